Source: an optimization exercise on an open RTL-to-GDS flow (aim: small area). Production flows keep margins and buffers that such runs may drop.
The RTL was checked by simulation tests, not by an equivalence proof against the original design.
Order is by start time. A run may have started before the one above it ended, and the first run may already hold edits.
Some runs may be left out. An edit can pass the tests and still lose a function that they never use.

[flow/run.sh]
#!/bin/bash
# synth_recipe.tcl (not shown) runs the flow's synth.tcl, then flattens the netlist and writes it again
# the make line also repeats each setting of config.mk as NAME=value (left out here)
make -C /OpenROAD-flow-scripts/flow DESIGN_CONFIG=/design/flow/config.mk WORK_HOME=/design/flow/orfs CLKGATE_MAP_FILE= SYNTH_SCRIPT=/design/flow/synth_recipe.tcl finish
[flow/config.mk]
export PLATFORM = sky130hd
export DESIGN_NAME = btle_rx
export DESIGN_NICKNAME = btle_rx
export VERILOG_FILES = /design/flow/design.v
export SDC_FILE = /design/flow/constraint.sdc
export NUM_CORES = 4
export LEC_CHECK = 0
export CAP_MARGIN = 20
export CORE_MARGIN = 2
export CORE_UTILIZATION = 35
export PLACE_DENSITY = 0.5
export SLEW_MARGIN = 20
[flow/constraint.sdc]
create_clock -name core_clock -period 20.0 [get_ports {clk}]
set_input_delay 4.0000 -clock core_clock [delete_from_list [all_inputs] [get_ports {clk}]]
set_output_delay 4.0000 -clock core_clock [all_outputs]
set_load 0.01 [all_outputs]
[flow/design.v]
`timescale 1ns / 1ps
module btle_rx #
(
  parameter SAMPLE_PER_SYMBOL = 8,
  parameter GFSK_DEMODULATION_BIT_WIDTH = 16,
  parameter LEN_UNIQUE_BIT_SEQUENCE = 32,
  parameter CHANNEL_NUMBER_BIT_WIDTH = 6,
  parameter CRC_STATE_BIT_WIDTH = 24
) (
  input wire clk,
  input wire rst,
  input wire [(LEN_UNIQUE_BIT_SEQUENCE-1) : 0] unique_bit_sequence,
  input wire [(CHANNEL_NUMBER_BIT_WIDTH-1) : 0] channel_number,
  input wire [(CRC_STATE_BIT_WIDTH-1) : 0] crc_state_init_bit,
  input wire signed [(GFSK_DEMODULATION_BIT_WIDTH-1) : 0] i,
  input wire signed [(GFSK_DEMODULATION_BIT_WIDTH-1) : 0] q,
  input wire iq_valid,
  output wire hit_flag,
  output reg  decode_run,
  output reg  decode_end,
  output reg  crc_ok,
  output reg  [2:0] best_phase,
  output reg  [6:0] payload_length,
  output reg  [7:0] pdu_octet_mem_data,
  input  wire [5:0] pdu_octet_mem_addr
);
localparam [0:0] IDLE                     = 0,
                 WAIT_DECODE_END_LONGEST  = 1;
reg signed [(GFSK_DEMODULATION_BIT_WIDTH-1) : 0] i_store [0 : (SAMPLE_PER_SYMBOL-1)];
reg signed [(GFSK_DEMODULATION_BIT_WIDTH-1) : 0] q_store [0 : (SAMPLE_PER_SYMBOL-1)];
reg [(SAMPLE_PER_SYMBOL-1) : 0] iq_valid_store;
reg [2:0] iq_phase;
wire [(SAMPLE_PER_SYMBOL-1) : 0] hit_flag_internal;
wire [6:0] payload_length_internal [0 : (SAMPLE_PER_SYMBOL-1)];
wire [(SAMPLE_PER_SYMBOL-1) : 0] payload_length_valid;
wire [(SAMPLE_PER_SYMBOL-1) : 0] bit_internal;
wire [(SAMPLE_PER_SYMBOL-1) : 0] bit_valid;
wire [7:0] octet_internal [0 : (SAMPLE_PER_SYMBOL-1)];
wire [(SAMPLE_PER_SYMBOL-1) : 0] octet_valid;
wire [(SAMPLE_PER_SYMBOL-1) : 0] decode_end_internal;
wire [(SAMPLE_PER_SYMBOL-1) : 0] crc_ok_internal;
wire [7:0] data_internal [0 : (SAMPLE_PER_SYMBOL-1)];
reg  [6:0] payload_length_store [0 : (SAMPLE_PER_SYMBOL-1)];
reg  [(SAMPLE_PER_SYMBOL-1) : 0] crc_ok_store;
reg  [(SAMPLE_PER_SYMBOL-1) : 0] decode_end_store;
wire [(SAMPLE_PER_SYMBOL-1) : 0] decode_end_and_crc_ok_store;
reg  [(SAMPLE_PER_SYMBOL-1) : 0] hit_flag_all_phase;
wire [6:0] payload_length_store_wire [0 : (SAMPLE_PER_SYMBOL-1)];
wire hit_flag_any;
reg  hit_flag_any_delay;
wire decode_end_all;
wire decode_end_any;
wire decode_end_early;
reg [0:0] decode_end_state;
assign payload_length_store_wire[0] = payload_length_store[0];
assign payload_length_store_wire[1] = payload_length_store[1];
assign payload_length_store_wire[2] = payload_length_store[2];
assign payload_length_store_wire[3] = payload_length_store[3];
assign payload_length_store_wire[4] = payload_length_store[4];
assign payload_length_store_wire[5] = payload_length_store[5];
assign payload_length_store_wire[6] = payload_length_store[6];
assign payload_length_store_wire[7] = payload_length_store[7];
assign hit_flag_any = (|hit_flag_all_phase);
assign decode_end_all = (&decode_end_store);
assign decode_end_any = (|decode_end_store);
assign decode_end_and_crc_ok_store = (decode_end_store&crc_ok_store);
assign decode_end_early = (|decode_end_and_crc_ok_store);
assign hit_flag = (hit_flag_any==1 && hit_flag_any_delay==0);
always @ (posedge clk) begin
  if (rst) begin
    decode_run <= 0;
    hit_flag_any_delay <= 0;
    decode_end <= 0;
    crc_ok <= 0;
    best_phase <= 0;
    payload_length <= 0;
    decode_end_state <= IDLE;
  end else begin
    hit_flag_any_delay <= hit_flag_any;
    if (hit_flag) begin
      decode_run <= 1;
    end else if (decode_end) begin
      decode_run <= 0;
    end
    case (decode_end_and_crc_ok_store)
      8'h01 : begin 
        best_phase <= 0;
        payload_length <= payload_length_store_wire[0];
        end
      8'h02 : begin 
        best_phase <= 1;
        payload_length <= payload_length_store_wire[1];
        end
      8'h04 : begin 
        best_phase <= 2;
        payload_length <= payload_length_store_wire[2];
        end
      8'h08 : begin 
        best_phase <= 3;
        payload_length <= payload_length_store_wire[3];
        end
      8'h10 : begin 
        best_phase <= 4;
        payload_length <= payload_length_store_wire[4];
        end
      8'h20 : begin 
        best_phase <= 5;
        payload_length <= payload_length_store_wire[5];
        end
      8'h40 : begin 
        best_phase <= 6;
        payload_length <= payload_length_store_wire[6];
        end
      8'h80 : begin 
        best_phase <= 7;
        payload_length <= payload_length_store_wire[7];
        end
      default:begin 
        best_phase <= best_phase;
        payload_length <= payload_length;
        end
    endcase
    case(decode_end_state)
      IDLE: begin
        decode_end <= 0;
        crc_ok <= 0;
        decode_end_state <= (hit_flag? WAIT_DECODE_END_LONGEST : decode_end_state);
      end
      WAIT_DECODE_END_LONGEST: begin
        if (decode_end_early) begin
          decode_end <= 1;
          crc_ok <= 1;
          decode_end_state <= IDLE;
        end else if (decode_end_all) begin  
          decode_end <= 1;
          decode_end_state <= IDLE;
        end
      end
    endcase
  end
end
always @* begin
  case (best_phase)
      3'd0 : begin 
        pdu_octet_mem_data = data_internal[0]; 
        end
      3'd1 : begin 
        pdu_octet_mem_data = data_internal[1]; 
        end
      3'd2 : begin 
        pdu_octet_mem_data = data_internal[2]; 
        end
      3'd3 : begin 
        pdu_octet_mem_data = data_internal[3]; 
        end
      3'd4 : begin 
        pdu_octet_mem_data = data_internal[4]; 
        end
      3'd5 : begin 
        pdu_octet_mem_data = data_internal[5]; 
        end
      3'd6 : begin 
        pdu_octet_mem_data = data_internal[6]; 
        end
      3'd7 : begin
        pdu_octet_mem_data = data_internal[7]; 
        end
  endcase
end
integer idx;
always @ (posedge clk) begin
  if (rst) begin
    iq_valid_store <= 0;
    iq_phase <= 0;
      for (idx=0; idx<SAMPLE_PER_SYMBOL; idx = idx + 1) begin
        i_store[idx] <= 0;
        q_store[idx] <= 0;
      end
  end else begin
    if (iq_valid) begin
      iq_phase <= iq_phase + 1;
      i_store[iq_phase] <= i;
      q_store[iq_phase] <= q;
      iq_valid_store <= (1<<iq_phase);
    end else begin
      iq_valid_store <= 0;
    end
  end
end
genvar gen_idx;
generate
  for (gen_idx=0; gen_idx<SAMPLE_PER_SYMBOL; gen_idx=gen_idx+1) begin
    btle_rx_core # (
      .GFSK_DEMODULATION_BIT_WIDTH(GFSK_DEMODULATION_BIT_WIDTH),
      .LEN_UNIQUE_BIT_SEQUENCE(LEN_UNIQUE_BIT_SEQUENCE),
      .CHANNEL_NUMBER_BIT_WIDTH(CHANNEL_NUMBER_BIT_WIDTH),
      .CRC_STATE_BIT_WIDTH(CRC_STATE_BIT_WIDTH)
    ) btle_rx_core_i (
      .clk(clk),
      .rst(rst|decode_end_early|decode_end_all),
      .unique_bit_sequence(unique_bit_sequence),
      .channel_number(channel_number),
      .crc_state_init_bit(crc_state_init_bit),
      .i(i_store[gen_idx]),
      .q(q_store[gen_idx]),
      .iq_valid(iq_valid_store[gen_idx]),
      .hit_flag(hit_flag_internal[gen_idx]),
      .payload_length(payload_length_internal[gen_idx]),
      .payload_length_valid(payload_length_valid[gen_idx]),
      .info_bit(bit_internal[gen_idx]),
      .bit_valid(bit_valid[gen_idx]),
      .octet(octet_internal[gen_idx]),
      .octet_valid(octet_valid[gen_idx]),
      .decode_end(decode_end_internal[gen_idx]),
      .crc_ok(crc_ok_internal[gen_idx])
    );
    serial_in_ram_out # (
      .DATA_WIDTH(8),
      .ADDRESS_WIDTH(6)
    ) serial_in_ram_out_i (
      .clk(clk),
      .rst(rst|hit_flag_internal[gen_idx]),
      .data_in(octet_internal[gen_idx]),
      .data_in_valid(octet_valid[gen_idx]),
      .addr(pdu_octet_mem_addr),
      .data(data_internal[gen_idx])
    );
    always @ (posedge clk) begin
      if (rst|hit_flag_internal[gen_idx]) begin
        payload_length_store[gen_idx] <= 0;
      end else if (payload_length_valid[gen_idx]) begin
        payload_length_store[gen_idx] <= payload_length_internal[gen_idx];
      end
    end
    always @ (posedge clk) begin
      if (rst|hit_flag_internal[gen_idx]) begin
        crc_ok_store[gen_idx] <= 0;
        decode_end_store[gen_idx] <= 0;
      end else if (decode_end_internal[gen_idx]) begin
        crc_ok_store[gen_idx] <= crc_ok_internal[gen_idx];
        decode_end_store[gen_idx] <= 1;
      end
    end
    always @ (posedge clk) begin
      if (rst|decode_end_internal[gen_idx]|decode_end_early|decode_end_all) begin
        hit_flag_all_phase[gen_idx] <= 0;
      end else if (hit_flag_internal[gen_idx]) begin
        hit_flag_all_phase[gen_idx] <= 1;
      end
    end
  end
endgenerate
endmodule
`timescale 1ns / 1ps
module btle_rx_core #
(
  parameter GFSK_DEMODULATION_BIT_WIDTH = 16,
  parameter LEN_UNIQUE_BIT_SEQUENCE = 32,
  parameter CHANNEL_NUMBER_BIT_WIDTH = 6,
  parameter CRC_STATE_BIT_WIDTH = 24
) (
  input wire clk,
  input wire rst,
  input wire [(LEN_UNIQUE_BIT_SEQUENCE-1) : 0] unique_bit_sequence,
  input wire [(CHANNEL_NUMBER_BIT_WIDTH-1) : 0] channel_number,
  input wire [(CRC_STATE_BIT_WIDTH-1) : 0] crc_state_init_bit,
  input wire signed [(GFSK_DEMODULATION_BIT_WIDTH-1) : 0] i,
  input wire signed [(GFSK_DEMODULATION_BIT_WIDTH-1) : 0] q,
  input wire iq_valid,
  output wire hit_flag,
  output reg  [6:0] payload_length,
  output reg  payload_length_valid,
  output wire info_bit,
  output wire bit_valid,
  output reg  [7:0] octet,
  output reg  octet_valid,
  output reg  decode_end,
  output reg  crc_ok
);
localparam [1:0] IDLE           = 0,
                 EXTRACT_LENGTH = 1,
                 CHECK_CRC      = 2;
wire adv_pdu_flag;
wire phy_bit;
wire phy_bit_valid;
wire [(CRC_STATE_BIT_WIDTH-1) : 0] lfsr;
wire [(CRC_STATE_BIT_WIDTH-1) : 0] crc24_bit;
reg        bit_valid_delay;
reg  [1:0] phy_rx_state;
reg  [9:0] bit_count;
wire [6:0] octet_count;
assign adv_pdu_flag = (channel_number==37 || channel_number==38 || channel_number==39);
assign octet_count = bit_count[9:3];
assign crc24_bit = lfsr;
always @ (posedge clk) begin
  if (rst) begin
    bit_valid_delay <= 0;
    octet <= 0;
    octet_valid <= 0;
    bit_count <= 0;
    payload_length <= 0;
    payload_length_valid <= 0;
    decode_end <= 0;
    crc_ok <= 0;
    phy_rx_state <= IDLE;
  end else begin
    bit_valid_delay <= bit_valid;
    case(phy_rx_state)
      IDLE: begin
        octet <= 0;
        octet_valid <= 0;
        bit_count <= 0;
        payload_length <= 0;
        payload_length_valid <= 0;
        decode_end <= 0;
        crc_ok <= 0;
        phy_rx_state <= (hit_flag? EXTRACT_LENGTH : phy_rx_state);
      end
      EXTRACT_LENGTH: begin
        if (bit_valid) begin
          octet[7] <= info_bit;
          octet[6:0] <= octet[7:1];
          bit_count <= bit_count + 1;
        end
        if (octet_count == 2) begin
          payload_length <= (adv_pdu_flag? octet[5:0] : octet[4:0]);
          payload_length_valid <= 1;
          bit_count <= 0;
          phy_rx_state <= CHECK_CRC;
        end
        octet_valid <= (octet_count>=1? (bit_valid_delay && bit_count[2:0] == 0) : octet_valid);
      end
      CHECK_CRC: begin
        payload_length_valid <= 0;
        if (bit_valid) begin
          octet[7] <= info_bit;
          octet[6:0] <= octet[7:1];
          bit_count <= bit_count + 1;
        end
        if (octet_count == (payload_length+3)) begin
          decode_end <= 1;
          crc_ok <= (crc24_bit == 0);
          phy_rx_state <= IDLE;
        end else if (octet_count >= 1 && octet_count <= payload_length) begin
          octet_valid <= (bit_valid_delay && bit_count[2:0] == 0);
        end else begin
          octet_valid <= 0;
        end
      end
    endcase
  end
end
gfsk_demodulation # (
  .GFSK_DEMODULATION_BIT_WIDTH(GFSK_DEMODULATION_BIT_WIDTH)
) gfsk_demodulation_i (
  .clk(clk),
  .rst(rst),
  .i(i),
  .q(q),
  .iq_valid(iq_valid),
  .signal_for_decision(),
  .signal_for_decision_valid(),
  .phy_bit(phy_bit),
  .bit_valid(phy_bit_valid)
);
search_unique_bit_sequence # (
  .LEN_UNIQUE_BIT_SEQUENCE(LEN_UNIQUE_BIT_SEQUENCE)
) search_unique_bit_sequence_i (
  .clk(clk),
  .rst(rst),
  .phy_bit(phy_bit),
  .bit_valid(phy_bit_valid),
  .unique_bit_sequence(unique_bit_sequence),
  .hit_flag(hit_flag)
);
scramble_core # (
  .CHANNEL_NUMBER_BIT_WIDTH(CHANNEL_NUMBER_BIT_WIDTH)
) scramble_core_i (
  .clk(clk),
  .rst(rst|hit_flag),
  .channel_number(channel_number),
  .channel_number_load(1'b0),
  .data_in(phy_bit),
  .data_in_valid(phy_bit_valid),
  .data_out(info_bit),
  .data_out_valid(bit_valid)
);
crc24_core # (
  .CRC_STATE_BIT_WIDTH(CRC_STATE_BIT_WIDTH)
) crc24_core_i (
  .clk(clk),
  .rst(rst|hit_flag),
  .crc_state_init_bit(crc_state_init_bit),
  .crc_state_init_bit_load(1'b0),
  .data_in(info_bit),
  .data_in_valid(bit_valid),
  .lfsr(lfsr)
);
endmodule
`timescale 1ns / 1ps
module gfsk_demodulation #
(
  parameter GFSK_DEMODULATION_BIT_WIDTH = 16
) (
  input wire clk,
  input wire rst,
  input wire signed [(GFSK_DEMODULATION_BIT_WIDTH-1) : 0] i,
  input wire signed [(GFSK_DEMODULATION_BIT_WIDTH-1) : 0] q,
  input wire iq_valid,
  output reg signed [(2*GFSK_DEMODULATION_BIT_WIDTH-1) : 0] signal_for_decision,
  output wire signal_for_decision_valid,
  output reg  phy_bit,
  output wire bit_valid
);
reg signed [(2*GFSK_DEMODULATION_BIT_WIDTH-1) : 0] i0;
reg signed [(2*GFSK_DEMODULATION_BIT_WIDTH-1) : 0] i1;
reg signed [(2*GFSK_DEMODULATION_BIT_WIDTH-1) : 0] q0;
reg signed [(2*GFSK_DEMODULATION_BIT_WIDTH-1) : 0] q1;
reg iq_valid_delay1;
reg iq_valid_delay2;
reg iq_valid_delay3;
assign signal_for_decision_valid = iq_valid_delay2;
assign bit_valid = iq_valid_delay3;
always @ (posedge clk) begin
  if (rst) begin
    i0 <= 0;
    i1 <= 0;
    q0 <= 0;
    q1 <= 0;
    signal_for_decision <= 0;
    phy_bit <= 0;
    iq_valid_delay1 <= 0;
    iq_valid_delay2 <= 0;
    iq_valid_delay3 <= 0;
  end else begin
    iq_valid_delay1 <= iq_valid;
    iq_valid_delay2 <= iq_valid_delay1;
    iq_valid_delay3 <= iq_valid_delay2;
    if (iq_valid) begin
      i1 <= {{GFSK_DEMODULATION_BIT_WIDTH{i[GFSK_DEMODULATION_BIT_WIDTH-1]}}, i};
      i0 <= i1;
      q1 <= {{GFSK_DEMODULATION_BIT_WIDTH{q[GFSK_DEMODULATION_BIT_WIDTH-1]}}, q};
      q0 <= q1;
    end
    signal_for_decision <= i0*q1 - i1*q0;
    phy_bit <= (signal_for_decision > 0);
  end
end
endmodule
`timescale 1ns / 1ps
module search_unique_bit_sequence #
(
  parameter LEN_UNIQUE_BIT_SEQUENCE = 32
) (
  input wire clk,
  input wire rst,
  input wire phy_bit,
  input wire bit_valid,
  input wire [(LEN_UNIQUE_BIT_SEQUENCE-1) : 0] unique_bit_sequence,
  output wire hit_flag
);
reg bit_valid_delay1;
reg [(LEN_UNIQUE_BIT_SEQUENCE-1) : 0] bit_store;
assign hit_flag = (bit_store == unique_bit_sequence)&bit_valid_delay1;
always @ (posedge clk) begin
  if (rst) begin
    bit_store <= 0;
    bit_valid_delay1 <= 0;
  end else begin
    bit_valid_delay1 <= bit_valid;
    if (bit_valid) begin
      bit_store[LEN_UNIQUE_BIT_SEQUENCE-1] <= phy_bit;
      bit_store[(LEN_UNIQUE_BIT_SEQUENCE-2) : 0] <= bit_store[(LEN_UNIQUE_BIT_SEQUENCE-1) : 1];
    end
  end
end
endmodule
`timescale 1ns / 1ps
module scramble_core #
(
  parameter CHANNEL_NUMBER_BIT_WIDTH = 6
) (
  input wire clk,
  input wire rst,
  input  wire [(CHANNEL_NUMBER_BIT_WIDTH-1) : 0] channel_number,  
  input  wire channel_number_load,
  input  wire data_in,
  input  wire data_in_valid,
  output reg  data_out,
  output reg  data_out_valid
);
reg [CHANNEL_NUMBER_BIT_WIDTH : 0] lfsr;
always @ (posedge clk) begin
  if (rst) begin
    data_out <= 0;
    data_out_valid <= 0;
    lfsr[0] <= 1;
    lfsr[1] <= channel_number[5];
    lfsr[2] <= channel_number[4];
    lfsr[3] <= channel_number[3];
    lfsr[4] <= channel_number[2];
    lfsr[5] <= channel_number[1];
    lfsr[6] <= channel_number[0];
  end else begin
    if (channel_number_load) begin
      lfsr[0] <= 1;
      lfsr[1] <= channel_number[5];
      lfsr[2] <= channel_number[4];
      lfsr[3] <= channel_number[3];
      lfsr[4] <= channel_number[2];
      lfsr[5] <= channel_number[1];
      lfsr[6] <= channel_number[0];
    end else begin
      if (data_in_valid) begin
        lfsr[0] <= lfsr[6];
        lfsr[1] <= lfsr[0];
        lfsr[2] <= lfsr[1];
        lfsr[3] <= lfsr[2];
        lfsr[4] <= lfsr[3]^lfsr[6];
        lfsr[5] <= lfsr[4];
        lfsr[6] <= lfsr[5];
        data_out <= lfsr[6]^data_in;
        data_out_valid <= 1;
      end else begin
        data_out_valid <= 0;
      end
    end
  end
end
endmodule
`timescale 1ns / 1ps
module crc24_core #
(
  parameter CRC_STATE_BIT_WIDTH = 24
) (
  input wire clk,
  input wire rst,
  input  wire [(CRC_STATE_BIT_WIDTH-1) : 0] crc_state_init_bit,  
  input  wire crc_state_init_bit_load,
  input  wire data_in,
  input  wire data_in_valid,
  output reg  [(CRC_STATE_BIT_WIDTH-1) : 0] lfsr
);
wire [(CRC_STATE_BIT_WIDTH-1) : 0] crc_state_init_bit_switch;
wire new_bit;
assign crc_state_init_bit_switch[7:0] = crc_state_init_bit[(16+7):(16+0)];
assign crc_state_init_bit_switch[(8+7):(8+0)] = crc_state_init_bit[(8+7):(8+0)];
assign crc_state_init_bit_switch[(16+7):(16+0)] = crc_state_init_bit[7:0];
assign new_bit = lfsr[23]^data_in;
always @ (posedge clk) begin
  if (rst) begin
    lfsr <= crc_state_init_bit_switch;
  end else begin
    if (crc_state_init_bit_load) begin
      lfsr <= crc_state_init_bit_switch;
    end else begin
      if (data_in_valid) begin
        lfsr[0] <= new_bit;
        lfsr[1] <= lfsr[0]^new_bit;
        lfsr[2] <= lfsr[1];
        lfsr[3] <= lfsr[2]^new_bit;
        lfsr[4] <= lfsr[3]^new_bit;
        lfsr[5] <= lfsr[4];
        lfsr[6] <= lfsr[5]^new_bit;
        lfsr[7] <= lfsr[6];
        lfsr[8] <= lfsr[7];
        lfsr[9] <= lfsr[8]^new_bit;
        lfsr[10] <= lfsr[9]^new_bit;
        lfsr[23:11] <= lfsr[22:10];
      end
    end
  end
end
endmodule
`timescale 1ns / 1ps
module serial_in_ram_out #
(
  parameter DATA_WIDTH = 8,
  parameter ADDRESS_WIDTH = 6
) (
  input wire clk,
  input wire rst,
  input  wire [(DATA_WIDTH-1) : 0] data_in,
  input  wire data_in_valid,
  input  wire [(ADDRESS_WIDTH-1) : 0] addr,
  output wire [(DATA_WIDTH-1) : 0] data
);
reg [(ADDRESS_WIDTH-1) : 0] addr_internal;
always @ (posedge clk) begin
  if (rst) begin
    addr_internal <= 0;
  end else begin
    if (data_in_valid) begin
      addr_internal <= addr_internal + 1;
    end
  end
end
dpram # (
  .DATA_WIDTH(DATA_WIDTH),
  .ADDRESS_WIDTH(ADDRESS_WIDTH)
) cos_table_dpram_i (
  .clk(clk),
  .rst(rst),
  .write_address(addr_internal),
  .write_data(data_in),
  .write_enable(1'b1),
  .read_address(addr),
  .read_data(data)
);
endmodule
`timescale 1ns / 1ps
module dpram #
(
  parameter DATA_WIDTH = 8,
  parameter ADDRESS_WIDTH = 11
) (
  input wire clk,
  input wire rst,
  input wire [ADDRESS_WIDTH-1:0] write_address,
  input wire [DATA_WIDTH-1:0] write_data,
  input wire write_enable,
  input wire [ADDRESS_WIDTH-1:0] read_address,
  output wire [DATA_WIDTH-1:0] read_data
);
reg [DATA_WIDTH-1:0] memory [0:(1<<ADDRESS_WIDTH)-1];
integer i;
assign read_data = memory[read_address];
always @ (posedge clk) begin
  if (rst) begin
  end else begin
    if (write_enable) begin
      memory[write_address] <= write_data;
    end
  end
end
endmodule
==> results.sh, run 1 <==
export IMPL_outcome="timing/DRC/antenna clean"
export IMPL_period_share=0.7035
export IMPL_place_ws_ns=5.759
export IMPL_num_io_pins=125
export IMPL_antenna_found_initial=86
export IMPL_layout_common_cells="inv_1 (5343), fa_1 (4616), edfxtp_1 (4592), and2_1 (2516), nand2_1 (2082)"
export IMPL_end_kind="primary output"
export IMPL_finClkSkew_ns=0.1474
export IMPL_final_nets=37400
export IMPL_hold_buffers=0
export IMPL_setup_violations=0
export IMPL_die_w_um=1069
export IMPL_clockBufferDepth=5
export IMPL_cts_repair_resized=0
export IMPL_r2r_setup_slack_ns=10.80
export IMPL_drive_above_1_share=0.1030
export IMPL_start_util=0.3508
export IMPL_tightest_slew_ns=1.226
export IMPL_syn_cell_area_um2=397100
export IMPL_avgSynthCellArea_um2=12.68
export IMPL_cap_viol_max_count=0
export IMPL_dr_first_iter_drc_count=18030
export IMPL_crit_chain="buf_8 -> buf_12 -> buf_4 -> buf_4 -> mux4_2 -> mux2_2 -> o311ai_0 -> nor3_1 -> buf_4 -> a2111oi_0 -> buf_4 -> nand3_1 -> clkdlybuf4s50_1"
export IMPL_synth_cells=31330
export IMPL_synthXorXnorAreaFrac=0.01924
export IMPL_synth_edf_count=4592
export IMPL_synth_area_mux_share=0.09378
export IMPL_arrival_ns=10.07
export IMPL_critPathTopFamily="buffers and inverters"
export IMPL_wirelength_um=1111000
export IMPL_crit_path_max_fanout=86
export IMPL_yosysTopAreaCellShare=0.3473
export IMPL_min_period_ns=14.07
export IMPL_yosys_area_share_simple=0.09850
export IMPL_rows=391
export IMPL_synthAdderAreaFrac=0.2765
export IMPL_critPathBufInv=7
export IMPL_timing_setup_tns_ns=0
export IMPL_hold_path_class="reg2reg"
export IMPL_yosys_top_cells_area="edfxtp_1 (35%), fa_1 (23%), dfxtp_1 (7.5%)"
export IMPL_postLayoutSetupSlackWorst_ns=5.930
export IMPL_cts_root_buffer="clkbuf_16"
export IMPL_wl_per_cell_um=23.56
export IMPL_gr_usage_all_layers=0.1944
export IMPL_dpl_instance_area_um2=416100
export IMPL_start_kind="primary input"
export IMPL_synth_main_ff_cell="edfxtp_1"
export IMPL_final_antenna_net_count=0
export IMPL_ys_types=87
export IMPL_grt_start_max_net_pins=164
export IMPL_grt_overflow_total=0
export IMPL_gp_congestion=0.8267
export IMPL_worstRegToRegCells=22
export IMPL_crit_path_top_delay_cell="buf_4"
export IMPL_synth_warnings=10
export IMPL_htreeDepth=6
export IMPL_firstDrtPassIters=6
export IMPL_cp_required_ns=16.00
export IMPL_yosysSeqAreaShare=0.4219
export IMPL_grt_pass1_vias=250200
export IMPL_synth_async_reset_ratio=0
export IMPL_die_area_um2=1143000
export IMPL_report_final_hold_viol_count=0
export IMPL_drcViolationCount=0
export IMPL_synth_top_area_cell="edfxtp_1"
export IMPL_vias=234900
export IMPL_slew_headroom=0.1740
export IMPL_clk_pin_slew_ns=0.06
export IMPL_clk_latency_ns=1.17
export IMPL_final_common_cell="inv_1"
export IMPL_coreArea_um2=1132000
export IMPL_crit_top_cell="buf_4"
export IMPL_critPathMaxStageDelay_ns=0.76
export IMPL_rsz0062_at_grt="false"
export IMPL_area_growth_synth_to_final_pct=10.75
export IMPL_dp_hpwl_um=796200
export IMPL_cts_tree="yes"
export IMPL_clock_sinks=6073
export IMPL_synth_compound_area_share=0.02503
export IMPL_slew_violations=0
export IMPL_cts_setup_buffers=0
export IMPL_design_area_um2=439800
export IMPL_die_height_um=1069
export IMPL_synth_top_family_by_area="adder cells"
export IMPL_path_class="in2out"
export IMPL_ys_ff_latch=6073
export IMPL_grt_pass1_wl_um=1666000
export IMPL_viasPerCell=4.980
export IMPL_worstHoldPathCells=1
export IMPL_port_buffers=123
export IMPL_cts_buffers=693
export IMPL_synth_nets=37430
export IMPL_fmax_mhz=71.08
-- per-layer routing --
layer / track usage / wire (um) / vias up
met2: 0.3303 / 545100 / 6190
met4: 0.05550 / 32010 / 14
li1: - / - / 102800
met3: 0.02331 / 60650 / 1309
met1: 0.2633 / 473400 / 124600
met5: 0 / 96 / -
-- worst register-to-register path: stages, from the launching register on --
cell and delay, ns:
dfxtp_1 0.89, nand2_1 0.43, inv_1 0.75, fa_1 0.59
fa_1 0.49, fa_1 0.49, inv_1 0.05, fa_1 0.48
fa_1 0.58, fa_1 0.43, fa_1 0.55, inv_1 0.07
fa_1 0.48, inv_1 0.04, ha_1 0.34, a21o_1 0.21
a21o_1 0.19, a21o_1 0.22, a2111oi_1 0.74, o21ai_1 0.25
a2111oi_0 0.58, or4_1 0.19, o21ai_0 0.07
-- registers in the layout, indices dropped and copies added, names as in the netlist, 16 cells and up, named ones only --
name / cells
genblk1.btle_rx_core_i.octet: 64
genblk1.btle_rx_core_i.phy_rx_state: 16
payload_length_store: 48
genblk1.btle_rx_core_i.gfsk_demodulation_i.i1: 128
q_store: 128
genblk1.btle_rx_core_i.crc24_core_i.lfsr: 192
i_store: 128
genblk1.btle_rx_core_i.scramble_core_i.lfsr: 56
genblk1.btle_rx_core_i.gfsk_demodulation_i.q1: 128
genblk1.btle_rx_core_i.gfsk_demodulation_i.q0: 128
genblk1.btle_rx_core_i.gfsk_demodulation_i.i0: 128
genblk1.btle_rx_core_i.bit_count: 80
genblk1.btle_rx_core_i.payload_length: 48
genblk1.serial_in_ram_out_i.cos_table_dpram_i.memory: 4096
genblk1.serial_in_ram_out_i.addr_internal: 48
-- layout make-up --
type | count | area (um2)
multi-input cells | 18520 | 204200
inverters | 5345 | 20070
repair buffers | 667 | 5524
clock inverters | 383 | 4379
clock buffers | 891 | 18550
flip-flops and latches | 6073 | 167700
well taps | 15130 | 18930
fillers | 107900 | 692300
diodes | 160 | 400.4
-- kinds of logic (layout without fill, tap and decap cells) --
family / after synthesis / in the layout
AND/OR/NAND/NOR: 7923 / 7923
buffers and inverters: 6738 / 7286
AO/OA/AOI/OAI: 1487 / 1487
flip-flops: 6073 / 6073
adder cells (fa/ha/maj): 6004 / 6004
multiplexers: 2234 / 2234
other: 1 / 161
XOR/XNOR: 866 / 866
-- per-stage QoR --
step	cells	hold WS, ns	utilization
floorplan	31330	0.3762	-
global placement	45690	0.3888	0.3672
detailed placement	45710	0.3807	0.3676
CTS	46980	0.3912	0.3878
global route	47070	0.4070	0.3883
finish	47160	0.3895	0.3885
-- synth_stat cells, types with 19 or more instances --
library cell,n
a211o_1,20
a211oi_1,66
a21o_1,81
a21oi_1,374
a221oi_1,43
a22o_1,39
a22oi_1,252
a31oi_1,32
and2_1,2517
and3_1,55
buf_1,88
buf_2,149
buf_4,41
buf_6,26
clkbuf_1,1088
dfxtp_1,1481
edfxtp_1,4592
fa_1,4616
ha_1,1388
inv_1,5343
mux2_2,175
mux2i_1,875
mux4_2,1170
nand2_1,2082
nand2b_1,173
nand3_1,223
nand3b_1,48
nand4_1,112
nor2_1,2029
nor2b_1,180
nor3_1,134
nor3b_1,22
nor4_1,164
o211ai_1,22
o21a_1,71
o21ai_0,233
o21bai_1,23
o22ai_1,33
or2_2,36
or3_1,57
or3b_2,19
or4_1,30
xnor2_1,445
xor2_1,417
-- how the worst max path moves through the flow --
stage / from / endpoint / slack [ns] / cells after the start
finish: pdu_octet_mem_addr[1] / pdu_octet_mem_data[4] / 5.93 / 13
global route: pdu_octet_mem_addr[0] / pdu_octet_mem_data[0] / 5.63 / 11
CTS: pdu_octet_mem_addr[0] / pdu_octet_mem_data[0] / 5.74 / 11
detailed placement: pdu_octet_mem_addr[0] / pdu_octet_mem_data[0] / 5.76 / 11
global placement: pdu_octet_mem_addr[3] / pdu_octet_mem_data[7] / 5.76 / 14
floorplan: pdu_octet_mem_addr[0] / pdu_octet_mem_data[7] / 9.57 / 12
Power of run 1 is not shown: the default activity estimate is doubtful for this run.
==> run 2: changes to the inputs <==
==> flow/design.v (replaced) <==
`timescale 1ns / 1ps
module btle_rx #
(
  parameter SAMPLE_PER_SYMBOL = 8,
  parameter GFSK_DEMODULATION_BIT_WIDTH = 16,
  parameter LEN_UNIQUE_BIT_SEQUENCE = 32,
  parameter CHANNEL_NUMBER_BIT_WIDTH = 6,
  parameter CRC_STATE_BIT_WIDTH = 24
) (
  input wire clk,
  input wire rst,
  input wire [(LEN_UNIQUE_BIT_SEQUENCE-1) : 0] unique_bit_sequence,
  input wire [(CHANNEL_NUMBER_BIT_WIDTH-1) : 0] channel_number,
  input wire [(CRC_STATE_BIT_WIDTH-1) : 0] crc_state_init_bit,
  input wire signed [(GFSK_DEMODULATION_BIT_WIDTH-1) : 0] i,
  input wire signed [(GFSK_DEMODULATION_BIT_WIDTH-1) : 0] q,
  input wire iq_valid,
  output wire hit_flag,
  output reg  decode_run,
  output reg  decode_end,
  output reg  crc_ok,
  output reg  [2:0] best_phase,
  output reg  [6:0] payload_length,
  output reg  [7:0] pdu_octet_mem_data,
  input  wire [5:0] pdu_octet_mem_addr
);
localparam [0:0] IDLE                     = 0,
                 WAIT_DECODE_END_LONGEST  = 1;
wire [7:0] hit_flag_internal;
wire [6:0] payload_length_internal [0:7];
wire [7:0] payload_length_valid;
wire [7:0] octet_internal [0:7];
wire [7:0] octet_valid;
wire [7:0] decode_end_internal;
wire [7:0] crc_ok_internal;
reg  [6:0] payload_length_store [0:7];
reg  [7:0] crc_ok_store;
reg  [7:0] decode_end_store;
wire [7:0] decode_end_and_crc_ok_store;
reg  [7:0] hit_flag_all_phase;
wire hit_flag_any;
reg  hit_flag_any_delay;
wire decode_end_all;
wire decode_end_early;
reg  [0:0] decode_end_state;
wire crst;
assign hit_flag_any = (|hit_flag_all_phase);
assign decode_end_all = (&decode_end_store);
assign decode_end_and_crc_ok_store = (decode_end_store&crc_ok_store);
assign decode_end_early = (|decode_end_and_crc_ok_store);
assign crst = rst|decode_end_early|decode_end_all;
assign hit_flag = (hit_flag_any==1 && hit_flag_any_delay==0);
always @ (posedge clk) begin
  if (rst) begin
    decode_run <= 0;
    hit_flag_any_delay <= 0;
    decode_end <= 0;
    crc_ok <= 0;
    best_phase <= 0;
    payload_length <= 0;
    decode_end_state <= IDLE;
  end else begin
    hit_flag_any_delay <= hit_flag_any;
    if (hit_flag) begin
      decode_run <= 1;
    end else if (decode_end) begin
      decode_run <= 0;
    end
    case (decode_end_and_crc_ok_store)
      8'h01 : begin best_phase <= 0; payload_length <= payload_length_store[0]; end
      8'h02 : begin best_phase <= 1; payload_length <= payload_length_store[1]; end
      8'h04 : begin best_phase <= 2; payload_length <= payload_length_store[2]; end
      8'h08 : begin best_phase <= 3; payload_length <= payload_length_store[3]; end
      8'h10 : begin best_phase <= 4; payload_length <= payload_length_store[4]; end
      8'h20 : begin best_phase <= 5; payload_length <= payload_length_store[5]; end
      8'h40 : begin best_phase <= 6; payload_length <= payload_length_store[6]; end
      8'h80 : begin best_phase <= 7; payload_length <= payload_length_store[7]; end
      default: ;
    endcase
    case(decode_end_state)
      IDLE: begin
        decode_end <= 0;
        crc_ok <= 0;
        decode_end_state <= (hit_flag? WAIT_DECODE_END_LONGEST : decode_end_state);
      end
      WAIT_DECODE_END_LONGEST: begin
        if (decode_end_early) begin
          decode_end <= 1;
          crc_ok <= 1;
          decode_end_state <= IDLE;
        end else if (decode_end_all) begin
          decode_end <= 1;
          decode_end_state <= IDLE;
        end
      end
    endcase
  end
end
reg [31:0] h [0:7];
reg [31:0] pr;             
reg [2:0]  iq_phase;
reg        v1, v2, v3, v4, v5, v6;
reg [2:0]  tag1, tag2, tag3, tag4, tag5, tag6;
reg        b2, b3, b4;
reg        info5;
integer k;
always @ (posedge clk) begin
  if (rst) begin
    for (k=0; k<8; k=k+1) h[k] <= 0;
    iq_phase <= 0;
  end else begin
    if (iq_valid) begin
      iq_phase <= iq_phase + 1;
      h[0] <= {i, q};
      for (k=1; k<8; k=k+1) h[k] <= crst ? 32'd0 : h[k-1];
    end else if (crst) begin
      for (k=0; k<8; k=k+1) h[k] <= 0;
    end
  end
end
always @ (posedge clk) begin
  pr <= crst ? 32'd0 : h[7];
  v1 <= iq_valid & ~rst;
  tag1 <= iq_phase;
end
wire signed [15:0] new_i = h[0][31:16];
wire signed [15:0] new_q = h[0][15:0];
wire signed [15:0] old_i = pr[31:16];
wire signed [15:0] old_q = pr[15:0];
wire signed [31:0] prod_a = old_i * new_q;
wire signed [31:0] prod_b = new_i * old_q;
wire cross_pos = (prod_a > prod_b);
always @ (posedge clk) begin
  b2 <= cross_pos;
  b3 <= b2;
  b4 <= b3;
  v2 <= v1 & ~crst;
  v3 <= v2 & ~crst;
  v4 <= v3 & ~crst;
  v5 <= v4 & ~crst;
  v6 <= v5 & ~crst;
  tag2 <= tag1;
  tag3 <= tag2;
  tag4 <= tag3;
  tag5 <= tag4;
  tag6 <= tag5;
end
reg  [255:0] sr;
wire [31:0]  view;
genvar g;
generate
  for (g=0; g<32; g=g+1) begin : g_view
    assign view[31-g] = sr[8*g];
  end
endgenerate
always @ (posedge clk) begin
  if (crst) begin
    sr <= 0;
  end else if (v4) begin
    sr <= {sr[254:0], b4};
  end
end
wire aa_match = (view == unique_bit_sequence);
wire [6:0] wl_init = {channel_number[0], channel_number[1], channel_number[2],
                      channel_number[3], channel_number[4], channel_number[5], 1'b1};
reg  [6:0] wl [0:7];
reg  [7:0] wl6;
always @* begin
  for (k=0; k<8; k=k+1) wl6[k] = wl[k][6];
end
always @ (posedge clk) begin
  info5 <= wl6[tag4] ^ b4;
end
wire [23:0] crc_init_sw = {crc_state_init_bit[7:0], crc_state_init_bit[15:8],
                           crc_state_init_bit[23:16]};
wire adv_pdu_flag = (channel_number==37 || channel_number==38 || channel_number==39);
reg [5:0] mcnt;
always @ (posedge clk) begin
  if (rst) mcnt <= 0;
  else mcnt <= mcnt + 1;
end
wire [5:0] rd_slot = pdu_octet_mem_addr + mcnt;
reg [511:0] ring [0:7];
generate
  for (g=0; g<8; g=g+1) begin : g_phase
    wire bv  = v5 & (tag5 == g);
    wire bvd = v6 & (tag6 == g);
    assign hit_flag_internal[g] = aa_match & bv;
    always @ (posedge clk) begin
      if (crst | hit_flag_internal[g]) begin
        wl[g] <= wl_init;
      end else if (v4 & (tag4 == g)) begin
        wl[g] <= {wl[g][5], wl[g][4], wl[g][3] ^ wl[g][6], wl[g][2], wl[g][1], wl[g][0], wl[g][6]};
      end
    end
    btle_rx_core btle_rx_core_i (
      .clk(clk),
      .rst(crst),
      .hit_flag(hit_flag_internal[g]),
      .adv_pdu_flag(adv_pdu_flag),
      .crc_init(crc_init_sw),
      .bit_valid(bv),
      .info_bit(info5),
      .bit_valid_delay(bvd),
      .payload_length(payload_length_internal[g]),
      .payload_length_valid(payload_length_valid[g]),
      .octet(octet_internal[g]),
      .octet_valid(octet_valid[g]),
      .decode_end(decode_end_internal[g]),
      .crc_ok(crc_ok_internal[g])
    );
    reg [5:0] addr_internal;
    reg       pend;
    reg [5:0] paddr;
    reg [7:0] pdata;
    wire      mrst = rst | hit_flag_internal[g];
    wire      we = pend & (paddr == ~mcnt);
    always @ (posedge clk) begin
      if (mrst) begin
        addr_internal <= 0;
      end else if (octet_valid[g]) begin
        addr_internal <= addr_internal + 1;
      end
    end
    always @ (posedge clk) begin
      if (rst) begin
        pend <= 0;
      end else if (octet_valid[g] & ~hit_flag_internal[g]) begin
        pend <= 1;
      end else if (we) begin
        pend <= 0;
      end
      if (~mrst & octet_valid[g]) begin
        paddr <= addr_internal;
        pdata <= octet_internal[g];
      end
    end
    always @ (posedge clk) begin
      ring[g] <= {ring[g][503:0], (we ? pdata : ring[g][511:504])};
    end
    always @ (posedge clk) begin
      if (rst|hit_flag_internal[g]) begin
        payload_length_store[g] <= 0;
      end else if (payload_length_valid[g]) begin
        payload_length_store[g] <= payload_length_internal[g];
      end
    end
    always @ (posedge clk) begin
      if (rst|hit_flag_internal[g]) begin
        crc_ok_store[g] <= 0;
        decode_end_store[g] <= 0;
      end else if (decode_end_internal[g]) begin
        crc_ok_store[g] <= crc_ok_internal[g];
        decode_end_store[g] <= 1;
      end
    end
    always @ (posedge clk) begin
      if (rst|decode_end_internal[g]|decode_end_early|decode_end_all) begin
        hit_flag_all_phase[g] <= 0;
      end else if (hit_flag_internal[g]) begin
        hit_flag_all_phase[g] <= 1;
      end
    end
  end
endgenerate
wire [511:0] ring_sel = ring[best_phase];
always @* begin
  pdu_octet_mem_data = ring_sel[8*rd_slot +: 8];
end
endmodule
`timescale 1ns / 1ps
module btle_rx_core (
  input wire clk,
  input wire rst,
  input wire hit_flag,
  input wire adv_pdu_flag,
  input wire [23:0] crc_init,
  input wire bit_valid,
  input wire info_bit,
  input wire bit_valid_delay,
  output reg  [6:0] payload_length,
  output reg  payload_length_valid,
  output reg  [7:0] octet,
  output reg  octet_valid,
  output reg  decode_end,
  output reg  crc_ok
);
localparam [1:0] IDLE           = 0,
                 EXTRACT_LENGTH = 1,
                 CHECK_CRC      = 2;
reg  [1:0] phy_rx_state;
reg  [9:0] bit_count;
wire [6:0] octet_count = bit_count[9:3];
reg  [23:0] lfsr;
wire new_bit = lfsr[23]^info_bit;
always @ (posedge clk) begin
  if (rst | hit_flag) begin
    lfsr <= crc_init;
  end else if (bit_valid) begin
    lfsr[0] <= new_bit;
    lfsr[1] <= lfsr[0]^new_bit;
    lfsr[2] <= lfsr[1];
    lfsr[3] <= lfsr[2]^new_bit;
    lfsr[4] <= lfsr[3]^new_bit;
    lfsr[5] <= lfsr[4];
    lfsr[6] <= lfsr[5]^new_bit;
    lfsr[7] <= lfsr[6];
    lfsr[8] <= lfsr[7];
    lfsr[9] <= lfsr[8]^new_bit;
    lfsr[10] <= lfsr[9]^new_bit;
    lfsr[23:11] <= lfsr[22:10];
  end
end
always @ (posedge clk) begin
  if (rst) begin
    octet <= 0;
    octet_valid <= 0;
    bit_count <= 0;
    payload_length <= 0;
    payload_length_valid <= 0;
    decode_end <= 0;
    crc_ok <= 0;
    phy_rx_state <= IDLE;
  end else begin
    case(phy_rx_state)
      IDLE: begin
        octet <= 0;
        octet_valid <= 0;
        bit_count <= 0;
        payload_length <= 0;
        payload_length_valid <= 0;
        decode_end <= 0;
        crc_ok <= 0;
        phy_rx_state <= (hit_flag? EXTRACT_LENGTH : phy_rx_state);
      end
      EXTRACT_LENGTH: begin
        if (bit_valid) begin
          octet[7] <= info_bit;
          octet[6:0] <= octet[7:1];
          bit_count <= bit_count + 1;
        end
        if (octet_count == 2) begin
          payload_length <= (adv_pdu_flag? octet[5:0] : octet[4:0]);
          payload_length_valid <= 1;
          bit_count <= 0;
          phy_rx_state <= CHECK_CRC;
        end
        octet_valid <= (octet_count>=1? (bit_valid_delay && bit_count[2:0] == 0) : octet_valid);
      end
      CHECK_CRC: begin
        payload_length_valid <= 0;
        if (bit_valid) begin
          octet[7] <= info_bit;
          octet[6:0] <= octet[7:1];
          bit_count <= bit_count + 1;
        end
        if (octet_count == (payload_length+3)) begin
          decode_end <= 1;
          crc_ok <= (lfsr == 0);
          phy_rx_state <= IDLE;
        end else if (octet_count >= 1 && octet_count <= payload_length) begin
          octet_valid <= (bit_valid_delay && bit_count[2:0] == 0);
        end else begin
          octet_valid <= 0;
        end
      end
      default: ;
    endcase
  end
end
endmodule
==> run 2 against run 1 <==
Still clean on timing, DRC and antenna. Synthesized cell count decreased by 47%. Worst setup slack improved by 0.29 ns. Register-to-register slack got worse by 0.05 ns. Clock-buffer cell count decreased by 34. First-iteration DRC count decreased by 43%. Worst hold slack got worse by 0.095 ns. Non-clock buffer count decreased by 298. Die area decreased by 52%. Routed wire length decreased by 48%. Sequential share of layout area increased by 13 points. Critical path depth increased by 1.
==> results.sh, run 2 <==
export IMPL_grt_pass1_wl_um=853200
export IMPL_firstDrtPassIters=7
export IMPL_timing_critical_path_from="pdu_octet_mem_addr[0]"
export IMPL_largest_reg_flops=4096
export IMPL_grt_pass1_vias=125500
export IMPL_yosysTopAreaCellShare=0.5295
export IMPL_slew_violations=0
export IMPL_period_share=0.6888
export IMPL_grt_start_max_net_pins=186
export IMPL_area_growth_synth_to_final_pct=13.94
export IMPL_rows=271
export IMPL_coreArea_um2=544600
export IMPL_fillers=52540
export IMPL_yosys_top_cells_area="dfxtp_1 (53%), edfxtp_1 (5.5%), fa_1 (5.5%)"
export IMPL_die_w_um=743.3
export IMPL_netlist_top_cells_count="dfxtp_1 (5060), nand2_1 (1484), nor2_1 (1268)"
export IMPL_dr_first_iter_drc_count=10280
export IMPL_synth_edf_count=352
export IMPL_antenna_found_initial=23
export IMPL_clock_sinks=5412
export IMPL_holdCritStartpoint="ring[6][168]"
export IMPL_avgSynthCellArea_um2=11.47
export IMPL_slew_headroom=0.2607
export IMPL_cts_buffers=565
export IMPL_r2r_setup_slack_ns=10.75
export IMPL_drive_above_1_share=0.09911
export IMPL_critPathMaxStageDelay_ns=0.90
export IMPL_arrival_ns=9.78
export IMPL_rr_endpoint="b2"
export IMPL_die_height_um=743.3
export IMPL_synth_async_reset_ratio=0
export IMPL_dp_hpwl_um=369300
export IMPL_critPathBufInv=4
export IMPL_dp_cells=23280
export IMPL_rsz0062_at_grt="false"
export IMPL_clk_latency_ns=1.04
export IMPL_r2r_start="h[0][1]"
export IMPL_cp_required_ns=16.00
export IMPL_viasPerCell=5.113
export IMPL_wl_per_cell_um=23.78
export IMPL_hold_buffers=0
export IMPL_path_class="in2out"
export IMPL_clk_pin_slew_ns=0.06
export IMPL_yosysSeqAreaShare=0.5847
export IMPL_final_common_cell="dfxtp_1"
export IMPL_end_kind="primary output"
export IMPL_die_area_um2=552600
export IMPL_gr_usage_all_layers=0.2032
export IMPL_crit_path_top_delay_cell="nor4_2"
export IMPL_report_final_hold_viol_count=0
export IMPL_num_io_pins=125
export IMPL_cts_repair_resized=0
export IMPL_grt_overflow_total=0
export IMPL_outcome="timing/DRC/antenna clean"
export IMPL_drcViolationCount=0
export IMPL_start_util=0.3513
export IMPL_crit_chain="clkdlybuf4s50_1 -> ha_4 -> buf_12 -> buf_4 -> a221o_1 -> a221oi_1 -> o21ai_0 -> nand3_1 -> o21ai_0 -> o21ai_1 -> a2111oi_2 -> nor3_1 -> nor4_2 -> clkdlybuf4s50_1"
export IMPL_fmax_mhz=72.59
export IMPL_start_kind="primary input"
export IMPL_htreeDepth=6
export IMPL_finClkSkew_ns=0.06596
export IMPL_cts_tree="yes"
export IMPL_yosysMostFrequentCell="dfxtp_1"
export IMPL_wirelength_um=578000
export IMPL_min_period_ns=13.78
export IMPL_ys_types=95
export IMPL_worstRegToRegCells=33
export IMPL_tightest_slew_ns=1.108
export IMPL_worstHoldPathCells=0
export IMPL_ys_ff_latch=5412
export IMPL_cap_viol_max_count=0
export IMPL_crit_path_max_fanout=56
export IMPL_clockBufferDepth=4
export IMPL_layout_common_cells="dfxtp_1 (5056), nand2_1 (1478), nor2_1 (1244), mux2i_1 (1029), o21ai_0 (741)"
export IMPL_fin_cells=24310
export IMPL_reg_top3="ring: 4096 flops, h: 256 flops, sr: 249 flops"
export IMPL_timing_setup_tns_ns=0
export IMPL_final_nets=17560
export IMPL_final_antenna_net_count=0
export IMPL_setup_violations=0
export IMPL_min_delay_worst_endpoint="ring[6][176]"
export IMPL_largest_register="ring"
export IMPL_gp_congestion=0.8217
export IMPL_syn_cell_area_um2=191300
export IMPL_synth_cells=16680
export IMPL_synth_nets=17630
export IMPL_cts_root_buffer="clkbuf_16"
export IMPL_vias=124300
export IMPL_synth_warnings=10
export IMPL_hold_path_class="reg2reg"
export IMPL_critPathTopFamily="buffers and inverters"
export IMPL_cts_setup_buffers=0
export IMPL_port_buffers=123
export IMPL_synth_top_area_cell="dfxtp_1"
export IMPL_synth_main_ff_cell="dfxtp_1"
## run 2: cell types whose count changed in the layout (fill, tap and decap cells not counted), sizes merged, moves of 234 or more
| cell | change |
|---|---|
| xor2 | -234 |
| a221oi | +398 |
| nor2 | -757 |
| inv | -4621 |
| buf | -338 |
| fa | -4091 |
| ha | -1073 |
| o21ai | +517 |
| mux4 | -1067 |
| nand2 | -598 |
| edfxtp | -4240 |
| and2 | -2233 |
| dfxtp | +3579 |
## run 2: cell families after synthesis
| group | count (synthesis) | synth area share |
|---|---|---|
| muxes | 1471 | 0.08595 |
| DFF | 5412 | 0.5847 |
| buffers and inverters | 1735 | 0.04099 |
| adders and majority gates | 840 | 0.07554 |
| xor gates and xnor gates | 412 | 0.01886 |
| and+or+nand+nor | 3736 | 0.08516 |
| other | 1 | 0.00001960 |
| AOI/OAI and AO/OA | 3075 | 0.1088 |
## run 2: worst max path at each step
stage / to / cells after the start
floorplan: pdu_octet_mem_data[7] / 11
CTS: pdu_octet_mem_data[1] / 13
global route: pdu_octet_mem_data[4] / 14
finish: pdu_octet_mem_data[4] / 14
detailed placement: pdu_octet_mem_data[1] / 13
global placement: pdu_octet_mem_data[1] / 13
## run 2: metrics by stage
stage | area, um2 | hold slack, ns | worst slack [ns] | utilization
final | 218000 | 0.2942 | 6.225 | 0.4003
after global routing | 218000 | 0.3206 | 6.209 | 0.4003
after CTS | 217900 | 0.2946 | 6.277 | 0.4002
after detailed placement | 199000 | 0.3121 | 6.272 | 0.3655
after global placement | 199000 | 0.3100 | 6.238 | 0.3654
after floorplan | 191300 | 0.3096 | 9.292 | -
## run 2: per-layer routing
metal | share of wire | vias to the layer above | wire length (um) | global-route usage
met5 | 0.000099 | - | 57 | 0
met4 | 0.025 | 8 | 14480 | 0.05359
met3 | 0.053 | 813 | 30660 | 0.02768
met2 | 0.45 | 3349 | 260500 | 0.3240
met1 | 0.47 | 62230 | 272400 | 0.2892
li1 | - | 57860 | - | -
## run 2: area by class of cell
cell class                      count  area (um2)  area share
Clock inverter                    157        1837    0.008426
Inverter                          732        2780     0.01275
Sequential cell                  5412      111900      0.5132
Multi-Input combinational cell   9535       71990      0.3302
Tap cell                         7234        9051     0.04152
Clock buffer                      857       17060     0.07827
Timing Repair Buffer              369        3363     0.01543
Antenna cell                       10       25.02   0.0001148
## run 2: worst reg2reg max path, delay by kind of cell (launching register included)
kind	cells	cell delay, ns
flops	1	0.96
mux	1	0.51
simple gates	8	1.16
compound gates	10	2.41
buf+inv	5	0.45
fa+ha+maj	8	3.45
xor+xnor	1	0.17
Power of run 2 is not shown: the default activity estimate is doubtful for this run.
==> run 3: changes to the inputs <==
--- a/flow/design.v
+++ b/flow/design.v
@@ -97,7 +97,9 @@
   end
 end
 reg [31:0] h [0:7];
+reg [7:0]  hv;
 reg [31:0] pr;             
+reg        pv;
 reg [2:0]  iq_phase;
 reg        v1, v2, v3, v4, v5, v6;
 reg [2:0]  tag1, tag2, tag3, tag4, tag5, tag6;
@@ -105,33 +107,38 @@
 reg        info5;
 integer k;
 always @ (posedge clk) begin
+  if (iq_valid) begin
+    h[0] <= {i, q};
+    for (k=1; k<8; k=k+1) h[k] <= h[k-1];
+  end
+end
+always @ (posedge clk) begin
   if (rst) begin
-    for (k=0; k<8; k=k+1) h[k] <= 0;
+    hv <= 0;
     iq_phase <= 0;
-  end else begin
-    if (iq_valid) begin
-      iq_phase <= iq_phase + 1;
-      h[0] <= {i, q};
-      for (k=1; k<8; k=k+1) h[k] <= crst ? 32'd0 : h[k-1];
-    end else if (crst) begin
-      for (k=0; k<8; k=k+1) h[k] <= 0;
-    end
+  end else if (iq_valid) begin
+    hv <= {(crst ? 7'd0 : hv[6:0]), 1'b1};
+    iq_phase <= iq_phase + 1;
+  end else if (crst) begin
+    hv <= 0;
   end
 end
 always @ (posedge clk) begin
-  pr <= crst ? 32'd0 : h[7];
+  pr <= h[7];
+  pv <= hv[7] & ~crst;
   v1 <= iq_valid & ~rst;
   tag1 <= iq_phase;
 end
-wire signed [15:0] new_i = h[0][31:16];
-wire signed [15:0] new_q = h[0][15:0];
-wire signed [15:0] old_i = pr[31:16];
-wire signed [15:0] old_q = pr[15:0];
-wire signed [31:0] prod_a = old_i * new_q;
-wire signed [31:0] prod_b = new_i * old_q;
-wire cross_pos = (prod_a > prod_b);
+wire cross_pos;
+cross_sign cross_sign_i (
+  .a(pr[31:16]),    
+  .b(pr[15:0]),     
+  .c(h[0][31:16]),  
+  .d(h[0][15:0]),   
+  .out(cross_pos)   
+);
 always @ (posedge clk) begin
-  b2 <= cross_pos;
+  b2 <= cross_pos & pv;
   b3 <= b2;
   b4 <= b3;
   v2 <= v1 & ~crst;
@@ -146,20 +153,26 @@
   tag6 <= tag5;
 end
 reg  [255:0] sr;
+reg  [7:0]   sn;
 wire [31:0]  view;
 genvar g;
 generate
   for (g=0; g<32; g=g+1) begin : g_view
-    assign view[31-g] = sr[8*g];
+    assign view[31-g] = sr[8*g] & (sn > 8*g);
   end
 endgenerate
 always @ (posedge clk) begin
-  if (crst) begin
-    sr <= 0;
-  end else if (v4) begin
+  if (v4) begin
     sr <= {sr[254:0], b4};
   end
 end
+always @ (posedge clk) begin
+  if (crst) begin
+    sn <= 0;
+  end else if (v4 && sn != 8'hff) begin
+    sn <= sn + 1;
+  end
+end
 wire aa_match = (view == unique_bit_sequence);
 wire [6:0] wl_init = {channel_number[0], channel_number[1], channel_number[2],
                       channel_number[3], channel_number[4], channel_number[5], 1'b1};
@@ -369,3 +382,1660 @@
   end
 end
 endmodule
+`timescale 1ns / 1ps
+module cross_sign (
+  input  wire [15:0] a,
+  input  wire [15:0] b,
+  input  wire [15:0] c,
+  input  wire [15:0] d,
+  output wire out
+);
+  wire p1 = a[0] & d[0];
+  wire p2 = c[0] & b[0];
+  wire p3 = a[0] & d[1];
+  wire p4 = c[0] & b[1];
+  wire p5 = a[0] & d[2];
+  wire p6 = c[0] & b[2];
+  wire p7 = a[0] & d[3];
+  wire p8 = c[0] & b[3];
+  wire p9 = a[0] & d[4];
+  wire p10 = c[0] & b[4];
+  wire p11 = a[0] & d[5];
+  wire p12 = c[0] & b[5];
+  wire p13 = a[0] & d[6];
+  wire p14 = c[0] & b[6];
+  wire p15 = a[0] & d[7];
+  wire p16 = c[0] & b[7];
+  wire p17 = a[0] & d[8];
+  wire p18 = c[0] & b[8];
+  wire p19 = a[0] & d[9];
+  wire p20 = c[0] & b[9];
+  wire p21 = a[0] & d[10];
+  wire p22 = c[0] & b[10];
+  wire p23 = a[0] & d[11];
+  wire p24 = c[0] & b[11];
+  wire p25 = a[0] & d[12];
+  wire p26 = c[0] & b[12];
+  wire p27 = a[0] & d[13];
+  wire p28 = c[0] & b[13];
+  wire p29 = a[0] & d[14];
+  wire p30 = c[0] & b[14];
+  wire p31 = a[0] & d[15];
+  wire p32 = c[0] & b[15];
+  wire p33 = a[1] & d[0];
+  wire p34 = c[1] & b[0];
+  wire p35 = a[1] & d[1];
+  wire p36 = c[1] & b[1];
+  wire p37 = a[1] & d[2];
+  wire p38 = c[1] & b[2];
+  wire p39 = a[1] & d[3];
+  wire p40 = c[1] & b[3];
+  wire p41 = a[1] & d[4];
+  wire p42 = c[1] & b[4];
+  wire p43 = a[1] & d[5];
+  wire p44 = c[1] & b[5];
+  wire p45 = a[1] & d[6];
+  wire p46 = c[1] & b[6];
+  wire p47 = a[1] & d[7];
+  wire p48 = c[1] & b[7];
+  wire p49 = a[1] & d[8];
+  wire p50 = c[1] & b[8];
+  wire p51 = a[1] & d[9];
+  wire p52 = c[1] & b[9];
+  wire p53 = a[1] & d[10];
+  wire p54 = c[1] & b[10];
+  wire p55 = a[1] & d[11];
+  wire p56 = c[1] & b[11];
+  wire p57 = a[1] & d[12];
+  wire p58 = c[1] & b[12];
+  wire p59 = a[1] & d[13];
+  wire p60 = c[1] & b[13];
+  wire p61 = a[1] & d[14];
+  wire p62 = c[1] & b[14];
+  wire p63 = a[1] & d[15];
+  wire p64 = c[1] & b[15];
+  wire p65 = a[2] & d[0];
+  wire p66 = c[2] & b[0];
+  wire p67 = a[2] & d[1];
+  wire p68 = c[2] & b[1];
+  wire p69 = a[2] & d[2];
+  wire p70 = c[2] & b[2];
+  wire p71 = a[2] & d[3];
+  wire p72 = c[2] & b[3];
+  wire p73 = a[2] & d[4];
+  wire p74 = c[2] & b[4];
+  wire p75 = a[2] & d[5];
+  wire p76 = c[2] & b[5];
+  wire p77 = a[2] & d[6];
+  wire p78 = c[2] & b[6];
+  wire p79 = a[2] & d[7];
+  wire p80 = c[2] & b[7];
+  wire p81 = a[2] & d[8];
+  wire p82 = c[2] & b[8];
+  wire p83 = a[2] & d[9];
+  wire p84 = c[2] & b[9];
+  wire p85 = a[2] & d[10];
+  wire p86 = c[2] & b[10];
+  wire p87 = a[2] & d[11];
+  wire p88 = c[2] & b[11];
+  wire p89 = a[2] & d[12];
+  wire p90 = c[2] & b[12];
+  wire p91 = a[2] & d[13];
+  wire p92 = c[2] & b[13];
+  wire p93 = a[2] & d[14];
+  wire p94 = c[2] & b[14];
+  wire p95 = a[2] & d[15];
+  wire p96 = c[2] & b[15];
+  wire p97 = a[3] & d[0];
+  wire p98 = c[3] & b[0];
+  wire p99 = a[3] & d[1];
+  wire p100 = c[3] & b[1];
+  wire p101 = a[3] & d[2];
+  wire p102 = c[3] & b[2];
+  wire p103 = a[3] & d[3];
+  wire p104 = c[3] & b[3];
+  wire p105 = a[3] & d[4];
+  wire p106 = c[3] & b[4];
+  wire p107 = a[3] & d[5];
+  wire p108 = c[3] & b[5];
+  wire p109 = a[3] & d[6];
+  wire p110 = c[3] & b[6];
+  wire p111 = a[3] & d[7];
+  wire p112 = c[3] & b[7];
+  wire p113 = a[3] & d[8];
+  wire p114 = c[3] & b[8];
+  wire p115 = a[3] & d[9];
+  wire p116 = c[3] & b[9];
+  wire p117 = a[3] & d[10];
+  wire p118 = c[3] & b[10];
+  wire p119 = a[3] & d[11];
+  wire p120 = c[3] & b[11];
+  wire p121 = a[3] & d[12];
+  wire p122 = c[3] & b[12];
+  wire p123 = a[3] & d[13];
+  wire p124 = c[3] & b[13];
+  wire p125 = a[3] & d[14];
+  wire p126 = c[3] & b[14];
+  wire p127 = a[3] & d[15];
+  wire p128 = c[3] & b[15];
+  wire p129 = a[4] & d[0];
+  wire p130 = c[4] & b[0];
+  wire p131 = a[4] & d[1];
+  wire p132 = c[4] & b[1];
+  wire p133 = a[4] & d[2];
+  wire p134 = c[4] & b[2];
+  wire p135 = a[4] & d[3];
+  wire p136 = c[4] & b[3];
+  wire p137 = a[4] & d[4];
+  wire p138 = c[4] & b[4];
+  wire p139 = a[4] & d[5];
+  wire p140 = c[4] & b[5];
+  wire p141 = a[4] & d[6];
+  wire p142 = c[4] & b[6];
+  wire p143 = a[4] & d[7];
+  wire p144 = c[4] & b[7];
+  wire p145 = a[4] & d[8];
+  wire p146 = c[4] & b[8];
+  wire p147 = a[4] & d[9];
+  wire p148 = c[4] & b[9];
+  wire p149 = a[4] & d[10];
+  wire p150 = c[4] & b[10];
+  wire p151 = a[4] & d[11];
+  wire p152 = c[4] & b[11];
+  wire p153 = a[4] & d[12];
+  wire p154 = c[4] & b[12];
+  wire p155 = a[4] & d[13];
+  wire p156 = c[4] & b[13];
+  wire p157 = a[4] & d[14];
+  wire p158 = c[4] & b[14];
+  wire p159 = a[4] & d[15];
+  wire p160 = c[4] & b[15];
+  wire p161 = a[5] & d[0];
+  wire p162 = c[5] & b[0];
+  wire p163 = a[5] & d[1];
+  wire p164 = c[5] & b[1];
+  wire p165 = a[5] & d[2];
+  wire p166 = c[5] & b[2];
+  wire p167 = a[5] & d[3];
+  wire p168 = c[5] & b[3];
+  wire p169 = a[5] & d[4];
+  wire p170 = c[5] & b[4];
+  wire p171 = a[5] & d[5];
+  wire p172 = c[5] & b[5];
+  wire p173 = a[5] & d[6];
+  wire p174 = c[5] & b[6];
+  wire p175 = a[5] & d[7];
+  wire p176 = c[5] & b[7];
+  wire p177 = a[5] & d[8];
+  wire p178 = c[5] & b[8];
+  wire p179 = a[5] & d[9];
+  wire p180 = c[5] & b[9];
+  wire p181 = a[5] & d[10];
+  wire p182 = c[5] & b[10];
+  wire p183 = a[5] & d[11];
+  wire p184 = c[5] & b[11];
+  wire p185 = a[5] & d[12];
+  wire p186 = c[5] & b[12];
+  wire p187 = a[5] & d[13];
+  wire p188 = c[5] & b[13];
+  wire p189 = a[5] & d[14];
+  wire p190 = c[5] & b[14];
+  wire p191 = a[5] & d[15];
+  wire p192 = c[5] & b[15];
+  wire p193 = a[6] & d[0];
+  wire p194 = c[6] & b[0];
+  wire p195 = a[6] & d[1];
+  wire p196 = c[6] & b[1];
+  wire p197 = a[6] & d[2];
+  wire p198 = c[6] & b[2];
+  wire p199 = a[6] & d[3];
+  wire p200 = c[6] & b[3];
+  wire p201 = a[6] & d[4];
+  wire p202 = c[6] & b[4];
+  wire p203 = a[6] & d[5];
+  wire p204 = c[6] & b[5];
+  wire p205 = a[6] & d[6];
+  wire p206 = c[6] & b[6];
+  wire p207 = a[6] & d[7];
+  wire p208 = c[6] & b[7];
+  wire p209 = a[6] & d[8];
+  wire p210 = c[6] & b[8];
+  wire p211 = a[6] & d[9];
+  wire p212 = c[6] & b[9];
+  wire p213 = a[6] & d[10];
+  wire p214 = c[6] & b[10];
+  wire p215 = a[6] & d[11];
+  wire p216 = c[6] & b[11];
+  wire p217 = a[6] & d[12];
+  wire p218 = c[6] & b[12];
+  wire p219 = a[6] & d[13];
+  wire p220 = c[6] & b[13];
+  wire p221 = a[6] & d[14];
+  wire p222 = c[6] & b[14];
+  wire p223 = a[6] & d[15];
+  wire p224 = c[6] & b[15];
+  wire p225 = a[7] & d[0];
+  wire p226 = c[7] & b[0];
+  wire p227 = a[7] & d[1];
+  wire p228 = c[7] & b[1];
+  wire p229 = a[7] & d[2];
+  wire p230 = c[7] & b[2];
+  wire p231 = a[7] & d[3];
+  wire p232 = c[7] & b[3];
+  wire p233 = a[7] & d[4];
+  wire p234 = c[7] & b[4];
+  wire p235 = a[7] & d[5];
+  wire p236 = c[7] & b[5];
+  wire p237 = a[7] & d[6];
+  wire p238 = c[7] & b[6];
+  wire p239 = a[7] & d[7];
+  wire p240 = c[7] & b[7];
+  wire p241 = a[7] & d[8];
+  wire p242 = c[7] & b[8];
+  wire p243 = a[7] & d[9];
+  wire p244 = c[7] & b[9];
+  wire p245 = a[7] & d[10];
+  wire p246 = c[7] & b[10];
+  wire p247 = a[7] & d[11];
+  wire p248 = c[7] & b[11];
+  wire p249 = a[7] & d[12];
+  wire p250 = c[7] & b[12];
+  wire p251 = a[7] & d[13];
+  wire p252 = c[7] & b[13];
+  wire p253 = a[7] & d[14];
+  wire p254 = c[7] & b[14];
+  wire p255 = a[7] & d[15];
+  wire p256 = c[7] & b[15];
+  wire p257 = a[8] & d[0];
+  wire p258 = c[8] & b[0];
+  wire p259 = a[8] & d[1];
+  wire p260 = c[8] & b[1];
+  wire p261 = a[8] & d[2];
+  wire p262 = c[8] & b[2];
+  wire p263 = a[8] & d[3];
+  wire p264 = c[8] & b[3];
+  wire p265 = a[8] & d[4];
+  wire p266 = c[8] & b[4];
+  wire p267 = a[8] & d[5];
+  wire p268 = c[8] & b[5];
+  wire p269 = a[8] & d[6];
+  wire p270 = c[8] & b[6];
+  wire p271 = a[8] & d[7];
+  wire p272 = c[8] & b[7];
+  wire p273 = a[8] & d[8];
+  wire p274 = c[8] & b[8];
+  wire p275 = a[8] & d[9];
+  wire p276 = c[8] & b[9];
+  wire p277 = a[8] & d[10];
+  wire p278 = c[8] & b[10];
+  wire p279 = a[8] & d[11];
+  wire p280 = c[8] & b[11];
+  wire p281 = a[8] & d[12];
+  wire p282 = c[8] & b[12];
+  wire p283 = a[8] & d[13];
+  wire p284 = c[8] & b[13];
+  wire p285 = a[8] & d[14];
+  wire p286 = c[8] & b[14];
+  wire p287 = a[8] & d[15];
+  wire p288 = c[8] & b[15];
+  wire p289 = a[9] & d[0];
+  wire p290 = c[9] & b[0];
+  wire p291 = a[9] & d[1];
+  wire p292 = c[9] & b[1];
+  wire p293 = a[9] & d[2];
+  wire p294 = c[9] & b[2];
+  wire p295 = a[9] & d[3];
+  wire p296 = c[9] & b[3];
+  wire p297 = a[9] & d[4];
+  wire p298 = c[9] & b[4];
+  wire p299 = a[9] & d[5];
+  wire p300 = c[9] & b[5];
+  wire p301 = a[9] & d[6];
+  wire p302 = c[9] & b[6];
+  wire p303 = a[9] & d[7];
+  wire p304 = c[9] & b[7];
+  wire p305 = a[9] & d[8];
+  wire p306 = c[9] & b[8];
+  wire p307 = a[9] & d[9];
+  wire p308 = c[9] & b[9];
+  wire p309 = a[9] & d[10];
+  wire p310 = c[9] & b[10];
+  wire p311 = a[9] & d[11];
+  wire p312 = c[9] & b[11];
+  wire p313 = a[9] & d[12];
+  wire p314 = c[9] & b[12];
+  wire p315 = a[9] & d[13];
+  wire p316 = c[9] & b[13];
+  wire p317 = a[9] & d[14];
+  wire p318 = c[9] & b[14];
+  wire p319 = a[9] & d[15];
+  wire p320 = c[9] & b[15];
+  wire p321 = a[10] & d[0];
+  wire p322 = c[10] & b[0];
+  wire p323 = a[10] & d[1];
+  wire p324 = c[10] & b[1];
+  wire p325 = a[10] & d[2];
+  wire p326 = c[10] & b[2];
+  wire p327 = a[10] & d[3];
+  wire p328 = c[10] & b[3];
+  wire p329 = a[10] & d[4];
+  wire p330 = c[10] & b[4];
+  wire p331 = a[10] & d[5];
+  wire p332 = c[10] & b[5];
+  wire p333 = a[10] & d[6];
+  wire p334 = c[10] & b[6];
+  wire p335 = a[10] & d[7];
+  wire p336 = c[10] & b[7];
+  wire p337 = a[10] & d[8];
+  wire p338 = c[10] & b[8];
+  wire p339 = a[10] & d[9];
+  wire p340 = c[10] & b[9];
+  wire p341 = a[10] & d[10];
+  wire p342 = c[10] & b[10];
+  wire p343 = a[10] & d[11];
+  wire p344 = c[10] & b[11];
+  wire p345 = a[10] & d[12];
+  wire p346 = c[10] & b[12];
+  wire p347 = a[10] & d[13];
+  wire p348 = c[10] & b[13];
+  wire p349 = a[10] & d[14];
+  wire p350 = c[10] & b[14];
+  wire p351 = a[10] & d[15];
+  wire p352 = c[10] & b[15];
+  wire p353 = a[11] & d[0];
+  wire p354 = c[11] & b[0];
+  wire p355 = a[11] & d[1];
+  wire p356 = c[11] & b[1];
+  wire p357 = a[11] & d[2];
+  wire p358 = c[11] & b[2];
+  wire p359 = a[11] & d[3];
+  wire p360 = c[11] & b[3];
+  wire p361 = a[11] & d[4];
+  wire p362 = c[11] & b[4];
+  wire p363 = a[11] & d[5];
+  wire p364 = c[11] & b[5];
+  wire p365 = a[11] & d[6];
+  wire p366 = c[11] & b[6];
+  wire p367 = a[11] & d[7];
+  wire p368 = c[11] & b[7];
+  wire p369 = a[11] & d[8];
+  wire p370 = c[11] & b[8];
+  wire p371 = a[11] & d[9];
+  wire p372 = c[11] & b[9];
+  wire p373 = a[11] & d[10];
+  wire p374 = c[11] & b[10];
+  wire p375 = a[11] & d[11];
+  wire p376 = c[11] & b[11];
+  wire p377 = a[11] & d[12];
+  wire p378 = c[11] & b[12];
+  wire p379 = a[11] & d[13];
+  wire p380 = c[11] & b[13];
+  wire p381 = a[11] & d[14];
+  wire p382 = c[11] & b[14];
+  wire p383 = a[11] & d[15];
+  wire p384 = c[11] & b[15];
+  wire p385 = a[12] & d[0];
+  wire p386 = c[12] & b[0];
+  wire p387 = a[12] & d[1];
+  wire p388 = c[12] & b[1];
+  wire p389 = a[12] & d[2];
+  wire p390 = c[12] & b[2];
+  wire p391 = a[12] & d[3];
+  wire p392 = c[12] & b[3];
+  wire p393 = a[12] & d[4];
+  wire p394 = c[12] & b[4];
+  wire p395 = a[12] & d[5];
+  wire p396 = c[12] & b[5];
+  wire p397 = a[12] & d[6];
+  wire p398 = c[12] & b[6];
+  wire p399 = a[12] & d[7];
+  wire p400 = c[12] & b[7];
+  wire p401 = a[12] & d[8];
+  wire p402 = c[12] & b[8];
+  wire p403 = a[12] & d[9];
+  wire p404 = c[12] & b[9];
+  wire p405 = a[12] & d[10];
+  wire p406 = c[12] & b[10];
+  wire p407 = a[12] & d[11];
+  wire p408 = c[12] & b[11];
+  wire p409 = a[12] & d[12];
+  wire p410 = c[12] & b[12];
+  wire p411 = a[12] & d[13];
+  wire p412 = c[12] & b[13];
+  wire p413 = a[12] & d[14];
+  wire p414 = c[12] & b[14];
+  wire p415 = a[12] & d[15];
+  wire p416 = c[12] & b[15];
+  wire p417 = a[13] & d[0];
+  wire p418 = c[13] & b[0];
+  wire p419 = a[13] & d[1];
+  wire p420 = c[13] & b[1];
+  wire p421 = a[13] & d[2];
+  wire p422 = c[13] & b[2];
+  wire p423 = a[13] & d[3];
+  wire p424 = c[13] & b[3];
+  wire p425 = a[13] & d[4];
+  wire p426 = c[13] & b[4];
+  wire p427 = a[13] & d[5];
+  wire p428 = c[13] & b[5];
+  wire p429 = a[13] & d[6];
+  wire p430 = c[13] & b[6];
+  wire p431 = a[13] & d[7];
+  wire p432 = c[13] & b[7];
+  wire p433 = a[13] & d[8];
+  wire p434 = c[13] & b[8];
+  wire p435 = a[13] & d[9];
+  wire p436 = c[13] & b[9];
+  wire p437 = a[13] & d[10];
+  wire p438 = c[13] & b[10];
+  wire p439 = a[13] & d[11];
+  wire p440 = c[13] & b[11];
+  wire p441 = a[13] & d[12];
+  wire p442 = c[13] & b[12];
+  wire p443 = a[13] & d[13];
+  wire p444 = c[13] & b[13];
+  wire p445 = a[13] & d[14];
+  wire p446 = c[13] & b[14];
+  wire p447 = a[13] & d[15];
+  wire p448 = c[13] & b[15];
+  wire p449 = a[14] & d[0];
+  wire p450 = c[14] & b[0];
+  wire p451 = a[14] & d[1];
+  wire p452 = c[14] & b[1];
+  wire p453 = a[14] & d[2];
+  wire p454 = c[14] & b[2];
+  wire p455 = a[14] & d[3];
+  wire p456 = c[14] & b[3];
+  wire p457 = a[14] & d[4];
+  wire p458 = c[14] & b[4];
+  wire p459 = a[14] & d[5];
+  wire p460 = c[14] & b[5];
+  wire p461 = a[14] & d[6];
+  wire p462 = c[14] & b[6];
+  wire p463 = a[14] & d[7];
+  wire p464 = c[14] & b[7];
+  wire p465 = a[14] & d[8];
+  wire p466 = c[14] & b[8];
+  wire p467 = a[14] & d[9];
+  wire p468 = c[14] & b[9];
+  wire p469 = a[14] & d[10];
+  wire p470 = c[14] & b[10];
+  wire p471 = a[14] & d[11];
+  wire p472 = c[14] & b[11];
+  wire p473 = a[14] & d[12];
+  wire p474 = c[14] & b[12];
+  wire p475 = a[14] & d[13];
+  wire p476 = c[14] & b[13];
+  wire p477 = a[14] & d[14];
+  wire p478 = c[14] & b[14];
+  wire p479 = a[14] & d[15];
+  wire p480 = c[14] & b[15];
+  wire p481 = a[15] & d[0];
+  wire p482 = c[15] & b[0];
+  wire p483 = a[15] & d[1];
+  wire p484 = c[15] & b[1];
+  wire p485 = a[15] & d[2];
+  wire p486 = c[15] & b[2];
+  wire p487 = a[15] & d[3];
+  wire p488 = c[15] & b[3];
+  wire p489 = a[15] & d[4];
+  wire p490 = c[15] & b[4];
+  wire p491 = a[15] & d[5];
+  wire p492 = c[15] & b[5];
+  wire p493 = a[15] & d[6];
+  wire p494 = c[15] & b[6];
+  wire p495 = a[15] & d[7];
+  wire p496 = c[15] & b[7];
+  wire p497 = a[15] & d[8];
+  wire p498 = c[15] & b[8];
+  wire p499 = a[15] & d[9];
+  wire p500 = c[15] & b[9];
+  wire p501 = a[15] & d[10];
+  wire p502 = c[15] & b[10];
+  wire p503 = a[15] & d[11];
+  wire p504 = c[15] & b[11];
+  wire p505 = a[15] & d[12];
+  wire p506 = c[15] & b[12];
+  wire p507 = a[15] & d[13];
+  wire p508 = c[15] & b[13];
+  wire p509 = a[15] & d[14];
+  wire p510 = c[15] & b[14];
+  wire p511 = a[15] & d[15];
+  wire p512 = c[15] & b[15];
+  wire s513 = p27 ^ p57;
+  wire c514 = p27 & p57;
+  wire s515 = p29 ^ p59 ^ p89;
+  wire c516 = (p29 & p59) | (p29 & p89) | (p59 & p89);
+  wire s517 = p119 ^ p149 ^ p179;
+  wire c518 = (p119 & p149) | (p119 & p179) | (p149 & p179);
+  wire s519 = p32 ^ p61 ^ p91;
+  wire c520 = (p32 & p61) | (p32 & p91) | (p61 & p91);
+  wire s521 = p121 ^ p151 ^ p181;
+  wire c522 = (p121 & p151) | (p121 & p181) | (p151 & p181);
+  wire s523 = p211 ^ p241 ^ p271;
+  wire c524 = (p211 & p241) | (p211 & p271) | (p241 & p271);
+  wire s525 = p301 ^ p331;
+  wire c526 = p301 & p331;
+  wire s527 = p64 ^ p93 ^ p123;
+  wire c528 = (p64 & p93) | (p64 & p123) | (p93 & p123);
+  wire s529 = p153 ^ p183 ^ p213;
+  wire c530 = (p153 & p183) | (p153 & p213) | (p183 & p213);
+  wire s531 = p243 ^ p273 ^ p303;
+  wire c532 = (p243 & p273) | (p243 & p303) | (p273 & p303);
+  wire s533 = p333 ^ p363;
+  wire c534 = p333 & p363;
+  wire s535 = p96 ^ p125 ^ p155;
+  wire c536 = (p96 & p125) | (p96 & p155) | (p125 & p155);
+  wire s537 = p185 ^ p215 ^ p245;
+  wire c538 = (p185 & p215) | (p185 & p245) | (p215 & p245);
+  wire s539 = p19 ^ p49 ^ p79;
+  wire c540 = (p19 & p49) | (p19 & p79) | (p49 & p79);
+  wire s541 = p21 ^ p51 ^ p81;
+  wire c542 = (p21 & p51) | (p21 & p81) | (p51 & p81);
+  wire s543 = p111 ^ p141 ^ p171;
+  wire c544 = (p111 & p141) | (p111 & p171) | (p141 & p171);
+  wire s545 = p201 ^ p231;
+  wire c546 = p201 & p231;
+  wire s547 = p23 ^ p53 ^ p83;
+  wire c548 = (p23 & p53) | (p23 & p83) | (p53 & p83);
+  wire s549 = p113 ^ p143 ^ p173;
+  wire c550 = (p113 & p143) | (p113 & p173) | (p143 & p173);
+  wire s551 = p203 ^ p233 ^ p263;
+  wire c552 = (p203 & p233) | (p203 & p263) | (p233 & p263);
+  wire s553 = p293 ^ p323 ^ p353;
+  wire c554 = (p293 & p323) | (p293 & p353) | (p323 & p353);
+  wire s555 = p24 ^ p54;
+  wire c556 = ~(p24 | p54);
+  wire s557 = p25 ^ p55 ^ p85;
+  wire c558 = (p25 & p55) | (p25 & p85) | (p55 & p85);
+  wire s559 = p115 ^ p145 ^ p175;
+  wire c560 = (p115 & p145) | (p115 & p175) | (p145 & p175);
+  wire s561 = p205 ^ p235 ^ p265;
+  wire c562 = (p205 & p235) | (p205 & p265) | (p235 & p265);
+  wire s563 = p295 ^ p325 ^ p355;
+  wire c564 = (p295 & p325) | (p295 & p355) | (p325 & p355);
+  wire s565 = p26 ^ p56 ^ p86;
+  wire c566 = (p26 & p56) | (p26 & p86) | (p56 & p86);
+  wire s567 = p116 ^ p146 ^ p176;
+  wire c568 = (p116 & p146) | (p116 & p176) | (p146 & p176);
+  wire s569 = p385 ^ 1'b1;
+  wire c570 = p385 & 1'b1;
+  wire s571 = s513 ^ p87 ^ p117;
+  wire c572 = (s513 & p87) | (s513 & p117) | (p87 & p117);
+  wire s573 = p147 ^ p177 ^ p207;
+  wire c574 = (p147 & p177) | (p147 & p207) | (p177 & p207);
+  wire s575 = p237 ^ p267 ^ p297;
+  wire c576 = (p237 & p267) | (p237 & p297) | (p267 & p297);
+  wire s577 = p327 ^ p357 ^ p387;
+  wire c578 = (p327 & p357) | (p327 & p387) | (p357 & p387);
+  wire s579 = p28 ^ p58 ^ p88;
+  wire c580 = (p28 & p58) | (p28 & p88) | (p58 & p88);
+  wire s581 = p118 ^ p148 ^ p178;
+  wire c582 = (p118 & p148) | (p118 & p178) | (p148 & p178);
+  wire s583 = p208 ^ p238 ^ p268;
+  wire c584 = (p208 & p238) | (p208 & p268) | (p238 & p268);
+  wire s585 = p298 ^ p328 ^ p358;
+  wire c586 = (p298 & p328) | (p298 & p358) | (p328 & p358);
+  wire s587 = c514 ^ s515 ^ s517;
+  wire c588 = (c514 & s515) | (c514 & s517) | (s515 & s517);
+  wire s589 = p209 ^ p239 ^ p269;
+  wire c590 = (p209 & p239) | (p209 & p269) | (p239 & p269);
+  wire s591 = p299 ^ p329 ^ p359;
+  wire c592 = (p299 & p329) | (p299 & p359) | (p329 & p359);
+  wire s593 = p389 ^ p419 ^ p449;
+  wire c594 = (p389 & p419) | (p389 & p449) | (p419 & p449);
+  wire s595 = p30 ^ p60 ^ p90;
+  wire c596 = (p30 & p60) | (p30 & p90) | (p60 & p90);
+  wire s597 = p120 ^ p150 ^ p180;
+  wire c598 = (p120 & p150) | (p120 & p180) | (p150 & p180);
+  wire s599 = p210 ^ p240 ^ p270;
+  wire c600 = (p210 & p240) | (p210 & p270) | (p240 & p270);
+  wire s601 = p300 ^ p330 ^ p360;
+  wire c602 = (p300 & p330) | (p300 & p360) | (p330 & p360);
+  wire s603 = p390 ^ p420;
+  wire c604 = ~(p390 | p420);
+  wire s605 = c516 ^ c518 ^ s519;
+  wire c606 = (c516 & c518) | (c516 & s519) | (c518 & s519);
+  wire s607 = s521 ^ s523 ^ s525;
+  wire c608 = (s521 & s523) | (s521 & s525) | (s523 & s525);
+  wire s609 = p361 ^ p391 ^ p421;
+  wire c610 = (p361 & p391) | (p361 & p421) | (p391 & p421);
+  wire s611 = p451 ^ p482 ^ 1'b1;
+  wire c612 = (p451 & p482) | (p451 & 1'b1) | (p482 & 1'b1);
+  wire s613 = p31 ^ p62 ^ p92;
+  wire c614 = (p31 & p62) | (p31 & p92) | (p62 & p92);
+  wire s615 = p122 ^ p152 ^ p182;
+  wire c616 = (p122 & p152) | (p122 & p182) | (p152 & p182);
+  wire s617 = p212 ^ p242 ^ p272;
+  wire c618 = (p212 & p242) | (p212 & p272) | (p242 & p272);
+  wire s619 = p302 ^ p332 ^ p362;
+  wire c620 = (p302 & p332) | (p302 & p362) | (p332 & p362);
+  wire s621 = p392 ^ p422 ^ p452;
+  wire c622 = (p392 & p422) | (p392 & p452) | (p422 & p452);
+  wire s623 = c520 ^ c522 ^ c524;
+  wire c624 = (c520 & c522) | (c520 & c524) | (c522 & c524);
+  wire s625 = c526 ^ s527 ^ s529;
+  wire c626 = (c526 & s527) | (c526 & s529) | (s527 & s529);
+  wire s627 = s531 ^ s533 ^ p393;
+  wire c628 = (s531 & s533) | (s531 & p393) | (s533 & p393);
+  wire s629 = p423 ^ p453 ^ p484;
+  wire c630 = (p423 & p453) | (p423 & p484) | (p453 & p484);
+  wire s631 = p63 ^ p94 ^ p124;
+  wire c632 = (p63 & p94) | (p63 & p124) | (p94 & p124);
+  wire s633 = p154 ^ p184 ^ p214;
+  wire c634 = (p154 & p184) | (p154 & p214) | (p184 & p214);
+  wire s635 = p244 ^ p274 ^ p304;
+  wire c636 = (p244 & p274) | (p244 & p304) | (p274 & p304);
+  wire s637 = p334 ^ p364 ^ p394;
+  wire c638 = (p334 & p364) | (p334 & p394) | (p364 & p394);
+  wire s639 = p424 ^ p454 ^ p483;
+  wire c640 = (p424 & p454) | (p424 & p483) | (p454 & p483);
+  wire s641 = c528 ^ c530 ^ c532;
+  wire c642 = (c528 & c530) | (c528 & c532) | (c530 & c532);
+  wire s643 = c534 ^ s535 ^ s537;
+  wire c644 = (c534 & s535) | (c534 & s537) | (s535 & s537);
+  wire s645 = p275 ^ p305 ^ p335;
+  wire c646 = (p275 & p305) | (p275 & p335) | (p305 & p335);
+  wire s647 = p365 ^ p395 ^ p425;
+  wire c648 = (p365 & p395) | (p365 & p425) | (p395 & p425);
+  wire s649 = p95 ^ p126 ^ p156;
+  wire c650 = (p95 & p126) | (p95 & p156) | (p126 & p156);
+  wire s651 = p186 ^ p216 ^ p246;
+  wire c652 = (p186 & p216) | (p186 & p246) | (p216 & p246);
+  wire s653 = p276 ^ p306 ^ p336;
+  wire c654 = (p276 & p306) | (p276 & p336) | (p306 & p336);
+  wire s655 = p366 ^ p396 ^ p426;
+  wire c656 = (p366 & p396) | (p366 & p426) | (p396 & p426);
+  wire n657 = ~p456;
+  wire s658 = p455 ^ p486 ^ n657;
+  wire c659 = (p455 & p486) | (p455 & n657) | (p486 & n657);
+  wire s660 = c536 ^ c538 ^ p128;
+  wire c661 = (c536 & c538) | (c536 & p128) | (c538 & p128);
+  wire s662 = p157 ^ p187 ^ p217;
+  wire c663 = (p157 & p187) | (p157 & p217) | (p187 & p217);
+  wire s664 = p247 ^ p277 ^ p307;
+  wire c665 = (p247 & p277) | (p247 & p307) | (p277 & p307);
+  wire s666 = p337 ^ p367 ^ p397;
+  wire c667 = (p337 & p367) | (p337 & p397) | (p367 & p397);
+  wire s668 = p427 ^ p457 ^ p488;
+  wire c669 = (p427 & p457) | (p427 & p488) | (p457 & p488);
+  wire s670 = p127 ^ p158 ^ p188;
+  wire c671 = (p127 & p158) | (p127 & p188) | (p158 & p188);
+  wire s672 = p218 ^ p248 ^ p278;
+  wire c673 = (p218 & p248) | (p218 & p278) | (p248 & p278);
+  wire s674 = p308 ^ p338 ^ p368;
+  wire c675 = (p308 & p338) | (p308 & p368) | (p338 & p368);
+  wire s676 = p398 ^ p428 ^ p458;
+  wire c677 = (p398 & p428) | (p398 & p458) | (p428 & p458);
+  wire s678 = p160 ^ p189 ^ p219;
+  wire c679 = (p160 & p189) | (p160 & p219) | (p189 & p219);
+  wire s680 = p249 ^ p279 ^ p309;
+  wire c681 = (p249 & p279) | (p249 & p309) | (p279 & p309);
+  wire s682 = p339 ^ p369 ^ p399;
+  wire c683 = (p339 & p369) | (p339 & p399) | (p369 & p399);
+  wire s684 = p429 ^ p459 ^ p490;
+  wire c685 = (p429 & p459) | (p429 & p490) | (p459 & p490);
+  wire s686 = p159 ^ p190 ^ p220;
+  wire c687 = (p159 & p190) | (p159 & p220) | (p190 & p220);
+  wire s688 = p250 ^ p280 ^ p310;
+  wire c689 = (p250 & p280) | (p250 & p310) | (p280 & p310);
+  wire s690 = p340 ^ p370 ^ p400;
+  wire c691 = (p340 & p370) | (p340 & p400) | (p370 & p400);
+  wire s692 = p192 ^ p221 ^ p251;
+  wire c693 = (p192 & p221) | (p192 & p251) | (p221 & p251);
+  wire s694 = p281 ^ p311 ^ p341;
+  wire c695 = (p281 & p311) | (p281 & p341) | (p311 & p341);
+  wire s696 = p371 ^ p401 ^ p431;
+  wire c697 = (p371 & p401) | (p371 & p431) | (p401 & p431);
+  wire s698 = p191 ^ p222 ^ p252;
+  wire c699 = (p191 & p222) | (p191 & p252) | (p222 & p252);
+  wire s700 = p282 ^ p312 ^ p342;
+  wire c701 = (p282 & p312) | (p282 & p342) | (p312 & p342);
+  wire s702 = p224 ^ p253 ^ p283;
+  wire c703 = (p224 & p253) | (p224 & p283) | (p253 & p283);
+  wire s704 = p313 ^ p343 ^ p373;
+  wire c705 = (p313 & p343) | (p313 & p373) | (p343 & p373);
+  wire s706 = p403 ^ p433 ^ p463;
+  wire c707 = (p403 & p433) | (p403 & p463) | (p433 & p463);
+  wire s708 = p256 ^ p285 ^ p315;
+  wire c709 = (p256 & p285) | (p256 & p315) | (p285 & p315);
+  wire s710 = p13 ^ p43 ^ p73;
+  wire c711 = (p13 & p43) | (p13 & p73) | (p43 & p73);
+  wire s712 = p15 ^ p45 ^ p75;
+  wire c713 = (p15 & p45) | (p15 & p75) | (p45 & p75);
+  wire s714 = p105 ^ p135 ^ p165;
+  wire c715 = (p105 & p135) | (p105 & p165) | (p135 & p165);
+  wire s716 = p195 ^ p225;
+  wire c717 = p195 & p225;
+  wire s718 = p17 ^ p47 ^ p77;
+  wire c719 = (p17 & p47) | (p17 & p77) | (p47 & p77);
+  wire s720 = p107 ^ p137 ^ p167;
+  wire c721 = (p107 & p137) | (p107 & p167) | (p137 & p167);
+  wire s722 = p197 ^ p227 ^ p257;
+  wire c723 = (p197 & p227) | (p197 & p257) | (p227 & p257);
+  wire s724 = p18 ^ p48 ^ p78;
+  wire c725 = (p18 & p48) | (p18 & p78) | (p48 & p78);
+  wire s726 = p108 ^ p138;
+  wire c727 = ~(p108 | p138);
+  wire s728 = s539 ^ p109 ^ p139;
+  wire c729 = (s539 & p109) | (s539 & p139) | (p109 & p139);
+  wire s730 = p169 ^ p199 ^ p229;
+  wire c731 = (p169 & p199) | (p169 & p229) | (p199 & p229);
+  wire s732 = p259 ^ p289 ^ 1'b1;
+  wire c733 = (p259 & p289) | (p259 & 1'b1) | (p289 & 1'b1);
+  wire s734 = p20 ^ p50 ^ p80;
+  wire c735 = (p20 & p50) | (p20 & p80) | (p50 & p80);
+  wire s736 = p110 ^ p140 ^ p170;
+  wire c737 = (p110 & p140) | (p110 & p170) | (p140 & p170);
+  wire s738 = p200 ^ p230;
+  wire c739 = ~(p200 | p230);
+  wire s740 = c540 ^ s541 ^ s543;
+  wire c741 = (c540 & s541) | (c540 & s543) | (s541 & s543);
+  wire s742 = s545 ^ p261 ^ p291;
+  wire c743 = (s545 & p261) | (s545 & p291) | (p261 & p291);
+  wire s744 = p22 ^ p52 ^ p82;
+  wire c745 = (p22 & p52) | (p22 & p82) | (p52 & p82);
+  wire s746 = p112 ^ p142 ^ p172;
+  wire c747 = (p112 & p142) | (p112 & p172) | (p142 & p172);
+  wire s748 = p202 ^ p232 ^ p262;
+  wire c749 = (p202 & p232) | (p202 & p262) | (p232 & p262);
+  wire n750 = ~p292;
+  wire s751 = p321 ^ 1'b1 ^ n750;
+  wire c752 = (p321 & 1'b1) | (p321 & n750) | (1'b1 & n750);
+  wire s753 = c542 ^ c544 ^ c546;
+  wire c754 = (c542 & c544) | (c542 & c546) | (c544 & c546);
+  wire s755 = s547 ^ s549 ^ s551;
+  wire c756 = (s547 & s549) | (s547 & s551) | (s549 & s551);
+  wire s757 = s553 ^ s555 ^ 1'b1;
+  wire c758 = (s553 & s555) | (s553 & 1'b1) | (s555 & 1'b1);
+  wire s759 = p84 ^ p114 ^ p144;
+  wire c760 = (p84 & p114) | (p84 & p144) | (p114 & p144);
+  wire s761 = p174 ^ p204 ^ p234;
+  wire c762 = (p174 & p204) | (p174 & p234) | (p204 & p234);
+  wire s763 = p264 ^ p294 ^ p324;
+  wire c764 = (p264 & p294) | (p264 & p324) | (p294 & p324);
+  wire s765 = c548 ^ c550 ^ c552;
+  wire c766 = (c548 & c550) | (c548 & c552) | (c550 & c552);
+  wire s767 = c554 ^ c556 ^ s557;
+  wire c768 = (c554 & c556) | (c554 & s557) | (c556 & s557);
+  wire s769 = s559 ^ s561 ^ s563;
+  wire c770 = (s559 & s561) | (s559 & s563) | (s561 & s563);
+  wire s771 = s565 ^ s567 ^ p206;
+  wire c772 = (s565 & s567) | (s565 & p206) | (s567 & p206);
+  wire s773 = p236 ^ p266 ^ p296;
+  wire c774 = (p236 & p266) | (p236 & p296) | (p266 & p296);
+  wire s775 = p326 ^ p356 ^ p386;
+  wire c776 = (p326 & p356) | (p326 & p386) | (p356 & p386);
+  wire s777 = c558 ^ c560 ^ c562;
+  wire c778 = (c558 & c560) | (c558 & c562) | (c560 & c562);
+  wire s779 = c564 ^ c570 ^ s571;
+  wire c780 = (c564 & c570) | (c564 & s571) | (c570 & s571);
+  wire s781 = s573 ^ s575 ^ s577;
+  wire c782 = (s573 & s575) | (s573 & s577) | (s575 & s577);
+  wire s783 = c566 ^ c568 ^ s579;
+  wire c784 = (c566 & c568) | (c566 & s579) | (c568 & s579);
+  wire s785 = s581 ^ s583 ^ s585;
+  wire c786 = (s581 & s583) | (s581 & s585) | (s583 & s585);
+  wire n787 = ~p388;
+  wire s788 = p417 ^ 1'b1 ^ n787;
+  wire c789 = (p417 & 1'b1) | (p417 & n787) | (1'b1 & n787);
+  wire s790 = c572 ^ c574 ^ c576;
+  wire c791 = (c572 & c574) | (c572 & c576) | (c574 & c576);
+  wire s792 = c578 ^ s587 ^ s589;
+  wire c793 = (c578 & s587) | (c578 & s589) | (s587 & s589);
+  wire s794 = s591 ^ s593 ^ s603;
+  wire c795 = (s591 & s593) | (s591 & s603) | (s593 & s603);
+  wire s796 = c580 ^ c582 ^ c584;
+  wire c797 = (c580 & c582) | (c580 & c584) | (c582 & c584);
+  wire s798 = c586 ^ s595 ^ s597;
+  wire c799 = (c586 & s595) | (c586 & s597) | (s595 & s597);
+  wire s800 = s599 ^ s601 ^ p450;
+  wire c801 = (s599 & s601) | (s599 & p450) | (s601 & p450);
+  wire s802 = c588 ^ c590 ^ c592;
+  wire c803 = (c588 & c590) | (c588 & c592) | (c590 & c592);
+  wire s804 = c594 ^ c604 ^ s605;
+  wire c805 = (c594 & c604) | (c594 & s605) | (c604 & s605);
+  wire s806 = s607 ^ s609 ^ s611;
+  wire c807 = (s607 & s609) | (s607 & s611) | (s609 & s611);
+  wire s808 = c596 ^ c598 ^ c600;
+  wire c809 = (c596 & c598) | (c596 & c600) | (c598 & c600);
+  wire s810 = c602 ^ s613 ^ s615;
+  wire c811 = (c602 & s613) | (c602 & s615) | (s613 & s615);
+  wire s812 = s617 ^ s619 ^ s621;
+  wire c813 = (s617 & s619) | (s617 & s621) | (s619 & s621);
+  wire s814 = c606 ^ c608 ^ c610;
+  wire c815 = (c606 & c608) | (c606 & c610) | (c608 & c610);
+  wire s816 = c612 ^ s623 ^ s625;
+  wire c817 = (c612 & s623) | (c612 & s625) | (s623 & s625);
+  wire s818 = s627 ^ s629 ^ 1'b1;
+  wire c819 = (s627 & s629) | (s627 & 1'b1) | (s629 & 1'b1);
+  wire s820 = c614 ^ c616 ^ c618;
+  wire c821 = (c614 & c616) | (c614 & c618) | (c616 & c618);
+  wire s822 = c620 ^ c622 ^ s631;
+  wire c823 = (c620 & c622) | (c620 & s631) | (c622 & s631);
+  wire s824 = s633 ^ s635 ^ s637;
+  wire c825 = (s633 & s635) | (s633 & s637) | (s635 & s637);
+  wire s826 = c624 ^ c626 ^ c628;
+  wire c827 = (c624 & c626) | (c624 & c628) | (c626 & c628);
+  wire s828 = c630 ^ s641 ^ s643;
+  wire c829 = (c630 & s641) | (c630 & s643) | (s641 & s643);
+  wire s830 = s645 ^ s647 ^ s658;
+  wire c831 = (s645 & s647) | (s645 & s658) | (s647 & s658);
+  wire s832 = c632 ^ c634 ^ c636;
+  wire c833 = (c632 & c634) | (c632 & c636) | (c634 & c636);
+  wire s834 = c638 ^ c640 ^ s649;
+  wire c835 = (c638 & c640) | (c638 & s649) | (c640 & s649);
+  wire s836 = s651 ^ s653 ^ s655;
+  wire c837 = (s651 & s653) | (s651 & s655) | (s653 & s655);
+  wire s838 = c642 ^ c644 ^ c646;
+  wire c839 = (c642 & c644) | (c642 & c646) | (c644 & c646);
+  wire s840 = c648 ^ c659 ^ s660;
+  wire c841 = (c648 & c659) | (c648 & s660) | (c659 & s660);
+  wire s842 = s662 ^ s664 ^ s666;
+  wire c843 = (s662 & s664) | (s662 & s666) | (s664 & s666);
+  wire s844 = c650 ^ c652 ^ c654;
+  wire c845 = (c650 & c652) | (c650 & c654) | (c652 & c654);
+  wire s846 = c656 ^ s670 ^ s672;
+  wire c847 = (c656 & s670) | (c656 & s672) | (s670 & s672);
+  wire s848 = s674 ^ s676 ^ p487;
+  wire c849 = (s674 & s676) | (s674 & p487) | (s676 & p487);
+  wire s850 = c661 ^ c663 ^ c665;
+  wire c851 = (c661 & c663) | (c661 & c665) | (c663 & c665);
+  wire s852 = c667 ^ c669 ^ s678;
+  wire c853 = (c667 & c669) | (c667 & s678) | (c669 & s678);
+  wire s854 = s680 ^ s682 ^ s684;
+  wire c855 = (s680 & s682) | (s680 & s684) | (s682 & s684);
+  wire s856 = c671 ^ c673 ^ c675;
+  wire c857 = (c671 & c673) | (c671 & c675) | (c673 & c675);
+  wire s858 = c677 ^ s686 ^ s688;
+  wire c859 = (c677 & s686) | (c677 & s688) | (s686 & s688);
+  wire s860 = s690 ^ p430 ^ p460;
+  wire c861 = (s690 & p430) | (s690 & p460) | (p430 & p460);
+  wire s862 = c679 ^ c681 ^ c683;
+  wire c863 = (c679 & c681) | (c679 & c683) | (c681 & c683);
+  wire s864 = c685 ^ s692 ^ s694;
+  wire c865 = (c685 & s692) | (c685 & s694) | (s692 & s694);
+  wire s866 = s696 ^ p461 ^ p492;
+  wire c867 = (s696 & p461) | (s696 & p492) | (p461 & p492);
+  wire s868 = c687 ^ c689 ^ c691;
+  wire c869 = (c687 & c689) | (c687 & c691) | (c689 & c691);
+  wire s870 = s698 ^ s700 ^ p372;
+  wire c871 = (s698 & s700) | (s698 & p372) | (s700 & p372);
+  wire s872 = p402 ^ p432 ^ p462;
+  wire c873 = (p402 & p432) | (p402 & p462) | (p432 & p462);
+  wire s874 = c693 ^ c695 ^ c697;
+  wire c875 = (c693 & c695) | (c693 & c697) | (c695 & c697);
+  wire s876 = s702 ^ s704 ^ s706;
+  wire c877 = (s702 & s704) | (s702 & s706) | (s704 & s706);
+  wire s878 = c699 ^ c701 ^ p223;
+  wire c879 = (c699 & c701) | (c699 & p223) | (c701 & p223);
+  wire s880 = p254 ^ p284 ^ p314;
+  wire c881 = (p254 & p284) | (p254 & p314) | (p284 & p314);
+  wire s882 = p344 ^ p374 ^ p404;
+  wire c883 = (p344 & p374) | (p344 & p404) | (p374 & p404);
+  wire s884 = p434 ^ p464 ^ p493;
+  wire c885 = (p434 & p464) | (p434 & p493) | (p464 & p493);
+  wire s886 = c703 ^ c705 ^ c707;
+  wire c887 = (c703 & c705) | (c703 & c707) | (c705 & c707);
+  wire s888 = s708 ^ p345 ^ p375;
+  wire c889 = (s708 & p345) | (s708 & p375) | (p345 & p375);
+  wire s890 = p405 ^ p435 ^ p465;
+  wire c891 = (p405 & p435) | (p405 & p465) | (p435 & p465);
+  wire s892 = p255 ^ p286 ^ p316;
+  wire c893 = (p255 & p286) | (p255 & p316) | (p286 & p316);
+  wire s894 = p346 ^ p376 ^ p406;
+  wire c895 = (p346 & p376) | (p346 & p406) | (p376 & p406);
+  wire s896 = p436 ^ p466 ^ p495;
+  wire c897 = (p436 & p466) | (p436 & p495) | (p466 & p495);
+  wire s898 = c709 ^ p288 ^ p317;
+  wire c899 = (c709 & p288) | (c709 & p317) | (p288 & p317);
+  wire s900 = p347 ^ p377 ^ p407;
+  wire c901 = (p347 & p377) | (p347 & p407) | (p377 & p407);
+  wire s902 = p437 ^ p467 ^ p498;
+  wire c903 = (p437 & p467) | (p437 & p498) | (p467 & p498);
+  wire s904 = p287 ^ p318 ^ p348;
+  wire c905 = (p287 & p318) | (p287 & p348) | (p318 & p348);
+  wire s906 = p378 ^ p408 ^ p438;
+  wire c907 = (p378 & p408) | (p378 & p438) | (p408 & p438);
+  wire s908 = p320 ^ p349 ^ p379;
+  wire c909 = (p320 & p349) | (p320 & p379) | (p349 & p379);
+  wire s910 = p409 ^ p439 ^ p469;
+  wire c911 = (p409 & p439) | (p409 & p469) | (p439 & p469);
+  wire s912 = p319 ^ p350 ^ p380;
+  wire c913 = (p319 & p350) | (p319 & p380) | (p350 & p380);
+  wire s914 = p352 ^ p381 ^ p411;
+  wire c915 = (p352 & p381) | (p352 & p411) | (p381 & p411);
+  wire s916 = p9 ^ p39 ^ p69;
+  wire c917 = (p9 & p39) | (p9 & p69) | (p39 & p69);
+  wire s918 = p11 ^ p41 ^ p71;
+  wire c919 = (p11 & p41) | (p11 & p71) | (p41 & p71);
+  wire s920 = p101 ^ p131 ^ p161;
+  wire c921 = (p101 & p131) | (p101 & p161) | (p131 & p161);
+  wire s922 = p12 ^ p42;
+  wire c923 = ~(p12 | p42);
+  wire s924 = s710 ^ p103 ^ p133;
+  wire c925 = (s710 & p103) | (s710 & p133) | (p103 & p133);
+  wire s926 = p163 ^ p193 ^ 1'b1;
+  wire c927 = (p163 & p193) | (p163 & 1'b1) | (p193 & 1'b1);
+  wire s928 = p14 ^ p44 ^ p74;
+  wire c929 = (p14 & p44) | (p14 & p74) | (p44 & p74);
+  wire s930 = p104 ^ p134;
+  wire c931 = ~(p104 | p134);
+  wire s932 = c711 ^ s712 ^ s714;
+  wire c933 = (c711 & s712) | (c711 & s714) | (s712 & s714);
+  wire s934 = p16 ^ p46 ^ p76;
+  wire c935 = (p16 & p46) | (p16 & p76) | (p46 & p76);
+  wire s936 = p106 ^ p136 ^ p166;
+  wire c937 = (p106 & p136) | (p106 & p166) | (p136 & p166);
+  wire n938 = ~p196;
+  wire s939 = s716 ^ 1'b1 ^ n938;
+  wire c940 = (s716 & 1'b1) | (s716 & n938) | (1'b1 & n938);
+  wire s941 = c713 ^ c715 ^ c717;
+  wire c942 = (c713 & c715) | (c713 & c717) | (c715 & c717);
+  wire s943 = s718 ^ s720 ^ s722;
+  wire c944 = (s718 & s720) | (s718 & s722) | (s720 & s722);
+  wire s945 = s724 ^ p168 ^ p198;
+  wire c946 = (s724 & p168) | (s724 & p198) | (p168 & p198);
+  wire n947 = ~p228;
+  wire s948 = s726 ^ 1'b1 ^ n947;
+  wire c949 = (s726 & 1'b1) | (s726 & n947) | (1'b1 & n947);
+  wire s950 = c719 ^ c721 ^ c723;
+  wire c951 = (c719 & c721) | (c719 & c723) | (c721 & c723);
+  wire s952 = c727 ^ s728 ^ s730;
+  wire c953 = (c727 & s728) | (c727 & s730) | (s728 & s730);
+  wire s954 = c725 ^ s734 ^ s736;
+  wire c955 = (c725 & s734) | (c725 & s736) | (s734 & s736);
+  wire n956 = ~p260;
+  wire s957 = s732 ^ s738 ^ n956;
+  wire c958 = (s732 & s738) | (s732 & n956) | (s738 & n956);
+  wire s959 = c729 ^ c731 ^ c733;
+  wire c960 = (c729 & c731) | (c729 & c733) | (c731 & c733);
+  wire s961 = c739 ^ s740 ^ s742;
+  wire c962 = (c739 & s740) | (c739 & s742) | (s740 & s742);
+  wire s963 = c735 ^ c737 ^ s744;
+  wire c964 = (c735 & c737) | (c735 & s744) | (c737 & s744);
+  wire s965 = s746 ^ s748 ^ p322;
+  wire c966 = (s746 & s748) | (s746 & p322) | (s748 & p322);
+  wire s967 = c741 ^ c743 ^ c752;
+  wire c968 = (c741 & c743) | (c741 & c752) | (c743 & c752);
+  wire s969 = s753 ^ s755 ^ s757;
+  wire c970 = (s753 & s755) | (s753 & s757) | (s755 & s757);
+  wire s971 = c745 ^ c747 ^ c749;
+  wire c972 = (c745 & c747) | (c745 & c749) | (c747 & c749);
+  wire s973 = s759 ^ s761 ^ s763;
+  wire c974 = (s759 & s761) | (s759 & s763) | (s761 & s763);
+  wire s975 = c754 ^ c756 ^ c758;
+  wire c976 = (c754 & c756) | (c754 & c758) | (c756 & c758);
+  wire s977 = s765 ^ s767 ^ s769;
+  wire c978 = (s765 & s767) | (s765 & s769) | (s767 & s769);
+  wire s979 = c760 ^ c762 ^ c764;
+  wire c980 = (c760 & c762) | (c760 & c764) | (c762 & c764);
+  wire s981 = s771 ^ s773 ^ s775;
+  wire c982 = (s771 & s773) | (s771 & s775) | (s773 & s775);
+  wire s983 = c766 ^ c768 ^ c770;
+  wire c984 = (c766 & c768) | (c766 & c770) | (c768 & c770);
+  wire s985 = s777 ^ s779 ^ s781;
+  wire c986 = (s777 & s779) | (s777 & s781) | (s779 & s781);
+  wire s987 = c772 ^ c774 ^ c776;
+  wire c988 = (c772 & c774) | (c772 & c776) | (c774 & c776);
+  wire s989 = s783 ^ s785 ^ p418;
+  wire c990 = (s783 & s785) | (s783 & p418) | (s785 & p418);
+  wire s991 = c778 ^ c780 ^ c782;
+  wire c992 = (c778 & c780) | (c778 & c782) | (c780 & c782);
+  wire s993 = c789 ^ s790 ^ s792;
+  wire c994 = (c789 & s790) | (c789 & s792) | (s790 & s792);
+  wire s995 = c784 ^ c786 ^ s796;
+  wire c996 = (c784 & c786) | (c784 & s796) | (c786 & s796);
+  wire n997 = ~s798;
+  wire s998 = s794 ^ 1'b1 ^ n997;
+  wire c999 = (s794 & 1'b1) | (s794 & n997) | (1'b1 & n997);
+  wire s1000 = c791 ^ c793 ^ c795;
+  wire c1001 = (c791 & c793) | (c791 & c795) | (c793 & c795);
+  wire s1002 = s802 ^ s804 ^ s806;
+  wire c1003 = (s802 & s804) | (s802 & s806) | (s804 & s806);
+  wire s1004 = c797 ^ c799 ^ c801;
+  wire c1005 = (c797 & c799) | (c797 & c801) | (c799 & c801);
+  wire s1006 = s808 ^ s810 ^ s812;
+  wire c1007 = (s808 & s810) | (s808 & s812) | (s810 & s812);
+  wire s1008 = c803 ^ c805 ^ c807;
+  wire c1009 = (c803 & c805) | (c803 & c807) | (c805 & c807);
+  wire s1010 = s814 ^ s816 ^ s818;
+  wire c1011 = (s814 & s816) | (s814 & s818) | (s816 & s818);
+  wire s1012 = c809 ^ c811 ^ c813;
+  wire c1013 = (c809 & c811) | (c809 & c813) | (c811 & c813);
+  wire s1014 = s820 ^ s822 ^ s824;
+  wire c1015 = (s820 & s822) | (s820 & s824) | (s822 & s824);
+  wire s1016 = c815 ^ c817 ^ c819;
+  wire c1017 = (c815 & c817) | (c815 & c819) | (c817 & c819);
+  wire s1018 = s826 ^ s828 ^ s830;
+  wire c1019 = (s826 & s828) | (s826 & s830) | (s828 & s830);
+  wire s1020 = c821 ^ c823 ^ c825;
+  wire c1021 = (c821 & c823) | (c821 & c825) | (c823 & c825);
+  wire s1022 = s832 ^ s834 ^ s836;
+  wire c1023 = (s832 & s834) | (s832 & s836) | (s834 & s836);
+  wire s1024 = c827 ^ c829 ^ c831;
+  wire c1025 = (c827 & c829) | (c827 & c831) | (c829 & c831);
+  wire s1026 = s838 ^ s840 ^ s842;
+  wire c1027 = (s838 & s840) | (s838 & s842) | (s840 & s842);
+  wire s1028 = c833 ^ c835 ^ c837;
+  wire c1029 = (c833 & c835) | (c833 & c837) | (c835 & c837);
+  wire s1030 = s844 ^ s846 ^ s848;
+  wire c1031 = (s844 & s846) | (s844 & s848) | (s846 & s848);
+  wire s1032 = c839 ^ c841 ^ c843;
+  wire c1033 = (c839 & c841) | (c839 & c843) | (c841 & c843);
+  wire s1034 = s850 ^ s852 ^ s854;
+  wire c1035 = (s850 & s852) | (s850 & s854) | (s852 & s854);
+  wire s1036 = c845 ^ c847 ^ c849;
+  wire c1037 = (c845 & c847) | (c845 & c849) | (c847 & c849);
+  wire s1038 = s856 ^ s858 ^ s860;
+  wire c1039 = (s856 & s858) | (s856 & s860) | (s858 & s860);
+  wire s1040 = c851 ^ c853 ^ c855;
+  wire c1041 = (c851 & c853) | (c851 & c855) | (c853 & c855);
+  wire s1042 = s862 ^ s864 ^ s866;
+  wire c1043 = (s862 & s864) | (s862 & s866) | (s864 & s866);
+  wire s1044 = c857 ^ c859 ^ c861;
+  wire c1045 = (c857 & c859) | (c857 & c861) | (c859 & c861);
+  wire s1046 = s868 ^ s870 ^ s872;
+  wire c1047 = (s868 & s870) | (s868 & s872) | (s870 & s872);
+  wire s1048 = c863 ^ c865 ^ c867;
+  wire c1049 = (c863 & c865) | (c863 & c867) | (c865 & c867);
+  wire s1050 = s874 ^ s876 ^ p494;
+  wire c1051 = (s874 & s876) | (s874 & p494) | (s876 & p494);
+  wire s1052 = c869 ^ c871 ^ c873;
+  wire c1053 = (c869 & c871) | (c869 & c873) | (c871 & c873);
+  wire s1054 = s878 ^ s880 ^ s882;
+  wire c1055 = (s878 & s880) | (s878 & s882) | (s880 & s882);
+  wire s1056 = c875 ^ c877 ^ s886;
+  wire c1057 = (c875 & c877) | (c875 & s886) | (c877 & s886);
+  wire s1058 = s888 ^ s890 ^ p496;
+  wire c1059 = (s888 & s890) | (s888 & p496) | (s890 & p496);
+  wire s1060 = c879 ^ c881 ^ c883;
+  wire c1061 = (c879 & c881) | (c879 & c883) | (c881 & c883);
+  wire s1062 = c885 ^ s892 ^ s894;
+  wire c1063 = (c885 & s892) | (c885 & s894) | (s892 & s894);
+  wire s1064 = c887 ^ c889 ^ c891;
+  wire c1065 = (c887 & c889) | (c887 & c891) | (c889 & c891);
+  wire s1066 = s898 ^ s900 ^ s902;
+  wire c1067 = (s898 & s900) | (s898 & s902) | (s900 & s902);
+  wire s1068 = c893 ^ c895 ^ c897;
+  wire c1069 = (c893 & c895) | (c893 & c897) | (c895 & c897);
+  wire s1070 = s904 ^ s906 ^ p468;
+  wire c1071 = (s904 & s906) | (s904 & p468) | (s906 & p468);
+  wire s1072 = c899 ^ c901 ^ c903;
+  wire c1073 = (c899 & c901) | (c899 & c903) | (c901 & c903);
+  wire s1074 = s908 ^ s910 ^ p500;
+  wire c1075 = (s908 & s910) | (s908 & p500) | (s910 & p500);
+  wire s1076 = c905 ^ c907 ^ s912;
+  wire c1077 = (c905 & c907) | (c905 & s912) | (c907 & s912);
+  wire s1078 = p410 ^ p440 ^ p470;
+  wire c1079 = (p410 & p440) | (p410 & p470) | (p440 & p470);
+  wire s1080 = c909 ^ c911 ^ s914;
+  wire c1081 = (c909 & c911) | (c909 & s914) | (c911 & s914);
+  wire s1082 = p441 ^ p471 ^ p502;
+  wire c1083 = (p441 & p471) | (p441 & p502) | (p471 & p502);
+  wire s1084 = c913 ^ p351 ^ p382;
+  wire c1085 = (c913 & p351) | (c913 & p382) | (p351 & p382);
+  wire s1086 = p412 ^ p442 ^ p472;
+  wire c1087 = (p412 & p442) | (p412 & p472) | (p442 & p472);
+  wire s1088 = c915 ^ p384 ^ p413;
+  wire c1089 = (c915 & p384) | (c915 & p413) | (p384 & p413);
+  wire s1090 = p443 ^ p473 ^ p504;
+  wire c1091 = (p443 & p473) | (p443 & p504) | (p473 & p504);
+  wire s1092 = p383 ^ p414 ^ p444;
+  wire c1093 = (p383 & p414) | (p383 & p444) | (p414 & p444);
+  wire s1094 = p416 ^ p445 ^ p475;
+  wire c1095 = (p416 & p445) | (p416 & p475) | (p445 & p475);
+  wire s1096 = p5 ^ p35;
+  wire c1097 = p5 & p35;
+  wire s1098 = p7 ^ p37 ^ p67;
+  wire c1099 = (p7 & p37) | (p7 & p67) | (p37 & p67);
+  wire s1100 = p8 ^ p38 ^ p68;
+  wire c1101 = (p8 & p38) | (p8 & p68) | (p38 & p68);
+  wire s1102 = s916 ^ p99 ^ p129;
+  wire c1103 = (s916 & p99) | (s916 & p129) | (p99 & p129);
+  wire s1104 = p10 ^ p40 ^ p70;
+  wire c1105 = (p10 & p40) | (p10 & p70) | (p40 & p70);
+  wire s1106 = p100 ^ p130;
+  wire c1107 = ~(p100 | p130);
+  wire s1108 = c917 ^ s918 ^ s920;
+  wire c1109 = (c917 & s918) | (c917 & s920) | (s918 & s920);
+  wire s1110 = p72 ^ p102 ^ p132;
+  wire c1111 = (p72 & p102) | (p72 & p132) | (p102 & p132);
+  wire n1112 = ~p162;
+  wire s1113 = s922 ^ 1'b1 ^ n1112;
+  wire c1114 = (s922 & 1'b1) | (s922 & n1112) | (1'b1 & n1112);
+  wire s1115 = c919 ^ c921 ^ c923;
+  wire c1116 = (c919 & c921) | (c919 & c923) | (c921 & c923);
+  wire s1117 = s924 ^ s926 ^ s930;
+  wire c1118 = (s924 & s926) | (s924 & s930) | (s926 & s930);
+  wire s1119 = s928 ^ p164 ^ p194;
+  wire c1120 = (s928 & p164) | (s928 & p194) | (p164 & p194);
+  wire s1121 = c925 ^ c927 ^ c931;
+  wire c1122 = (c925 & c927) | (c925 & c931) | (c927 & c931);
+  wire s1123 = c929 ^ s934 ^ s936;
+  wire c1124 = (c929 & s934) | (c929 & s936) | (s934 & s936);
+  wire n1125 = ~p226;
+  wire s1126 = s932 ^ s939 ^ n1125;
+  wire c1127 = (s932 & s939) | (s932 & n1125) | (s939 & n1125);
+  wire s1128 = c933 ^ c940 ^ s941;
+  wire c1129 = (c933 & c940) | (c933 & s941) | (c940 & s941);
+  wire s1130 = c935 ^ c937 ^ s945;
+  wire c1131 = (c935 & c937) | (c935 & s945) | (c937 & s945);
+  wire n1132 = ~p258;
+  wire s1133 = s943 ^ s948 ^ n1132;
+  wire c1134 = (s943 & s948) | (s943 & n1132) | (s948 & n1132);
+  wire s1135 = c942 ^ c944 ^ c949;
+  wire c1136 = (c942 & c944) | (c942 & c949) | (c944 & c949);
+  wire s1137 = s950 ^ s952 ^ s957;
+  wire c1138 = (s950 & s952) | (s950 & s957) | (s952 & s957);
+  wire s1139 = c946 ^ s954 ^ p290;
+  wire c1140 = (c946 & s954) | (c946 & p290) | (s954 & p290);
+  wire s1141 = c951 ^ c953 ^ c958;
+  wire c1142 = (c951 & c953) | (c951 & c958) | (c953 & c958);
+  wire s1143 = s959 ^ s961 ^ s751;
+  wire c1144 = (s959 & s961) | (s959 & s751) | (s961 & s751);
+  wire s1145 = c955 ^ s963 ^ s965;
+  wire c1146 = (c955 & s963) | (c955 & s965) | (s963 & s965);
+  wire s1147 = c960 ^ c962 ^ s967;
+  wire c1148 = (c960 & c962) | (c960 & s967) | (c962 & s967);
+  wire s1149 = c964 ^ c966 ^ s971;
+  wire c1150 = (c964 & c966) | (c964 & s971) | (c966 & s971);
+  wire n1151 = ~s969;
+  wire s1152 = s973 ^ p354 ^ n1151;
+  wire c1153 = (s973 & p354) | (s973 & n1151) | (p354 & n1151);
+  wire s1154 = c968 ^ c970 ^ s975;
+  wire c1155 = (c968 & c970) | (c968 & s975) | (c970 & s975);
+  wire s1156 = c972 ^ c974 ^ s979;
+  wire c1157 = (c972 & c974) | (c972 & s979) | (c974 & s979);
+  wire n1158 = ~s981;
+  wire s1159 = s977 ^ s569 ^ n1158;
+  wire c1160 = (s977 & s569) | (s977 & n1158) | (s569 & n1158);
+  wire s1161 = c976 ^ c978 ^ s983;
+  wire c1162 = (c976 & c978) | (c976 & s983) | (c978 & s983);
+  wire s1163 = c980 ^ c982 ^ s987;
+  wire c1164 = (c980 & c982) | (c980 & s987) | (c982 & s987);
+  wire n1165 = ~s989;
+  wire s1166 = s985 ^ s788 ^ n1165;
+  wire c1167 = (s985 & s788) | (s985 & n1165) | (s788 & n1165);
+  wire s1168 = c984 ^ c986 ^ s991;
+  wire c1169 = (c984 & c986) | (c984 & s991) | (c986 & s991);
+  wire s1170 = c988 ^ c990 ^ s995;
+  wire c1171 = (c988 & c990) | (c988 & s995) | (c990 & s995);
+  wire n1172 = ~s800;
+  wire s1173 = s993 ^ s998 ^ n1172;
+  wire c1174 = (s993 & s998) | (s993 & n1172) | (s998 & n1172);
+  wire s1175 = c992 ^ c994 ^ c999;
+  wire c1176 = (c992 & c994) | (c992 & c999) | (c994 & c999);
+  wire s1177 = c996 ^ s1004 ^ s1006;
+  wire c1178 = (c996 & s1004) | (c996 & s1006) | (s1004 & s1006);
+  wire n1179 = ~p481;
+  wire s1180 = s1000 ^ s1002 ^ n1179;
+  wire c1181 = (s1000 & s1002) | (s1000 & n1179) | (s1002 & n1179);
+  wire s1182 = c1001 ^ c1003 ^ s1008;
+  wire c1183 = (c1001 & c1003) | (c1001 & s1008) | (c1003 & s1008);
+  wire s1184 = c1005 ^ c1007 ^ s1012;
+  wire c1185 = (c1005 & c1007) | (c1005 & s1012) | (c1007 & s1012);
+  wire n1186 = ~s1010;
+  wire s1187 = s1014 ^ s639 ^ n1186;
+  wire c1188 = (s1014 & s639) | (s1014 & n1186) | (s639 & n1186);
+  wire s1189 = c1009 ^ c1011 ^ s1016;
+  wire c1190 = (c1009 & c1011) | (c1009 & s1016) | (c1011 & s1016);
+  wire s1191 = c1013 ^ c1015 ^ s1020;
+  wire c1192 = (c1013 & c1015) | (c1013 & s1020) | (c1015 & s1020);
+  wire n1193 = ~s1018;
+  wire s1194 = s1022 ^ p485 ^ n1193;
+  wire c1195 = (s1022 & p485) | (s1022 & n1193) | (p485 & n1193);
+  wire s1196 = c1017 ^ c1019 ^ s1024;
+  wire c1197 = (c1017 & c1019) | (c1017 & s1024) | (c1019 & s1024);
+  wire s1198 = c1021 ^ c1023 ^ s1028;
+  wire c1199 = (c1021 & c1023) | (c1021 & s1028) | (c1023 & s1028);
+  wire n1200 = ~s1030;
+  wire s1201 = s1026 ^ s668 ^ n1200;
+  wire c1202 = (s1026 & s668) | (s1026 & n1200) | (s668 & n1200);
+  wire s1203 = c1025 ^ c1027 ^ s1032;
+  wire c1204 = (c1025 & c1027) | (c1025 & s1032) | (c1027 & s1032);
+  wire s1205 = c1029 ^ c1031 ^ s1036;
+  wire c1206 = (c1029 & c1031) | (c1029 & s1036) | (c1031 & s1036);
+  wire n1207 = ~s1034;
+  wire s1208 = s1038 ^ p489 ^ n1207;
+  wire c1209 = (s1038 & p489) | (s1038 & n1207) | (p489 & n1207);
+  wire s1210 = c1033 ^ c1035 ^ s1040;
+  wire c1211 = (c1033 & c1035) | (c1033 & s1040) | (c1035 & s1040);
+  wire s1212 = c1037 ^ c1039 ^ s1044;
+  wire c1213 = (c1037 & c1039) | (c1037 & s1044) | (c1039 & s1044);
+  wire n1214 = ~s1042;
+  wire s1215 = s1046 ^ p491 ^ n1214;
+  wire c1216 = (s1046 & p491) | (s1046 & n1214) | (p491 & n1214);
+  wire s1217 = c1041 ^ c1043 ^ s1048;
+  wire c1218 = (c1041 & c1043) | (c1041 & s1048) | (c1043 & s1048);
+  wire s1219 = c1045 ^ c1047 ^ s1052;
+  wire c1220 = (c1045 & c1047) | (c1045 & s1052) | (c1047 & s1052);
+  wire n1221 = ~s1050;
+  wire s1222 = s1054 ^ s884 ^ n1221;
+  wire c1223 = (s1054 & s884) | (s1054 & n1221) | (s884 & n1221);
+  wire s1224 = c1049 ^ c1051 ^ s1056;
+  wire c1225 = (c1049 & c1051) | (c1049 & s1056) | (c1051 & s1056);
+  wire s1226 = c1053 ^ c1055 ^ s1060;
+  wire c1227 = (c1053 & c1055) | (c1053 & s1060) | (c1055 & s1060);
+  wire n1228 = ~s1058;
+  wire s1229 = s1062 ^ s896 ^ n1228;
+  wire c1230 = (s1062 & s896) | (s1062 & n1228) | (s896 & n1228);
+  wire s1231 = c1057 ^ c1059 ^ s1064;
+  wire c1232 = (c1057 & c1059) | (c1057 & s1064) | (c1059 & s1064);
+  wire s1233 = c1061 ^ c1063 ^ s1068;
+  wire c1234 = (c1061 & c1063) | (c1061 & s1068) | (c1063 & s1068);
+  wire n1235 = ~s1066;
+  wire s1236 = s1070 ^ p497 ^ n1235;
+  wire c1237 = (s1070 & p497) | (s1070 & n1235) | (p497 & n1235);
+  wire s1238 = c1065 ^ c1067 ^ s1072;
+  wire c1239 = (c1065 & c1067) | (c1065 & s1072) | (c1067 & s1072);
+  wire s1240 = c1069 ^ c1071 ^ s1076;
+  wire c1241 = (c1069 & c1071) | (c1069 & s1076) | (c1071 & s1076);
+  wire n1242 = ~s1074;
+  wire s1243 = s1078 ^ p499 ^ n1242;
+  wire c1244 = (s1078 & p499) | (s1078 & n1242) | (p499 & n1242);
+  wire s1245 = c1073 ^ c1075 ^ s1080;
+  wire c1246 = (c1073 & c1075) | (c1073 & s1080) | (c1075 & s1080);
+  wire s1247 = c1077 ^ c1079 ^ s1084;
+  wire c1248 = (c1077 & c1079) | (c1077 & s1084) | (c1079 & s1084);
+  wire n1249 = ~s1082;
+  wire s1250 = s1086 ^ p501 ^ n1249;
+  wire c1251 = (s1086 & p501) | (s1086 & n1249) | (p501 & n1249);
+  wire s1252 = c1081 ^ c1083 ^ s1088;
+  wire c1253 = (c1081 & c1083) | (c1081 & s1088) | (c1083 & s1088);
+  wire s1254 = c1085 ^ c1087 ^ s1092;
+  wire c1255 = (c1085 & c1087) | (c1085 & s1092) | (c1087 & s1092);
+  wire n1256 = ~s1090;
+  wire s1257 = p474 ^ p503 ^ n1256;
+  wire c1258 = (p474 & p503) | (p474 & n1256) | (p503 & n1256);
+  wire s1259 = c1089 ^ c1091 ^ s1094;
+  wire c1260 = (c1089 & c1091) | (c1089 & s1094) | (c1091 & s1094);
+  wire s1261 = c1093 ^ p415 ^ p446;
+  wire c1262 = (c1093 & p415) | (c1093 & p446) | (p415 & p446);
+  wire n1263 = ~p506;
+  wire s1264 = p476 ^ p505 ^ n1263;
+  wire c1265 = (p476 & p505) | (p476 & n1263) | (p505 & n1263);
+  wire s1266 = c1095 ^ p448 ^ p477;
+  wire c1267 = (c1095 & p448) | (c1095 & p477) | (p448 & p477);
+  wire s1268 = p447 ^ p478 ^ p507;
+  wire c1269 = (p447 & p478) | (p447 & p507) | (p478 & p507);
+  wire s1270 = p3 ^ p33;
+  wire c1271 = p3 & p33;
+  wire s1272 = s1096 ^ p65 ^ 1'b1;
+  wire c1273 = (s1096 & p65) | (s1096 & 1'b1) | (p65 & 1'b1);
+  wire s1274 = p6 ^ p36;
+  wire c1275 = ~(p6 | p36);
+  wire s1276 = c1097 ^ s1098 ^ p97;
+  wire c1277 = (c1097 & s1098) | (c1097 & p97) | (s1098 & p97);
+  wire s1278 = s1100 ^ p98 ^ 1'b0;
+  wire c1279 = (s1100 & p98) | (s1100 & 1'b0) | (p98 & 1'b0);
+  wire s1280 = c1099 ^ s1102 ^ s1106;
+  wire c1281 = (c1099 & s1102) | (c1099 & s1106) | (s1102 & s1106);
+  wire s1282 = c1101 ^ s1104 ^ 1'b0;
+  wire c1283 = (c1101 & s1104) | (c1101 & 1'b0) | (s1104 & 1'b0);
+  wire s1284 = c1103 ^ c1107 ^ s1108;
+  wire c1285 = (c1103 & c1107) | (c1103 & s1108) | (c1107 & s1108);
+  wire n1286 = ~s1113;
+  wire s1287 = c1105 ^ s1110 ^ n1286;
+  wire c1288 = (c1105 & s1110) | (c1105 & n1286) | (s1110 & n1286);
+  wire s1289 = c1109 ^ c1114 ^ s1115;
+  wire c1290 = (c1109 & c1114) | (c1109 & s1115) | (c1114 & s1115);
+  wire n1291 = ~s1117;
+  wire s1292 = c1111 ^ s1119 ^ n1291;
+  wire c1293 = (c1111 & s1119) | (c1111 & n1291) | (s1119 & n1291);
+  wire s1294 = c1116 ^ c1118 ^ s1121;
+  wire c1295 = (c1116 & c1118) | (c1116 & s1121) | (c1118 & s1121);
+  wire n1296 = ~s1126;
+  wire s1297 = c1120 ^ s1123 ^ n1296;
+  wire c1298 = (c1120 & s1123) | (c1120 & n1296) | (s1123 & n1296);
+  wire s1299 = c1122 ^ c1127 ^ s1128;
+  wire c1300 = (c1122 & c1127) | (c1122 & s1128) | (c1127 & s1128);
+  wire n1301 = ~s1133;
+  wire s1302 = c1124 ^ s1130 ^ n1301;
+  wire c1303 = (c1124 & s1130) | (c1124 & n1301) | (s1130 & n1301);
+  wire s1304 = c1129 ^ c1134 ^ s1135;
+  wire c1305 = (c1129 & c1134) | (c1129 & s1135) | (c1134 & s1135);
+  wire n1306 = ~s1137;
+  wire s1307 = c1131 ^ s1139 ^ n1306;
+  wire c1308 = (c1131 & s1139) | (c1131 & n1306) | (s1139 & n1306);
+  wire s1309 = c1136 ^ c1138 ^ s1141;
+  wire c1310 = (c1136 & c1138) | (c1136 & s1141) | (c1138 & s1141);
+  wire n1311 = ~s1143;
+  wire s1312 = c1140 ^ s1145 ^ n1311;
+  wire c1313 = (c1140 & s1145) | (c1140 & n1311) | (s1145 & n1311);
+  wire s1314 = c1142 ^ c1144 ^ s1147;
+  wire c1315 = (c1142 & c1144) | (c1142 & s1147) | (c1144 & s1147);
+  wire s1316 = c1146 ^ s1149 ^ s1152;
+  wire c1317 = (c1146 & s1149) | (c1146 & s1152) | (s1149 & s1152);
+  wire s1318 = c1148 ^ s1154 ^ s1159;
+  wire c1319 = (c1148 & s1154) | (c1148 & s1159) | (s1154 & s1159);
+  wire s1320 = c1150 ^ c1153 ^ s1156;
+  wire c1321 = (c1150 & c1153) | (c1150 & s1156) | (c1153 & s1156);
+  wire s1322 = c1155 ^ c1160 ^ s1161;
+  wire c1323 = (c1155 & c1160) | (c1155 & s1161) | (c1160 & s1161);
+  wire n1324 = ~s1166;
+  wire s1325 = c1157 ^ s1163 ^ n1324;
+  wire c1326 = (c1157 & s1163) | (c1157 & n1324) | (s1163 & n1324);
+  wire s1327 = c1162 ^ c1167 ^ s1168;
+  wire c1328 = (c1162 & c1167) | (c1162 & s1168) | (c1167 & s1168);
+  wire n1329 = ~s1173;
+  wire s1330 = c1164 ^ s1170 ^ n1329;
+  wire c1331 = (c1164 & s1170) | (c1164 & n1329) | (s1170 & n1329);
+  wire s1332 = c1169 ^ c1174 ^ s1175;
+  wire c1333 = (c1169 & c1174) | (c1169 & s1175) | (c1174 & s1175);
+  wire n1334 = ~s1180;
+  wire s1335 = c1171 ^ s1177 ^ n1334;
+  wire c1336 = (c1171 & s1177) | (c1171 & n1334) | (s1177 & n1334);
+  wire s1337 = c1176 ^ c1181 ^ s1182;
+  wire c1338 = (c1176 & c1181) | (c1176 & s1182) | (c1181 & s1182);
+  wire s1339 = c1178 ^ s1184 ^ s1187;
+  wire c1340 = (c1178 & s1184) | (c1178 & s1187) | (s1184 & s1187);
+  wire s1341 = c1185 ^ c1188 ^ s1191;
+  wire c1342 = (c1185 & c1188) | (c1185 & s1191) | (c1188 & s1191);
+  wire n1343 = ~s1194;
+  wire s1344 = c1183 ^ s1189 ^ n1343;
+  wire c1345 = (c1183 & s1189) | (c1183 & n1343) | (s1189 & n1343);
+  wire s1346 = c1190 ^ s1196 ^ s1201;
+  wire c1347 = (c1190 & s1196) | (c1190 & s1201) | (s1196 & s1201);
+  wire s1348 = c1192 ^ c1195 ^ s1198;
+  wire c1349 = (c1192 & c1195) | (c1192 & s1198) | (c1195 & s1198);
+  wire s1350 = c1197 ^ c1202 ^ s1203;
+  wire c1351 = (c1197 & c1202) | (c1197 & s1203) | (c1202 & s1203);
+  wire s1352 = c1199 ^ s1205 ^ s1208;
+  wire c1353 = (c1199 & s1205) | (c1199 & s1208) | (s1205 & s1208);
+  wire s1354 = c1206 ^ c1209 ^ s1212;
+  wire c1355 = (c1206 & c1209) | (c1206 & s1212) | (c1209 & s1212);
+  wire n1356 = ~s1215;
+  wire s1357 = c1204 ^ s1210 ^ n1356;
+  wire c1358 = (c1204 & s1210) | (c1204 & n1356) | (s1210 & n1356);
+  wire s1359 = c1213 ^ c1216 ^ s1219;
+  wire c1360 = (c1213 & c1216) | (c1213 & s1219) | (c1216 & s1219);
+  wire n1361 = ~s1222;
+  wire s1362 = c1211 ^ s1217 ^ n1361;
+  wire c1363 = (c1211 & s1217) | (c1211 & n1361) | (s1217 & n1361);
+  wire s1364 = c1220 ^ c1223 ^ s1226;
+  wire c1365 = (c1220 & c1223) | (c1220 & s1226) | (c1223 & s1226);
+  wire n1366 = ~s1229;
+  wire s1367 = c1218 ^ s1224 ^ n1366;
+  wire c1368 = (c1218 & s1224) | (c1218 & n1366) | (s1224 & n1366);
+  wire s1369 = c1227 ^ c1230 ^ s1233;
+  wire c1370 = (c1227 & c1230) | (c1227 & s1233) | (c1230 & s1233);
+  wire n1371 = ~s1236;
+  wire s1372 = c1225 ^ s1231 ^ n1371;
+  wire c1373 = (c1225 & s1231) | (c1225 & n1371) | (s1231 & n1371);
+  wire s1374 = c1234 ^ c1237 ^ s1240;
+  wire c1375 = (c1234 & c1237) | (c1234 & s1240) | (c1237 & s1240);
+  wire n1376 = ~s1243;
+  wire s1377 = c1232 ^ s1238 ^ n1376;
+  wire c1378 = (c1232 & s1238) | (c1232 & n1376) | (s1238 & n1376);
+  wire s1379 = c1241 ^ c1244 ^ s1247;
+  wire c1380 = (c1241 & c1244) | (c1241 & s1247) | (c1244 & s1247);
+  wire n1381 = ~s1250;
+  wire s1382 = c1239 ^ s1245 ^ n1381;
+  wire c1383 = (c1239 & s1245) | (c1239 & n1381) | (s1245 & n1381);
+  wire s1384 = c1248 ^ c1251 ^ s1254;
+  wire c1385 = (c1248 & c1251) | (c1248 & s1254) | (c1251 & s1254);
+  wire n1386 = ~s1257;
+  wire s1387 = c1246 ^ s1252 ^ n1386;
+  wire c1388 = (c1246 & s1252) | (c1246 & n1386) | (s1252 & n1386);
+  wire s1389 = c1255 ^ c1258 ^ s1261;
+  wire c1390 = (c1255 & c1258) | (c1255 & s1261) | (c1258 & s1261);
+  wire n1391 = ~s1264;
+  wire s1392 = c1253 ^ s1259 ^ n1391;
+  wire c1393 = (c1253 & s1259) | (c1253 & n1391) | (s1259 & n1391);
+  wire s1394 = c1260 ^ s1266 ^ p508;
+  wire c1395 = (c1260 & s1266) | (c1260 & p508) | (s1266 & p508);
+  wire s1396 = c1262 ^ c1265 ^ s1268;
+  wire c1397 = (c1262 & c1265) | (c1262 & s1268) | (c1265 & s1268);
+  wire s1398 = c1267 ^ p480 ^ p510;
+  wire c1399 = (c1267 & p480) | (c1267 & p510) | (p480 & p510);
+  wire s1400 = c1269 ^ p479 ^ p509;
+  wire c1401 = (c1269 & p479) | (c1269 & p509) | (p479 & p509);
+  wire s1402 = s1270 ^ 1'b1;
+  wire c1403 = s1270 & 1'b1;
+  wire s1404 = c1271 ^ s1272 ^ s1274;
+  wire c1405 = (c1271 & s1272) | (c1271 & s1274) | (s1272 & s1274);
+  wire s1406 = c1273 ^ c1275 ^ s1276;
+  wire c1407 = (c1273 & c1275) | (c1273 & s1276) | (c1275 & s1276);
+  wire n1408 = ~c1279;
+  wire s1409 = c1277 ^ s1280 ^ n1408;
+  wire c1410 = (c1277 & s1280) | (c1277 & n1408) | (s1280 & n1408);
+  wire n1411 = ~c1283;
+  wire s1412 = c1281 ^ s1284 ^ n1411;
+  wire c1413 = (c1281 & s1284) | (c1281 & n1411) | (s1284 & n1411);
+  wire n1414 = ~c1288;
+  wire s1415 = c1285 ^ s1289 ^ n1414;
+  wire c1416 = (c1285 & s1289) | (c1285 & n1414) | (s1289 & n1414);
+  wire n1417 = ~c1293;
+  wire s1418 = c1290 ^ s1294 ^ n1417;
+  wire c1419 = (c1290 & s1294) | (c1290 & n1417) | (s1294 & n1417);
+  wire n1420 = ~c1298;
+  wire s1421 = c1295 ^ s1299 ^ n1420;
+  wire c1422 = (c1295 & s1299) | (c1295 & n1420) | (s1299 & n1420);
+  wire n1423 = ~c1303;
+  wire s1424 = c1300 ^ s1304 ^ n1423;
+  wire c1425 = (c1300 & s1304) | (c1300 & n1423) | (s1304 & n1423);
+  wire n1426 = ~c1308;
+  wire s1427 = c1305 ^ s1309 ^ n1426;
+  wire c1428 = (c1305 & s1309) | (c1305 & n1426) | (s1309 & n1426);
+  wire n1429 = ~c1313;
+  wire s1430 = c1310 ^ s1314 ^ n1429;
+  wire c1431 = (c1310 & s1314) | (c1310 & n1429) | (s1314 & n1429);
+  wire n1432 = ~c1317;
+  wire s1433 = c1315 ^ s1318 ^ n1432;
+  wire c1434 = (c1315 & s1318) | (c1315 & n1432) | (s1318 & n1432);
+  wire n1435 = ~c1321;
+  wire s1436 = c1319 ^ s1322 ^ n1435;
+  wire c1437 = (c1319 & s1322) | (c1319 & n1435) | (s1322 & n1435);
+  wire n1438 = ~c1326;
+  wire s1439 = c1323 ^ s1327 ^ n1438;
+  wire c1440 = (c1323 & s1327) | (c1323 & n1438) | (s1327 & n1438);
+  wire n1441 = ~c1331;
+  wire s1442 = c1328 ^ s1332 ^ n1441;
+  wire c1443 = (c1328 & s1332) | (c1328 & n1441) | (s1332 & n1441);
+  wire n1444 = ~c1336;
+  wire s1445 = c1333 ^ s1337 ^ n1444;
+  wire c1446 = (c1333 & s1337) | (c1333 & n1444) | (s1337 & n1444);
+  wire n1447 = ~c1340;
+  wire s1448 = c1338 ^ s1344 ^ n1447;
+  wire c1449 = (c1338 & s1344) | (c1338 & n1447) | (s1344 & n1447);
+  wire n1450 = ~c1342;
+  wire s1451 = c1345 ^ s1346 ^ n1450;
+  wire c1452 = (c1345 & s1346) | (c1345 & n1450) | (s1346 & n1450);
+  wire n1453 = ~c1349;
+  wire s1454 = c1347 ^ s1350 ^ n1453;
+  wire c1455 = (c1347 & s1350) | (c1347 & n1453) | (s1350 & n1453);
+  wire n1456 = ~c1353;
+  wire s1457 = c1351 ^ s1357 ^ n1456;
+  wire c1458 = (c1351 & s1357) | (c1351 & n1456) | (s1357 & n1456);
+  wire n1459 = ~c1355;
+  wire s1460 = c1358 ^ s1362 ^ n1459;
+  wire c1461 = (c1358 & s1362) | (c1358 & n1459) | (s1362 & n1459);
+  wire n1462 = ~c1360;
+  wire s1463 = c1363 ^ s1367 ^ n1462;
+  wire c1464 = (c1363 & s1367) | (c1363 & n1462) | (s1367 & n1462);
+  wire n1465 = ~c1365;
+  wire s1466 = c1368 ^ s1372 ^ n1465;
+  wire c1467 = (c1368 & s1372) | (c1368 & n1465) | (s1372 & n1465);
+  wire n1468 = ~c1370;
+  wire s1469 = c1373 ^ s1377 ^ n1468;
+  wire c1470 = (c1373 & s1377) | (c1373 & n1468) | (s1377 & n1468);
+  wire n1471 = ~c1375;
+  wire s1472 = c1378 ^ s1382 ^ n1471;
+  wire c1473 = (c1378 & s1382) | (c1378 & n1471) | (s1382 & n1471);
+  wire n1474 = ~c1380;
+  wire s1475 = c1383 ^ s1387 ^ n1474;
+  wire c1476 = (c1383 & s1387) | (c1383 & n1474) | (s1387 & n1474);
+  wire n1477 = ~c1385;
+  wire s1478 = c1388 ^ s1392 ^ n1477;
+  wire c1479 = (c1388 & s1392) | (c1388 & n1477) | (s1392 & n1477);
+  wire n1480 = ~c1390;
+  wire s1481 = c1393 ^ s1394 ^ n1480;
+  wire c1482 = (c1393 & s1394) | (c1393 & n1480) | (s1394 & n1480);
+  wire n1483 = ~c1397;
+  wire s1484 = c1395 ^ s1398 ^ n1483;
+  wire c1485 = (c1395 & s1398) | (c1395 & n1483) | (s1398 & n1483);
+  wire n1486 = ~c1401;
+  wire s1487 = c1399 ^ p511 ^ n1486;
+  wire c1488 = (c1399 & p511) | (c1399 & n1486) | (p511 & n1486);
+  wire s1489 = p1 ^ 1'b1;
+  wire c1490 = p1 & 1'b1;
+  wire n1491 = ~s1402;
+  wire s1492 = p4 ^ p34 ^ n1491;
+  wire c1493 = (p4 & p34) | (p4 & n1491) | (p34 & n1491);
+  wire n1494 = ~p66;
+  wire s1495 = c1403 ^ s1404 ^ n1494;
+  wire c1496 = (c1403 & s1404) | (c1403 & n1494) | (s1404 & n1494);
+  wire n1497 = ~s1278;
+  wire s1498 = c1405 ^ s1406 ^ n1497;
+  wire c1499 = (c1405 & s1406) | (c1405 & n1497) | (s1406 & n1497);
+  wire n1500 = ~s1282;
+  wire s1501 = c1407 ^ s1409 ^ n1500;
+  wire c1502 = (c1407 & s1409) | (c1407 & n1500) | (s1409 & n1500);
+  wire n1503 = ~s1287;
+  wire s1504 = c1410 ^ s1412 ^ n1503;
+  wire c1505 = (c1410 & s1412) | (c1410 & n1503) | (s1412 & n1503);
+  wire n1506 = ~s1292;
+  wire s1507 = c1413 ^ s1415 ^ n1506;
+  wire c1508 = (c1413 & s1415) | (c1413 & n1506) | (s1415 & n1506);
+  wire n1509 = ~s1297;
+  wire s1510 = c1416 ^ s1418 ^ n1509;
+  wire c1511 = (c1416 & s1418) | (c1416 & n1509) | (s1418 & n1509);
+  wire n1512 = ~s1302;
+  wire s1513 = c1419 ^ s1421 ^ n1512;
+  wire c1514 = (c1419 & s1421) | (c1419 & n1512) | (s1421 & n1512);
+  wire n1515 = ~s1307;
+  wire s1516 = c1422 ^ s1424 ^ n1515;
+  wire c1517 = (c1422 & s1424) | (c1422 & n1515) | (s1424 & n1515);
+  wire n1518 = ~s1312;
+  wire s1519 = c1425 ^ s1427 ^ n1518;
+  wire c1520 = (c1425 & s1427) | (c1425 & n1518) | (s1427 & n1518);
+  wire n1521 = ~s1316;
+  wire s1522 = c1428 ^ s1430 ^ n1521;
+  wire c1523 = (c1428 & s1430) | (c1428 & n1521) | (s1430 & n1521);
+  wire n1524 = ~s1320;
+  wire s1525 = c1431 ^ s1433 ^ n1524;
+  wire c1526 = (c1431 & s1433) | (c1431 & n1524) | (s1433 & n1524);
+  wire n1527 = ~s1325;
+  wire s1528 = c1434 ^ s1436 ^ n1527;
+  wire c1529 = (c1434 & s1436) | (c1434 & n1527) | (s1436 & n1527);
+  wire n1530 = ~s1330;
+  wire s1531 = c1437 ^ s1439 ^ n1530;
+  wire c1532 = (c1437 & s1439) | (c1437 & n1530) | (s1439 & n1530);
+  wire n1533 = ~s1335;
+  wire s1534 = c1440 ^ s1442 ^ n1533;
+  wire c1535 = (c1440 & s1442) | (c1440 & n1533) | (s1442 & n1533);
+  wire n1536 = ~s1339;
+  wire s1537 = c1443 ^ s1445 ^ n1536;
+  wire c1538 = (c1443 & s1445) | (c1443 & n1536) | (s1445 & n1536);
+  wire n1539 = ~s1341;
+  wire s1540 = c1446 ^ s1448 ^ n1539;
+  wire c1541 = (c1446 & s1448) | (c1446 & n1539) | (s1448 & n1539);
+  wire n1542 = ~s1348;
+  wire s1543 = c1449 ^ s1451 ^ n1542;
+  wire c1544 = (c1449 & s1451) | (c1449 & n1542) | (s1451 & n1542);
+  wire n1545 = ~s1352;
+  wire s1546 = c1452 ^ s1454 ^ n1545;
+  wire c1547 = (c1452 & s1454) | (c1452 & n1545) | (s1454 & n1545);
+  wire n1548 = ~s1354;
+  wire s1549 = c1455 ^ s1457 ^ n1548;
+  wire c1550 = (c1455 & s1457) | (c1455 & n1548) | (s1457 & n1548);
+  wire n1551 = ~s1359;
+  wire s1552 = c1458 ^ s1460 ^ n1551;
+  wire c1553 = (c1458 & s1460) | (c1458 & n1551) | (s1460 & n1551);
+  wire n1554 = ~s1364;
+  wire s1555 = c1461 ^ s1463 ^ n1554;
+  wire c1556 = (c1461 & s1463) | (c1461 & n1554) | (s1463 & n1554);
+  wire n1557 = ~s1369;
+  wire s1558 = c1464 ^ s1466 ^ n1557;
+  wire c1559 = (c1464 & s1466) | (c1464 & n1557) | (s1466 & n1557);
+  wire n1560 = ~s1374;
+  wire s1561 = c1467 ^ s1469 ^ n1560;
+  wire c1562 = (c1467 & s1469) | (c1467 & n1560) | (s1469 & n1560);
+  wire n1563 = ~s1379;
+  wire s1564 = c1470 ^ s1472 ^ n1563;
+  wire c1565 = (c1470 & s1472) | (c1470 & n1563) | (s1472 & n1563);
+  wire n1566 = ~s1384;
+  wire s1567 = c1473 ^ s1475 ^ n1566;
+  wire c1568 = (c1473 & s1475) | (c1473 & n1566) | (s1475 & n1566);
+  wire n1569 = ~s1389;
+  wire s1570 = c1476 ^ s1478 ^ n1569;
+  wire c1571 = (c1476 & s1478) | (c1476 & n1569) | (s1478 & n1569);
+  wire n1572 = ~s1396;
+  wire s1573 = c1479 ^ s1481 ^ n1572;
+  wire c1574 = (c1479 & s1481) | (c1479 & n1572) | (s1481 & n1572);
+  wire n1575 = ~s1400;
+  wire s1576 = c1482 ^ s1484 ^ n1575;
+  wire c1577 = (c1482 & s1484) | (c1482 & n1575) | (s1484 & n1575);
+  wire n1578 = ~p512;
+  wire s1579 = c1485 ^ s1487 ^ n1578;
+  wire c1580 = (c1485 & s1487) | (c1485 & n1578) | (s1487 & n1578);
+  wire n1581 = ~p2;
+  wire s1582 = s1489 ^ n1581;
+  wire c1583 = s1489 & n1581;
+  wire n1584 = ~s1492;
+  wire s1585 = c1490 ^ c1583 ^ n1584;
+  wire c1586 = (c1490 & c1583) | (c1490 & n1584) | (c1583 & n1584);
+  wire n1587 = ~c1493;
+  wire s1588 = s1495 ^ c1586 ^ n1587;
+  wire c1589 = (s1495 & c1586) | (s1495 & n1587) | (c1586 & n1587);
+  wire s1590 = c1496 ^ s1498 ^ c1589;
+  wire c1591 = (c1496 & s1498) | (c1496 & c1589) | (s1498 & c1589);
+  wire s1592 = c1499 ^ s1501 ^ c1591;
+  wire c1593 = (c1499 & s1501) | (c1499 & c1591) | (s1501 & c1591);
+  wire s1594 = c1502 ^ s1504 ^ c1593;
+  wire c1595 = (c1502 & s1504) | (c1502 & c1593) | (s1504 & c1593);
+  wire s1596 = c1505 ^ s1507 ^ c1595;
+  wire c1597 = (c1505 & s1507) | (c1505 & c1595) | (s1507 & c1595);
+  wire s1598 = c1508 ^ s1510 ^ c1597;
+  wire c1599 = (c1508 & s1510) | (c1508 & c1597) | (s1510 & c1597);
+  wire s1600 = c1511 ^ s1513 ^ c1599;
+  wire c1601 = (c1511 & s1513) | (c1511 & c1599) | (s1513 & c1599);
+  wire s1602 = c1514 ^ s1516 ^ c1601;
+  wire c1603 = (c1514 & s1516) | (c1514 & c1601) | (s1516 & c1601);
+  wire s1604 = c1517 ^ s1519 ^ c1603;
+  wire c1605 = (c1517 & s1519) | (c1517 & c1603) | (s1519 & c1603);
+  wire s1606 = c1520 ^ s1522 ^ c1605;
+  wire c1607 = (c1520 & s1522) | (c1520 & c1605) | (s1522 & c1605);
+  wire s1608 = c1523 ^ s1525 ^ c1607;
+  wire c1609 = (c1523 & s1525) | (c1523 & c1607) | (s1525 & c1607);
+  wire s1610 = c1526 ^ s1528 ^ c1609;
+  wire c1611 = (c1526 & s1528) | (c1526 & c1609) | (s1528 & c1609);
+  wire s1612 = c1529 ^ s1531 ^ c1611;
+  wire c1613 = (c1529 & s1531) | (c1529 & c1611) | (s1531 & c1611);
+  wire s1614 = c1532 ^ s1534 ^ c1613;
+  wire c1615 = (c1532 & s1534) | (c1532 & c1613) | (s1534 & c1613);
+  wire s1616 = c1535 ^ s1537 ^ c1615;
+  wire c1617 = (c1535 & s1537) | (c1535 & c1615) | (s1537 & c1615);
+  wire s1618 = c1538 ^ s1540 ^ c1617;
+  wire c1619 = (c1538 & s1540) | (c1538 & c1617) | (s1540 & c1617);
+  wire s1620 = c1541 ^ s1543 ^ c1619;
+  wire c1621 = (c1541 & s1543) | (c1541 & c1619) | (s1543 & c1619);
+  wire s1622 = c1544 ^ s1546 ^ c1621;
+  wire c1623 = (c1544 & s1546) | (c1544 & c1621) | (s1546 & c1621);
+  wire s1624 = c1547 ^ s1549 ^ c1623;
+  wire c1625 = (c1547 & s1549) | (c1547 & c1623) | (s1549 & c1623);
+  wire s1626 = c1550 ^ s1552 ^ c1625;
+  wire c1627 = (c1550 & s1552) | (c1550 & c1625) | (s1552 & c1625);
+  wire s1628 = c1553 ^ s1555 ^ c1627;
+  wire c1629 = (c1553 & s1555) | (c1553 & c1627) | (s1555 & c1627);
+  wire s1630 = c1556 ^ s1558 ^ c1629;
+  wire c1631 = (c1556 & s1558) | (c1556 & c1629) | (s1558 & c1629);
+  wire s1632 = c1559 ^ s1561 ^ c1631;
+  wire c1633 = (c1559 & s1561) | (c1559 & c1631) | (s1561 & c1631);
+  wire s1634 = c1562 ^ s1564 ^ c1633;
+  wire c1635 = (c1562 & s1564) | (c1562 & c1633) | (s1564 & c1633);
+  wire s1636 = c1565 ^ s1567 ^ c1635;
+  wire c1637 = (c1565 & s1567) | (c1565 & c1635) | (s1567 & c1635);
+  wire s1638 = c1568 ^ s1570 ^ c1637;
+  wire c1639 = (c1568 & s1570) | (c1568 & c1637) | (s1570 & c1637);
+  wire s1640 = c1571 ^ s1573 ^ c1639;
+  wire c1641 = (c1571 & s1573) | (c1571 & c1639) | (s1573 & c1639);
+  wire s1642 = c1574 ^ s1576 ^ c1641;
+  wire c1643 = (c1574 & s1576) | (c1574 & c1641) | (s1576 & c1641);
+  wire s1644 = c1577 ^ s1579 ^ c1643;
+  wire c1645 = (c1577 & s1579) | (c1577 & c1643) | (s1579 & c1643);
+  wire s1646 = c1580 ^ c1488 ^ c1645;
+  wire [31:0] x = {s1646, s1644, s1642, s1640, s1638, s1636, s1634, s1632, s1630, s1628, s1626, s1624, s1622, s1620, s1618, s1616, s1614, s1612, s1610, s1608, s1606, s1604, s1602, s1600, s1598, s1596, s1594, s1592, s1590, s1588, s1585, s1582};
+  assign out = ~x[31] & (|x[30:0]);
+endmodule
==> flow/flow/run.sh (new file) <==
#!/bin/bash
# Layout flow: the standard ORFS flow (standard.sh), with one change in
# synthesis: ABC maps the logic with an area-oriented script (flow/area.abc)
# instead of ORFS's delay-oriented one. Everything else (Yosys passes, flip-flop
# mapping, floorplan, placement, CTS, routing) is the standard flow.
set -euo pipefail
W=$(pwd)
{
  echo "proc abc {args} {"
  echo "  set i [lsearch -exact \$args -script]"
  echo "  if {\$i >= 0} { lset args [expr {\$i+1}] $W/flow/area.abc }"
  echo "  yosys abc {*}\$args"
  echo "}"
  cat "$W/synth_recipe.tcl"
} > "$W/area_synth.tcl"
bash "$W/standard.sh" SYNTH_SCRIPT="$W/area_synth.tcl" finish > "$W/standard_flow.log" 2>&1
==> flow/flow/area.abc (new file) <==
&get -n
&st
&dch
&nf -R 1000
&put
topo
stime -c
==> flow/standard.sh (new file) <==
#!/bin/bash
# synth_recipe.tcl (not shown) runs the flow's synth.tcl, then flattens the netlist and writes it again
# the make line also repeats each setting of config.mk as NAME=value (left out here)
make -C /OpenROAD-flow-scripts/flow DESIGN_CONFIG=/design/flow/config.mk WORK_HOME=/design/flow/orfs CLKGATE_MAP_FILE= SYNTH_SCRIPT=/design/flow/synth_recipe.tcl "${@:-finish}"
--- a/flow/config.mk
+++ b/flow/config.mk
@@ -7,6 +7,9 @@
 export LEC_CHECK = 0
 export CAP_MARGIN = 20
 export CORE_MARGIN = 2
-export CORE_UTILIZATION = 35
-export PLACE_DENSITY = 0.5
+export CORE_UTILIZATION = 55
+export CTS_BUF_LIST = sky130_fd_sc_hd__clkbuf_16
+export CTS_CLUSTER_DIAMETER = 60
+export CTS_CLUSTER_SIZE = 24
+export PLACE_DENSITY = 0.65
 export SLEW_MARGIN = 20
removed: flow/run.sh
==> run 3 against run 2 <==
Largest cell class unchanged. Critical path type is now reg2reg. Routed wire length down 32%. Utilization up 21 points. Global-route usage up 4.1 points. Critical path depth up 28. Maximum frequency down 11%. Worst setup slack worse by 1.6 ns. Final area down 13%. Sequential cell count up 17. Worst hold slack better by 0.033 ns. Die area down 43%.
==> results.sh, run 3 <==
export IMPL_outcome="timing/DRC/antenna clean"
export IMPL_die_w_um=560.5
export IMPL_clockBufferDepth=4
export IMPL_htreeDepth=5
export IMPL_synth_main_ff_cell="dfxtp_1"
export IMPL_cts_buffers=321
export IMPL_dp_hpwl_um=244300
export IMPL_setup_violations=0
export IMPL_final_antenna_net_count=0
export IMPL_final_nets=14080
export IMPL_dp_cells=17140
export IMPL_worstRegToRegCells=42
export IMPL_hold_path_class="reg2reg"
export IMPL_avgSynthCellArea_um2=13.34
export IMPL_slew_violations=0
export IMPL_multi_input_comb_area_um2=51160
export IMPL_yosys_top_cells_area="dfxtp_1 (54%), edfxtp_1 (15%), fa_1 (5.7%)"
export IMPL_coreArea_um2=308600
export IMPL_port_buffers=123
export IMPL_fin_cells=17670
export IMPL_final_util=0.6111
export IMPL_cts_tree="yes"
export IMPL_path_class="reg2reg"
export IMPL_timing_setup_tns_ns=0
export IMPL_clock_sinks=5429
export IMPL_die_height_um=560.5
export IMPL_cts_root_buffer="clkbuf_16"
export IMPL_crit_path_top_delay_cell="edfxtp_1"
export IMPL_synth_edf_count=857
export IMPL_fmax_mhz=64.85
export IMPL_drive_above_1_share=0.05451
export IMPL_crit_top_cell="fa_1"
export IMPL_ys_ff_latch=5429
export IMPL_start_kind="register"
export IMPL_r2r_setup_slack_ns=4.58
export IMPL_rows=204
export IMPL_rsz0062_at_grt="false"
export IMPL_largest_register="ring"
export IMPL_crit_path_max_fanout=17
export IMPL_layout_common_cells="dfxtp_1 (4570), nand2_1 (969), a22oi_1 (931), edfxtp_1 (857), a21oi_1 (680)"
export IMPL_die_area_um2=314100
export IMPL_finClkSkew_ns=0.04843
export IMPL_hold_buffers=0
export IMPL_yosysTopAreaCellShare=0.5374
export IMPL_synth_cells=12770
export IMPL_slew_headroom=0.2262
export IMPL_cp_required_ns=20.81
export IMPL_firstDrtPassIters=10
export IMPL_drcViolationCount=0
export IMPL_end_kind="register"
export IMPL_start_util=0.5519
export IMPL_cts_setup_buffers=0
export IMPL_num_io_pins=125
export IMPL_cap_viol_max_count=0
export IMPL_ys_types=61
export IMPL_grt_start_max_net_pins=181
export IMPL_area_growth_synth_to_final_pct=10.72
export IMPL_cts_repair_resized=0
export IMPL_tightest_slew_ns=1.152
export IMPL_arrival_ns=16.23
export IMPL_gp_congestion=0.8778
export IMPL_antenna_found_initial=9
export IMPL_viasPerCell=5.922
export IMPL_yosysMostFrequentCell="dfxtp_1"
export IMPL_ff_latch_area_um2=117300
export IMPL_largest_reg_flops=4096
export IMPL_crit_end="b2"
export IMPL_clk_pin_slew_ns=0.09
export IMPL_report_final_hold_viol_count=0
export IMPL_synth_top_area_cell="dfxtp_1"
export IMPL_wirelength_um=390500
export IMPL_clk_latency_ns=0.94
export IMPL_final_common_cell="dfxtp_1"
export IMPL_r2r_start="h[0][2]"
export IMPL_vias=104600
export IMPL_syn_cell_area_um2=170300
export IMPL_grt_pass1_vias=106300
export IMPL_reg_top3="ring: 4096 flops, h: 256 flops, sr: 249 flops"
export IMPL_dr_first_iter_drc_count=10930
export IMPL_critPathMaxStageDelay_ns=0.75
export IMPL_fillers=23660
export IMPL_gr_usage_all_layers=0.2445
export IMPL_timing_critical_path_from="h[0][2]"
export IMPL_synth_async_reset_ratio=0
export IMPL_min_period_ns=15.42
export IMPL_yosysSeqAreaShare=0.6885
export IMPL_synth_nets=13500
export IMPL_period_share=0.7710
export IMPL_netlist_top_cells_count="dfxtp_1 (4572), nand2_1 (969), a22oi_1 (931)"
export IMPL_rr_endpoint="b2"
export IMPL_wl_per_cell_um=22.11
export IMPL_hold_ws_ns=0.3272
export IMPL_synth_warnings=10
export IMPL_grt_pass1_wl_um=616400
export IMPL_grt_overflow_total=0
## run 3: cell type report
cell class	count	area share
Inverter	566	0.01127
Timing Repair Buffer	257	0.01325
Sequential cell	5429	0.6218
Clock buffer	330	0.04379
Multi-Input combinational cell	6772	0.2713
Tap cell	4120	0.02734
Antenna cell	6	0.00007962
Clock inverter	185	0.01115
## run 3: stage by stage
stage	instance area, um2	setup slack, ns
2_1_floorplan	170400	2.898
3_3_place_gp	178100	4.757
3_5_place_dp	178200	4.540
4_1_cts	188500	4.505
5_1_grt	188600	3.874
6_report	188600	4.581
## run 3: worst min-delay path by stage
stage                       startpoint            to  slack, ns  cells past startpoint
after floorplan                     b2            b3       0.31                      0
after global placement         tag1[2]       tag2[2]       0.31                      0
after detailed placement       tag1[0]       tag2[0]       0.31                      0
after CTS                 ring[5][128]  ring[5][136]       0.32                      0
after global routing      ring[4][128]  ring[4][136]       0.33                      0
final                     ring[7][128]  ring[7][136]       0.33                      0
## run 3: cell families (layout without fill, tap and decap cells)
| logic type | Yosys count | count (layout) | synth area share |
|---|---|---|---|
| AO/OA/AOI/OAI | 2944 | 2944 | 0.1243 |
| XOR/XNOR | 287 | 287 | 0.01476 |
| adder cells (fa/ha/maj) | 633 | 633 | 0.06770 |
| buffers and inverters | 567 | 1338 | 0.01252 |
| flip-flops | 5429 | 5429 | 0.6885 |
| multiplexers | 197 | 197 | 0.01842 |
| other | 1 | 7 | 0.00002202 |
| AND/OR/NAND/NOR | 2710 | 2710 | 0.07379 |
## run 3: metal layers
layer | part of all wire | global-route usage
met3 | 0.054 | 0.03247
met5 | 0.000064 | 0
met2 | 0.47 | 0.3942
met1 | 0.45 | 0.3425
met4 | 0.035 | 0.08106
## run 3: worst max-delay path: cells and delay by family (launching register included)
| family | cells | cell delay, ns |
|---|---|---|
| flip-flops | 1 | 0.75 |
| adder cells (fa/ha/maj) | 32 | 13.07 |
| AND/OR/NAND/NOR | 5 | 1.10 |
| buffers and inverters | 5 | 0.40 |
Power of run 3 is not shown: the default activity estimate is doubtful for this run.
==> run 4: changes to the inputs <==
--- a/flow/config.mk
+++ b/flow/config.mk
@@ -8,8 +8,8 @@
 export CAP_MARGIN = 20
 export CORE_MARGIN = 2
 export CORE_UTILIZATION = 55
-export CTS_BUF_LIST = sky130_fd_sc_hd__clkbuf_16
-export CTS_CLUSTER_DIAMETER = 60
-export CTS_CLUSTER_SIZE = 24
+export CTS_BUF_LIST = sky130_fd_sc_hd__clkbuf_8
+export CTS_CLUSTER_DIAMETER = 50
+export CTS_CLUSTER_SIZE = 16
 export PLACE_DENSITY = 0.65
 export SLEW_MARGIN = 20
==> run 4 against run 3 <==
Clock skew is 0.045 ns higher. Global-route usage about the same. Sequential cell count unchanged. Maximum frequency about the same. Die area unchanged. Worst hold slack lost 0.043 ns. Largest cell class unchanged.
==> results.sh, run 4 <==
export IMPL_crit_path_max_fanout=17
export IMPL_cts_repair_resized=0
export IMPL_avgSynthCellArea_um2=13.34
export IMPL_outcome="timing/DRC/antenna clean"
export IMPL_final_common_cell="dfxtp_1"
export IMPL_grt_pass1_wl_um=616600
export IMPL_arrival_ns=16.43
export IMPL_dp_hpwl_um=244300
export IMPL_cts_buffers=441
export IMPL_start_kind="register"
export IMPL_cts_root_buffer="clkbuf_8"
export IMPL_tightest_slew_ns=1.095
export IMPL_finClkSkew_ns=0.09329
export IMPL_crit_path_top_delay_cell="edfxtp_1"
export IMPL_reg_top3="ring: 4096 flops, h: 256 flops, sr: 249 flops"
export IMPL_largest_reg_flops=4096
export IMPL_grt_pass1_vias=107100
export IMPL_critPathTopFamily="adder cells"
export IMPL_die_area_um2=314100
export IMPL_critPathMaxStageDelay_ns=0.74
export IMPL_layout_common_cells="dfxtp_1 (4570), nand2_1 (969), a22oi_1 (931), edfxtp_1 (857), a21oi_1 (680)"
export IMPL_crit_top_cell="fa_1"
export IMPL_die_w_um=560.5
export IMPL_drcViolationCount=0
export IMPL_die_height_um=560.5
export IMPL_worstRegToRegCells=42
export IMPL_ys_ff_latch=5429
export IMPL_yosys_top_cells_area="dfxtp_1 (54%), edfxtp_1 (15%), fa_1 (5.7%)"
export IMPL_start_util=0.5519
export IMPL_cts_setup_buffers=0
export IMPL_dr_first_iter_drc_count=10660
export IMPL_grt_overflow_total=0
export IMPL_worstHoldPathCells=0
export IMPL_synth_top_area_cell="dfxtp_1"
export IMPL_yosysMostFrequentCell="dfxtp_1"
export IMPL_port_buffers=123
export IMPL_synth_main_ff_cell="dfxtp_1"
export IMPL_setup_violations=0
export IMPL_wl_per_cell_um=21.89
export IMPL_dpl_instance_area_um2=178200
export IMPL_path_class="reg2reg"
export IMPL_cp_depth=42
export IMPL_design_area_um2=187100
export IMPL_antenna_found_initial=11
export IMPL_netlist_top_cells_count="dfxtp_1 (4572), nand2_1 (969), a22oi_1 (931)"
export IMPL_firstDrtPassIters=10
export IMPL_slew_violations=0
export IMPL_coreArea_um2=308600
export IMPL_num_io_pins=125
export IMPL_area_growth_synth_to_final_pct=9.833
export IMPL_viasPerCell=5.871
export IMPL_largest_register="ring"
export IMPL_final_antenna_net_count=0
export IMPL_gr_usage_all_layers=0.2444
export IMPL_clockBufferDepth=4
export IMPL_clk_pin_slew_ns=0.10
export IMPL_synth_async_reset_ratio=0
export IMPL_vias=104800
export IMPL_slew_headroom=0.2641
export IMPL_critPathBufInv=5
export IMPL_grt_start_max_net_pins=181
export IMPL_fmax_mhz=64.80
export IMPL_clock_sinks=5429
export IMPL_yosysSeqAreaShare=0.6885
export IMPL_synth_cells=12770
export IMPL_final_nets=14200
export IMPL_min_period_ns=15.43
export IMPL_timing_setup_tns_ns=0
export IMPL_yosysTopAreaCellShare=0.5374
export IMPL_period_share=0.7716
export IMPL_synth_nets=13500
export IMPL_rsz0062_at_grt="false"
export IMPL_cap_viol_max_count=0
export IMPL_hold_path_class="reg2reg"
export IMPL_htreeDepth=5
export IMPL_ys_types=61
export IMPL_end_kind="register"
export IMPL_clk_latency_ns=1.14
export IMPL_hold_buffers=0
export IMPL_rows=204
export IMPL_cts_tree="yes"
export IMPL_report_final_hold_viol_count=0
export IMPL_synth_warnings=10
export IMPL_syn_cell_area_um2=170300
export IMPL_drive_above_1_share=0.06544
export IMPL_gp_congestion=0.8778
export IMPL_wirelength_um=390800
export IMPL_synth_edf_count=857
export IMPL_cp_required_ns=21.00
## run 4: cell counts after synthesis
Identical to the previous run, type by type.
## run 4: cell families after synthesis
logic type,count (synthesis),synth area share
fa+ha+maj,633,0.06770
flops,5429,0.6885
mux,197,0.01842
buf+inv,567,0.01252
other cells,1,0.00002202
compound gates,2944,0.1243
xor+xnor,287,0.01476
simple gates,2710,0.07379
## run 4: final cells by class
class	instances	area [um2]
Multi-Input combinational cell	6772	51160
Sequential cell	5429	117300
Tap cell	4120	5155
Clock buffer	482	6634
Timing Repair Buffer	257	2499
Inverter	566	2125
Antenna cell	10	25.02
Fill cell	23940	121500
Clock inverter	217	2198
## run 4: worst paths after layout
| path | startpoint | to | slack, ns |
|---|---|---|---|
| hold reg to reg | tag2[0] | tag3[0] | 0.28 |
| setup reg to reg | h[0][2] | b2 | 4.57 |
| hold / removal | tag2[0] | tag3[0] | 0.28 |
| setup / recovery | h[0][2] | b2 | 4.57 |
## run 4: through the flow
stage	setup WS, ns	util	instances	hold slack (ns)
2_1_floorplan	2.898	-	12770	0.3096
3_3_place_gp	4.757	0.5772	17140	0.3106
3_5_place_dp	4.540	0.5774	17140	0.3128
4_1_cts	4.494	0.6060	17840	0.2678
5_1_grt	3.867	0.6061	17850	0.2825
6_report	4.568	0.6062	17850	0.2842
## run 4: metal layers
metal,vias to the layer above,GRT usage,share of wire
met5,-,0,0.000074
met4,4,0.08375,0.034
met3,715,0.03228,0.055
met2,3136,0.3930,0.47
met1,52660,0.3426,0.45
li1,48300,-,-
Power of run 4 is not shown: the default activity estimate is doubtful for this run.
==> run 5: changes to the inputs <==
==> flow/design.v (replaced) <==
`timescale 1ns / 1ps
module btle_rx #
(
  parameter SAMPLE_PER_SYMBOL = 8,
  parameter GFSK_DEMODULATION_BIT_WIDTH = 16,
  parameter LEN_UNIQUE_BIT_SEQUENCE = 32,
  parameter CHANNEL_NUMBER_BIT_WIDTH = 6,
  parameter CRC_STATE_BIT_WIDTH = 24
) (
  input wire clk,
  input wire rst,
  input wire [(LEN_UNIQUE_BIT_SEQUENCE-1) : 0] unique_bit_sequence,
  input wire [(CHANNEL_NUMBER_BIT_WIDTH-1) : 0] channel_number,
  input wire [(CRC_STATE_BIT_WIDTH-1) : 0] crc_state_init_bit,
  input wire signed [(GFSK_DEMODULATION_BIT_WIDTH-1) : 0] i,
  input wire signed [(GFSK_DEMODULATION_BIT_WIDTH-1) : 0] q,
  input wire iq_valid,
  output wire hit_flag,
  output reg  decode_run,
  output reg  decode_end,
  output reg  crc_ok,
  output reg  [2:0] best_phase,
  output reg  [6:0] payload_length,
  output reg  [7:0] pdu_octet_mem_data,
  input  wire [5:0] pdu_octet_mem_addr
);
localparam [0:0] IDLE                     = 0,
                 WAIT_DECODE_END_LONGEST  = 1;
wire [7:0] hit_flag_internal;
wire [6:0] payload_length_internal [0:7];
wire [7:0] payload_length_valid;
wire [7:0] octet_internal [0:7];
wire [7:0] octet_valid;
wire [7:0] decode_end_internal;
wire [7:0] crc_ok_internal;
reg  [7:0] payload_length_stored;
wire [6:0] payload_length_store [0:7];
reg  [7:0] crc_ok_store;
reg  [7:0] decode_end_store;
wire [7:0] decode_end_and_crc_ok_store;
reg  [7:0] hit_flag_all_phase;
wire hit_flag_any;
reg  hit_flag_any_delay;
wire decode_end_all;
wire decode_end_early;
reg  [0:0] decode_end_state;
wire crst;
assign hit_flag_any = (|hit_flag_all_phase);
assign decode_end_all = (&decode_end_store);
assign decode_end_and_crc_ok_store = (decode_end_store&crc_ok_store);
assign decode_end_early = (|decode_end_and_crc_ok_store);
assign crst = rst|decode_end_early|decode_end_all;
assign hit_flag = (hit_flag_any==1 && hit_flag_any_delay==0);
always @ (posedge clk) begin
  if (rst) begin
    decode_run <= 0;
    hit_flag_any_delay <= 0;
    decode_end <= 0;
    crc_ok <= 0;
    best_phase <= 0;
    payload_length <= 0;
    decode_end_state <= IDLE;
  end else begin
    hit_flag_any_delay <= hit_flag_any;
    if (hit_flag) begin
      decode_run <= 1;
    end else if (decode_end) begin
      decode_run <= 0;
    end
    case (decode_end_and_crc_ok_store)
      8'h01 : begin best_phase <= 0; payload_length <= payload_length_store[0]; end
      8'h02 : begin best_phase <= 1; payload_length <= payload_length_store[1]; end
      8'h04 : begin best_phase <= 2; payload_length <= payload_length_store[2]; end
      8'h08 : begin best_phase <= 3; payload_length <= payload_length_store[3]; end
      8'h10 : begin best_phase <= 4; payload_length <= payload_length_store[4]; end
      8'h20 : begin best_phase <= 5; payload_length <= payload_length_store[5]; end
      8'h40 : begin best_phase <= 6; payload_length <= payload_length_store[6]; end
      8'h80 : begin best_phase <= 7; payload_length <= payload_length_store[7]; end
      default: ;
    endcase
    case(decode_end_state)
      IDLE: begin
        decode_end <= 0;
        crc_ok <= 0;
        decode_end_state <= (hit_flag? WAIT_DECODE_END_LONGEST : decode_end_state);
      end
      WAIT_DECODE_END_LONGEST: begin
        if (decode_end_early) begin
          decode_end <= 1;
          crc_ok <= 1;
          decode_end_state <= IDLE;
        end else if (decode_end_all) begin
          decode_end <= 1;
          decode_end_state <= IDLE;
        end
      end
    endcase
  end
end
reg [31:0] h [0:7];
reg [7:0]  hv;
reg [31:0] pr;             
reg        pv;
reg [2:0]  iq_phase;
reg        v1, v2, v3, v4, v5, v6;
reg [2:0]  tag1, tag2, tag3, tag4, tag5, tag6;
reg        b2, b3, b4;
reg        info5;
integer k;
always @ (posedge clk) begin
  if (iq_valid) begin
    h[0] <= {i, q};
    for (k=1; k<8; k=k+1) h[k] <= h[k-1];
  end
end
always @ (posedge clk) begin
  if (rst) begin
    hv <= 0;
    iq_phase <= 0;
  end else if (iq_valid) begin
    hv <= {(crst ? 7'd0 : hv[6:0]), 1'b1};
    iq_phase <= iq_phase + 1;
  end else if (crst) begin
    hv <= 0;
  end
end
always @ (posedge clk) begin
  pr <= h[7];
  pv <= hv[7] & ~crst;
  v1 <= iq_valid & ~rst;
  tag1 <= iq_phase;
end
wire cross_pos;
cross_sign cross_sign_i (
  .a(pr[31:16]),    
  .b(pr[15:0]),     
  .c(h[0][31:16]),  
  .d(h[0][15:0]),   
  .out(cross_pos)   
);
always @ (posedge clk) begin
  b2 <= cross_pos & pv;
  b3 <= b2;
  b4 <= b3;
  v2 <= v1 & ~crst;
  v3 <= v2 & ~crst;
  v4 <= v3 & ~crst;
  v5 <= v4 & ~crst;
  v6 <= v5 & ~crst;
  tag2 <= tag1;
  tag3 <= tag2;
  tag4 <= tag3;
  tag5 <= tag4;
  tag6 <= tag5;
end
reg  [255:0] sr;
reg  [7:0]   sn;
wire [31:0]  view;
genvar g;
generate
  for (g=0; g<32; g=g+1) begin : g_view
    assign view[31-g] = sr[8*g] & (sn > 8*g);
  end
endgenerate
always @ (posedge clk) begin
  if (v4) begin
    sr <= {sr[254:0], b4};
  end
end
always @ (posedge clk) begin
  if (crst) begin
    sn <= 0;
  end else if (v4 && sn != 8'hff) begin
    sn <= sn + 1;
  end
end
wire aa_match = (view == unique_bit_sequence);
wire [6:0] wl_init = {channel_number[0], channel_number[1], channel_number[2],
                      channel_number[3], channel_number[4], channel_number[5], 1'b1};
reg  [6:0] wl [0:7];
reg  [7:0] wl6;
always @* begin
  for (k=0; k<8; k=k+1) wl6[k] = wl[k][6];
end
always @ (posedge clk) begin
  info5 <= wl6[tag4] ^ b4;
end
wire [23:0] crc_init_sw = {crc_state_init_bit[7:0], crc_state_init_bit[15:8],
                           crc_state_init_bit[23:16]};
wire adv_pdu_flag = (channel_number==37 || channel_number==38 || channel_number==39);
reg [5:0] mcnt;
always @ (posedge clk) begin
  if (rst) mcnt <= 0;
  else mcnt <= mcnt + 1;
end
wire [5:0] rd_slot = pdu_octet_mem_addr + mcnt;
wire [5:0] mslot = -mcnt;
reg [511:0] ring [0:7];
generate
  for (g=0; g<8; g=g+1) begin : g_phase
    wire bv  = v5 & (tag5 == g);
    wire bvd = v6 & (tag6 == g);
    assign hit_flag_internal[g] = aa_match & bv;
    always @ (posedge clk) begin
      if (crst | hit_flag_internal[g]) begin
        wl[g] <= wl_init;
      end else if (v4 & (tag4 == g)) begin
        wl[g] <= {wl[g][5], wl[g][4], wl[g][3] ^ wl[g][6], wl[g][2], wl[g][1], wl[g][0], wl[g][6]};
      end
    end
    btle_rx_core btle_rx_core_i (
      .clk(clk),
      .rst(crst),
      .hit_flag(hit_flag_internal[g]),
      .adv_pdu_flag(adv_pdu_flag),
      .crc_init(crc_init_sw),
      .bit_valid(bv),
      .info_bit(info5),
      .bit_valid_delay(bvd),
      .payload_length(payload_length_internal[g]),
      .payload_length_valid(payload_length_valid[g]),
      .octet(octet_internal[g]),
      .octet_valid(octet_valid[g]),
      .decode_end(decode_end_internal[g]),
      .crc_ok(crc_ok_internal[g])
    );
    reg [5:0] addr;
    reg       pend;
    reg       hr;
    reg [7:0] pdata;
    wire      we = pend & (addr == mslot);
    always @ (posedge clk) begin
      if (rst) begin
        addr <= 0;
        pend <= 0;
        hr <= 0;
      end else if (hit_flag_internal[g]) begin
        if (pend & ~we) begin
          hr <= 1;
        end else begin
          addr <= 0;
          hr <= 0;
          pend <= 0;
        end
      end else if (octet_valid[g]) begin
        pend <= 1;
        addr <= ((we & hr) ? 6'd0 : addr) + 6'd1;
        hr <= 0;
      end else if (we) begin
        pend <= 0;
        if (hr) begin
          addr <= 0;
          hr <= 0;
        end
      end
    end
    always @ (posedge clk) begin
      if (~rst & ~hit_flag_internal[g] & octet_valid[g]) begin
        pdata <= octet_internal[g];
      end
    end
    always @ (posedge clk) begin
      ring[g] <= {ring[g][503:0], (we ? pdata : ring[g][511:504])};
    end
    always @ (posedge clk) begin
      if (rst|hit_flag_internal[g]) begin
        payload_length_stored[g] <= 0;
      end else if (payload_length_valid[g]) begin
        payload_length_stored[g] <= 1;
      end
    end
    assign payload_length_store[g] = payload_length_stored[g] ? payload_length_internal[g] : 7'd0;
    always @ (posedge clk) begin
      if (rst|hit_flag_internal[g]) begin
        crc_ok_store[g] <= 0;
        decode_end_store[g] <= 0;
      end else if (decode_end_internal[g]) begin
        crc_ok_store[g] <= crc_ok_internal[g];
        decode_end_store[g] <= 1;
      end
    end
    always @ (posedge clk) begin
      if (rst|decode_end_internal[g]|decode_end_early|decode_end_all) begin
        hit_flag_all_phase[g] <= 0;
      end else if (hit_flag_internal[g]) begin
        hit_flag_all_phase[g] <= 1;
      end
    end
  end
endgenerate
wire [63:0] sel_wd = 64'd1 << rd_slot;
wire [7:0]  sel_ph = 8'd1 << best_phase;
wire [21:0] grp [0:63];
wire [7:0]  pd [0:7];
genvar gb, gg, gp;
generate
  for (gp=0; gp<8; gp=gp+1) begin : g_ph
    for (gb=0; gb<8; gb=gb+1) begin : g_bit
      for (gg=0; gg<22; gg=gg+1) begin : g_grp
        if (3*gg+2 < 64) begin : g3
          assign grp[8*gp+gb][gg] = (ring[gp][8*(3*gg)+gb] & sel_wd[3*gg]) |
                                    (ring[gp][8*(3*gg+1)+gb] & sel_wd[3*gg+1]) |
                                    (ring[gp][8*(3*gg+2)+gb] & sel_wd[3*gg+2]);
        end else begin : g1
          assign grp[8*gp+gb][gg] = (ring[gp][8*(3*gg)+gb] & sel_wd[3*gg]);
        end
      end
      assign pd[gp][gb] = (|grp[8*gp+gb]) & sel_ph[gp];
    end
  end
endgenerate
always @* begin
  pdu_octet_mem_data = pd[0] | pd[1] | pd[2] | pd[3] | pd[4] | pd[5] | pd[6] | pd[7];
end
endmodule
`timescale 1ns / 1ps
module btle_rx_core (
  input wire clk,
  input wire rst,
  input wire hit_flag,
  input wire adv_pdu_flag,
  input wire [23:0] crc_init,
  input wire bit_valid,
  input wire info_bit,
  input wire bit_valid_delay,
  output reg  [6:0] payload_length,
  output reg  payload_length_valid,
  output reg  [7:0] octet,
  output reg  octet_valid,
  output reg  decode_end,
  output reg  crc_ok
);
localparam [1:0] IDLE           = 0,
                 EXTRACT_LENGTH = 1,
                 CHECK_CRC      = 2;
reg  [1:0] phy_rx_state;
reg  [9:0] bit_count;
wire [6:0] octet_count = bit_count[9:3];
reg  [23:0] lfsr;
wire new_bit = lfsr[23]^info_bit;
always @ (posedge clk) begin
  if (rst | hit_flag) begin
    lfsr <= crc_init;
  end else if (bit_valid) begin
    lfsr[0] <= new_bit;
    lfsr[1] <= lfsr[0]^new_bit;
    lfsr[2] <= lfsr[1];
    lfsr[3] <= lfsr[2]^new_bit;
    lfsr[4] <= lfsr[3]^new_bit;
    lfsr[5] <= lfsr[4];
    lfsr[6] <= lfsr[5]^new_bit;
    lfsr[7] <= lfsr[6];
    lfsr[8] <= lfsr[7];
    lfsr[9] <= lfsr[8]^new_bit;
    lfsr[10] <= lfsr[9]^new_bit;
    lfsr[23:11] <= lfsr[22:10];
  end
end
always @ (posedge clk) begin
  if (rst) begin
    octet <= 0;
    octet_valid <= 0;
    bit_count <= 0;
    payload_length_valid <= 0;
    decode_end <= 0;
    crc_ok <= 0;
    phy_rx_state <= IDLE;
  end else begin
    case(phy_rx_state)
      IDLE: begin
        octet <= 0;
        octet_valid <= 0;
        bit_count <= 0;
        payload_length_valid <= 0;
        decode_end <= 0;
        crc_ok <= 0;
        phy_rx_state <= (hit_flag? EXTRACT_LENGTH : phy_rx_state);
      end
      EXTRACT_LENGTH: begin
        if (bit_valid) begin
          octet[7] <= info_bit;
          octet[6:0] <= octet[7:1];
          bit_count <= bit_count + 1;
        end
        if (octet_count == 2) begin
          payload_length <= (adv_pdu_flag? octet[5:0] : octet[4:0]);
          payload_length_valid <= 1;
          bit_count <= 0;
          phy_rx_state <= CHECK_CRC;
        end
        octet_valid <= (octet_count>=1? (bit_valid_delay && bit_count[2:0] == 0) : octet_valid);
      end
      CHECK_CRC: begin
        payload_length_valid <= 0;
        if (bit_valid) begin
          octet[7] <= info_bit;
          octet[6:0] <= octet[7:1];
          bit_count <= bit_count + 1;
        end
        if (octet_count == (payload_length+3)) begin
          decode_end <= 1;
          crc_ok <= (lfsr == 0);
          phy_rx_state <= IDLE;
        end else if (octet_count >= 1 && octet_count <= payload_length) begin
          octet_valid <= (bit_valid_delay && bit_count[2:0] == 0);
        end else begin
          octet_valid <= 0;
        end
      end
      default: ;
    endcase
  end
end
endmodule
`timescale 1ns / 1ps
module cross_sign (
  input  wire [15:0] a,
  input  wire [15:0] b,
  input  wire [15:0] c,
  input  wire [15:0] d,
  output wire out
);
  wire Ao0 = d[0] ^ 1'b0;
  wire At0 = (d[1] & ~d[0] & ~1'b0) | (~d[1] & d[0] & 1'b0);
  wire An0 = d[1];
  wire p1 = (Ao0 & a[0]) ^ An0;
  wire p2 = ((Ao0 & a[1]) | (At0 & a[0])) ^ An0;
  wire p3 = ((Ao0 & a[2]) | (At0 & a[1])) ^ An0;
  wire p4 = ((Ao0 & a[3]) | (At0 & a[2])) ^ An0;
  wire p5 = ((Ao0 & a[4]) | (At0 & a[3])) ^ An0;
  wire p6 = ((Ao0 & a[5]) | (At0 & a[4])) ^ An0;
  wire p7 = ((Ao0 & a[6]) | (At0 & a[5])) ^ An0;
  wire p8 = ((Ao0 & a[7]) | (At0 & a[6])) ^ An0;
  wire p9 = ((Ao0 & a[8]) | (At0 & a[7])) ^ An0;
  wire p10 = ((Ao0 & a[9]) | (At0 & a[8])) ^ An0;
  wire p11 = ((Ao0 & a[10]) | (At0 & a[9])) ^ An0;
  wire p12 = ((Ao0 & a[11]) | (At0 & a[10])) ^ An0;
  wire p13 = ((Ao0 & a[12]) | (At0 & a[11])) ^ An0;
  wire p14 = ((Ao0 & a[13]) | (At0 & a[12])) ^ An0;
  wire p15 = ((Ao0 & a[14]) | (At0 & a[13])) ^ An0;
  wire p16 = ((Ao0 & a[15]) | (At0 & a[14])) ^ An0;
  wire p17 = ((Ao0 & a[15]) | (At0 & a[15])) ^ An0;
  wire Ao1 = d[2] ^ d[1];
  wire At1 = (d[3] & ~d[2] & ~d[1]) | (~d[3] & d[2] & d[1]);
  wire An1 = d[3];
  wire p18 = (Ao1 & a[0]) ^ An1;
  wire p19 = ((Ao1 & a[1]) | (At1 & a[0])) ^ An1;
  wire p20 = ((Ao1 & a[2]) | (At1 & a[1])) ^ An1;
  wire p21 = ((Ao1 & a[3]) | (At1 & a[2])) ^ An1;
  wire p22 = ((Ao1 & a[4]) | (At1 & a[3])) ^ An1;
  wire p23 = ((Ao1 & a[5]) | (At1 & a[4])) ^ An1;
  wire p24 = ((Ao1 & a[6]) | (At1 & a[5])) ^ An1;
  wire p25 = ((Ao1 & a[7]) | (At1 & a[6])) ^ An1;
  wire p26 = ((Ao1 & a[8]) | (At1 & a[7])) ^ An1;
  wire p27 = ((Ao1 & a[9]) | (At1 & a[8])) ^ An1;
  wire p28 = ((Ao1 & a[10]) | (At1 & a[9])) ^ An1;
  wire p29 = ((Ao1 & a[11]) | (At1 & a[10])) ^ An1;
  wire p30 = ((Ao1 & a[12]) | (At1 & a[11])) ^ An1;
  wire p31 = ((Ao1 & a[13]) | (At1 & a[12])) ^ An1;
  wire p32 = ((Ao1 & a[14]) | (At1 & a[13])) ^ An1;
  wire p33 = ((Ao1 & a[15]) | (At1 & a[14])) ^ An1;
  wire p34 = ((Ao1 & a[15]) | (At1 & a[15])) ^ An1;
  wire Ao2 = d[4] ^ d[3];
  wire At2 = (d[5] & ~d[4] & ~d[3]) | (~d[5] & d[4] & d[3]);
  wire An2 = d[5];
  wire p35 = (Ao2 & a[0]) ^ An2;
  wire p36 = ((Ao2 & a[1]) | (At2 & a[0])) ^ An2;
  wire p37 = ((Ao2 & a[2]) | (At2 & a[1])) ^ An2;
  wire p38 = ((Ao2 & a[3]) | (At2 & a[2])) ^ An2;
  wire p39 = ((Ao2 & a[4]) | (At2 & a[3])) ^ An2;
  wire p40 = ((Ao2 & a[5]) | (At2 & a[4])) ^ An2;
  wire p41 = ((Ao2 & a[6]) | (At2 & a[5])) ^ An2;
  wire p42 = ((Ao2 & a[7]) | (At2 & a[6])) ^ An2;
  wire p43 = ((Ao2 & a[8]) | (At2 & a[7])) ^ An2;
  wire p44 = ((Ao2 & a[9]) | (At2 & a[8])) ^ An2;
  wire p45 = ((Ao2 & a[10]) | (At2 & a[9])) ^ An2;
  wire p46 = ((Ao2 & a[11]) | (At2 & a[10])) ^ An2;
  wire p47 = ((Ao2 & a[12]) | (At2 & a[11])) ^ An2;
  wire p48 = ((Ao2 & a[13]) | (At2 & a[12])) ^ An2;
  wire p49 = ((Ao2 & a[14]) | (At2 & a[13])) ^ An2;
  wire p50 = ((Ao2 & a[15]) | (At2 & a[14])) ^ An2;
  wire p51 = ((Ao2 & a[15]) | (At2 & a[15])) ^ An2;
  wire Ao3 = d[6] ^ d[5];
  wire At3 = (d[7] & ~d[6] & ~d[5]) | (~d[7] & d[6] & d[5]);
  wire An3 = d[7];
  wire p52 = (Ao3 & a[0]) ^ An3;
  wire p53 = ((Ao3 & a[1]) | (At3 & a[0])) ^ An3;
  wire p54 = ((Ao3 & a[2]) | (At3 & a[1])) ^ An3;
  wire p55 = ((Ao3 & a[3]) | (At3 & a[2])) ^ An3;
  wire p56 = ((Ao3 & a[4]) | (At3 & a[3])) ^ An3;
  wire p57 = ((Ao3 & a[5]) | (At3 & a[4])) ^ An3;
  wire p58 = ((Ao3 & a[6]) | (At3 & a[5])) ^ An3;
  wire p59 = ((Ao3 & a[7]) | (At3 & a[6])) ^ An3;
  wire p60 = ((Ao3 & a[8]) | (At3 & a[7])) ^ An3;
  wire p61 = ((Ao3 & a[9]) | (At3 & a[8])) ^ An3;
  wire p62 = ((Ao3 & a[10]) | (At3 & a[9])) ^ An3;
  wire p63 = ((Ao3 & a[11]) | (At3 & a[10])) ^ An3;
  wire p64 = ((Ao3 & a[12]) | (At3 & a[11])) ^ An3;
  wire p65 = ((Ao3 & a[13]) | (At3 & a[12])) ^ An3;
  wire p66 = ((Ao3 & a[14]) | (At3 & a[13])) ^ An3;
  wire p67 = ((Ao3 & a[15]) | (At3 & a[14])) ^ An3;
  wire p68 = ((Ao3 & a[15]) | (At3 & a[15])) ^ An3;
  wire Ao4 = d[8] ^ d[7];
  wire At4 = (d[9] & ~d[8] & ~d[7]) | (~d[9] & d[8] & d[7]);
  wire An4 = d[9];
  wire p69 = (Ao4 & a[0]) ^ An4;
  wire p70 = ((Ao4 & a[1]) | (At4 & a[0])) ^ An4;
  wire p71 = ((Ao4 & a[2]) | (At4 & a[1])) ^ An4;
  wire p72 = ((Ao4 & a[3]) | (At4 & a[2])) ^ An4;
  wire p73 = ((Ao4 & a[4]) | (At4 & a[3])) ^ An4;
  wire p74 = ((Ao4 & a[5]) | (At4 & a[4])) ^ An4;
  wire p75 = ((Ao4 & a[6]) | (At4 & a[5])) ^ An4;
  wire p76 = ((Ao4 & a[7]) | (At4 & a[6])) ^ An4;
  wire p77 = ((Ao4 & a[8]) | (At4 & a[7])) ^ An4;
  wire p78 = ((Ao4 & a[9]) | (At4 & a[8])) ^ An4;
  wire p79 = ((Ao4 & a[10]) | (At4 & a[9])) ^ An4;
  wire p80 = ((Ao4 & a[11]) | (At4 & a[10])) ^ An4;
  wire p81 = ((Ao4 & a[12]) | (At4 & a[11])) ^ An4;
  wire p82 = ((Ao4 & a[13]) | (At4 & a[12])) ^ An4;
  wire p83 = ((Ao4 & a[14]) | (At4 & a[13])) ^ An4;
  wire p84 = ((Ao4 & a[15]) | (At4 & a[14])) ^ An4;
  wire p85 = ((Ao4 & a[15]) | (At4 & a[15])) ^ An4;
  wire Ao5 = d[10] ^ d[9];
  wire At5 = (d[11] & ~d[10] & ~d[9]) | (~d[11] & d[10] & d[9]);
  wire An5 = d[11];
  wire p86 = (Ao5 & a[0]) ^ An5;
  wire p87 = ((Ao5 & a[1]) | (At5 & a[0])) ^ An5;
  wire p88 = ((Ao5 & a[2]) | (At5 & a[1])) ^ An5;
  wire p89 = ((Ao5 & a[3]) | (At5 & a[2])) ^ An5;
  wire p90 = ((Ao5 & a[4]) | (At5 & a[3])) ^ An5;
  wire p91 = ((Ao5 & a[5]) | (At5 & a[4])) ^ An5;
  wire p92 = ((Ao5 & a[6]) | (At5 & a[5])) ^ An5;
  wire p93 = ((Ao5 & a[7]) | (At5 & a[6])) ^ An5;
  wire p94 = ((Ao5 & a[8]) | (At5 & a[7])) ^ An5;
  wire p95 = ((Ao5 & a[9]) | (At5 & a[8])) ^ An5;
  wire p96 = ((Ao5 & a[10]) | (At5 & a[9])) ^ An5;
  wire p97 = ((Ao5 & a[11]) | (At5 & a[10])) ^ An5;
  wire p98 = ((Ao5 & a[12]) | (At5 & a[11])) ^ An5;
  wire p99 = ((Ao5 & a[13]) | (At5 & a[12])) ^ An5;
  wire p100 = ((Ao5 & a[14]) | (At5 & a[13])) ^ An5;
  wire p101 = ((Ao5 & a[15]) | (At5 & a[14])) ^ An5;
  wire p102 = ((Ao5 & a[15]) | (At5 & a[15])) ^ An5;
  wire Ao6 = d[12] ^ d[11];
  wire At6 = (d[13] & ~d[12] & ~d[11]) | (~d[13] & d[12] & d[11]);
  wire An6 = d[13];
  wire p103 = (Ao6 & a[0]) ^ An6;
  wire p104 = ((Ao6 & a[1]) | (At6 & a[0])) ^ An6;
  wire p105 = ((Ao6 & a[2]) | (At6 & a[1])) ^ An6;
  wire p106 = ((Ao6 & a[3]) | (At6 & a[2])) ^ An6;
  wire p107 = ((Ao6 & a[4]) | (At6 & a[3])) ^ An6;
  wire p108 = ((Ao6 & a[5]) | (At6 & a[4])) ^ An6;
  wire p109 = ((Ao6 & a[6]) | (At6 & a[5])) ^ An6;
  wire p110 = ((Ao6 & a[7]) | (At6 & a[6])) ^ An6;
  wire p111 = ((Ao6 & a[8]) | (At6 & a[7])) ^ An6;
  wire p112 = ((Ao6 & a[9]) | (At6 & a[8])) ^ An6;
  wire p113 = ((Ao6 & a[10]) | (At6 & a[9])) ^ An6;
  wire p114 = ((Ao6 & a[11]) | (At6 & a[10])) ^ An6;
  wire p115 = ((Ao6 & a[12]) | (At6 & a[11])) ^ An6;
  wire p116 = ((Ao6 & a[13]) | (At6 & a[12])) ^ An6;
  wire p117 = ((Ao6 & a[14]) | (At6 & a[13])) ^ An6;
  wire p118 = ((Ao6 & a[15]) | (At6 & a[14])) ^ An6;
  wire p119 = ((Ao6 & a[15]) | (At6 & a[15])) ^ An6;
  wire Ao7 = d[14] ^ d[13];
  wire At7 = (d[15] & ~d[14] & ~d[13]) | (~d[15] & d[14] & d[13]);
  wire An7 = d[15];
  wire p120 = (Ao7 & a[0]) ^ An7;
  wire p121 = ((Ao7 & a[1]) | (At7 & a[0])) ^ An7;
  wire p122 = ((Ao7 & a[2]) | (At7 & a[1])) ^ An7;
  wire p123 = ((Ao7 & a[3]) | (At7 & a[2])) ^ An7;
  wire p124 = ((Ao7 & a[4]) | (At7 & a[3])) ^ An7;
  wire p125 = ((Ao7 & a[5]) | (At7 & a[4])) ^ An7;
  wire p126 = ((Ao7 & a[6]) | (At7 & a[5])) ^ An7;
  wire p127 = ((Ao7 & a[7]) | (At7 & a[6])) ^ An7;
  wire p128 = ((Ao7 & a[8]) | (At7 & a[7])) ^ An7;
  wire p129 = ((Ao7 & a[9]) | (At7 & a[8])) ^ An7;
  wire p130 = ((Ao7 & a[10]) | (At7 & a[9])) ^ An7;
  wire p131 = ((Ao7 & a[11]) | (At7 & a[10])) ^ An7;
  wire p132 = ((Ao7 & a[12]) | (At7 & a[11])) ^ An7;
  wire p133 = ((Ao7 & a[13]) | (At7 & a[12])) ^ An7;
  wire p134 = ((Ao7 & a[14]) | (At7 & a[13])) ^ An7;
  wire p135 = ((Ao7 & a[15]) | (At7 & a[14])) ^ An7;
  wire p136 = ((Ao7 & a[15]) | (At7 & a[15])) ^ An7;
  wire Co0 = b[0] ^ 1'b0;
  wire Ct0 = (b[1] & ~b[0] & ~1'b0) | (~b[1] & b[0] & 1'b0);
  wire Cn0 = ~b[1];
  wire p137 = (Co0 & c[0]) ^ Cn0;
  wire p138 = ((Co0 & c[1]) | (Ct0 & c[0])) ^ Cn0;
  wire p139 = ((Co0 & c[2]) | (Ct0 & c[1])) ^ Cn0;
  wire p140 = ((Co0 & c[3]) | (Ct0 & c[2])) ^ Cn0;
  wire p141 = ((Co0 & c[4]) | (Ct0 & c[3])) ^ Cn0;
  wire p142 = ((Co0 & c[5]) | (Ct0 & c[4])) ^ Cn0;
  wire p143 = ((Co0 & c[6]) | (Ct0 & c[5])) ^ Cn0;
  wire p144 = ((Co0 & c[7]) | (Ct0 & c[6])) ^ Cn0;
  wire p145 = ((Co0 & c[8]) | (Ct0 & c[7])) ^ Cn0;
  wire p146 = ((Co0 & c[9]) | (Ct0 & c[8])) ^ Cn0;
  wire p147 = ((Co0 & c[10]) | (Ct0 & c[9])) ^ Cn0;
  wire p148 = ((Co0 & c[11]) | (Ct0 & c[10])) ^ Cn0;
  wire p149 = ((Co0 & c[12]) | (Ct0 & c[11])) ^ Cn0;
  wire p150 = ((Co0 & c[13]) | (Ct0 & c[12])) ^ Cn0;
  wire p151 = ((Co0 & c[14]) | (Ct0 & c[13])) ^ Cn0;
  wire p152 = ((Co0 & c[15]) | (Ct0 & c[14])) ^ Cn0;
  wire p153 = ((Co0 & c[15]) | (Ct0 & c[15])) ^ Cn0;
  wire Co1 = b[2] ^ b[1];
  wire Ct1 = (b[3] & ~b[2] & ~b[1]) | (~b[3] & b[2] & b[1]);
  wire Cn1 = ~b[3];
  wire p154 = (Co1 & c[0]) ^ Cn1;
  wire p155 = ((Co1 & c[1]) | (Ct1 & c[0])) ^ Cn1;
  wire p156 = ((Co1 & c[2]) | (Ct1 & c[1])) ^ Cn1;
  wire p157 = ((Co1 & c[3]) | (Ct1 & c[2])) ^ Cn1;
  wire p158 = ((Co1 & c[4]) | (Ct1 & c[3])) ^ Cn1;
  wire p159 = ((Co1 & c[5]) | (Ct1 & c[4])) ^ Cn1;
  wire p160 = ((Co1 & c[6]) | (Ct1 & c[5])) ^ Cn1;
  wire p161 = ((Co1 & c[7]) | (Ct1 & c[6])) ^ Cn1;
  wire p162 = ((Co1 & c[8]) | (Ct1 & c[7])) ^ Cn1;
  wire p163 = ((Co1 & c[9]) | (Ct1 & c[8])) ^ Cn1;
  wire p164 = ((Co1 & c[10]) | (Ct1 & c[9])) ^ Cn1;
  wire p165 = ((Co1 & c[11]) | (Ct1 & c[10])) ^ Cn1;
  wire p166 = ((Co1 & c[12]) | (Ct1 & c[11])) ^ Cn1;
  wire p167 = ((Co1 & c[13]) | (Ct1 & c[12])) ^ Cn1;
  wire p168 = ((Co1 & c[14]) | (Ct1 & c[13])) ^ Cn1;
  wire p169 = ((Co1 & c[15]) | (Ct1 & c[14])) ^ Cn1;
  wire p170 = ((Co1 & c[15]) | (Ct1 & c[15])) ^ Cn1;
  wire Co2 = b[4] ^ b[3];
  wire Ct2 = (b[5] & ~b[4] & ~b[3]) | (~b[5] & b[4] & b[3]);
  wire Cn2 = ~b[5];
  wire p171 = (Co2 & c[0]) ^ Cn2;
  wire p172 = ((Co2 & c[1]) | (Ct2 & c[0])) ^ Cn2;
  wire p173 = ((Co2 & c[2]) | (Ct2 & c[1])) ^ Cn2;
  wire p174 = ((Co2 & c[3]) | (Ct2 & c[2])) ^ Cn2;
  wire p175 = ((Co2 & c[4]) | (Ct2 & c[3])) ^ Cn2;
  wire p176 = ((Co2 & c[5]) | (Ct2 & c[4])) ^ Cn2;
  wire p177 = ((Co2 & c[6]) | (Ct2 & c[5])) ^ Cn2;
  wire p178 = ((Co2 & c[7]) | (Ct2 & c[6])) ^ Cn2;
  wire p179 = ((Co2 & c[8]) | (Ct2 & c[7])) ^ Cn2;
  wire p180 = ((Co2 & c[9]) | (Ct2 & c[8])) ^ Cn2;
  wire p181 = ((Co2 & c[10]) | (Ct2 & c[9])) ^ Cn2;
  wire p182 = ((Co2 & c[11]) | (Ct2 & c[10])) ^ Cn2;
  wire p183 = ((Co2 & c[12]) | (Ct2 & c[11])) ^ Cn2;
  wire p184 = ((Co2 & c[13]) | (Ct2 & c[12])) ^ Cn2;
  wire p185 = ((Co2 & c[14]) | (Ct2 & c[13])) ^ Cn2;
  wire p186 = ((Co2 & c[15]) | (Ct2 & c[14])) ^ Cn2;
  wire p187 = ((Co2 & c[15]) | (Ct2 & c[15])) ^ Cn2;
  wire Co3 = b[6] ^ b[5];
  wire Ct3 = (b[7] & ~b[6] & ~b[5]) | (~b[7] & b[6] & b[5]);
  wire Cn3 = ~b[7];
  wire p188 = (Co3 & c[0]) ^ Cn3;
  wire p189 = ((Co3 & c[1]) | (Ct3 & c[0])) ^ Cn3;
  wire p190 = ((Co3 & c[2]) | (Ct3 & c[1])) ^ Cn3;
  wire p191 = ((Co3 & c[3]) | (Ct3 & c[2])) ^ Cn3;
  wire p192 = ((Co3 & c[4]) | (Ct3 & c[3])) ^ Cn3;
  wire p193 = ((Co3 & c[5]) | (Ct3 & c[4])) ^ Cn3;
  wire p194 = ((Co3 & c[6]) | (Ct3 & c[5])) ^ Cn3;
  wire p195 = ((Co3 & c[7]) | (Ct3 & c[6])) ^ Cn3;
  wire p196 = ((Co3 & c[8]) | (Ct3 & c[7])) ^ Cn3;
  wire p197 = ((Co3 & c[9]) | (Ct3 & c[8])) ^ Cn3;
  wire p198 = ((Co3 & c[10]) | (Ct3 & c[9])) ^ Cn3;
  wire p199 = ((Co3 & c[11]) | (Ct3 & c[10])) ^ Cn3;
  wire p200 = ((Co3 & c[12]) | (Ct3 & c[11])) ^ Cn3;
  wire p201 = ((Co3 & c[13]) | (Ct3 & c[12])) ^ Cn3;
  wire p202 = ((Co3 & c[14]) | (Ct3 & c[13])) ^ Cn3;
  wire p203 = ((Co3 & c[15]) | (Ct3 & c[14])) ^ Cn3;
  wire p204 = ((Co3 & c[15]) | (Ct3 & c[15])) ^ Cn3;
  wire Co4 = b[8] ^ b[7];
  wire Ct4 = (b[9] & ~b[8] & ~b[7]) | (~b[9] & b[8] & b[7]);
  wire Cn4 = ~b[9];
  wire p205 = (Co4 & c[0]) ^ Cn4;
  wire p206 = ((Co4 & c[1]) | (Ct4 & c[0])) ^ Cn4;
  wire p207 = ((Co4 & c[2]) | (Ct4 & c[1])) ^ Cn4;
  wire p208 = ((Co4 & c[3]) | (Ct4 & c[2])) ^ Cn4;
  wire p209 = ((Co4 & c[4]) | (Ct4 & c[3])) ^ Cn4;
  wire p210 = ((Co4 & c[5]) | (Ct4 & c[4])) ^ Cn4;
  wire p211 = ((Co4 & c[6]) | (Ct4 & c[5])) ^ Cn4;
  wire p212 = ((Co4 & c[7]) | (Ct4 & c[6])) ^ Cn4;
  wire p213 = ((Co4 & c[8]) | (Ct4 & c[7])) ^ Cn4;
  wire p214 = ((Co4 & c[9]) | (Ct4 & c[8])) ^ Cn4;
  wire p215 = ((Co4 & c[10]) | (Ct4 & c[9])) ^ Cn4;
  wire p216 = ((Co4 & c[11]) | (Ct4 & c[10])) ^ Cn4;
  wire p217 = ((Co4 & c[12]) | (Ct4 & c[11])) ^ Cn4;
  wire p218 = ((Co4 & c[13]) | (Ct4 & c[12])) ^ Cn4;
  wire p219 = ((Co4 & c[14]) | (Ct4 & c[13])) ^ Cn4;
  wire p220 = ((Co4 & c[15]) | (Ct4 & c[14])) ^ Cn4;
  wire p221 = ((Co4 & c[15]) | (Ct4 & c[15])) ^ Cn4;
  wire Co5 = b[10] ^ b[9];
  wire Ct5 = (b[11] & ~b[10] & ~b[9]) | (~b[11] & b[10] & b[9]);
  wire Cn5 = ~b[11];
  wire p222 = (Co5 & c[0]) ^ Cn5;
  wire p223 = ((Co5 & c[1]) | (Ct5 & c[0])) ^ Cn5;
  wire p224 = ((Co5 & c[2]) | (Ct5 & c[1])) ^ Cn5;
  wire p225 = ((Co5 & c[3]) | (Ct5 & c[2])) ^ Cn5;
  wire p226 = ((Co5 & c[4]) | (Ct5 & c[3])) ^ Cn5;
  wire p227 = ((Co5 & c[5]) | (Ct5 & c[4])) ^ Cn5;
  wire p228 = ((Co5 & c[6]) | (Ct5 & c[5])) ^ Cn5;
  wire p229 = ((Co5 & c[7]) | (Ct5 & c[6])) ^ Cn5;
  wire p230 = ((Co5 & c[8]) | (Ct5 & c[7])) ^ Cn5;
  wire p231 = ((Co5 & c[9]) | (Ct5 & c[8])) ^ Cn5;
  wire p232 = ((Co5 & c[10]) | (Ct5 & c[9])) ^ Cn5;
  wire p233 = ((Co5 & c[11]) | (Ct5 & c[10])) ^ Cn5;
  wire p234 = ((Co5 & c[12]) | (Ct5 & c[11])) ^ Cn5;
  wire p235 = ((Co5 & c[13]) | (Ct5 & c[12])) ^ Cn5;
  wire p236 = ((Co5 & c[14]) | (Ct5 & c[13])) ^ Cn5;
  wire p237 = ((Co5 & c[15]) | (Ct5 & c[14])) ^ Cn5;
  wire p238 = ((Co5 & c[15]) | (Ct5 & c[15])) ^ Cn5;
  wire Co6 = b[12] ^ b[11];
  wire Ct6 = (b[13] & ~b[12] & ~b[11]) | (~b[13] & b[12] & b[11]);
  wire Cn6 = ~b[13];
  wire p239 = (Co6 & c[0]) ^ Cn6;
  wire p240 = ((Co6 & c[1]) | (Ct6 & c[0])) ^ Cn6;
  wire p241 = ((Co6 & c[2]) | (Ct6 & c[1])) ^ Cn6;
  wire p242 = ((Co6 & c[3]) | (Ct6 & c[2])) ^ Cn6;
  wire p243 = ((Co6 & c[4]) | (Ct6 & c[3])) ^ Cn6;
  wire p244 = ((Co6 & c[5]) | (Ct6 & c[4])) ^ Cn6;
  wire p245 = ((Co6 & c[6]) | (Ct6 & c[5])) ^ Cn6;
  wire p246 = ((Co6 & c[7]) | (Ct6 & c[6])) ^ Cn6;
  wire p247 = ((Co6 & c[8]) | (Ct6 & c[7])) ^ Cn6;
  wire p248 = ((Co6 & c[9]) | (Ct6 & c[8])) ^ Cn6;
  wire p249 = ((Co6 & c[10]) | (Ct6 & c[9])) ^ Cn6;
  wire p250 = ((Co6 & c[11]) | (Ct6 & c[10])) ^ Cn6;
  wire p251 = ((Co6 & c[12]) | (Ct6 & c[11])) ^ Cn6;
  wire p252 = ((Co6 & c[13]) | (Ct6 & c[12])) ^ Cn6;
  wire p253 = ((Co6 & c[14]) | (Ct6 & c[13])) ^ Cn6;
  wire p254 = ((Co6 & c[15]) | (Ct6 & c[14])) ^ Cn6;
  wire p255 = ((Co6 & c[15]) | (Ct6 & c[15])) ^ Cn6;
  wire Co7 = b[14] ^ b[13];
  wire Ct7 = (b[15] & ~b[14] & ~b[13]) | (~b[15] & b[14] & b[13]);
  wire Cn7 = ~b[15];
  wire p256 = (Co7 & c[0]) ^ Cn7;
  wire p257 = ((Co7 & c[1]) | (Ct7 & c[0])) ^ Cn7;
  wire p258 = ((Co7 & c[2]) | (Ct7 & c[1])) ^ Cn7;
  wire p259 = ((Co7 & c[3]) | (Ct7 & c[2])) ^ Cn7;
  wire p260 = ((Co7 & c[4]) | (Ct7 & c[3])) ^ Cn7;
  wire p261 = ((Co7 & c[5]) | (Ct7 & c[4])) ^ Cn7;
  wire p262 = ((Co7 & c[6]) | (Ct7 & c[5])) ^ Cn7;
  wire p263 = ((Co7 & c[7]) | (Ct7 & c[6])) ^ Cn7;
  wire p264 = ((Co7 & c[8]) | (Ct7 & c[7])) ^ Cn7;
  wire p265 = ((Co7 & c[9]) | (Ct7 & c[8])) ^ Cn7;
  wire p266 = ((Co7 & c[10]) | (Ct7 & c[9])) ^ Cn7;
  wire p267 = ((Co7 & c[11]) | (Ct7 & c[10])) ^ Cn7;
  wire p268 = ((Co7 & c[12]) | (Ct7 & c[11])) ^ Cn7;
  wire p269 = ((Co7 & c[13]) | (Ct7 & c[12])) ^ Cn7;
  wire p270 = ((Co7 & c[14]) | (Ct7 & c[13])) ^ Cn7;
  wire p271 = ((Co7 & c[15]) | (Ct7 & c[14])) ^ Cn7;
  wire p272 = ((Co7 & c[15]) | (Ct7 & c[15])) ^ Cn7;
  wire s273 = p11 ^ p26;
  wire c274 = p11 & p26;
  wire s275 = p13 ^ p28 ^ p43;
  wire c276 = (p13 & p28) | (p13 & p43) | (p28 & p43);
  wire s277 = p58 ^ p73;
  wire c278 = p58 & p73;
  wire s279 = p14 ^ p29 ^ p44;
  wire c280 = (p14 & p29) | (p14 & p44) | (p29 & p44);
  wire s281 = p59 ^ p74;
  wire c282 = p59 & p74;
  wire s283 = p15 ^ p30 ^ p45;
  wire c284 = (p15 & p30) | (p15 & p45) | (p30 & p45);
  wire s285 = p60 ^ p75 ^ p90;
  wire c286 = (p60 & p75) | (p60 & p90) | (p75 & p90);
  wire s287 = p105 ^ p120 ^ An7;
  wire c288 = (p105 & p120) | (p105 & An7) | (p120 & An7);
  wire s289 = p151 ^ p166;
  wire c290 = p151 & p166;
  wire s291 = p16 ^ p31 ^ p46;
  wire c292 = (p16 & p31) | (p16 & p46) | (p31 & p46);
  wire s293 = p61 ^ p76 ^ p91;
  wire c294 = (p61 & p76) | (p61 & p91) | (p76 & p91);
  wire s295 = p106 ^ p121 ^ p152;
  wire c296 = (p106 & p121) | (p106 & p152) | (p121 & p152);
  wire s297 = p167 ^ p182;
  wire c298 = p167 & p182;
  wire s299 = p32 ^ p47 ^ p62;
  wire c300 = (p32 & p47) | (p32 & p62) | (p47 & p62);
  wire s301 = p77 ^ p92 ^ p107;
  wire c302 = (p77 & p92) | (p77 & p107) | (p92 & p107);
  wire s303 = p122 ^ p168 ^ p183;
  wire c304 = (p122 & p168) | (p122 & p183) | (p168 & p183);
  wire s305 = p198 ^ p213;
  wire c306 = p198 & p213;
  wire s307 = p33 ^ p48 ^ p63;
  wire c308 = (p33 & p48) | (p33 & p63) | (p48 & p63);
  wire s309 = p78 ^ p93 ^ p108;
  wire c310 = (p78 & p93) | (p78 & p108) | (p93 & p108);
  wire s311 = p123 ^ p169 ^ p184;
  wire c312 = (p123 & p169) | (p123 & p184) | (p169 & p184);
  wire s313 = p49 ^ p64 ^ p79;
  wire c314 = (p49 & p64) | (p49 & p79) | (p64 & p79);
  wire s315 = p94 ^ p109 ^ p124;
  wire c316 = (p94 & p109) | (p94 & p124) | (p109 & p124);
  wire s317 = p185 ^ p200;
  wire c318 = p185 & p200;
  wire s319 = p50 ^ p65 ^ p80;
  wire c320 = (p50 & p65) | (p50 & p80) | (p65 & p80);
  wire s321 = p66 ^ p81;
  wire c322 = p66 & p81;
  wire s323 = p7 ^ p22;
  wire c324 = p7 & p22;
  wire s325 = p9 ^ p24 ^ p39;
  wire c326 = (p9 & p24) | (p9 & p39) | (p24 & p39);
  wire s327 = p54 ^ p69;
  wire c328 = p54 & p69;
  wire s329 = p10 ^ p25 ^ p40;
  wire c330 = (p10 & p25) | (p10 & p40) | (p25 & p40);
  wire s331 = p55 ^ p70;
  wire c332 = p55 & p70;
  wire s333 = s273 ^ p41 ^ p56;
  wire c334 = (s273 & p41) | (s273 & p56) | (p41 & p56);
  wire s335 = p71 ^ p86 ^ An5;
  wire c336 = (p71 & p86) | (p71 & An5) | (p86 & An5);
  wire s337 = p147 ^ p162 ^ p177;
  wire c338 = (p147 & p162) | (p147 & p177) | (p162 & p177);
  wire s339 = c274 ^ p12 ^ p27;
  wire c340 = (c274 & p12) | (c274 & p27) | (p12 & p27);
  wire s341 = p42 ^ p57 ^ p72;
  wire c342 = (p42 & p57) | (p42 & p72) | (p57 & p72);
  wire s343 = p87 ^ p148 ^ p163;
  wire c344 = (p87 & p148) | (p87 & p163) | (p148 & p163);
  wire s345 = p178 ^ p193;
  wire c346 = p178 & p193;
  wire s347 = s275 ^ s277 ^ p88;
  wire c348 = (s275 & s277) | (s275 & p88) | (s277 & p88);
  wire s349 = p103 ^ An6 ^ p149;
  wire c350 = (p103 & An6) | (p103 & p149) | (An6 & p149);
  wire s351 = p164 ^ p179 ^ p194;
  wire c352 = (p164 & p179) | (p164 & p194) | (p179 & p194);
  wire s353 = p209 ^ p224 ^ p239;
  wire c354 = (p209 & p224) | (p209 & p239) | (p224 & p239);
  wire s355 = c276 ^ c278 ^ s279;
  wire c356 = (c276 & c278) | (c276 & s279) | (c278 & s279);
  wire s357 = s281 ^ p89 ^ p104;
  wire c358 = (s281 & p89) | (s281 & p104) | (p89 & p104);
  wire s359 = p150 ^ p165 ^ p180;
  wire c360 = (p150 & p165) | (p150 & p180) | (p165 & p180);
  wire s361 = p195 ^ p210 ^ p225;
  wire c362 = (p195 & p210) | (p195 & p225) | (p210 & p225);
  wire s363 = c280 ^ c282 ^ s283;
  wire c364 = (c280 & c282) | (c280 & s283) | (c282 & s283);
  wire s365 = s285 ^ s287 ^ s289;
  wire c366 = (s285 & s287) | (s285 & s289) | (s287 & s289);
  wire s367 = p181 ^ p196 ^ p211;
  wire c368 = (p181 & p196) | (p181 & p211) | (p196 & p211);
  wire s369 = p226 ^ p241 ^ p256;
  wire c370 = (p226 & p241) | (p226 & p256) | (p241 & p256);
  wire s371 = c284 ^ c286 ^ c288;
  wire c372 = (c284 & c286) | (c284 & c288) | (c286 & c288);
  wire s373 = c290 ^ s291 ^ s293;
  wire c374 = (c290 & s291) | (c290 & s293) | (s291 & s293);
  wire s375 = s295 ^ s297 ^ p197;
  wire c376 = (s295 & s297) | (s295 & p197) | (s297 & p197);
  wire s377 = p212 ^ p227 ^ p242;
  wire c378 = (p212 & p227) | (p212 & p242) | (p227 & p242);
  wire s379 = c292 ^ c294 ^ c296;
  wire c380 = (c292 & c294) | (c292 & c296) | (c294 & c296);
  wire s381 = c298 ^ s299 ^ s301;
  wire c382 = (c298 & s299) | (c298 & s301) | (s299 & s301);
  wire s383 = s303 ^ s305 ^ p228;
  wire c384 = (s303 & s305) | (s303 & p228) | (s305 & p228);
  wire n385 = ~p17;
  wire s386 = p243 ^ p258 ^ n385;
  wire c387 = (p243 & p258) | (p243 & n385) | (p258 & n385);
  wire s388 = c300 ^ c302 ^ c304;
  wire c389 = (c300 & c302) | (c300 & c304) | (c302 & c304);
  wire s390 = c306 ^ s307 ^ s309;
  wire c391 = (c306 & s307) | (c306 & s309) | (s307 & s309);
  wire s392 = s311 ^ p199 ^ p214;
  wire c393 = (s311 & p199) | (s311 & p214) | (p199 & p214);
  wire s394 = p229 ^ p244 ^ p259;
  wire c395 = (p229 & p244) | (p229 & p259) | (p244 & p259);
  wire s396 = c308 ^ c310 ^ c312;
  wire c397 = (c308 & c310) | (c308 & c312) | (c310 & c312);
  wire s398 = s313 ^ s315 ^ s317;
  wire c399 = (s313 & s315) | (s313 & s317) | (s315 & s317);
  wire s400 = p215 ^ p230 ^ p245;
  wire c401 = (p215 & p230) | (p215 & p245) | (p230 & p245);
  wire n402 = ~p34;
  wire s403 = p260 ^ 1'b1 ^ n402;
  wire c404 = (p260 & 1'b1) | (p260 & n402) | (1'b1 & n402);
  wire s405 = c314 ^ c316 ^ c318;
  wire c406 = (c314 & c316) | (c314 & c318) | (c316 & c318);
  wire s407 = s319 ^ p95 ^ p110;
  wire c408 = (s319 & p95) | (s319 & p110) | (p95 & p110);
  wire s409 = p125 ^ p186 ^ p201;
  wire c410 = (p125 & p186) | (p125 & p201) | (p186 & p201);
  wire s411 = p216 ^ p231 ^ p246;
  wire c412 = (p216 & p231) | (p216 & p246) | (p231 & p246);
  wire s413 = c320 ^ s321 ^ p96;
  wire c414 = (c320 & s321) | (c320 & p96) | (s321 & p96);
  wire s415 = p111 ^ p126 ^ p202;
  wire c416 = (p111 & p126) | (p111 & p202) | (p126 & p202);
  wire s417 = p217 ^ p232 ^ p247;
  wire c418 = (p217 & p232) | (p217 & p247) | (p232 & p247);
  wire n419 = ~p51;
  wire s420 = p262 ^ 1'b1 ^ n419;
  wire c421 = (p262 & 1'b1) | (p262 & n419) | (1'b1 & n419);
  wire s422 = c322 ^ p67 ^ p82;
  wire c423 = (c322 & p67) | (c322 & p82) | (p67 & p82);
  wire s424 = p97 ^ p112 ^ p127;
  wire c425 = (p97 & p112) | (p97 & p127) | (p112 & p127);
  wire s426 = p203 ^ p218 ^ p233;
  wire c427 = (p203 & p218) | (p203 & p233) | (p218 & p233);
  wire s428 = p83 ^ p98 ^ p113;
  wire c429 = (p83 & p98) | (p83 & p113) | (p98 & p113);
  wire s430 = p128 ^ p219 ^ p234;
  wire c431 = (p128 & p219) | (p128 & p234) | (p219 & p234);
  wire s432 = p249 ^ p264;
  wire c433 = p249 & p264;
  wire s434 = p84 ^ p99 ^ p114;
  wire c435 = (p84 & p99) | (p84 & p114) | (p99 & p114);
  wire s436 = p100 ^ p115;
  wire c437 = p100 & p115;
  wire s438 = p5 ^ p20 ^ p35;
  wire c439 = (p5 & p20) | (p5 & p35) | (p20 & p35);
  wire s440 = p6 ^ p21;
  wire c441 = p6 & p21;
  wire s442 = s323 ^ p37 ^ p52;
  wire c443 = (s323 & p37) | (s323 & p52) | (p37 & p52);
  wire s444 = An3 ^ p143 ^ p158;
  wire c445 = (An3 & p143) | (An3 & p158) | (p143 & p158);
  wire s446 = c324 ^ p8 ^ p23;
  wire c447 = (c324 & p8) | (c324 & p23) | (p8 & p23);
  wire s448 = p38 ^ p53 ^ p144;
  wire c449 = (p38 & p53) | (p38 & p144) | (p53 & p144);
  wire s450 = p159 ^ p174;
  wire c451 = p159 & p174;
  wire s452 = s325 ^ s327 ^ An4;
  wire c453 = (s325 & s327) | (s325 & An4) | (s327 & An4);
  wire s454 = p145 ^ p160 ^ p175;
  wire c455 = (p145 & p160) | (p145 & p175) | (p160 & p175);
  wire s456 = p190 ^ p205 ^ Cn4;
  wire c457 = (p190 & p205) | (p190 & Cn4) | (p205 & Cn4);
  wire s458 = c326 ^ c328 ^ s329;
  wire c459 = (c326 & c328) | (c326 & s329) | (c328 & s329);
  wire s460 = s331 ^ p146 ^ p161;
  wire c461 = (s331 & p146) | (s331 & p161) | (p146 & p161);
  wire s462 = p176 ^ p191 ^ p206;
  wire c463 = (p176 & p191) | (p176 & p206) | (p191 & p206);
  wire s464 = c330 ^ c332 ^ s333;
  wire c465 = (c330 & c332) | (c330 & s333) | (c332 & s333);
  wire s466 = s335 ^ s337 ^ p192;
  wire c467 = (s335 & s337) | (s335 & p192) | (s337 & p192);
  wire s468 = p207 ^ p222 ^ Cn5;
  wire c469 = (p207 & p222) | (p207 & Cn5) | (p222 & Cn5);
  wire s470 = c334 ^ c336 ^ c338;
  wire c471 = (c334 & c336) | (c334 & c338) | (c336 & c338);
  wire s472 = s339 ^ s341 ^ s343;
  wire c473 = (s339 & s341) | (s339 & s343) | (s341 & s343);
  wire s474 = s345 ^ p208 ^ p223;
  wire c475 = (s345 & p208) | (s345 & p223) | (p208 & p223);
  wire s476 = c340 ^ c342 ^ c344;
  wire c477 = (c340 & c342) | (c340 & c344) | (c342 & c344);
  wire s478 = c346 ^ s347 ^ s349;
  wire c479 = (c346 & s347) | (c346 & s349) | (s347 & s349);
  wire s480 = s351 ^ s353 ^ Cn6;
  wire c481 = (s351 & s353) | (s351 & Cn6) | (s353 & Cn6);
  wire s482 = c348 ^ c350 ^ c352;
  wire c483 = (c348 & c350) | (c348 & c352) | (c350 & c352);
  wire s484 = c354 ^ s355 ^ s357;
  wire c485 = (c354 & s355) | (c354 & s357) | (s355 & s357);
  wire s486 = s359 ^ s361 ^ p240;
  wire c487 = (s359 & s361) | (s359 & p240) | (s361 & p240);
  wire s488 = c356 ^ c358 ^ c360;
  wire c489 = (c356 & c358) | (c356 & c360) | (c358 & c360);
  wire s490 = c362 ^ s363 ^ s365;
  wire c491 = (c362 & s363) | (c362 & s365) | (s363 & s365);
  wire s492 = s367 ^ s369 ^ Cn7;
  wire c493 = (s367 & s369) | (s367 & Cn7) | (s369 & Cn7);
  wire s494 = c364 ^ c366 ^ c368;
  wire c495 = (c364 & c366) | (c364 & c368) | (c366 & c368);
  wire s496 = c370 ^ s371 ^ s373;
  wire c497 = (c370 & s371) | (c370 & s373) | (s371 & s373);
  wire s498 = s375 ^ s377 ^ p257;
  wire c499 = (s375 & s377) | (s375 & p257) | (s377 & p257);
  wire s500 = c372 ^ c374 ^ c376;
  wire c501 = (c372 & c374) | (c372 & c376) | (c374 & c376);
  wire s502 = c378 ^ s379 ^ s381;
  wire c503 = (c378 & s379) | (c378 & s381) | (s379 & s381);
  wire n504 = ~p153;
  wire s505 = s383 ^ s386 ^ n504;
  wire c506 = (s383 & s386) | (s383 & n504) | (s386 & n504);
  wire s507 = c380 ^ c382 ^ c384;
  wire c508 = (c380 & c382) | (c380 & c384) | (c382 & c384);
  wire s509 = c387 ^ s388 ^ s390;
  wire c510 = (c387 & s388) | (c387 & s390) | (s388 & s390);
  wire s511 = s392 ^ s394 ^ 1'b1;
  wire c512 = (s392 & s394) | (s392 & 1'b1) | (s394 & 1'b1);
  wire s513 = c389 ^ c391 ^ c393;
  wire c514 = (c389 & c391) | (c389 & c393) | (c391 & c393);
  wire s515 = c395 ^ s396 ^ s398;
  wire c516 = (c395 & s396) | (c395 & s398) | (s396 & s398);
  wire n517 = ~p170;
  wire s518 = s400 ^ s403 ^ n517;
  wire c519 = (s400 & s403) | (s400 & n517) | (s403 & n517);
  wire s520 = c397 ^ c399 ^ c401;
  wire c521 = (c397 & c399) | (c397 & c401) | (c399 & c401);
  wire s522 = c404 ^ s405 ^ s407;
  wire c523 = (c404 & s405) | (c404 & s407) | (s405 & s407);
  wire s524 = s409 ^ s411 ^ p261;
  wire c525 = (s409 & s411) | (s409 & p261) | (s411 & p261);
  wire s526 = c406 ^ c408 ^ c410;
  wire c527 = (c406 & c408) | (c406 & c410) | (c408 & c410);
  wire s528 = c412 ^ s413 ^ s415;
  wire c529 = (c412 & s413) | (c412 & s415) | (s413 & s415);
  wire n530 = ~p187;
  wire s531 = s417 ^ s420 ^ n530;
  wire c532 = (s417 & s420) | (s417 & n530) | (s420 & n530);
  wire s533 = c414 ^ c416 ^ c418;
  wire c534 = (c414 & c416) | (c414 & c418) | (c416 & c418);
  wire s535 = c421 ^ s422 ^ s424;
  wire c536 = (c421 & s422) | (c421 & s424) | (s422 & s424);
  wire s537 = s426 ^ p248 ^ p263;
  wire c538 = (s426 & p248) | (s426 & p263) | (p248 & p263);
  wire s539 = c423 ^ c425 ^ c427;
  wire c540 = (c423 & c425) | (c423 & c427) | (c425 & c427);
  wire s541 = s428 ^ s430 ^ s432;
  wire c542 = (s428 & s430) | (s428 & s432) | (s430 & s432);
  wire s543 = p68 ^ p204 ^ 1'b0;
  wire c544 = (p68 & p204) | (p68 & 1'b0) | (p204 & 1'b0);
  wire s545 = c429 ^ c431 ^ c433;
  wire c546 = (c429 & c431) | (c429 & c433) | (c431 & c433);
  wire s547 = s434 ^ p129 ^ p220;
  wire c548 = (s434 & p129) | (s434 & p220) | (p129 & p220);
  wire s549 = p235 ^ p250 ^ p265;
  wire c550 = (p235 & p250) | (p235 & p265) | (p250 & p265);
  wire s551 = c435 ^ s436 ^ p130;
  wire c552 = (c435 & s436) | (c435 & p130) | (s436 & p130);
  wire s553 = p236 ^ p251 ^ p266;
  wire c554 = (p236 & p251) | (p236 & p266) | (p251 & p266);
  wire s555 = p85 ^ p221 ^ 1'b0;
  wire c556 = (p85 & p221) | (p85 & 1'b0) | (p221 & 1'b0);
  wire s557 = c437 ^ p101 ^ p116;
  wire c558 = (c437 & p101) | (c437 & p116) | (p101 & p116);
  wire s559 = p131 ^ p237 ^ p252;
  wire c560 = (p131 & p237) | (p131 & p252) | (p237 & p252);
  wire s561 = p117 ^ p132 ^ p253;
  wire c562 = (p117 & p132) | (p117 & p253) | (p132 & p253);
  wire s563 = p268 ^ 1'b1;
  wire c564 = p268 & 1'b1;
  wire s565 = p3 ^ p18 ^ An1;
  wire c566 = (p3 & p18) | (p3 & An1) | (p18 & An1);
  wire s567 = p4 ^ p19;
  wire c568 = p4 & p19;
  wire s569 = s438 ^ An2 ^ p141;
  wire c570 = (s438 & An2) | (s438 & p141) | (An2 & p141);
  wire s571 = p156 ^ p171;
  wire c572 = p156 & p171;
  wire s573 = c439 ^ s440 ^ p36;
  wire c574 = (c439 & s440) | (c439 & p36) | (s440 & p36);
  wire s575 = p142 ^ p157 ^ p172;
  wire c576 = (p142 & p157) | (p142 & p172) | (p157 & p172);
  wire s577 = c441 ^ s442 ^ s444;
  wire c578 = (c441 & s442) | (c441 & s444) | (s442 & s444);
  wire s579 = p173 ^ p188 ^ Cn3;
  wire c580 = (p173 & p188) | (p173 & Cn3) | (p188 & Cn3);
  wire s581 = c443 ^ c445 ^ s446;
  wire c582 = (c443 & c445) | (c443 & s446) | (c445 & s446);
  wire s583 = s448 ^ s450 ^ p189;
  wire c584 = (s448 & s450) | (s448 & p189) | (s450 & p189);
  wire s585 = c447 ^ c449 ^ c451;
  wire c586 = (c447 & c449) | (c447 & c451) | (c449 & c451);
  wire s587 = s452 ^ s454 ^ s456;
  wire c588 = (s452 & s454) | (s452 & s456) | (s454 & s456);
  wire s589 = c453 ^ c455 ^ c457;
  wire c590 = (c453 & c455) | (c453 & c457) | (c455 & c457);
  wire s591 = s458 ^ s460 ^ s462;
  wire c592 = (s458 & s460) | (s458 & s462) | (s460 & s462);
  wire s593 = c459 ^ c461 ^ c463;
  wire c594 = (c459 & c461) | (c459 & c463) | (c461 & c463);
  wire s595 = s464 ^ s466 ^ s468;
  wire c596 = (s464 & s466) | (s464 & s468) | (s466 & s468);
  wire s597 = c465 ^ c467 ^ c469;
  wire c598 = (c465 & c467) | (c465 & c469) | (c467 & c469);
  wire s599 = s470 ^ s472 ^ s474;
  wire c600 = (s470 & s472) | (s470 & s474) | (s472 & s474);
  wire s601 = c471 ^ c473 ^ c475;
  wire c602 = (c471 & c473) | (c471 & c475) | (c473 & c475);
  wire s603 = s476 ^ s478 ^ s480;
  wire c604 = (s476 & s478) | (s476 & s480) | (s478 & s480);
  wire s605 = c477 ^ c479 ^ c481;
  wire c606 = (c477 & c479) | (c477 & c481) | (c479 & c481);
  wire s607 = s482 ^ s484 ^ s486;
  wire c608 = (s482 & s484) | (s482 & s486) | (s484 & s486);
  wire s609 = c483 ^ c485 ^ c487;
  wire c610 = (c483 & c485) | (c483 & c487) | (c485 & c487);
  wire s611 = s488 ^ s490 ^ s492;
  wire c612 = (s488 & s490) | (s488 & s492) | (s490 & s492);
  wire s613 = c489 ^ c491 ^ c493;
  wire c614 = (c489 & c491) | (c489 & c493) | (c491 & c493);
  wire s615 = s494 ^ s496 ^ s498;
  wire c616 = (s494 & s496) | (s494 & s498) | (s496 & s498);
  wire s617 = c495 ^ c497 ^ c499;
  wire c618 = (c495 & c497) | (c495 & c499) | (c497 & c499);
  wire s619 = s500 ^ s502 ^ s505;
  wire c620 = (s500 & s502) | (s500 & s505) | (s502 & s505);
  wire s621 = c501 ^ c503 ^ c506;
  wire c622 = (c501 & c503) | (c501 & c506) | (c503 & c506);
  wire s623 = s507 ^ s509 ^ s511;
  wire c624 = (s507 & s509) | (s507 & s511) | (s509 & s511);
  wire s625 = c508 ^ c510 ^ c512;
  wire c626 = (c508 & c510) | (c508 & c512) | (c510 & c512);
  wire s627 = s513 ^ s515 ^ s518;
  wire c628 = (s513 & s515) | (s513 & s518) | (s515 & s518);
  wire s629 = c514 ^ c516 ^ c519;
  wire c630 = (c514 & c516) | (c514 & c519) | (c516 & c519);
  wire s631 = s520 ^ s522 ^ s524;
  wire c632 = (s520 & s522) | (s520 & s524) | (s522 & s524);
  wire s633 = c521 ^ c523 ^ c525;
  wire c634 = (c521 & c523) | (c521 & c525) | (c523 & c525);
  wire s635 = s526 ^ s528 ^ s531;
  wire c636 = (s526 & s528) | (s526 & s531) | (s528 & s531);
  wire s637 = c527 ^ c529 ^ c532;
  wire c638 = (c527 & c529) | (c527 & c532) | (c529 & c532);
  wire s639 = s533 ^ s535 ^ s537;
  wire c640 = (s533 & s535) | (s533 & s537) | (s535 & s537);
  wire s641 = c534 ^ c536 ^ c538;
  wire c642 = (c534 & c536) | (c534 & c538) | (c536 & c538);
  wire n643 = ~s543;
  wire s644 = s539 ^ s541 ^ n643;
  wire c645 = (s539 & s541) | (s539 & n643) | (s541 & n643);
  wire s646 = c540 ^ c542 ^ s545;
  wire c647 = (c540 & c542) | (c540 & s545) | (c542 & s545);
  wire n648 = ~c544;
  wire s649 = s547 ^ s549 ^ n648;
  wire c650 = (s547 & s549) | (s547 & n648) | (s549 & n648);
  wire s651 = c546 ^ c548 ^ c550;
  wire c652 = (c546 & c548) | (c546 & c550) | (c548 & c550);
  wire n653 = ~s555;
  wire s654 = s551 ^ s553 ^ n653;
  wire c655 = (s551 & s553) | (s551 & n653) | (s553 & n653);
  wire s656 = c552 ^ c554 ^ s557;
  wire c657 = (c552 & c554) | (c552 & s557) | (c554 & s557);
  wire n658 = ~c556;
  wire s659 = s559 ^ p267 ^ n658;
  wire c660 = (s559 & p267) | (s559 & n658) | (p267 & n658);
  wire s661 = c558 ^ c560 ^ s561;
  wire c662 = (c558 & c560) | (c558 & s561) | (c560 & s561);
  wire n663 = ~s563;
  wire s664 = p102 ^ p238 ^ n663;
  wire c665 = (p102 & p238) | (p102 & n663) | (p238 & n663);
  wire s666 = c562 ^ c564 ^ p118;
  wire c667 = (c562 & c564) | (c562 & p118) | (c564 & p118);
  wire s668 = p133 ^ p254 ^ p269;
  wire c669 = (p133 & p254) | (p133 & p269) | (p254 & p269);
  wire s670 = p134 ^ p270 ^ 1'b1;
  wire c671 = (p134 & p270) | (p134 & 1'b1) | (p270 & 1'b1);
  wire s672 = p119 ^ p255;
  wire c673 = ~(p119 | p255);
  wire s674 = p1 ^ An0;
  wire c675 = p1 & An0;
  wire s676 = s565 ^ p139;
  wire c677 = s565 & p139;
  wire s678 = c566 ^ s567 ^ p140;
  wire c679 = (c566 & s567) | (c566 & p140) | (s567 & p140);
  wire s680 = c568 ^ s569 ^ s571;
  wire c681 = (c568 & s569) | (c568 & s571) | (s569 & s571);
  wire s682 = c570 ^ c572 ^ s573;
  wire c683 = (c570 & c572) | (c570 & s573) | (c572 & s573);
  wire s684 = c574 ^ c576 ^ s577;
  wire c685 = (c574 & c576) | (c574 & s577) | (c576 & s577);
  wire s686 = c578 ^ c580 ^ s581;
  wire c687 = (c578 & c580) | (c578 & s581) | (c580 & s581);
  wire s688 = c582 ^ c584 ^ s585;
  wire c689 = (c582 & c584) | (c582 & s585) | (c584 & s585);
  wire s690 = c586 ^ c588 ^ s589;
  wire c691 = (c586 & c588) | (c586 & s589) | (c588 & s589);
  wire s692 = c590 ^ c592 ^ s593;
  wire c693 = (c590 & c592) | (c590 & s593) | (c592 & s593);
  wire s694 = c594 ^ c596 ^ s597;
  wire c695 = (c594 & c596) | (c594 & s597) | (c596 & s597);
  wire s696 = c598 ^ c600 ^ s601;
  wire c697 = (c598 & c600) | (c598 & s601) | (c600 & s601);
  wire s698 = c602 ^ c604 ^ s605;
  wire c699 = (c602 & c604) | (c602 & s605) | (c604 & s605);
  wire s700 = c606 ^ c608 ^ s609;
  wire c701 = (c606 & c608) | (c606 & s609) | (c608 & s609);
  wire s702 = c610 ^ c612 ^ s613;
  wire c703 = (c610 & c612) | (c610 & s613) | (c612 & s613);
  wire s704 = c614 ^ c616 ^ s617;
  wire c705 = (c614 & c616) | (c614 & s617) | (c616 & s617);
  wire s706 = c618 ^ c620 ^ s621;
  wire c707 = (c618 & c620) | (c618 & s621) | (c620 & s621);
  wire s708 = c622 ^ c624 ^ s625;
  wire c709 = (c622 & c624) | (c622 & s625) | (c624 & s625);
  wire s710 = c626 ^ c628 ^ s629;
  wire c711 = (c626 & c628) | (c626 & s629) | (c628 & s629);
  wire s712 = c630 ^ c632 ^ s633;
  wire c713 = (c630 & c632) | (c630 & s633) | (c632 & s633);
  wire s714 = c634 ^ c636 ^ s637;
  wire c715 = (c634 & c636) | (c634 & s637) | (c636 & s637);
  wire s716 = c638 ^ c640 ^ s641;
  wire c717 = (c638 & c640) | (c638 & s641) | (c640 & s641);
  wire s718 = c642 ^ c645 ^ s646;
  wire c719 = (c642 & c645) | (c642 & s646) | (c645 & s646);
  wire s720 = c647 ^ c650 ^ s651;
  wire c721 = (c647 & c650) | (c647 & s651) | (c650 & s651);
  wire s722 = c652 ^ c655 ^ s656;
  wire c723 = (c652 & c655) | (c652 & s656) | (c655 & s656);
  wire s724 = c657 ^ c660 ^ s661;
  wire c725 = (c657 & c660) | (c657 & s661) | (c660 & s661);
  wire s726 = c662 ^ s666 ^ s668;
  wire c727 = (c662 & s666) | (c662 & s668) | (s666 & s668);
  wire s728 = c667 ^ c669 ^ s670;
  wire c729 = (c667 & c669) | (c667 & s670) | (c669 & s670);
  wire s730 = c671 ^ c673 ^ p135;
  wire c731 = (c671 & c673) | (c671 & p135) | (c673 & p135);
  wire s732 = p136 ^ p272;
  wire c733 = ~(p136 | p272);
  wire s734 = s674 ^ p137;
  wire c735 = s674 & p137;
  wire s736 = c675 ^ p2 ^ p138;
  wire c737 = (c675 & p2) | (c675 & p138) | (p2 & p138);
  wire s738 = s676 ^ p154 ^ Cn1;
  wire c739 = (s676 & p154) | (s676 & Cn1) | (p154 & Cn1);
  wire s740 = c677 ^ s678 ^ p155;
  wire c741 = (c677 & s678) | (c677 & p155) | (s678 & p155);
  wire s742 = c679 ^ s680 ^ Cn2;
  wire c743 = (c679 & s680) | (c679 & Cn2) | (s680 & Cn2);
  wire s744 = c681 ^ s682 ^ s575;
  wire c745 = (c681 & s682) | (c681 & s575) | (s682 & s575);
  wire s746 = c683 ^ s684 ^ s579;
  wire c747 = (c683 & s684) | (c683 & s579) | (s684 & s579);
  wire s748 = c685 ^ s686 ^ s583;
  wire c749 = (c685 & s686) | (c685 & s583) | (s686 & s583);
  wire s750 = c687 ^ s688 ^ s587;
  wire c751 = (c687 & s688) | (c687 & s587) | (s688 & s587);
  wire s752 = c689 ^ s690 ^ s591;
  wire c753 = (c689 & s690) | (c689 & s591) | (s690 & s591);
  wire s754 = c691 ^ s692 ^ s595;
  wire c755 = (c691 & s692) | (c691 & s595) | (s692 & s595);
  wire s756 = c693 ^ s694 ^ s599;
  wire c757 = (c693 & s694) | (c693 & s599) | (s694 & s599);
  wire s758 = c695 ^ s696 ^ s603;
  wire c759 = (c695 & s696) | (c695 & s603) | (s696 & s603);
  wire s760 = c697 ^ s698 ^ s607;
  wire c761 = (c697 & s698) | (c697 & s607) | (s698 & s607);
  wire s762 = c699 ^ s700 ^ s611;
  wire c763 = (c699 & s700) | (c699 & s611) | (s700 & s611);
  wire s764 = c701 ^ s702 ^ s615;
  wire c765 = (c701 & s702) | (c701 & s615) | (s702 & s615);
  wire s766 = c703 ^ s704 ^ s619;
  wire c767 = (c703 & s704) | (c703 & s619) | (s704 & s619);
  wire s768 = c705 ^ s706 ^ s623;
  wire c769 = (c705 & s706) | (c705 & s623) | (s706 & s623);
  wire s770 = c707 ^ s708 ^ s627;
  wire c771 = (c707 & s708) | (c707 & s627) | (s708 & s627);
  wire s772 = c709 ^ s710 ^ s631;
  wire c773 = (c709 & s710) | (c709 & s631) | (s710 & s631);
  wire s774 = c711 ^ s712 ^ s635;
  wire c775 = (c711 & s712) | (c711 & s635) | (s712 & s635);
  wire s776 = c713 ^ s714 ^ s639;
  wire c777 = (c713 & s714) | (c713 & s639) | (s714 & s639);
  wire s778 = c715 ^ s716 ^ s644;
  wire c779 = (c715 & s716) | (c715 & s644) | (s716 & s644);
  wire s780 = c717 ^ s718 ^ s649;
  wire c781 = (c717 & s718) | (c717 & s649) | (s718 & s649);
  wire s782 = c719 ^ s720 ^ s654;
  wire c783 = (c719 & s720) | (c719 & s654) | (s720 & s654);
  wire s784 = c721 ^ s722 ^ s659;
  wire c785 = (c721 & s722) | (c721 & s659) | (s722 & s659);
  wire n786 = ~s664;
  wire s787 = c723 ^ s724 ^ n786;
  wire c788 = (c723 & s724) | (c723 & n786) | (s724 & n786);
  wire n789 = ~c665;
  wire s790 = c725 ^ s726 ^ n789;
  wire c791 = (c725 & s726) | (c725 & n789) | (s726 & n789);
  wire s792 = c727 ^ s728 ^ s672;
  wire c793 = (c727 & s728) | (c727 & s672) | (s728 & s672);
  wire s794 = c729 ^ s730 ^ p271;
  wire c795 = (c729 & s730) | (c729 & p271) | (s730 & p271);
  wire s796 = c731 ^ s732 ^ 1'b1;
  wire c797 = (c731 & s732) | (c731 & 1'b1) | (s732 & 1'b1);
  wire s798 = s734 ^ Cn0;
  wire c799 = s734 & Cn0;
  wire s800 = c735 ^ s736 ^ c799;
  wire c801 = (c735 & s736) | (c735 & c799) | (s736 & c799);
  wire s802 = c737 ^ s738 ^ c801;
  wire c803 = (c737 & s738) | (c737 & c801) | (s738 & c801);
  wire s804 = c739 ^ s740 ^ c803;
  wire c805 = (c739 & s740) | (c739 & c803) | (s740 & c803);
  wire s806 = c741 ^ s742 ^ c805;
  wire c807 = (c741 & s742) | (c741 & c805) | (s742 & c805);
  wire s808 = c743 ^ s744 ^ c807;
  wire c809 = (c743 & s744) | (c743 & c807) | (s744 & c807);
  wire s810 = c745 ^ s746 ^ c809;
  wire c811 = (c745 & s746) | (c745 & c809) | (s746 & c809);
  wire s812 = c747 ^ s748 ^ c811;
  wire c813 = (c747 & s748) | (c747 & c811) | (s748 & c811);
  wire s814 = c749 ^ s750 ^ c813;
  wire c815 = (c749 & s750) | (c749 & c813) | (s750 & c813);
  wire s816 = c751 ^ s752 ^ c815;
  wire c817 = (c751 & s752) | (c751 & c815) | (s752 & c815);
  wire s818 = c753 ^ s754 ^ c817;
  wire c819 = (c753 & s754) | (c753 & c817) | (s754 & c817);
  wire s820 = c755 ^ s756 ^ c819;
  wire c821 = (c755 & s756) | (c755 & c819) | (s756 & c819);
  wire s822 = c757 ^ s758 ^ c821;
  wire c823 = (c757 & s758) | (c757 & c821) | (s758 & c821);
  wire s824 = c759 ^ s760 ^ c823;
  wire c825 = (c759 & s760) | (c759 & c823) | (s760 & c823);
  wire s826 = c761 ^ s762 ^ c825;
  wire c827 = (c761 & s762) | (c761 & c825) | (s762 & c825);
  wire s828 = c763 ^ s764 ^ c827;
  wire c829 = (c763 & s764) | (c763 & c827) | (s764 & c827);
  wire s830 = c765 ^ s766 ^ c829;
  wire c831 = (c765 & s766) | (c765 & c829) | (s766 & c829);
  wire s832 = c767 ^ s768 ^ c831;
  wire c833 = (c767 & s768) | (c767 & c831) | (s768 & c831);
  wire s834 = c769 ^ s770 ^ c833;
  wire c835 = (c769 & s770) | (c769 & c833) | (s770 & c833);
  wire s836 = c771 ^ s772 ^ c835;
  wire c837 = (c771 & s772) | (c771 & c835) | (s772 & c835);
  wire s838 = c773 ^ s774 ^ c837;
  wire c839 = (c773 & s774) | (c773 & c837) | (s774 & c837);
  wire s840 = c775 ^ s776 ^ c839;
  wire c841 = (c775 & s776) | (c775 & c839) | (s776 & c839);
  wire s842 = c777 ^ s778 ^ c841;
  wire c843 = (c777 & s778) | (c777 & c841) | (s778 & c841);
  wire s844 = c779 ^ s780 ^ c843;
  wire c845 = (c779 & s780) | (c779 & c843) | (s780 & c843);
  wire s846 = c781 ^ s782 ^ c845;
  wire c847 = (c781 & s782) | (c781 & c845) | (s782 & c845);
  wire s848 = c783 ^ s784 ^ c847;
  wire c849 = (c783 & s784) | (c783 & c847) | (s784 & c847);
  wire s850 = c785 ^ s787 ^ c849;
  wire c851 = (c785 & s787) | (c785 & c849) | (s787 & c849);
  wire s852 = c788 ^ s790 ^ c851;
  wire c853 = (c788 & s790) | (c788 & c851) | (s790 & c851);
  wire s854 = c791 ^ s792 ^ c853;
  wire c855 = (c791 & s792) | (c791 & c853) | (s792 & c853);
  wire s856 = c793 ^ s794 ^ c855;
  wire c857 = (c793 & s794) | (c793 & c855) | (s794 & c855);
  wire s858 = c795 ^ s796 ^ c857;
  wire c859 = (c795 & s796) | (c795 & c857) | (s796 & c857);
  wire s860 = c797 ^ c733 ^ c859;
  wire [31:0] x = {s860, s858, s856, s854, s852, s850, s848, s846, s844, s842, s840, s838, s836, s834, s832, s830, s828, s826, s824, s822, s820, s818, s816, s814, s812, s810, s808, s806, s804, s802, s800, s798};
  assign out = ~x[31] & (|x[30:0]);
endmodule
--- a/flow/config.mk
+++ b/flow/config.mk
@@ -7,9 +7,9 @@
 export LEC_CHECK = 0
 export CAP_MARGIN = 20
 export CORE_MARGIN = 2
-export CORE_UTILIZATION = 55
+export CORE_UTILIZATION = 70
 export CTS_BUF_LIST = sky130_fd_sc_hd__clkbuf_8
-export CTS_CLUSTER_DIAMETER = 50
-export CTS_CLUSTER_SIZE = 16
-export PLACE_DENSITY = 0.65
+export CTS_CLUSTER_DIAMETER = 45
+export CTS_CLUSTER_SIZE = 18
+export PLACE_DENSITY = 0.8
 export SLEW_MARGIN = 20
==> run 5 against run 4 <==
Still clean on timing, DRC and antenna. Synthesized cell count down 11%. Global-route usage up 12 points. Routed wire length up 12%. Register-to-register slack better by 0.31 ns. Clock-buffer cell count down 4. Maximum frequency up 2.1%. Worst hold slack better by 0.0080 ns. Critical path depth up 4. Area after synthesis down 5.6%. Final cell count down 13%. Die area down 26%. Clock skew up 0.0042 ns.
==> results.sh, run 5 <==
export IMPL_report_final_hold_viol_count=0
export IMPL_grt_use_met2=0.5801
export IMPL_vias=106200
export IMPL_dp_hpwl_um=277800
export IMPL_syn_cell_area_um2=160800
export IMPL_cts_tree="yes"
export IMPL_fillers=13240
export IMPL_port_buffers=123
export IMPL_clk_latency_ns=1.14
export IMPL_rsz0062_at_grt="false"
export IMPL_firstDrtPassIters=13
export IMPL_hold_buffers=0
export IMPL_final_common_cell="dfxtp_1"
export IMPL_cts_setup_buffers=0
export IMPL_grt_pass1_vias=107200
export IMPL_min_period_ns=15.12
export IMPL_tightest_slew_ns=1.212
export IMPL_cts_root_buffer="clkbuf_8"
export IMPL_avgSynthCellArea_um2=14.17
export IMPL_synth_top_area_cell="dfxtp_1"
export IMPL_crit_path_max_fanout=15
export IMPL_die_area_um2=233600
export IMPL_grt_overflow_total=0
export IMPL_yosysMostFrequentCell="dfxtp_1"
export IMPL_start_util=0.7055
export IMPL_clock_sinks=5349
export IMPL_grt_busiest_layer="met2"
export IMPL_synth_edf_count=857
export IMPL_slew_violations=0
export IMPL_synth_main_ff_cell="dfxtp_1"
export IMPL_synth_warnings=8
export IMPL_htreeDepth=5
export IMPL_start_kind="register"
export IMPL_coreArea_um2=227900
export IMPL_final_nets=12660
export IMPL_crit_path_top_delay_cell="nor2_1"
export IMPL_area_growth_synth_to_final_pct=10.80
export IMPL_worstRegToRegCells=46
export IMPL_layout_common_cells="dfxtp_1 (4491), a222oi_1 (1344), edfxtp_1 (857), nand2_1 (792), clkbuf_8 (478)"
export IMPL_clk_pin_slew_ns=0.10
export IMPL_hold_path_class="reg2reg"
export IMPL_die_height_um=483.3
export IMPL_yosys_top_cells_area="dfxtp_1 (56%), edfxtp_1 (16%), a222oi_1 (8.4%)"
export IMPL_gr_usage_all_layers=0.3652
export IMPL_place_ws_ns=4.881
export IMPL_finClkSkew_ns=0.09750
export IMPL_synth_top_family_by_area="compound AO/OA/AOI/OAI gates"
export IMPL_period_share=0.7561
export IMPL_antenna_found_initial=26
export IMPL_num_io_pins=125
export IMPL_cts_buffers=434
export IMPL_end_kind="register"
export IMPL_die_w_um=483.3
export IMPL_grtUsageMet1=0.4647
export IMPL_cts_repair_resized=0
export IMPL_yosys_area_share_simple=0.06980
export IMPL_drcViolationCount=0
export IMPL_wl_per_cell_um=28.30
export IMPL_arrival_ns=16.11
export IMPL_gr_usage_met3=0.08066
export IMPL_dp_cells=14730
export IMPL_slew_headroom=0.1915
export IMPL_synth_async_reset_ratio=0
export IMPL_reg_top3="ring: 4096 flops, h: 256 flops, sr: 249 flops"
export IMPL_synth_compound_area_share=0.1212
export IMPL_worstHoldPathCells=0
export IMPL_timing_setup_tns_ns=0
export IMPL_crit_top_cell="fa_1"
export IMPL_cap_viol_max_count=0
export IMPL_synth_cells=11350
export IMPL_critPathMaxStageDelay_ns=0.88
export IMPL_synth_area_mux_share=0.007220
export IMPL_clockBufferDepth=4
export IMPL_largest_reg_flops=4096
export IMPL_gp_congestion=0.9362
export IMPL_setup_violations=0
export IMPL_fmax_mhz=66.13
export IMPL_ys_ff_latch=5349
export IMPL_netlist_top_cells_count="dfxtp_1 (4492), a222oi_1 (1344), edfxtp_1 (857)"
export IMPL_wirelength_um=438300
export IMPL_final_antenna_net_count=0
export IMPL_grt_start_max_net_pins=97
export IMPL_postLayoutSetupSlackWorst_ns=4.879
export IMPL_outcome="timing/DRC/antenna clean"
export IMPL_grt_pass1_wl_um=652600
export IMPL_viasPerCell=6.854
export IMPL_yosysSeqAreaShare=0.7192
export IMPL_fin_cells=15490
export IMPL_rows=175
export IMPL_drive_above_1_share=0.08464
export IMPL_synth_nets=11850
export IMPL_yosysTopAreaCellShare=0.5592
export IMPL_dr_first_iter_drc_count=17600
export IMPL_synthXorXnorAreaFrac=0.03175
export IMPL_path_class="reg2reg"
export IMPL_ys_types=59
export IMPL_largest_register="ring"
export IMPL_synthAdderAreaFrac=0.04278
export IMPL_cp_required_ns=20.99
[run 5: changes by cell type in the layout (fill, tap and decap cells not counted), sizes merged, moves of 205 or more]
cell	before	now
a22oi	931	361
a21oi	680	223
and2	333	52
a222oi	518	1344
nand3	519	91
nand4	74	381
clkinv	641	436
fa	481	248
[run 5: cells by family (layout without fill, tap and decap cells)]
kind of cell,after synthesis,in the layout
flip-flops,5349,5349
AND/OR/NAND/NOR,2293,2293
AO/OA/AOI/OAI,2274,2274
XOR/XNOR,583,583
adder cells (fa/ha/maj),401,401
buffers and inverters,343,1460
multiplexers,104,104
other,1,14
[run 5: routing by layer]
metal | part of all wire | vias to the layer above
met5 | 0.00028 | -
met4 | 0.062 | 18
met3 | 0.11 | 1532
met2 | 0.46 | 6502
met1 | 0.37 | 52530
li1 | - | 45570
[run 5: layout make-up]
cell class / instances / area (um2) / share of cell area
antenna: 13 / 32.53 / 0.0001826
clock buffer: 478 / 6579 / 0.03692
inverter: 342 / 1284 / 0.007204
clock inverter: 265 / 3184 / 0.01787
sequential: 5349 / 115700 / 0.6491
timing repair buffer: 375 / 3194 / 0.01793
tap: 3009 / 3765 / 0.02113
multi-input combinational: 5656 / 44490 / 0.2497
[run 5: stage by stage]
step                        util  cell area [um2]  hold slack [ns]
after global routing      0.7817           178200           0.3179
final                     0.7817           178200           0.2923
after global placement    0.7384           168300           0.3096
after floorplan                -           160800           0.3096
after detailed placement  0.7386           168300           0.3138
after CTS                 0.7814           178100           0.2929
[run 5: final timing paths]
kind                      from           end  slack (ns)
setup / recovery         pr[1]            b2        4.88
hold / removal    ring[7][223]  ring[7][231]        0.29
setup reg to reg         pr[1]            b2        4.88
hold reg to reg   ring[7][223]  ring[7][231]        0.29
[run 5: worst max-delay path: cells and delay by family (launching register included)]
family | cells | cell delay (ns)
adder cells (fa/ha/maj) | 31 | 10.77
AND/OR/NAND/NOR | 5 | 2.06
buffers and inverters | 8 | 1.11
flip-flops | 1 | 0.72
AO/OA/AOI/OAI | 1 | 0.19
XOR/XNOR | 1 | 0.19
Power of run 5 is not shown: the default activity estimate is doubtful for this run.
==> run 6: changes to the inputs <==
--- a/flow/config.mk
+++ b/flow/config.mk
@@ -7,9 +7,9 @@
 export LEC_CHECK = 0
 export CAP_MARGIN = 20
 export CORE_MARGIN = 2
-export CORE_UTILIZATION = 70
+export CORE_UTILIZATION = 55
 export CTS_BUF_LIST = sky130_fd_sc_hd__clkbuf_8
-export CTS_CLUSTER_DIAMETER = 45
-export CTS_CLUSTER_SIZE = 18
-export PLACE_DENSITY = 0.8
+export CTS_CLUSTER_DIAMETER = 50
+export CTS_CLUSTER_SIZE = 16
+export PLACE_DENSITY = 0.65
 export SLEW_MARGIN = 20
==> run 6 against run 5 <==
Still clean. Global-route usage down 7.0 points. Utilization down 17 points. Clock skew up 0.038 ns. Sequential cell count unchanged. Register-to-register slack worse by 0.32 ns. Routed wire length up 2.1%. Area after synthesis unchanged. Non-clock buffer count down 7. Synthesized cell count unchanged. Sequential share of layout area about the same. Via count down 3.0%. Highest routed layer unchanged.
==> results.sh, run 6 <==
export IMPL_outcome="timing/DRC/antenna clean"
export IMPL_dp_hpwl_um=284900
export IMPL_syn_cell_area_um2=160800
export IMPL_min_period_ns=15.44
export IMPL_crit_path_top_delay_cell="nor2_1"
export IMPL_gr_usage_all_layers=0.2949
export IMPL_cts_root_buffer="clkbuf_8"
export IMPL_synth_warnings=8
export IMPL_synth_nets=11850
export IMPL_die_area_um2=296700
export IMPL_yosysTopAreaCellShare=0.5592
export IMPL_layout_common_cells="dfxtp_1 (4491), a222oi_1 (1344), edfxtp_1 (857), nand2_1 (792), clkbuf_8 (467)"
export IMPL_synth_async_reset_ratio=0
export IMPL_clockBufferDepth=4
export IMPL_cts_tree="yes"
export IMPL_cap_viol_max_count=0
export IMPL_dr_first_iter_drc_count=16100
export IMPL_rsz0062_at_grt="false"
export IMPL_largest_register="ring"
export IMPL_report_final_hold_viol_count=0
export IMPL_firstDrtPassIters=12
export IMPL_timing_setup_tns_ns=0
export IMPL_antenna_found_initial=27
export IMPL_die_height_um=544.7
export IMPL_port_buffers=123
export IMPL_final_common_cell="dfxtp_1"
export IMPL_synth_top_area_cell="dfxtp_1"
export IMPL_clk_latency_ns=1.17
export IMPL_avgSynthCellArea_um2=14.17
export IMPL_start_util=0.5529
export IMPL_slew_violations=0
export IMPL_synth_cells=11350
export IMPL_viasPerCell=6.313
export IMPL_coreArea_um2=290800
export IMPL_final_antenna_net_count=0
export IMPL_period_share=0.7719
export IMPL_finClkSkew_ns=0.1355
export IMPL_critPathMaxStageDelay_ns=0.89
export IMPL_die_w_um=544.7
export IMPL_yosys_top_cells_area="dfxtp_1 (56%), edfxtp_1 (16%), a222oi_1 (8.4%)"
export IMPL_slew_headroom=0.2406
export IMPL_synth_main_ff_cell="dfxtp_1"
export IMPL_hold_path_class="reg2reg"
export IMPL_clock_sinks=5349
export IMPL_area_growth_synth_to_final_pct=10.79
export IMPL_grt_pass1_vias=102500
export IMPL_grt_pass1_wl_um=659300
export IMPL_yosysSeqAreaShare=0.7192
export IMPL_clk_pin_slew_ns=0.09
export IMPL_hold_buffers=0
export IMPL_grt_start_max_net_pins=100
export IMPL_wl_per_cell_um=27.44
export IMPL_largest_reg_flops=4096
export IMPL_crit_path_max_fanout=15
export IMPL_reg_top3="ring: 4096 flops, h: 256 flops, sr: 249 flops"
export IMPL_crit_top_cell="fa_1"
export IMPL_synth_edf_count=857
export IMPL_fmax_mhz=64.78
export IMPL_setup_violations=0
export IMPL_drcViolationCount=0
export IMPL_tightest_slew_ns=1.129
export IMPL_path_class="reg2reg"
export IMPL_dpl_instance_area_um2=169600
export IMPL_cts_buffers=430
export IMPL_fillers=22290
export IMPL_ys_ff_latch=5349
export IMPL_drive_above_1_share=0.07755
export IMPL_final_util=0.6126
export IMPL_vias=102900
export IMPL_rows=198
export IMPL_num_io_pins=125
export IMPL_ys_types=59
export IMPL_cts_setup_buffers=0
export IMPL_cp_required_ns=20.99
export IMPL_grt_overflow_total=0
export IMPL_arrival_ns=16.43
export IMPL_cts_repair_resized=0
export IMPL_netlist_top_cells_count="dfxtp_1 (4492), a222oi_1 (1344), edfxtp_1 (857)"
export IMPL_final_nets=12650
export IMPL_start_kind="register"
export IMPL_wirelength_um=447400
export IMPL_htreeDepth=5
export IMPL_design_area_um2=178200
export IMPL_gp_congestion=0.8931
export IMPL_end_kind="register"
export IMPL_yosysMostFrequentCell="dfxtp_1"
## run 6: worst max-delay path: cells and delay by family (launching register included)
| family | cells | cell delay, ns |
|---|---|---|
| buf+inv | 8 | 1.15 |
| xor+xnor | 1 | 0.20 |
| fa+ha+maj | 31 | 10.87 |
| simple gates | 5 | 2.15 |
| flops | 1 | 0.79 |
| compound gates | 1 | 0.21 |
## run 6: final timing paths
check                                   from           end  slack [ns]  cells past startpoint
worst max-delay path                   pr[1]            b2        4.56                     46
worst min-delay path            ring[7][497]  ring[7][505]        0.25                      0
worst max register to register         pr[1]            b2        4.56                     46
worst min register to register  ring[7][497]  ring[7][505]        0.25                      0
## run 6: final cells by class
type | count | area, um2 | share of cell area
diodes | 13 | 32.53 | 0.0001826
multi-input cells | 5656 | 44470 | 0.2496
repair buffers | 368 | 3358 | 0.01885
clock buffers | 467 | 6427 | 0.03607
clock inverters | 210 | 2058 | 0.01155
well taps | 3900 | 4880 | 0.02739
inverters | 342 | 1284 | 0.007205
flip-flops and latches | 5349 | 115700 | 0.6492
## run 6: stage by stage
stage	setup slack, ns	hold WS (ns)	std cells
2_1_floorplan	4.536	0.3096	11350
3_3_place_gp	4.866	0.3102	15610
3_5_place_dp	4.642	0.3121	15610
4_1_cts	4.587	0.2512	16290
5_1_grt	3.980	0.2608	16300
6_report	4.563	0.2502	16310
## run 6: per-layer routing
metal,up-vias,GRT usage,routed length [um]
met1,51640,0.3979,183300
met3,894,0.05431,40080
met5,-,0,86
met4,12,0.1126,17730
met2,4901,0.4739,206100
li1,45490,-,-
## run 6: logic make-up (layout without fill, tap and decap cells)
family / Yosys count / count (layout) / share of synthesized area
multiplexers: 104 / 104 / 0.007220
buffers and inverters: 343 / 1387 / 0.008029
AND/OR/NAND/NOR: 2293 / 2293 / 0.06980
flip-flops: 5349 / 5349 / 0.7192
AO/OA/AOI/OAI: 2274 / 2274 / 0.1212
other: 1 / 14 / 0.00002332
XOR/XNOR: 583 / 583 / 0.03175
adder cells (fa/ha/maj): 401 / 401 / 0.04278
Power of run 6 is not shown: the default activity estimate is doubtful for this run.
==> run 7: changes to the inputs <==
==> flow/flow/run.sh (replaced) <==
#!/bin/bash
set -euo pipefail
W=$(pwd)
{
  echo "proc abc {args} {"
  echo "  set i [lsearch -exact \$args -script]"
  echo "  if {\$i >= 0} { lset args [expr {\$i+1}] $W/flow/area.abc }"
  echo "  yosys abc {*}\$args"
  echo "}"
  cat "$W/synth_recipe.tcl"
} > "$W/area_synth.tcl"
CTS="-sink_clustering_enable -repair_clock_nets -sink_clustering_size 16"
CTS="$CTS -sink_clustering_max_diameter 50 -buf_list sky130_fd_sc_hd__clkbuf_8 -dont_use_dummy_load"
bash "$W/standard.sh" SYNTH_SCRIPT="$W/area_synth.tcl" "CTS_ARGS=$CTS" finish > "$W/standard_flow.log" 2>&1
==> run 7 against run 6 <==
Still clean. Final area decreased by 1.4%. First-iteration DRC count decreased by 0.26%. Via count decreased by 0.47%. Maximum frequency increased by 0.43%. Critical endpoint unchanged. Highest routed layer unchanged.
==> results.sh, run 7 <==
export IMPL_rsz0062_at_grt="false"
export IMPL_die_area_um2=296700
export IMPL_timing_setup_tns_ns=0
export IMPL_place_ws_ns=4.642
export IMPL_final_nets=12650
export IMPL_period_share=0.7686
export IMPL_largest_register="ring"
export IMPL_critPathMaxStageDelay_ns=0.87
export IMPL_area_growth_synth_to_final_pct=9.193
export IMPL_hold_path_class="reg2reg"
export IMPL_cts_setup_buffers=0
export IMPL_arrival_ns=16.34
export IMPL_syn_cell_area_um2=160800
export IMPL_finClkSkew_ns=0.1823
export IMPL_clock_sinks=5349
export IMPL_yosys_top_cells_area="dfxtp_1 (56%), edfxtp_1 (16%), a222oi_1 (8.4%)"
export IMPL_min_delay_worst_endpoint="ring[7][505]"
export IMPL_firstDrtPassIters=13
export IMPL_drive_above_1_share=0.06340
export IMPL_grt_pass1_wl_um=657100
export IMPL_viasPerCell=6.381
export IMPL_die_w_um=544.7
export IMPL_netlist_top_cells_count="dfxtp_1 (4492), a222oi_1 (1344), edfxtp_1 (857)"
export IMPL_gr_usage_all_layers=0.2941
export IMPL_cts_repair_resized=0
export IMPL_clk_pin_slew_ns=0.09
export IMPL_final_antenna_net_count=0
export IMPL_multi_input_comb_area_um2=44470
export IMPL_fmax_mhz=65.05
export IMPL_synth_edf_count=857
export IMPL_synth_nets=11850
export IMPL_grt_overflow_total=0
export IMPL_clockBufferDepth=4
export IMPL_grt_pass1_vias=102300
export IMPL_hold_buffers=0
export IMPL_htreeDepth=5
export IMPL_largest_reg_flops=4096
export IMPL_ys_ff_latch=5349
export IMPL_crit_top_cell="fa_1"
export IMPL_port_buffers=123
export IMPL_fillers=22480
export IMPL_yosysMostFrequentCell="dfxtp_1"
export IMPL_worstHoldPathCells=0
export IMPL_end_kind="register"
export IMPL_cts_buffers=430
export IMPL_timing_critical_path_from="pr[1]"
export IMPL_coreArea_um2=290800
export IMPL_grt_start_max_net_pins=100
export IMPL_ys_types=59
export IMPL_r2r_start="pr[1]"
export IMPL_path_class="reg2reg"
export IMPL_cts_tree="yes"
export IMPL_slew_headroom=0.1917
export IMPL_wl_per_cell_um=27.77
export IMPL_rows=198
export IMPL_r2r_setup_slack_ns=4.63
export IMPL_outcome="timing/DRC/antenna clean"
export IMPL_synth_warnings=8
export IMPL_num_io_pins=125
export IMPL_start_util=0.5529
export IMPL_postLayoutSetupSlackWorst_ns=4.628
export IMPL_dr_first_iter_drc_count=16060
export IMPL_ff_latch_area_um2=115700
export IMPL_worstRegToRegCells=46
export IMPL_layout_common_cells="dfxtp_1 (4491), a222oi_1 (1344), edfxtp_1 (857), nand2_1 (792), nor2_1 (447)"
export IMPL_avgSynthCellArea_um2=14.17
export IMPL_slew_violations=0
export IMPL_dp_hpwl_um=284900
export IMPL_clk_latency_ns=1.18
export IMPL_final_common_cell="dfxtp_1"
export IMPL_cp_required_ns=20.97
export IMPL_synth_main_ff_cell="dfxtp_1"
export IMPL_wirelength_um=445900
export IMPL_crit_path_max_fanout=15
export IMPL_synth_cells=11350
export IMPL_min_period_ns=15.37
export IMPL_vias=102400
export IMPL_rr_endpoint="b2"
export IMPL_cap_viol_max_count=0
export IMPL_reg_top3="ring: 4096 flops, h: 256 flops, sr: 249 flops"
export IMPL_holdCritStartpoint="ring[7][497]"
export IMPL_synth_async_reset_ratio=0
export IMPL_synth_top_area_cell="dfxtp_1"
export IMPL_tightest_slew_ns=1.202
export IMPL_crit_path_top_delay_cell="nor2_1"
export IMPL_gp_congestion=0.8931
export IMPL_yosysSeqAreaShare=0.7192
export IMPL_yosysTopAreaCellShare=0.5592
export IMPL_antenna_found_initial=27
export IMPL_start_kind="register"
export IMPL_report_final_hold_viol_count=0
export IMPL_die_height_um=544.7
export IMPL_setup_violations=0
export IMPL_drcViolationCount=0
export IMPL_cts_root_buffer="clkbuf_8"
run 7: cell types whose count changed in the layout (fill, tap and decap cells not counted), sizes merged:
cell / before / now
bufinv: 22 / 0
diode: 13 / 10
inv: 102 / 0
clkinv: 415 / 342
clkbuf: 467 / 430
clkinvlp: 13 / 0
run 7: area by class of cell:
class                      instances  area share
antenna                           10   0.0001425
clock buffer                     430     0.03370
sequential                      5349      0.6587
timing repair buffer             368     0.01912
tap                             3900     0.02779
inverter                         342    0.007311
multi-input combinational       5656      0.2532
run 7: worst max path at each step:
stage,end,slack [ns],depth (start not counted)
after global routing,b2,4.00,46
after detailed placement,b2,4.64,46
after floorplan,pdu_octet_mem_data[6],4.54,13
final,b2,4.63,46
after global placement,b2,4.87,46
after CTS,b2,4.61,46
run 7: metal layers:
layer | wire [um] | GRT usage | vias to the layer above
met4 | 17890 | 0.1160 | 10
met1 | 181800 | 0.3976 | 51320
li1 | - | - | 45200
met2 | 205600 | 0.4708 | 4984
met3 | 40490 | 0.05351 | 932
met5 | 77 | 0 | -
run 7: critical path: cells and delay by family, from the launching register on:
kind	cells	cell delay [ns]
XOR/XNOR	1	0.19
AND/OR/NAND/NOR	5	2.12
buffers and inverters	8	1.14
flip-flops	1	0.77
adder cells (fa/ha/maj)	31	10.84
AO/OA/AOI/OAI	1	0.20
run 7: cell families (layout without fill, tap and decap cells):
family,count (synthesis),count (layout),share of synthesized area
other,1,11,0.00002332
flip-flops,5349,5349,0.7192
adder cells (fa/ha/maj),401,401,0.04278
XOR/XNOR,583,583,0.03175
multiplexers,104,104,0.007220
AO/OA/AOI/OAI,2274,2274,0.1212
AND/OR/NAND/NOR,2293,2293,0.06980
buffers and inverters,343,1140,0.008029
run 7: per-stage QoR:
stage / area, um2 / hold WS, ns / std cells / utilization
after floorplan: 160800 / 0.3096 / 11350 / -
after global placement: 169600 / 0.3102 / 15610 / 0.5831
after detailed placement: 169600 / 0.3121 / 15610 / 0.5831
after CTS: 175500 / 0.2353 / 16040 / 0.6035
after global routing: 175600 / 0.2530 / 16050 / 0.6037
final: 175600 / 0.2366 / 16060 / 0.6038
Power of run 7 is not shown: the default activity estimate is doubtful for this run.
==> run 8: changes to the inputs <==
--- a/flow/design.v
+++ b/flow/design.v
@@ -196,6 +196,7 @@
 wire [5:0] rd_slot = pdu_octet_mem_addr + mcnt;
 wire [5:0] mslot = -mcnt;
 reg [511:0] ring [0:7];
+wire [5:0] addr_phase [0:7];
 generate
   for (g=0; g<8; g=g+1) begin : g_phase
     wire bv  = v5 & (tag5 == g);
@@ -225,6 +226,7 @@
       .crc_ok(crc_ok_internal[g])
     );
     reg [5:0] addr;
+    assign addr_phase[g] = addr;
     reg       pend;
     reg       hr;
     reg [7:0] pdata;
@@ -309,8 +311,10 @@
     end
   end
 endgenerate
+wire [5:0] addr_best = addr_phase[best_phase];
 always @* begin
   pdu_octet_mem_data = pd[0] | pd[1] | pd[2] | pd[3] | pd[4] | pd[5] | pd[6] | pd[7];
+  if (pdu_octet_mem_addr == addr_best) pdu_octet_mem_data = 8'd0;
 end
 endmodule
 `timescale 1ns / 1ps
--- a/flow/flow/run.sh
+++ b/flow/flow/run.sh
@@ -1,4 +1,10 @@
 #!/bin/bash
+# Layout flow: the standard ORFS flow (standard.sh) with these changes:
+# * synthesis: ABC maps the logic with an area-oriented script (flow/area.abc)
+#   instead of ORFS's delay-oriented one; the Yosys passes and flip-flop
+#   mapping are the standard ones, so the registers are the same;
+# * port buffers: every input and output still gets its buffer, of the
+#   smallest buffer cell (buf_1; repair_design resizes it where needed).
 set -euo pipefail
 W=$(pwd)
 {
@@ -11,4 +17,5 @@
 } > "$W/area_synth.tcl"
 CTS="-sink_clustering_enable -repair_clock_nets -sink_clustering_size 16"
 CTS="$CTS -sink_clustering_max_diameter 50 -buf_list sky130_fd_sc_hd__clkbuf_8 -dont_use_dummy_load"
-bash "$W/standard.sh" SYNTH_SCRIPT="$W/area_synth.tcl" "CTS_ARGS=$CTS" finish > "$W/standard_flow.log" 2>&1
+bash "$W/standard.sh" SYNTH_SCRIPT="$W/area_synth.tcl" "CTS_ARGS=$CTS" \
+  "BUFFER_PORTS_ARGS=-buffer_cell sky130_fd_sc_hd__buf_1" finish > "$W/standard_flow.log" 2>&1
==> run 8 against run 7 <==
Still clean on timing, DRC and antenna. Via count is 0.63% lower. Maximum frequency hardly changed. Final area is 0.21% lower. Utilization is 0.23 points lower. Routed wire length hardly changed. Global-route usage is 0.34 points lower. Non-clock buffer count is 19 higher. Clock skew is 0.046 ns lower. Worst setup slack better by 0.012 ns. Die area is 0.24% higher. Critical path depth stayed put. First-iteration DRC count is 0.95% higher.
==> results.sh, run 8 <==
export IMPL_outcome="timing/DRC/antenna clean"
export IMPL_slew_violations=0
export IMPL_hold_path_class="reg2reg"
export IMPL_cts_buffers=431
export IMPL_largest_reg_flops=4096
export IMPL_dp_hpwl_um=300000
export IMPL_synthAdderAreaFrac=0.04267
export IMPL_vias=101800
export IMPL_end_kind="register"
export IMPL_grt_pass1_vias=100400
export IMPL_largest_register="ring"
export IMPL_final_antenna_net_count=0
export IMPL_timing_setup_tns_ns=0
export IMPL_antenna_found_initial=30
export IMPL_cp_required_ns=20.88
export IMPL_dr_first_iter_drc_count=16210
export IMPL_yosysSeqAreaShare=0.7175
export IMPL_grt_overflow_total=0
export IMPL_yosysMostFrequentCell="dfxtp_1"
export IMPL_rows=198
export IMPL_final_util=0.6014
export IMPL_synthXorXnorAreaFrac=0.03189
export IMPL_rsz0062_at_grt="false"
export IMPL_cap_viol_max_count=0
export IMPL_clock_sinks=5349
export IMPL_syn_cell_area_um2=161200
export IMPL_crit_top_cell="fa_1"
export IMPL_hold_ws_ns=0.2738
export IMPL_min_period_ns=15.36
export IMPL_report_final_hold_viol_count=0
export IMPL_avgSynthCellArea_um2=14.44
export IMPL_cts_repair_resized=0
export IMPL_wl_per_cell_um=28.06
export IMPL_design_area_um2=175200
export IMPL_drcViolationCount=0
export IMPL_die_area_um2=297400
export IMPL_die_w_um=545.4
export IMPL_area_growth_synth_to_final_pct=8.697
export IMPL_hold_buffers=0
export IMPL_synth_warnings=8
export IMPL_ys_ff_latch=5349
export IMPL_path_class="reg2reg"
export IMPL_viasPerCell=6.408
export IMPL_slew_headroom=0.08919
export IMPL_synth_edf_count=857
export IMPL_synth_cells=11160
export IMPL_tightest_slew_ns=1.354
export IMPL_critPathMaxStageDelay_ns=0.92
export IMPL_reg_top3="ring: 4096 flops, h: 256 flops, sr: 249 flops"
export IMPL_gp_congestion=0.8930
export IMPL_grt_pass1_wl_um=657600
export IMPL_synth_top_area_cell="dfxtp_1"
export IMPL_final_common_cell="dfxtp_1"
export IMPL_grt_start_max_net_pins=89
export IMPL_synth_nets=11670
export IMPL_coreArea_um2=291300
export IMPL_htreeDepth=5
export IMPL_arrival_ns=16.24
export IMPL_final_nets=12490
export IMPL_yosys_top_cells_area="dfxtp_1 (56%), edfxtp_1 (16%), a222oi_1 (8.4%)"
export IMPL_start_kind="register"
export IMPL_rr_endpoint="b2"
export IMPL_yosys_area_share_simple=0.06096
export IMPL_timing_critical_path_from="pr[1]"
export IMPL_firstDrtPassIters=13
export IMPL_dpl_instance_area_um2=169100
export IMPL_crit_end="b2"
export IMPL_clockBufferDepth=4
export IMPL_num_io_pins=125
export IMPL_fmax_mhz=65.11
export IMPL_r2r_start="pr[1]"
export IMPL_crit_path_top_delay_cell="nor2_1"
export IMPL_worstRegToRegCells=46
export IMPL_ys_types=59
export IMPL_finClkSkew_ns=0.1364
export IMPL_period_share=0.7680
export IMPL_synth_compound_area_share=0.1227
export IMPL_die_height_um=545.4
export IMPL_start_util=0.5533
export IMPL_layout_common_cells="dfxtp_1 (4491), a222oi_1 (1347), edfxtp_1 (857), nor2_1 (513), clkbuf_8 (431)"
export IMPL_clk_pin_slew_ns=0.09
export IMPL_synth_main_ff_cell="dfxtp_1"
export IMPL_cts_tree="yes"
export IMPL_port_buffers=123
export IMPL_setup_violations=0
export IMPL_netlist_top_cells_count="dfxtp_1 (4492), a222oi_1 (1347), edfxtp_1 (857)"
export IMPL_cts_root_buffer="clkbuf_8"
export IMPL_r2r_setup_slack_ns=4.64
export IMPL_crit_path_max_fanout=15
export IMPL_synth_area_mux_share=0.01632
export IMPL_drive_above_1_share=0.06669
export IMPL_synth_async_reset_ratio=0
export IMPL_synth_top_family_by_area="compound AO/OA/AOI/OAI gates"
export IMPL_gr_usage_all_layers=0.2907
export IMPL_clk_latency_ns=1.13
export IMPL_wirelength_um=445800
export IMPL_yosysTopAreaCellShare=0.5578
export IMPL_cts_setup_buffers=0
## run 8: cell types whose count changed in the layout (fill, tap and decap cells not counted), sizes merged, moves of 48 or more
cell,change
nand2,-411
buf,+138
mux2,+127
clkdlybuf4s50,-121
nor2,+70
a21oi,+55
o21ai,-48
## run 8: worst max-delay path, delay by kind of cell (launching register included)
family,cells,cell delay [ns]
XOR/XNOR,1,0.19
AO/OA/AOI/OAI,1,0.19
adder cells (fa/ha/maj),31,10.81
AND/OR/NAND/NOR,5,2.09
flip-flops,1,0.79
buffers and inverters,8,1.14
## run 8: cell families after synthesis
| group | count (synthesis) |
|---|---|
| adders and majority gates | 401 |
| DFF | 5349 |
| xor gates and xnor gates | 587 |
| muxes | 235 |
| and+or+nand+nor | 1939 |
| other | 1 |
| buffers and inverters | 341 |
| AOI/OAI and AO/OA | 2310 |
## run 8: layer usage
layer	wire, um	vias to the layer above	GRT usage
met2	195100	4799	0.4350
met3	43420	704	0.05694
li1	-	44840	-
met5	61	-	0
met1	193200	51440	0.4258
met4	14020	10	0.09247
## run 8: through the flow
stage	setup WS, ns	std cells
4_1_cts	4.631	15870
5_1_grt	3.892	15880
6_report	4.641	15890
3_3_place_gp	4.665	15440
3_5_place_dp	4.673	15440
2_1_floorplan	4.309	11160
## run 8: how the worst min path moves through the flow
stage | end | cells after the start | start | slack, ns
after floorplan | b3 | 0 | b2 | 0.31
after global placement | tag3[0] | 0 | tag2[0] | 0.31
after detailed placement | tag4[0] | 0 | tag3[0] | 0.31
after CTS | ring[5][116] | 0 | ring[5][108] | 0.27
after global routing | ring[2][352] | 0 | ring[2][344] | 0.27
final | ring[5][116] | 0 | ring[5][108] | 0.27
## run 8: final cells by class
type | count | area, um2
repair buffers | 387 | 2531
well taps | 3900 | 4880
inverters | 340 | 1276
clock buffers | 431 | 5932
fillers | 22710 | 116100
multi-input cells | 5473 | 44920
diodes | 7 | 17.52
flip-flops and latches | 5349 | 115700
Power of run 8 is not shown: the default activity estimate is doubtful for this run.
==> run 9: changes to the inputs <==
--- a/flow/flow/run.sh
+++ b/flow/flow/run.sh
@@ -15,7 +15,7 @@
   echo "}"
   cat "$W/synth_recipe.tcl"
 } > "$W/area_synth.tcl"
-CTS="-sink_clustering_enable -repair_clock_nets -sink_clustering_size 16"
-CTS="$CTS -sink_clustering_max_diameter 50 -buf_list sky130_fd_sc_hd__clkbuf_8 -dont_use_dummy_load"
+CTS="-sink_clustering_enable -repair_clock_nets -sink_clustering_size 18"
+CTS="$CTS -sink_clustering_max_diameter 60 -buf_list sky130_fd_sc_hd__clkbuf_8 -dont_use_dummy_load"
 bash "$W/standard.sh" SYNTH_SCRIPT="$W/area_synth.tcl" "CTS_ARGS=$CTS" \
   "BUFFER_PORTS_ARGS=-buffer_cell sky130_fd_sc_hd__buf_1" finish > "$W/standard_flow.log" 2>&1
--- a/flow/config.mk
+++ b/flow/config.mk
@@ -9,7 +9,7 @@
 export CORE_MARGIN = 2
 export CORE_UTILIZATION = 55
 export CTS_BUF_LIST = sky130_fd_sc_hd__clkbuf_8
-export CTS_CLUSTER_DIAMETER = 50
-export CTS_CLUSTER_SIZE = 16
+export CTS_CLUSTER_DIAMETER = 60
+export CTS_CLUSTER_SIZE = 18
 export PLACE_DENSITY = 0.65
 export SLEW_MARGIN = 20
==> run 9 against run 8 <==
Routed wire length shrank 0.25%. Global-route usage fell by 0.12 points. Sequential cell count did not move. Synthesized cell count stayed put. Utilization down 0.35 points. Maximum frequency about the same. Critical endpoint unchanged. Sequential share of layout area up 0.39 points. Non-clock buffer count decreased by 1. Worst setup slack improved by 0.0022 ns. Worst hold slack worse by 0.040 ns. Still clean. Highest routed layer unchanged. Clock skew down 0.028 ns.
==> results.sh, run 9 <==
export IMPL_synth_edf_count=857
export IMPL_yosysMostFrequentCell="dfxtp_1"
export IMPL_firstDrtPassIters=11
export IMPL_synth_area_mux_share=0.01632
export IMPL_period_share=0.7679
export IMPL_die_height_um=545.4
export IMPL_fillers=22760
export IMPL_start_kind="register"
export IMPL_grt_pass1_wl_um=654700
export IMPL_synthXorXnorAreaFrac=0.03189
export IMPL_drive_above_1_share=0.06074
export IMPL_clk_pin_slew_ns=0.10
export IMPL_reg_top3="ring: 4096 flops, h: 256 flops, sr: 249 flops"
export IMPL_critPathMaxStageDelay_ns=0.91
export IMPL_clockBufferDepth=4
export IMPL_largest_reg_flops=4096
export IMPL_end_kind="register"
export IMPL_cap_viol_max_count=0
export IMPL_yosys_top_cells_area="dfxtp_1 (56%), edfxtp_1 (16%), a222oi_1 (8.4%)"
export IMPL_timing_setup_tns_ns=0
export IMPL_yosys_area_share_simple=0.06096
export IMPL_drcViolationCount=0
export IMPL_viasPerCell=6.440
export IMPL_setup_violations=0
export IMPL_synth_warnings=8
export IMPL_yosysTopAreaCellShare=0.5578
export IMPL_coreArea_um2=291300
export IMPL_hold_path_class="reg2reg"
export IMPL_synth_async_reset_ratio=0
export IMPL_outcome="timing/DRC/antenna clean"
export IMPL_die_area_um2=297400
export IMPL_layout_common_cells="dfxtp_1 (4491), a222oi_1 (1347), edfxtp_1 (857), nor2_1 (513), nand2_1 (380)"
export IMPL_clk_latency_ns=1.10
export IMPL_clock_sinks=5349
export IMPL_path_class="reg2reg"
export IMPL_synth_top_family_by_area="compound AO/OA/AOI/OAI gates"
export IMPL_synth_main_ff_cell="dfxtp_1"
export IMPL_vias=101900
export IMPL_htreeDepth=5
export IMPL_ys_types=59
export IMPL_crit_path_top_delay_cell="nor2_1"
export IMPL_synth_nets=11670
export IMPL_synth_cells=11160
export IMPL_wl_per_cell_um=28.12
export IMPL_arrival_ns=16.25
export IMPL_report_final_hold_viol_count=0
export IMPL_largest_register="ring"
export IMPL_num_io_pins=125
export IMPL_start_util=0.5533
export IMPL_hold_buffers=0
export IMPL_cts_repair_resized=0
export IMPL_area_growth_synth_to_final_pct=8.061
export IMPL_gr_usage_all_layers=0.2896
export IMPL_syn_cell_area_um2=161200
export IMPL_cts_buffers=356
export IMPL_gp_congestion=0.8930
export IMPL_slew_violations=0
export IMPL_final_nets=12410
export IMPL_port_buffers=123
export IMPL_fmax_mhz=65.12
export IMPL_yosysSeqAreaShare=0.7175
export IMPL_final_common_cell="dfxtp_1"
export IMPL_die_w_um=545.4
export IMPL_ys_ff_latch=5349
export IMPL_avgSynthCellArea_um2=14.44
export IMPL_dr_first_iter_drc_count=16660
export IMPL_wirelength_um=444700
export IMPL_rows=198
export IMPL_synth_compound_area_share=0.1227
export IMPL_tightest_slew_ns=1.305
export IMPL_final_antenna_net_count=0
export IMPL_cts_root_buffer="clkbuf_8"
export IMPL_cts_setup_buffers=0
export IMPL_slew_headroom=0.1220
export IMPL_crit_top_cell="fa_1"
export IMPL_grt_pass1_vias=99530
export IMPL_cts_tree="yes"
export IMPL_grt_overflow_total=0
export IMPL_min_period_ns=15.36
export IMPL_finClkSkew_ns=0.1085
export IMPL_grt_start_max_net_pins=89
export IMPL_rsz0062_at_grt="false"
export IMPL_synth_top_area_cell="dfxtp_1"
export IMPL_dp_hpwl_um=300000
export IMPL_synthAdderAreaFrac=0.04267
export IMPL_crit_path_max_fanout=15
export IMPL_antenna_found_initial=30
export IMPL_netlist_top_cells_count="dfxtp_1 (4492), a222oi_1 (1347), edfxtp_1 (857)"
export IMPL_cp_required_ns=20.89
run 9: routing by layer:
layer / GRT usage / share of wire / wire, um / vias up
li1: - / - / - / 44740
met1: 0.4270 / 0.44 / 194700 / 51700
met2: 0.4324 / 0.44 / 193800 / 4735
met3: 0.05188 / 0.093 / 41490 / 679
met4: 0.09495 / 0.033 / 14620 / 4
met5: 0 / 0.000036 / 16 / -
run 9: worst max-delay path: cells and delay by family (launching register included):
kind	cells	cell delay (ns)
AO/OA/AOI/OAI	1	0.19
flip-flops	1	0.79
buffers and inverters	8	1.15
AND/OR/NAND/NOR	5	2.09
adder cells (fa/ha/maj)	31	10.83
XOR/XNOR	1	0.19
run 9: cells by family after synthesis:
logic type               after synthesis
adder cells (fa/ha/maj)              401
AO/OA/AOI/OAI                       2310
other                                  1
buffers and inverters                341
flip-flops                          5349
multiplexers                         235
AND/OR/NAND/NOR                     1939
XOR/XNOR                             587
run 9: area by class of cell:
| cell class | instances | area (um2) | area share |
|---|---|---|---|
| tap | 3900 | 4880 | 0.02801 |
| antenna | 12 | 30.03 | 0.0001724 |
| timing repair buffer | 386 | 2526 | 0.01450 |
| clock buffer | 356 | 4900 | 0.02813 |
| multi-input combinational | 5473 | 44920 | 0.2579 |
| inverter | 340 | 1276 | 0.007326 |
| sequential | 5349 | 115700 | 0.6640 |
run 9: through the flow:
stage	instance area (um2)	setup WS (ns)	utilization	hold slack, ns	instances
2_1_floorplan	161200	4.309	-	0.3096	11160
3_3_place_gp	169100	4.665	0.5803	0.3103	15440
3_5_place_dp	169100	4.673	0.5804	0.3143	15440
4_1_cts	174000	4.637	0.5972	0.2437	15800
5_1_grt	174200	3.937	0.5978	0.2436	15810
6_report	174200	4.643	0.5979	0.2343	15820
run 9: path summary, 6_finish.rpt:
| check | start | end | slack, ns | cells past startpoint |
|---|---|---|---|---|
| worst max-delay path | pr[1] | b2 | 4.64 | 46 |
| worst min register to register | ring[5][148] | ring[5][156] | 0.23 | 0 |
| worst max register to register | pr[1] | b2 | 4.64 | 46 |
| worst min-delay path | ring[5][148] | ring[5][156] | 0.23 | 0 |
Power of run 9 is not shown: the default activity estimate is doubtful for this run.

==> port drivers added, routing unchanged <==
No port has a modelled driver above. Below, the same layouts with a new extraction and two added sets of constraints. Step 1: set_driving_cell puts a clkbuf_16 on clk and a buf_2 on each other input, an assumption about the parent block. Step 2 moves the port delays by t, midway between the first and last clock arrival at a register: inputs arrive t later, outputs are due t later. That takes back most of the time a late clock gives input paths. Slacks: no drivers / after step 1 / after step 2; pairs: no drivers / after step 1.
| run | shift t [ns] | setup WS [ns] | clock arrival spread, ns |
|---|---|---|---|
| run 1 | 1.251 | 5.930 / 5.880 / 5.880 | 0.151 / 0.150 |
| run 2 | 1.125 | 6.225 / 6.205 / 6.205 | 0.078 / 0.078 |
| run 3 | 1.017 | 4.581 / 4.581 / 4.581 | 0.058 / 0.058 |
| run 4 | 1.200 | 4.568 / 4.568 / 4.568 | 0.098 / 0.098 |
| run 5 | 1.200 | 4.879 / 4.879 / 4.879 | 0.137 / 0.137 |
| run 6 | 1.202 | 4.563 / 4.563 / 4.563 | 0.147 / 0.146 |
| run 7 | 1.186 | 4.628 / 4.628 / 4.628 | 0.220 / 0.220 |
| run 8 | 1.154 | 4.641 / 4.641 / 4.641 | 0.143 / 0.144 |
| run 9 | 1.151 | 4.643 / 4.643 / 4.643 | 0.138 / 0.137 |
After both steps setup and hold are still met in every run listed. For run 1, which loses most, drivers alone change the setup slack by -0.050 ns; drivers and shift together by -0.050 ns.
